Context: an optimization exercise on an open-source flow, tuned for small area, a short achievable clock period and few clock cycles per item. The choices shown serve that exercise and are no tape-out recipe. Where RTL was checked, it was by simulation tests only, not by an equivalence proof against the original. Runs are listed by start time; runs that overlapped did not see each other's results, and the first one shown may already differ from the original design. Not every run is shown, and edits may drop behaviour that the tests do not exercise. No functional check of the RTL was part of runs 2 to 5, 8 and 9. No activity file was given, so power comes from the tool's default toggle rates.

==> flow/config.mk <==
export PLATFORM = sky130hd
export DESIGN_NAME = MCycle
export DESIGN_NICKNAME = MCycle
export VERILOG_FILES = /design/flow/design.v
export SDC_FILE = /design/flow/constraint.sdc
export NUM_CORES = 4
export LEC_CHECK = 0
export CAP_MARGIN = 20
export CORE_MARGIN = 2
export CORE_UTILIZATION = 40
export SLEW_MARGIN = 20
==> flow/design.v <==
module MCycle
#(
    parameter WIDTH = 32   
) 
(
    input CLK,    
    input RESET,  
    input Start,  
    input [1:0] MCycleOp,  
    input [WIDTH-1:0] Operand1,  
    input [WIDTH-1:0] Operand2,  
    output reg [WIDTH-1:0] Result,   
    output reg Busy  
);
    localparam IDLE = 1'b0;
    localparam COMPUTING = 1'b1;
    localparam ADD_LATENCY = 3;
    localparam MUL_LATENCY = 26;
    localparam EXP_WIDTH = 8;
    localparam FRAC_WIDTH = 24;
    localparam EXP_MAX = 2 ** EXP_WIDTH - 1;
    reg state, n_state;
    reg done;
    reg [1:0] reg_op;
    always @(posedge CLK or posedge RESET) begin
      if(RESET)
        state <= IDLE;
      else
        state <= n_state;
    end
    always @(*) begin
      case(state)
        IDLE: begin
          if(Start) begin
            n_state = COMPUTING;
            Busy = 1'b1;
          end
          else  begin
            n_state = IDLE;
            Busy = 1'b0;
          end
        end
        COMPUTING:  begin
          if(~done) begin
            n_state = COMPUTING;
            Busy = 1'b1;
          end
          else begin
            n_state = IDLE;
            Busy = 1'b0;
          end
        end
      endcase
    end
    reg [5:0] count;  
    reg [2*WIDTH-1:0] shifted_op1;
    reg [WIDTH-1:0] op2;
    wire DIVIDE_READY = (op2 <= shifted_op1[2*WIDTH-2:WIDTH-1]) ? 1: 0;
    wire [WIDTH-1:0] divide_temp_result = (DIVIDE_READY) ? shifted_op1[2*WIDTH-2:WIDTH-1] - op2 : shifted_op1[2*WIDTH-2:WIDTH-1];
    always@(posedge CLK or posedge RESET) begin: COMPUTING_PROCESS  
      if(RESET) begin
        count <= 0 ;
        shifted_op1 <= 0;
        op2 <= 0;
        done <= 0;
      end
      else if(state == IDLE) begin
        if(n_state == COMPUTING) begin
          count <= 0 ;
          shifted_op1 <= {{(WIDTH-1){1'b0}},Operand1};
          op2 <= Operand2;
          done <= 0;
          reg_op <= MCycleOp;
        end
      end
      else if(n_state == COMPUTING)
      begin
        case (reg_op)
          2'd0: begin
            if(count == WIDTH-1) begin  
                done <= 1'b1;
                count <= 0;
              end else begin 
                done <= 1'b0;
                count <= count + 1;
              end 
              if(shifted_op1[0])  begin
                shifted_op1 <= {op2, {(WIDTH-1){1'b0}}} + shifted_op1[2*WIDTH-1:1];
              end
              else  begin
                shifted_op1 <= {1'b0, shifted_op1[2*WIDTH-1:1]};
              end
              op2 <= op2;
          end
          2'd1: begin
            if(count == WIDTH-1) begin  
              done <= 1'b1;
              count <= 0;
            end else begin
              done <= 1'b0;
              count <= count + 1;
            end
            shifted_op1 <= {divide_temp_result, shifted_op1[WIDTH-2:0], DIVIDE_READY};
            op2 <= op2;
          end
          2'd2: begin
            if(count == ADD_LATENCY-2) begin  
              done <= 1'b1;
              count <= 0;
            end else begin
              done <= 1'b0;
              count <= count + 1;
            end
            shifted_op1 <= shifted_op1;
            op2 <= op2;
          end
          2'd3: begin
            if(count == MUL_LATENCY-2) begin  
              done <= 1'b1;
              count <= 0;
            end else begin
              done <= 1'b0;
              count <= count + 1;
            end
            shifted_op1 <= shifted_op1;
            op2 <= op2;
          end
        endcase
      end
    end
    wire [WIDTH-1:0] test = shifted_op1[2*WIDTH-2:WIDTH-1];
    wire zero_sig1,zero_sig2;  
    assign zero_sig1 = (Operand1[WIDTH-2-:EXP_WIDTH] == 0) ;
    assign zero_sig2 = (Operand2[WIDTH-2-:EXP_WIDTH] == 0) ;
    wire sign1,sign2;
    wire [EXP_WIDTH-1:0] exp1,exp2;
    wire [FRAC_WIDTH-2:0] frac1,frac2;
    wire inf_sig1,inf_sig2,nan_sig1,nan_sig2;
    assign {sign1,exp1,frac1} = Operand1;
    assign {sign2,exp2,frac2} = Operand2[EXP_WIDTH+FRAC_WIDTH-1:0];
    assign inf_sig1 = (exp1==EXP_MAX)&&(frac1=={(FRAC_WIDTH-1){1'b0}});
    assign nan_sig1 = (exp1==EXP_MAX)&&(frac1!={(FRAC_WIDTH-1){1'b0}});
    assign inf_sig2 = (exp2==EXP_MAX)&&(frac2=={(FRAC_WIDTH-1){1'b0}});
    assign nan_sig2 = (exp2==EXP_MAX)&&(frac2!={(FRAC_WIDTH-1){1'b0}});
    wire [EXP_WIDTH -1:0] exp_b = exp1> exp2 ? exp1 : exp2;
    wire [EXP_WIDTH - 1:0] shift_num1 = exp_b - exp1;  
    wire [EXP_WIDTH - 1:0] shift_num2 = exp_b - exp2;  
    wire [FRAC_WIDTH - 1 : 0] shift_data1= {1'b1,frac1} >>shift_num1;
    wire [FRAC_WIDTH - 1 : 0] shift_data2= {1'b1,frac2} >>shift_num2;
    reg signed [FRAC_WIDTH + 1 : 0] fix_num1 ;
    reg signed [FRAC_WIDTH + 1 : 0] fix_num2 ;
    wire [FRAC_WIDTH  : 0] shift_data1_comp = ~shift_data1 + 1;
    wire [FRAC_WIDTH  : 0] shift_data2_comp = ~shift_data2 + 1;
    always @(posedge CLK) begin
        if(zero_sig1)
            fix_num1 <= 0;
        else if(sign1)
            fix_num1 <= { sign1,shift_data1_comp};
        else
            fix_num1 <= { sign1,1'b0,shift_data1};  
    end
    always @(posedge CLK) begin
        if(zero_sig2)
            fix_num2 <= 0;
        else if(sign2)
            fix_num2 <= { sign2,shift_data2_comp};
        else
            fix_num2 <= { sign2,1'b0,shift_data2};  
    end
    reg signed [FRAC_WIDTH + 1 : 0] add_num_out_comp ; 
    wire [FRAC_WIDTH : 0] add_num_out_signed = ~add_num_out_comp[FRAC_WIDTH : 0] + 1;
    always @(posedge CLK) begin
        add_num_out_comp <= fix_num1 + fix_num2;; 
    end
    reg signed [FRAC_WIDTH + 1 : 0] add_num_out ; 
    always @(*) begin
        if(add_num_out_comp[FRAC_WIDTH + 1] )
          add_num_out = { add_num_out_comp[FRAC_WIDTH + 1],add_num_out_signed};
        else
          add_num_out = add_num_out_comp;
    end
    wire [31:0] a = add_num_out[FRAC_WIDTH : 0];  
    wire [4:0] one_location;
    wire [1:0] find_one1;
    wire [3:0] find_one2;
    wire [7:0] find_one3;
    wire [15:0] find_one4;
    assign one_location[4] = (|a[31:16]);
    assign find_one4 = one_location[4] ? a[31:16] : a[15:0];
    assign one_location[3] = (|find_one4[15:8]);
    assign find_one3 = one_location[3] ? find_one4[15:8] : find_one4[7:0];
    assign one_location[2] = (|find_one3[7:4]);
    assign find_one2 = one_location[2] ? find_one3[7:4] : find_one3[3:0];
    assign one_location[1] = (|find_one2[3:2]);
    assign find_one1 = one_location[1] ? find_one2[3:2] : find_one2[1:0];
    assign one_location[0] = find_one1[1];
    wire zero_judge_add = (one_location == 1'b0) && (find_one1[0] == 1'b0) ? 1'b1 : 1'b0; 
    wire [EXP_WIDTH -1:0] exp_b_delay;
    shiftregister #( 2, EXP_WIDTH)  u_reg_exp_b (
          .din(exp_b),
          .clk(CLK),
          .rst(RESET),
          .dout(exp_b_delay)
      );
    wire [EXP_WIDTH - 1:0] exp_o_add = exp_b_delay + one_location - 23;  
    wire [EXP_WIDTH - 1:0] shift_num = 25 - one_location;
    wire [FRAC_WIDTH : 0] shift_data = add_num_out << shift_num;  
    reg [WIDTH - 1:0] fl_out_add;
    wire inf_sig1_add,inf_sig2_add,nan_sig1_add,nan_sig2_add;
    wire sign1_add,sign2_add;
    shiftregister #( 2, 6)  u_reg_sig_add (
          .din({inf_sig1,inf_sig2,nan_sig1,nan_sig2,sign1,sign2}),
          .clk(CLK),
          .rst(RESET),
          .dout({inf_sig1_add,inf_sig2_add,nan_sig1_add,nan_sig2_add,sign1_add,sign2_add})
      );
    always @(posedge CLK) begin
        if(nan_sig1_add ||nan_sig2_add || ( inf_sig1_add && inf_sig2_add && sign1_add !=sign2_add )   ) 
            fl_out_add <= {1'b0, {EXP_WIDTH{1'b1}}, 1'b1, {(FRAC_WIDTH-2){1'b0}}};  
        else if(  (inf_sig1_add && !sign1_add ) || (inf_sig2_add && !sign2_add ) )
            fl_out_add <= {1'b0, {EXP_WIDTH{1'b1}}, {(FRAC_WIDTH-1){1'b0}}};  
        else if(  (inf_sig1_add && sign1_add ) || (inf_sig2_add && sign2_add ) )
            fl_out_add <= {1'b1, {EXP_WIDTH{1'b1}}, {(FRAC_WIDTH-1){1'b0}}};  
        else if(zero_judge_add)
            fl_out_add <= 32'b0;  
        else
            fl_out_add <= {add_num_out[FRAC_WIDTH + 1],exp_o_add,shift_data[FRAC_WIDTH  : 2]};
    end
    wire [FRAC_WIDTH - 1 : 0] mul_num1= zero_sig1 ? 0 : {1'b1,frac1};
    wire [FRAC_WIDTH - 1 : 0] mul_num2= zero_sig2 ? 0 : {1'b1,frac2};
    wire [FRAC_WIDTH * 2 -1 : 0] mul_num_out;
    wire  add_one_sig = mul_num_out[FRAC_WIDTH * 2 -1];
    wire sign_mul = sign1 + sign2;  
    mul u_mul(
      .clk(CLK),
      .RESET(RESET),
      .Start(Start&( &MCycleOp )),
      .a(mul_num1),
      .b(mul_num2),
      .c(mul_num_out)
    );
    wire [EXP_WIDTH-1:0] exp1_delay,exp2_delay;
    shiftregister #(25, EXP_WIDTH *2)  u_reg_exp_in (
        .din({exp1,exp2}),
        .clk(CLK),
        .rst(RESET),
        .dout({exp1_delay,exp2_delay})
    );
    wire inf_sig1_mul,inf_sig2_mul,nan_sig1_mul,nan_sig2_mul;
    wire sign_mul_delay;
    shiftregister #( 25, 5)  u_reg_sig_mul (
          .din({sign_mul,inf_sig1,inf_sig2,nan_sig1,nan_sig2}),
          .clk(CLK),
          .rst(RESET),
          .dout({sign_mul_delay,inf_sig1_mul,inf_sig2_mul,nan_sig1_mul,nan_sig2_mul})
      );
    wire [EXP_WIDTH : 0] exp_mul = exp1_delay + exp2_delay - 127;  
    wire [EXP_WIDTH : 0] exp_mul_p = exp_mul + 1;
    wire inf_judge = add_one_sig ? exp_mul_p[EXP_WIDTH] : exp_mul[EXP_WIDTH];
    wire [FRAC_WIDTH -2 :0] mantissa_mul = add_one_sig? mul_num_out[FRAC_WIDTH * 2 -2 -: (FRAC_WIDTH -1) ] : mul_num_out[FRAC_WIDTH * 2 -3 -: (FRAC_WIDTH -1)  ];
    wire [EXP_WIDTH -1 :0] exp_o_mul = add_one_sig? exp_mul_p[EXP_WIDTH -1 :0] : exp_mul[EXP_WIDTH -1 :0];
    reg [WIDTH - 1:0] fl_out_mul;
    always @(posedge CLK) begin
        if(nan_sig1_mul ||nan_sig2_mul   ) 
            fl_out_mul <= {1'b0, {EXP_WIDTH{1'b1}}, 1'b1, {(FRAC_WIDTH-2){1'b0}}};  
        else if(  inf_sig1_mul || inf_sig2_mul || inf_judge)
            fl_out_mul <= {sign_mul_delay, {EXP_WIDTH{1'b1}}, {(FRAC_WIDTH-1){1'b0}}};  
        else
            fl_out_mul <= {sign_mul_delay, exp_o_mul  , mantissa_mul };
    end
    reg Busy_reg;
    always @(*) begin
        case (reg_op)
          2'd0: Result = shifted_op1[WIDTH-1:0];
          2'd1: Result = shifted_op1[WIDTH-1:0];
          2'd2: Result = fl_out_add;
          2'd3: Result = fl_out_mul;
        endcase
    end
endmodule
module mul
#(
    parameter WIDTH = 24
) 
(
    input clk,   
    input RESET, 
    input Start, 
    input [WIDTH-1:0] a, 
    input [WIDTH-1:0] b, 
    output [WIDTH *2-1:0] c, 
    output reg Busy  
);
    reg [4:0] cnt;
    reg [WIDTH *2-1:0] Multiplicand;
    reg [WIDTH -1:0] Multiplier;
    reg [WIDTH *2-1:0] Product;
    assign c = Product;
    always @(posedge clk or posedge RESET) begin
      if(RESET) begin
        cnt <= 0 ;
        Multiplicand <=0;
        Multiplier <= 0;
        Product <=0;
        Busy <=0;
      end
      else if(Start) begin
        cnt <= 0;
        Multiplicand <=a;
        Multiplier <= b;
        Product <=0;
        Busy <= 1;
      end
      else if(Busy) begin
        if(cnt == WIDTH-1) begin
            cnt <= 0 ;
            Multiplicand <=0;
            Multiplier <= 0;
            Product <= Multiplier[0]? Product + Multiplicand : Product;
            Busy <=0;
        end
        else begin
            cnt <= cnt + 1;
            Multiplicand <= Multiplicand<<1;
            Multiplier <= Multiplier >>1;
            Busy <= Busy;
            Product <= Multiplier[0]? Product + Multiplicand : Product;
        end
      end
      else begin
        cnt <= 0 ;
        Multiplicand <=0;
        Multiplier <= 0;
        Product <=0;
        Busy <=0;
      end
    end
endmodule
module shiftregister #(parameter FIXED_DEPTH = 1, DATA_WIDTH = 1) (
    input clk,
    input rst,
    input [DATA_WIDTH-1:0] din,
    output [DATA_WIDTH-1:0] dout
);
generate
if(FIXED_DEPTH == 0) begin
    assign dout = din;
end
else if (FIXED_DEPTH == 1) begin
    regist #(DATA_WIDTH) u_reg (
        .i_clk(clk),  
        .i_rst_n(~rst),  
        .i_d(din),
        .o_q(dout)
    );
end else begin
    wire [FIXED_DEPTH*DATA_WIDTH-1:0] out_delay;
    regist #(FIXED_DEPTH*DATA_WIDTH) u_reg (
        .i_clk(clk),  
        .i_rst_n(~rst),  
        .i_d({out_delay[(FIXED_DEPTH-1)*DATA_WIDTH-1:0], din}),
        .o_q(out_delay)
    );
    assign dout = out_delay[FIXED_DEPTH*DATA_WIDTH-1-:DATA_WIDTH];
end
endgenerate
endmodule
module regist #(parameter N = 64) (
    input i_clk,
    input i_rst_n,
    input [N-1:0] i_d,
    output reg [N-1:0] o_q
);
always @(posedge i_clk or negedge i_rst_n) begin: blk_reg
    if (!i_rst_n)
        o_q <= {N{1'b0}};
    else
        o_q <= i_d;
end
endmodule
==> flow/run.sh <==
#!/bin/bash
# synth_recipe.tcl (not shown) runs the flow's synth.tcl, then flattens the netlist and writes it again
# the make line also repeats each setting of config.mk as NAME=value (left out here)
make -C /OpenROAD-flow-scripts/flow DESIGN_CONFIG=/design/flow/config.mk WORK_HOME=/design/flow/orfs CLKGATE_MAP_FILE= SYNTH_SCRIPT=/design/flow/synth_recipe.tcl finish
==> flow/constraint.sdc <==
create_clock -name core_clock -period 6.5 [get_ports {CLK}]
set_input_delay 1.3000 -clock core_clock [delete_from_list [all_inputs] [get_ports {CLK}]]
set_output_delay 1.3000 -clock core_clock [all_outputs]
set_load 0.01 [all_outputs]
==> impl_metrics.toml, run 1 <==
[die]
design.core.area_sq_mm = 0.1056
rows = 119
die_h_um = 330.6
dieArea_sq_mm = 0.1093
die_w_um = 330.6
initial_core_util = 0.4041
ioPinCount = 102

[pwr]
peakVddDrop_uv = 577.2
p_per_area_mw_per_mm2 = 539.2
p_leak_nw = 23.05

[critical_path]
r2r_setup_slack_ps = 580
startpoint_type = "primary input"
path_delay_family = "compound AO/OA/AOI/OAI gates"
critPathMaxFanout = 6
crit_path_top_delay_cell = "or4b_4"
path_class = "in2reg"
cp_common_cell = "mux2i_1"
end_kind = "register"
worstSetupStartpoint = "Operand2[26]"
cpPeakStageDelay_ps = 510
r2r_cells = 16
timing.rr.start = "add_num_out_comp[8]"
regToRegEndpoint = "fl_out_add[16]"
worst_ep_required_time_ps = 7080
arrival_ps = 6750
path_buf_inv = 5

[grt]
grt.total_usage = 0.2075
grt_pass1_vias = 30840
grt_pass1_wl_um = 177400
grt_max_degree = 174
antenna_found_initial = 10
overflow = 0

[sta]
worst_pin_slew_ps = 1129
setup_viol = 0
max_freq_ghz = 0.1620
slew_violations = 0
timing_hold_violations_final = 0
fin_skew_ps = 45.18
finalWorstSetupSlack_ps = 328.0
timing.hold.ws_ps = 320.9
fin_setup_tns_ps = 0
max-slew-margin-rel = 0.2450
post-route-period-util = 0.9495
fin_crit_ps = 6172

[clock_tree]
cts_made_buffers = 93
clock_sinks = 919
path_clk_slew_ps = 60
clk_latency_ps = 690
htree_levels = 3
clockBufferDepth = 3
cts_tree = "yes"
cts_root_buffer = "clkbuf_16"

[yosys]
synth_flop_cell = "dfrtp_1"
synth_edf_count = 2
avgSynthCellArea_sq_um = 10.52
synthesis.nets = 4327
ys_seq_area_frac = 0.5227
synth-seq-cells = 919
syn_inst = 4057
yosys_warnings = 6
synthArstFlopShare = 0.8433
syn_area_sq_mm = 0.04266
yosysUniqueCellTypes = 102

[outcome]
status = "finished clean"

[hold_path]
hold_end = "u_reg_exp_in.genblk1.genblk1.u_reg.o_q[24]"
min_from = "u_reg_exp_in.genblk1.genblk1.u_reg.o_q[8]"
hold_depth = 0
holdCritPathClass = "reg2reg"

[final_layout]
top_regs = "u_reg_exp_in.genblk1.genblk1.u_reg.o_q (400), u_reg_sig_mul.genblk1.genblk1.u_reg.o_q (125), shifted_op1 (64)"
largest_reg_flops = 400
fin_nets = 4647
area_growth_pct = 18.01
nFillCells = 9683
final_cell_area_sq_mm = 0.05034
drive_gt1_frac = 0.1290
largest-register = "u_reg_exp_in.genblk1.genblk1.u_reg.o_q"

[flow_run]
cap_violations = 0

[drt]
drtIter0Drc = 2330
wl_per_cell_um = 19.33
drc = 0
vias_per_cell = 5.365
dr.pass1.iters = 5
wl_um = 113000
vias = 31360
ant_nets = 0

[place]
gp_congestion = 0.9217
hpwl_um = 80800
post-place-ws_ps = -743.4
portBuffers = 101
placed_area_sq_mm = 0.04709
-- synthesized netlist by cell type (8+ instances only) --
cell | instances | share of area
inv_1 | 144 | 0.013
dfrtp_1 | 775 | 0.45
a21o_1 | 64 | 0.011
nor2b_1 | 31 | 0.0045
nand4_1 | 37 | 0.0054
nor4_1 | 30 | 0.0044
a211oi_1 | 46 | 0.0081
mux2_2 | 26 | 0.0069
or4_1 | 10 | 0.0018
or3_1 | 21 | 0.0031
buf_1 | 30 | 0.0026
o22ai_1 | 15 | 0.0022
o41ai_1 | 14 | 0.0029
a22o_1 | 54 | 0.011
xor2_1 | 70 | 0.014
o21a_1 | 23 | 0.0040
o31ai_1 | 27 | 0.0048
and4_1 | 10 | 0.0021
xnor2_1 | 147 | 0.030
o21ai_0 | 287 | 0.034
mux2i_1 | 212 | 0.050
ha_1 | 193 | 0.057
o31a_1 | 10 | 0.0021
fa_1 | 8 | 0.0038
nand2b_1 | 44 | 0.0065
o211ai_1 | 25 | 0.0044
mux4_2 | 18 | 0.0095
clkbuf_1 | 131 | 0.012
and2_1 | 49 | 0.0072
a21boi_0 | 12 | 0.0021
o21bai_1 | 23 | 0.0040
a2111oi_0 | 9 | 0.0018
or2_2 | 16 | 0.0023
dfxtp_1 | 142 | 0.067
a211o_1 | 13 | 0.0027
nand2_1 | 359 | 0.032
a21oi_1 | 235 | 0.028
nand3_1 | 117 | 0.014
and3_1 | 15 | 0.0022
nor3_1 | 51 | 0.0060
nor2_1 | 335 | 0.029
a31oi_1 | 20 | 0.0029
-- cells by family after synthesis --
family / after synthesis / share of synthesized area
buf+inv: 319 / 0.02918
mux: 257 / 0.06646
simple gates: 1173 / 0.1304
compound gates: 970 / 0.1460
flops: 919 / 0.5227
fa+ha+maj: 201 / 0.06036
xor+xnor: 218 / 0.04493
-- layout make-up --
type                       count  area (sq um)  area share
sequential                   919         22300      0.4430
timing repair buffer         396          3341     0.06636
clock inverter                40         439.2    0.008724
multi-input combinational   2819         19340      0.3841
antenna                        4         10.01   0.0001988
inverter                     148         564.3     0.01121
tap                         1391          1740     0.03457
clock buffer                 128          2610     0.05185
-- worst register-to-register path, cell delays in order (launching register included) --
cell	delay, ps
dfxtp_1	370
or3_1	550
or4_1	620
o21ai_2	250
xor2_2	450
and4b_1	530
inv_2	100
o2111ai_1	240
o31a_4	240
clkinv_4	260
ha_1	350
nand2b_1	440
nand2b_1	200
mux2i_1	110
mux2_2	300
a2111oi_0	660
nor4_1	120
-- worst max path at each step --
stage,to,cells after the start
finish,fix_num2[23],26
global placement,fix_num2[19],27
global route,fix_num2[11],29
detailed placement,fix_num2[17],25
floorplan,count[0],1
CTS,fix_num2[17],25
-- per-stage QoR --
step           cells  utilization  total power, W
2_1_floorplan   4057            -         0.01771
3_3_place_gp    5668       0.4461         0.02158
3_5_place_dp    5668       0.4461         0.02170
4_1_cts         5836       0.4750         0.02712
5_1_grt         5844       0.4768         0.02917
6_report        5845       0.4769         0.02714
-- placed cells by master, fill, tap and decap left out, drive strengths merged, types with 54 or more instances in the layout --
cell type,Yosys,layout
nand2,359,359
buf,40,295
a22o,54,54
ha,193,193
mux2i,212,212
a21oi,237,237
inv,146,149
dfrtp,775,775
o21ai,292,292
nand3,117,117
dfxtp,142,142
nor2,335,335
clkbuf,131,128
clkdlybuf4s50,0,100
a21o,64,64
xnor2,147,147
xor2,71,71
-- what timing repair did --
item	CTS	global route
setup endpoints to repair	4	38
resized for setup	1	44
buffers inserted	0	5
pin swaps	0	7
hold buffers	0	0
hold endpoints to repair	0	0
-- power breakdown --
part / leakage, nW / switching, W / internal, W
Clock: 1.47 / 0.00231 / 0.00296
Combinational: 10.8 / 0.00817 / 0.00601
Sequential: 10.7 / 0.000839 / 0.00684
Total: 23.0 / 0.0113 / 0.0158
-- metal layers --
layer | wire length [um] | GRT usage | up-vias | share of wire
met1 | 52370 | 0.2911 | 15340 | 0.46
met3 | 6074 | 0.03653 | 191 | 0.054
li1 | - | - | 15050 | -
met4 | 4332 | 0.08086 | 8 | 0.038
met5 | 50 | 0 | - | 0.00044
met2 | 50140 | 0.3203 | 763 | 0.44
Testbench counts, summed over its fixed seeds: cycles 48,074, items 1,920.
==> inputs of run 2 (changes only) <==
==> flow/design.v (replaced) <==
module MCycle
#(
    parameter WIDTH = 32
)
(
    input CLK,
    input RESET,
    input Start,
    input [1:0] MCycleOp,
    input [WIDTH-1:0] Operand1,
    input [WIDTH-1:0] Operand2,
    output [WIDTH-1:0] Result,
    output Busy
);
    reg        busy;
    reg [1:0]  op;
    reg [1:0]  stg;
    reg [4:0]  cnt;
    reg        one_q, two_q, neg_q, cin_q;    
    reg [31:0] R, X, Y;
    reg [8:0]  E;
    reg [4:0]  F;    
    reg [7:0]  E2;   
    assign Result = R;
    assign Busy = busy;
    function [32:0] padd;
        input [31:0] a, b;
        input cin;
        reg [32:0] g, p, G, P;
        integer l, i, j;
        begin
            g = {a & b, cin};
            p = {a ^ b, 1'b0};
            G = g; P = p;
            for (l = 0; l < 6; l = l + 1)
                for (i = 0; i < 33; i = i + 1)
                    if ((i >> l) & 1) begin
                        j = ((i >> l) << l) - 1;
                        G[i] = G[i] | (P[i] & G[j]);
                        P[i] = P[i] & P[j];
                    end
            padd = {G[32], p[32:1] ^ G[31:0]};
        end
    endfunction
    function [5:0] lzc32;
        input [31:0] v;
        reg [31:0] z1; reg [15:0] z2; reg [7:0] z3; reg [3:0] z4; reg [1:0] z5;
        reg [15:0] c2; reg [15:0] c3; reg [11:0] c4; reg [7:0] c5;
        integer k;
        begin
            z1 = ~v;
            for (k = 0; k < 16; k = k + 1) begin
                z2[k] = z1[2*k+1] & z1[2*k];
                c2[k] = z1[2*k+1];
            end
            for (k = 0; k < 8; k = k + 1) begin
                z3[k] = z2[2*k+1] & z2[2*k];
                c3[2*k+1 -: 2] = z2[2*k+1] ? {1'b1, c2[2*k]} : {1'b0, c2[2*k+1]};
            end
            for (k = 0; k < 4; k = k + 1) begin
                z4[k] = z3[2*k+1] & z3[2*k];
                c4[3*k+2 -: 3] = z3[2*k+1] ? {1'b1, c3[4*k+1 -: 2]} : {1'b0, c3[4*k+3 -: 2]};
            end
            for (k = 0; k < 2; k = k + 1) begin
                z5[k] = z4[2*k+1] & z4[2*k];
                c5[4*k+3 -: 4] = z4[2*k+1] ? {1'b1, c4[6*k+2 -: 3]} : {1'b0, c4[6*k+5 -: 3]};
            end
            lzc32 = (z5[1] & z5[0]) ? 6'd32 : z5[1] ? {2'b01, c5[3:0]} : {2'b00, c5[7:4]};
        end
    endfunction
    function [23:0] rev24;
        input [23:0] v;
        integer k;
        begin
            for (k = 0; k < 24; k = k + 1) rev24[k] = v[23-k];
        end
    endfunction
    wire        s1 = X[31], s2 = Y[31];
    wire [7:0]  e1 = X[30:23], e2 = Y[30:23];
    wire [22:0] f1 = X[22:0], f2 = Y[22:0];
    wire [7:0]  ie1 = Operand1[30:23], ie2 = Operand2[30:23];
    wire        iz1 = (ie1 == 8'd0), iz2 = (ie2 == 8'd0);
    wire        inan1 = (ie1 == 8'hff) && (Operand1[22:0] != 23'd0);
    wire        inan2 = (ie2 == 8'hff) && (Operand2[22:0] != 23'd0);
    wire        iinf1 = (ie1 == 8'hff) && (Operand1[22:0] == 23'd0);
    wire        iinf2 = (ie2 == 8'hff) && (Operand2[22:0] == 23'd0);
    wire [1:0]  im = (MCycleOp == 2'd3 && iz2) ? 2'b00 : Operand2[1:0];
    reg  st4;
    wire fa_align = (op == 2'd2) && (stg == 2'd1) && !st4;
    wire [32:0] agb_s = padd({1'b0, X[30:0]}, ~{1'b0, Y[30:0]}, 1'b1);
    wire [32:0] d12_s = padd({24'd0, e1}, ~{24'd0, e2}, 1'b1);
    wire [32:0] d21_s = padd({24'd0, e2}, ~{24'd0, e1}, 1'b1);
    wire [7:0]  dexp  = d12_s[8] ? d21_s[7:0] : d12_s[7:0];
    wire [32:0] esum_s = padd({23'd0, E}, {24'd0, E2}, 1'b0);
    wire [32:0] esum2_s = padd(esum_s[31:0], 32'd386, 1'b0);
    wire        agb = F[4];
    wire [23:0] mb  = agb ? {1'b1, f1} : {1'b1, f2};
    wire [23:0] ms  = agb ? {1'b1, f2} : {1'b1, f1};
    wire [7:0]  eb  = agb ? e1 : e2;
    wire [7:0]  es  = agb ? e2 : e1;
    wire        sb  = agb ? s1 : s2;
    wire        ss  = agb ? s2 : s1;
    wire        zb  = (eb == 8'd0);
    wire        zs  = (es == 8'd0);
    wire [32:0] ebp1 = padd({24'd0, eb}, 32'd1, 1'b0);
    wire        agb0 = agb_s[32];
    wire        zs0  = agb0 ? (e2 == 8'd0) : (e1 == 8'd0);
    wire        ss0  = agb0 ? s2 : s1;
    wire        kill0  = zs0 | (dexp[7:5] != 3'd0);
    wire        quirk0 = ~zs0 & ss0 & (dexp >= 8'd24);   
    wire        kill  = F[3];
    wire        quirk = F[2];
    wire        inf1 = (e1 == 8'hff) && (f1 == 23'd0);
    wire        inf2 = (e2 == 8'hff) && (f2 == 23'd0);
    wire        nan1 = (e1 == 8'hff) && (f1 != 23'd0);
    wire        nan2 = (e2 == 8'hff) && (f2 != 23'd0);
    wire        fa_nan  = nan1 | nan2 | (inf1 & inf2 & (s1 != s2));
    wire        fa_pinf = (inf1 & ~s1) | (inf2 & ~s2);
    wire        fa_ninf = (inf1 & s1) | (inf2 & s2);
    wire        fa_sub  = s1 ^ s2;
    wire        fa_sgn  = fa_pinf ? 1'b0 : fa_ninf ? 1'b1 : (quirk ? ~sb : sb);
    wire [31:0] shin = (op == 2'd1) ? Y :
                       fa_align ? {8'b0, rev24(ms)} :
                       {R[24:0] ^ {25{F[3]}}, 7'b0};
    wire [4:0]  shamt = fa_align ? (kill ? 5'd31 : E[4:0]) :
                        (op == 2'd3) ? {4'b0, ~R[24]} : cnt;
    wire [31:0] shout = shin << shamt;
    wire [5:0]  lz_in = lzc32(shin);
    wire [5:0]  lz_x  = lzc32(X);
    wire [32:0] i0_s  = padd({26'd0, F[0], cnt}, ~{26'd0, E[5:0]}, 1'b1);
    wire [5:0]  i0    = i0_s[5:0];           
    wire        div_b0 = F[0];               
    wire [31:0] bmag = ({32{one_q}} & X) | ({32{two_q}} & {X[30:0], 1'b0});
    wire [31:0] badd = bmag ^ {32{neg_q}};
    wire [32:0] S = padd(R, badd, cin_q);
    wire        cout = S[32];
    wire        nb2 = Y[3], nb1 = Y[2], nb0 = Y[1];
    wire [32:0] fexp_s = padd({23'd0, E}, ~{27'd0, cnt}, 1'b1);
    wire [8:0]  em1 = E - 9'd1;
    wire [8:0]  fexp = op[0] ? (R[24] ? E : em1) : fexp_s[8:0];
    wire        finf = F[1] | (op[0] & fexp[8]);
    wire [31:0] fres = F[2] ? 32'h7FC0_0000 :
                       finf ? {F[0], 8'hff, 23'd0} :
                       (F[4] & ~op[0]) ? 32'd0 : {F[0], fexp[7:0], shout[30:8]};
    reg done;
    always @(*) begin
        case (op)
            2'd0: done = (Y[31:1] == 31'd0);
            2'd1: done = (stg == 2'd1) ? (div_b0 | i0[5]) : (stg == 2'd3) && (cnt == 5'd0);
            2'd2: done = st4;
            default: done = (stg == 2'd1);
        endcase
    end
    always @(posedge CLK or posedge RESET) begin
        if (RESET)
            busy <= 1'b0;
        else if (!busy)
            busy <= Start;
        else if (done)
            busy <= 1'b0;
    end
    wire r_add   = busy && ((op == 2'd0) || (op == 2'd1 && stg == 2'd3 && cnt != 5'd0) ||
                            (op == 2'd2 && stg == 2'd2) || (op == 2'd3 && stg == 2'd0 && cnt == 5'd0));
    wire r_addsh = busy && (op == 2'd3) && (stg == 2'd0) && (cnt != 5'd0);
    reg [31:0] r_other;
    always @(*) begin
        r_other = fres;
        if (!busy)
            r_other = 32'd0;
        else if (op == 2'd1)
            r_other = (stg == 2'd0) ? R : (stg == 2'd1) ? {32{div_b0}} : (stg == 2'd2) ? X : {Y[30:0], cout};
        else if (fa_align)
            r_other = {6'd0, quirk, 1'b0, rev24(shout[23:0])};
        else if (op == 2'd2 && !st4)
            r_other = R;
    end
    always @(posedge CLK)
        R <= r_add ? S[31:0] : r_addsh ? {{2{S[31]}}, S[31:2]} : r_other;
    always @(posedge CLK) begin
        if (!busy) begin
            op   <= MCycleOp;
            stg  <= 2'd0;
            st4  <= 1'b0;
            cnt  <= 5'd12;
            one_q <= im[0];
            two_q <= im[1] & ~im[0];
            neg_q <= im[1];
            cin_q <= im[1];
            if (MCycleOp == 2'd3) begin
                X <= iz1 ? 32'd0 : {7'd0, 1'b1, Operand1[22:0], 1'b0};
                Y <= iz2 ? 32'd0 : {8'd0, 1'b1, Operand2[22:0]};
                E <= {1'b0, ie1};                  
            end else begin
                X <= Operand1;
                Y <= Operand2;
            end
            E2 <= ie2;
            F <= {1'b0, 1'b0, inan1 | inan2, iinf1 | iinf2, Operand1[31] ^ Operand2[31]};
        end else begin
            case (op)
                2'd0: begin
                    X     <= {X[29:0], 2'b0};
                    Y     <= {2'b0, Y[31:2]};
                    one_q <= nb1 ^ nb0;
                    two_q <= (nb2 & ~nb1 & ~nb0) | (~nb2 & nb1 & nb0);
                    neg_q <= nb2;
                    cin_q <= nb2;
                end
                2'd1: begin
                    if (stg == 2'd0) begin
                        E[5:0] <= lz_x;
                        cnt    <= lz_in[4:0];
                        F[0]   <= lz_in[5];
                        stg    <= 2'd1;
                    end else if (stg == 2'd1) begin
                        cnt <= i0[4:0];
                        stg <= 2'd2;
                    end else if (stg == 2'd2) begin
                        X     <= shout;
                        Y     <= 32'd0;
                        one_q <= 1'b1;
                        two_q <= 1'b0;
                        neg_q <= 1'b1;
                        cin_q <= 1'b1;
                        stg   <= 2'd3;
                    end else begin
                        X     <= {1'b0, X[31:1]};
                        Y     <= {Y[30:0], cout};
                        neg_q <= cout;
                        cin_q <= cout;
                        cnt   <= cnt - 5'd1;
                    end
                end
                2'd2: begin
                    stg <= stg + 2'd1;
                    if (stg == 2'd3) st4 <= 1'b1;
                    if (stg == 2'd0) begin
                        E    <= {1'b0, dexp};
                        F    <= {agb0, kill0, quirk0, 2'b00};
                    end else if (stg == 2'd1) begin
                        X     <= {8'd0, zb ? 24'd0 : mb};
                        one_q <= 1'b1;
                        two_q <= 1'b0;
                        neg_q <= fa_sub | quirk;
                        cin_q <= quirk;
                        E     <= ebp1[8:0];
                        F     <= {1'b0, fa_sub & ~quirk, fa_nan, fa_pinf | fa_ninf, fa_sgn};
                    end else if (stg == 2'd3) begin
                        cnt  <= lz_in[4:0];
                        F[4] <= lz_in[5];
                    end
                end
                default: begin
                    if (stg == 2'd0) begin
                        Y     <= {2'b0, Y[31:2]};
                        one_q <= nb1 ^ nb0;
                        two_q <= (nb2 & ~nb1 & ~nb0) | (~nb2 & nb1 & nb0);
                        neg_q <= nb2;
                        cin_q <= nb2;
                        cnt   <= cnt - 5'd1;
                        if (cnt == 5'd12) E <= esum2_s[8:0];
                        if (cnt == 5'd0) stg <= 2'd1;
                    end
                end
            endcase
        end
    end
endmodule
--- a/flow/config.mk
+++ b/flow/config.mk
@@ -6,6 +6,8 @@
 export NUM_CORES = 4
 export LEC_CHECK = 0
+export ABC_AREA = 1
 export CAP_MARGIN = 20
 export CORE_MARGIN = 2
-export CORE_UTILIZATION = 40
+export CORE_UTILIZATION = 50
+export SETUP_SLACK_MARGIN = 3.8
 export SLEW_MARGIN = 20
==> run 2 against run 1 <==
Net effect: the run now fails in global routing; area after synthesis shrank 58%; synthesized cell count shrank 31%.
==> impl_metrics.toml, run 2 <==
[outcome]
status = "aborted with a tool error"
stop_stage = "global routing"
stop_error = "[ERROR GRT-0232] Routing congestion too high. Check the congestion heatmap in the GUI."

[yosys]
synth_edf_count = 122
synth-seq-cells = 133
yosys.area.top_type = "edfxtp_1"
synthArstFlopShare = 0.007519
ys_seq_area_frac = 0.2195
yosysMostFrequentCell = "nand2_1"
avgSynthCellArea_sq_um = 6.300
synthesis.nets = 3005
yosys_warnings = 1
yosys.area.top_type_share = 0.2068
synth_flop_cell = "edfxtp_1"
syn_inst = 2812
synthTopCellsByArea = "edfxtp_1 (21%), nand2_1 (17%), nand3_1 (12%)"
synth_common_cells = "nand2_1 (787), nand3_1 (425), inv_1 (271)"
yosysUniqueCellTypes = 61
syn_area_sq_mm = 0.01772

[place]
placed_area_sq_mm = 0.01908
post-place-ws_ps = 1669
hpwl_um = 68950
portBuffers = 101
gp_congestion = 1.107

[clock_tree]
clock_sinks = 133
cts_made_buffers = 17
cts_root_buffer = "clkbuf_16"
htree_levels = 4
clockBufferDepth = 2

[grt]
grt_max_degree = 66
overflow = 171
grt.total_usage = 0.7812

[die]
ioPinCount = 102
initial_core_util = 0.5104
die_w_um = 192.2
rows = 68
die_h_um = 192.2

[sta]
worstEndpointType = "register input"
grt_worst_setup_endpoint = "R[0]$_DFFE_PP_/D"
[run 2: changes by cell type after synthesis, moves of 131 or more]
cell,previous run,this run
nor2_1,335,130
dfrtp_1,775,1
nand2_1,359,787
nand3_1,117,425
mux2i_1,212,0
dfxtp_1,142,10
xnor2_1,147,16
[run 2: timing repair]
action	CTS
pin swaps	231
endpoints found under the setup margin	259
hold buffers	0
setup buffers	275
gates resized for setup	868
gates cloned	35
endpoints found under the hold margin	0
[run 2: worst min-delay path by stage]
stage            from     end  depth (start not counted)
2_1_floorplan  cnt[1]  cnt[1]                          2
3_3_place_gp   cnt[1]  cnt[1]                          2
3_5_place_dp   cnt[1]  cnt[1]                          2
4_1_cts        cnt[1]  cnt[1]                          2
[run 2: kinds of logic after synthesis]
kind of cell             synth area share
AND/OR/NAND/NOR                    0.3562
AO/OA/AOI/OAI                      0.1939
buffers and inverters             0.09894
flip-flops                         0.2195
adder cells (fa/ha/maj)           0.09520
XOR/XNOR                          0.03559
multiplexers                    0.0006355
[run 2: through the flow]
| step | util | cells |
|---|---|---|
| after floorplan | - | 2812 |
| after global placement | 0.5496 | 3252 |
| after detailed placement | 0.5496 | 3252 |
| after CTS | 0.7510 | 3594 |
[run 2: metal layers]
layer	GRT overflow	global-route usage
met1	12	0.8034
met2	80	0.9263
met3	9	0.6393
met4	65	0.7108
met5	5	0.4698
==> inputs of run 3 (changes only) <==
--- a/flow/design.v
+++ b/flow/design.v
@@ -131,7 +131,6 @@
     wire [5:0]  i0    = i0_s[5:0];           
     wire        div_b0 = F[0];               
-    wire [31:0] bmag = ({32{one_q}} & X) | ({32{two_q}} & {X[30:0], 1'b0});
-    wire [31:0] badd = bmag ^ {32{neg_q}};
-    wire [32:0] S = padd(R, badd, cin_q);
+    wire [32:0] S;
+    mc_adder u_add (.a(R), .x(X), .one(one_q), .two(two_q), .neg(neg_q), .cin(cin_q), .s(S));
     wire        cout = S[32];
     wire        nb2 = Y[3], nb1 = Y[2], nb0 = Y[1];
@@ -160,7 +159,10 @@
             busy <= 1'b0;
     end
-    wire r_add   = busy && ((op == 2'd0) || (op == 2'd1 && stg == 2'd3 && cnt != 5'd0) ||
-                            (op == 2'd2 && stg == 2'd2) || (op == 2'd3 && stg == 2'd0 && cnt == 5'd0));
+    wire div_step = busy && (op == 2'd1) && (stg == 2'd3);
+    wire r_add   = busy && ((op == 2'd0) || (div_step && cnt != 5'd0) ||
+                            (op == 2'd2 && stg == 2'd2 && !st4) || (op == 2'd3 && stg == 2'd0 && cnt == 5'd0));
     wire r_addsh = busy && (op == 2'd3) && (stg == 2'd0) && (cnt != 5'd0);
+    wire r_quot  = div_step && (cnt == 5'd0);
+    wire r_oth   = ~(r_add | r_addsh | r_quot);
     reg [31:0] r_other;
     always @(*) begin
@@ -169,5 +171,5 @@
             r_other = 32'd0;
         else if (op == 2'd1)
-            r_other = (stg == 2'd0) ? R : (stg == 2'd1) ? {32{div_b0}} : (stg == 2'd2) ? X : {Y[30:0], cout};
+            r_other = (stg == 2'd1) ? {32{div_b0}} : (stg == 2'd2) ? X : 32'd0;
         else if (fa_align)
             r_other = {6'd0, quirk, 1'b0, rev24(shout[23:0])};
@@ -176,5 +178,46 @@
     end
     always @(posedge CLK)
-        R <= r_add ? S[31:0] : r_addsh ? {{2{S[31]}}, S[31:2]} : r_other;
+        R <= ({32{r_add}} & S[31:0]) | ({32{r_addsh}} & {{2{S[31]}}, S[31:2]}) |
+             ({32{r_quot}} & {Y[30:0], cout}) | ({32{r_oth}} & r_other);
+    reg [31:0] y_other;
+    reg        neg_other, cin_other;
+    always @(*) begin
+        y_other = Y;
+        neg_other = nb2;
+        cin_other = nb2;
+        if (!busy) begin
+            y_other = (MCycleOp == 2'd3) ? (iz2 ? 32'd0 : {8'd0, 1'b1, Operand2[22:0]}) : Operand2;
+            neg_other = im[1];
+            cin_other = im[1];
+        end else if (op == 2'd0 || (op == 2'd3 && stg == 2'd0)) begin
+            y_other = {2'b0, Y[31:2]};
+            neg_other = nb2;
+            cin_other = nb2;
+        end else if (op == 2'd1 && stg == 2'd2) begin
+            y_other = 32'd0;
+            neg_other = 1'b1;
+            cin_other = 1'b1;
+        end else if (fa_align) begin
+            neg_other = fa_sub | quirk;
+            cin_other = quirk;
+        end
+    end
+    always @(posedge CLK) begin
+        if (!busy) begin
+            one_q <= im[0];
+            two_q <= im[1] & ~im[0];
+        end else if ((op == 2'd1) || fa_align) begin
+            one_q <= 1'b1;
+            two_q <= 1'b0;
+        end else begin
+            one_q <= nb1 ^ nb0;
+            two_q <= (nb2 & ~nb1 & ~nb0) | (~nb2 & nb1 & nb0);
+        end
+    end
+    always @(posedge CLK) begin
+        Y     <= div_step ? {Y[30:0], cout} : y_other;
+        neg_q <= div_step ? cout : neg_other;
+        cin_q <= div_step ? cout : cin_other;
+    end
     always @(posedge CLK) begin
         if (!busy) begin
@@ -183,15 +226,9 @@
             st4  <= 1'b0;
             cnt  <= 5'd12;
-            one_q <= im[0];
-            two_q <= im[1] & ~im[0];
-            neg_q <= im[1];
-            cin_q <= im[1];
             if (MCycleOp == 2'd3) begin
                 X <= iz1 ? 32'd0 : {7'd0, 1'b1, Operand1[22:0], 1'b0};
-                Y <= iz2 ? 32'd0 : {8'd0, 1'b1, Operand2[22:0]};
                 E <= {1'b0, ie1};                  
             end else begin
                 X <= Operand1;
-                Y <= Operand2;
             end
             E2 <= ie2;
@@ -201,9 +238,4 @@
                 2'd0: begin
                     X     <= {X[29:0], 2'b0};
-                    Y     <= {2'b0, Y[31:2]};
-                    one_q <= nb1 ^ nb0;
-                    two_q <= (nb2 & ~nb1 & ~nb0) | (~nb2 & nb1 & nb0);
-                    neg_q <= nb2;
-                    cin_q <= nb2;
                 end
                 2'd1: begin
@@ -218,15 +250,7 @@
                     end else if (stg == 2'd2) begin
                         X     <= shout;
-                        Y     <= 32'd0;
-                        one_q <= 1'b1;
-                        two_q <= 1'b0;
-                        neg_q <= 1'b1;
-                        cin_q <= 1'b1;
                         stg   <= 2'd3;
                     end else begin
                         X     <= {1'b0, X[31:1]};
-                        Y     <= {Y[30:0], cout};
-                        neg_q <= cout;
-                        cin_q <= cout;
                         cnt   <= cnt - 5'd1;
                     end
@@ -240,8 +264,4 @@
                     end else if (stg == 2'd1) begin
                         X     <= {8'd0, zb ? 24'd0 : mb};
-                        one_q <= 1'b1;
-                        two_q <= 1'b0;
-                        neg_q <= fa_sub | quirk;
-                        cin_q <= quirk;
                         E     <= ebp1[8:0];
                         F     <= {1'b0, fa_sub & ~quirk, fa_nan, fa_pinf | fa_ninf, fa_sgn};
@@ -253,9 +273,4 @@
                 default: begin
                     if (stg == 2'd0) begin
-                        Y     <= {2'b0, Y[31:2]};
-                        one_q <= nb1 ^ nb0;
-                        two_q <= (nb2 & ~nb1 & ~nb0) | (~nb2 & nb1 & nb0);
-                        neg_q <= nb2;
-                        cin_q <= nb2;
                         cnt   <= cnt - 5'd1;
                         if (cnt == 5'd12) E <= esum2_s[8:0];
@@ -267,2 +282,30 @@
     end
 endmodule
+module mc_adder (
+    input  [31:0] a,
+    input  [31:0] x,
+    input         one, two, neg, cin,
+    output [32:0] s
+);
+    function [32:0] padd;
+        input [31:0] a, b;
+        input cin;
+        reg [32:0] g, p, G, P;
+        integer l, i, j;
+        begin
+            g = {a & b, cin};
+            p = {a ^ b, 1'b0};
+            G = g; P = p;
+            for (l = 0; l < 6; l = l + 1)
+                for (i = 0; i < 33; i = i + 1)
+                    if ((i >> l) & 1) begin
+                        j = ((i >> l) << l) - 1;
+                        G[i] = G[i] | (P[i] & G[j]);
+                        P[i] = P[i] & P[j];
+                    end
+            padd = {G[32], p[32:1] ^ G[31:0]};
+        end
+    endfunction
+    wire [31:0] bmag = ({32{one}} & x) | ({32{two}} & {x[30:0], 1'b0});
+    assign s = padd(a, bmag ^ {32{neg}}, cin);
+endmodule
--- a/flow/config.mk
+++ b/flow/config.mk
@@ -9,5 +9,6 @@
 export CAP_MARGIN = 20
 export CORE_MARGIN = 2
-export CORE_UTILIZATION = 50
-export SETUP_SLACK_MARGIN = 3.8
+export CORE_UTILIZATION = 40
+export SETUP_SLACK_MARGIN = 3.0
 export SLEW_MARGIN = 20
+export SYNTH_HIERARCHICAL = 1
==> run 3 against run 2 <==
Net effect: now clean on timing, DRC and antenna; synthesized cell count is 2.3% higher; area after synthesis is 0.49% lower.
==> impl_metrics.toml, run 3 <==
[outcome]
status = "finished clean"

[yosys]
synth_common_cells = "nand2_1 (838), nand3_1 (337), inv_1 (328)"
yosysUniqueCellTypes = 65
syn_area_sq_mm = 0.01763
synth_mux_area_frac = 0.001136
yosys.area.top_type_share = 0.1784
avgSynthCellArea_sq_um = 6.130
synthesis.nets = 3069
yosys_warnings = 8
synth_flop_cell = "edfxtp_1"
synthTopCellsByArea = "nand2_1 (18%), edfxtp_1 (15%), nand3_1 (9.6%)"
synthAdderAreaFrac = 0.09567
yosysMostFrequentCell = "nand2_1"
synth_compound_area_frac = 0.1921
synth_top_family_by_area = "simple AND/OR/NAND/NOR gates"
ys_seq_area_frac = 0.2001
synth_edf_count = 86
synth_xor_area_frac = 0.03676
synthSimpleGateAreaFrac = 0.3619
synthArstFlopShare = 0.007519
synth-seq-cells = 133
syn_inst = 2876
yosys.area.top_type = "nand2_1"

[place]
portBuffers = 101
hpwl_um = 72540
dp_cells = 3470
gp_congestion = 1.056

[sta]
timing.hold.ws_ps = 538.7
fin_crit_ps = 3443
rsz0062_at_grt = "yes"
fin_setup_tns_ps = 0
worst_pin_slew_ps = 988.2
post-route-period-util = 0.5297
slew_violations = 0
setup_viol = 0
timing_hold_violations_final = 0
fin_skew_ps = 15.27
max-slew-margin-rel = 0.3396
max_freq_ghz = 0.2905

[grt]
antenna_found_initial = 3
grt_pass1_wl_um = 135300
grt_max_degree = 63
grt_pass1_vias = 20240
overflow = 0
grt.total_usage = 0.3973

[drt]
wl_met2_um = 39630
vias_per_cell = 6.198
vias = 22050
ant_nets = 0
drc = 0
wl_um = 94280
dr.max_layer_used = "met5"
dr.pass1.iters = 6
wl_met1_um = 39290
routed-wl-met3_um = 11590
wl_per_cell_um = 26.51
drtIter0Drc = 3250

[flow_run]
cap_violations = 0

[die]
ioPinCount = 102
rows = 76
initial_core_util = 0.4075
dieArea_sq_mm = 0.04577
die_h_um = 213.9
design.core.area_sq_mm = 0.04327
die_w_um = 213.9

[critical_path]
cpPeakStageDelay_ps = 440
r2r_setup_slack_ps = 3060
r2r_cells = 17
timing.rr.start = "op[0]"
startpoint_type = "register"
path_class = "reg2reg"
cp-endpoint = "X[9]"
path_delay_family = "simple AND/OR/NAND/NOR gates"
cp.depth = 17
regToRegEndpoint = "X[9]"
end_kind = "register"
arrival_ps = 3790
critPathMaxFanout = 19
crit_chain = "clkinvlp_4 > ha_4 > nand2_4 > nor2_8 > buf_6 > nand2_1 > nand3_1 > nand2_1 > inv_1 > nand2_1 > nand3_1 > nand3_1 > nand3_1 > nand3_2 > nor2_1 > o221ai_1 > nand3_1"
path_buf_inv = 3
worst_ep_required_time_ps = 6850
worstSetupStartpoint = "op[0]"
crit_path_top_delay_cell = "edfxtp_1"
cp_common_cell = "nand3_1"

[clock_tree]
cts_root_buffer = "clkbuf_16"
clk_latency_ps = 480
path_clk_slew_ps = 80
clockBufferDepth = 2
clock_sinks = 133
cts_made_buffers = 17
cts_tree = "yes"
htree_levels = 4

[final_layout]
fin_nets = 3152
drive_gt1_frac = 0.08950
layout_commonest_cell = "nand2_1"
fin_cells = 3557
top_regs = "R (32), X (32), Y (32)"
final_cell_mix = "nand2_1 (829), nand3_1 (330), inv_1 (319)"
insertedDiodeCount = 0
area_growth_pct = 16.81

[hold_path]
holdCritPathClass = "reg2reg"
==> run 3: cell types whose count changed after synthesis, moves of 9 or more <==
cell,previous run,this run
edfxtp_1,122,86
dfxtp_1,10,46
inv_1,271,328
a31oi_1,9,27
nor2_1,130,157
nand2_2,4,13
nand2_1,787,838
nand3_1,425,337
a22oi_1,21,5
a21oi_1,194,174
o21ai_1,15,34
o2111ai_1,4,13
==> run 3: cell families after synthesis <==
logic type,Yosys count
and+or+nand+nor,1476
buffers and inverters,488
DFF,133
adders and majority gates,124
AOI/OAI and AO/OA,579
xor gates and xnor gates,74
muxes,2
==> run 3: per-module statistics from Yosys, one instance, submodules excluded <==
module | area [sq um] | flops+latches | cells inside | copies in the design
MCycle | 15240 | 133 | 2461 | 1
mc_adder | 2390 | 0 | 415 | 1
==> run 3: what timing repair did <==
| action | in CTS | in global routing |
|---|---|---|
| pin swaps | 2 | 7 |
| buffers inserted | 18 | 32 |
| hold buffers | 0 | 0 |
| resized for setup | 36 | 57 |
| gates cloned | 4 | 1 |
| endpoints found under the setup margin | 120 | 113 |
==> run 3: worst min-delay path by stage <==
| stage | slack, ps | start | cells after the start | endpoint |
|---|---|---|---|---|
| floorplan | 500 | cnt[1] | 2 | cnt[1] |
| global placement | 510 | cnt[1] | 2 | cnt[1] |
| detailed placement | 530 | cnt[1] | 2 | cnt[1] |
| CTS | 540 | cnt[1] | 2 | cnt[1] |
| global route | 590 | cnt[1] | 2 | cnt[1] |
| finish | 540 | cnt[1] | 2 | cnt[1] |
==> run 3: cell type report <==
class                           instances  area (sq um)
Clock inverter                         15         193.9
Tap cell                              585         732.0
Multi-Input combinational cell       2258         12430
Fill cell                            4581         22670
Timing Repair Buffer                  205          1929
Inverter                              342          1334
Sequential cell                       133          3536
Clock buffer                           17         425.4
Timing Repair inverter                  2         15.01
==> run 3: routing by layer <==
| metal | global-route usage | vias up |
|---|---|---|
| met4 | 0.1531 | 6 |
| li1 | - | 9879 |
| met5 | 0 | - |
| met3 | 0.1088 | 229 |
| met1 | 0.5472 | 10520 |
| met2 | 0.5876 | 1417 |
==> run 3: tightest hold or removal path, cell delays in order (launching register included) <==
cell and delay, ps:
dfxtp_1 360, nand2_1 80, a21oi_1 50
==> run 3: metrics by stage <==
stage / worst slack (ps) / cell area, sq um / util
final: 3057 / 20590 / 0.4760
after global routing: 2957 / 20590 / 0.4760
after floorplan: 3218 / 17640 / -
after CTS: 2976 / 20090 / 0.4642
after detailed placement: 1901 / 19120 / 0.4418
after global placement: 1957 / 19120 / 0.4418
Power of run 3 is not shown: the default activity estimate is doubtful for this run.
==> inputs of run 4 (changes only) <==
--- a/flow/design.v
+++ b/flow/design.v
@@ -20,6 +20,8 @@
     reg [31:0] R, X, Y;
     reg [8:0]  E;
-    reg [4:0]  F;    
-    reg [7:0]  E2;   
+    reg [7:0]  E2;    
+    reg [4:0]  F;     
+    reg        A3;    
+    reg        dz;    
     assign Result = R;
     assign Busy = busy;
@@ -76,7 +78,4 @@
         end
     endfunction
-    wire        s1 = X[31], s2 = Y[31];
-    wire [7:0]  e1 = X[30:23], e2 = Y[30:23];
-    wire [22:0] f1 = X[22:0], f2 = Y[22:0];
     wire [7:0]  ie1 = Operand1[30:23], ie2 = Operand2[30:23];
     wire        iz1 = (ie1 == 8'd0), iz2 = (ie2 == 8'd0);
@@ -85,30 +84,25 @@
     wire        iinf1 = (ie1 == 8'hff) && (Operand1[22:0] == 23'd0);
     wire        iinf2 = (ie2 == 8'hff) && (Operand2[22:0] == 23'd0);
+    wire [32:0] iagb_s = padd({1'b0, Operand1[30:0]}, ~{1'b0, Operand2[30:0]}, 1'b1);
+    wire        iagb  = iagb_s[32];
+    wire [32:0] id12_s = padd({24'd0, ie1}, ~{24'd0, ie2}, 1'b1);
+    wire [32:0] id21_s = padd({24'd0, ie2}, ~{24'd0, ie1}, 1'b1);
     wire [1:0]  im = (MCycleOp == 2'd3 && iz2) ? 2'b00 : Operand2[1:0];
-    reg  st4;
-    wire fa_align = (op == 2'd2) && (stg == 2'd1) && !st4;
-    wire [32:0] agb_s = padd({1'b0, X[30:0]}, ~{1'b0, Y[30:0]}, 1'b1);
-    wire [32:0] d12_s = padd({24'd0, e1}, ~{24'd0, e2}, 1'b1);
-    wire [32:0] d21_s = padd({24'd0, e2}, ~{24'd0, e1}, 1'b1);
-    wire [7:0]  dexp  = d12_s[8] ? d21_s[7:0] : d12_s[7:0];
-    wire [32:0] esum_s = padd({23'd0, E}, {24'd0, E2}, 1'b0);
-    wire [32:0] esum2_s = padd(esum_s[31:0], 32'd386, 1'b0);
-    wire        agb = F[4];
+    wire        s1 = X[31], s2 = Y[31];
+    wire [7:0]  e1 = X[30:23], e2 = Y[30:23];
+    wire [22:0] f1 = X[22:0], f2 = Y[22:0];
+    wire        fa_align = (op == 2'd2) && (stg == 2'd0);
+    wire        agb   = A3;
+    wire [7:0]  dexp  = E[8] ? E2 : E[7:0];              
+    wire        zs    = agb ? (e2 == 8'd0) : (e1 == 8'd0);
+    wire        ss    = agb ? s2 : s1;
+    wire        kill  = zs | (dexp[7:5] != 3'd0);
+    wire        quirk = ~zs & ss & (dexp >= 8'd24);     
     wire [23:0] mb  = agb ? {1'b1, f1} : {1'b1, f2};
     wire [23:0] ms  = agb ? {1'b1, f2} : {1'b1, f1};
     wire [7:0]  eb  = agb ? e1 : e2;
-    wire [7:0]  es  = agb ? e2 : e1;
     wire        sb  = agb ? s1 : s2;
-    wire        ss  = agb ? s2 : s1;
     wire        zb  = (eb == 8'd0);
-    wire        zs  = (es == 8'd0);
     wire [32:0] ebp1 = padd({24'd0, eb}, 32'd1, 1'b0);
-    wire        agb0 = agb_s[32];
-    wire        zs0  = agb0 ? (e2 == 8'd0) : (e1 == 8'd0);
-    wire        ss0  = agb0 ? s2 : s1;
-    wire        kill0  = zs0 | (dexp[7:5] != 3'd0);
-    wire        quirk0 = ~zs0 & ss0 & (dexp >= 8'd24);   
-    wire        kill  = F[3];
-    wire        quirk = F[2];
     wire        inf1 = (e1 == 8'hff) && (f1 == 23'd0);
     wire        inf2 = (e2 == 8'hff) && (f2 == 23'd0);
@@ -123,18 +117,19 @@
                        fa_align ? {8'b0, rev24(ms)} :
                        {R[24:0] ^ {25{F[3]}}, 7'b0};
-    wire [4:0]  shamt = fa_align ? (kill ? 5'd31 : E[4:0]) :
+    wire [4:0]  shamt = fa_align ? (kill ? 5'd31 : dexp[4:0]) :
                         (op == 2'd3) ? {4'b0, ~R[24]} : cnt;
     wire [31:0] shout = shin << shamt;
     wire [5:0]  lz_in = lzc32(shin);
     wire [5:0]  lz_x  = lzc32(X);
-    wire [32:0] i0_s  = padd({26'd0, F[0], cnt}, ~{26'd0, E[5:0]}, 1'b1);
+    wire [32:0] i0_s  = padd({26'd0, dz, cnt}, ~{26'd0, E[5:0]}, 1'b1);
     wire [5:0]  i0    = i0_s[5:0];           
-    wire        div_b0 = F[0];               
     wire [32:0] S;
     mc_adder u_add (.a(R), .x(X), .one(one_q), .two(two_q), .neg(neg_q), .cin(cin_q), .s(S));
     wire        cout = S[32];
     wire        nb2 = Y[3], nb1 = Y[2], nb0 = Y[1];
+    wire [32:0] esum_s  = padd({23'd0, E}, {24'd0, E2}, 1'b0);
+    wire [32:0] esum2_s = padd(esum_s[31:0], 32'd386, 1'b0);
     wire [32:0] fexp_s = padd({23'd0, E}, ~{27'd0, cnt}, 1'b1);
-    wire [8:0]  em1 = E - 9'd1;
+    wire [8:0]  em1  = E - 9'd1;
     wire [8:0]  fexp = op[0] ? (R[24] ? E : em1) : fexp_s[8:0];
     wire        finf = F[1] | (op[0] & fexp[8]);
@@ -142,10 +137,11 @@
                        finf ? {F[0], 8'hff, 23'd0} :
                        (F[4] & ~op[0]) ? 32'd0 : {F[0], fexp[7:0], shout[30:8]};
+    wire div_step = (op == 2'd1) && (stg == 2'd3);
     reg done;
     always @(*) begin
         case (op)
             2'd0: done = (Y[31:1] == 31'd0);
-            2'd1: done = (stg == 2'd1) ? (div_b0 | i0[5]) : (stg == 2'd3) && (cnt == 5'd0);
-            2'd2: done = st4;
+            2'd1: done = (stg == 2'd1) ? (dz | i0[5]) : div_step && (cnt == 5'd0);
+            2'd2: done = (stg == 2'd3);
             default: done = (stg == 2'd1);
         endcase
@@ -159,9 +155,8 @@
             busy <= 1'b0;
     end
-    wire div_step = busy && (op == 2'd1) && (stg == 2'd3);
     wire r_add   = busy && ((op == 2'd0) || (div_step && cnt != 5'd0) ||
-                            (op == 2'd2 && stg == 2'd2 && !st4) || (op == 2'd3 && stg == 2'd0 && cnt == 5'd0));
+                            (op == 2'd2 && stg == 2'd1) || (op == 2'd3 && stg == 2'd0 && cnt == 5'd0));
     wire r_addsh = busy && (op == 2'd3) && (stg == 2'd0) && (cnt != 5'd0);
-    wire r_quot  = div_step && (cnt == 5'd0);
+    wire r_quot  = busy && div_step && (cnt == 5'd0);
     wire r_oth   = ~(r_add | r_addsh | r_quot);
     reg [31:0] r_other;
@@ -171,8 +166,8 @@
             r_other = 32'd0;
         else if (op == 2'd1)
-            r_other = (stg == 2'd1) ? {32{div_b0}} : (stg == 2'd2) ? X : 32'd0;
+            r_other = (stg == 2'd1) ? {32{dz}} : (stg == 2'd2) ? X : 32'd0;
         else if (fa_align)
             r_other = {6'd0, quirk, 1'b0, rev24(shout[23:0])};
-        else if (op == 2'd2 && !st4)
+        else if (op == 2'd2 && stg == 2'd2)
             r_other = R;
     end
@@ -190,8 +185,6 @@
             neg_other = im[1];
             cin_other = im[1];
-        end else if (op == 2'd0 || (op == 2'd3 && stg == 2'd0)) begin
+        end else if (op == 2'd0 || op == 2'd3) begin
             y_other = {2'b0, Y[31:2]};
-            neg_other = nb2;
-            cin_other = nb2;
         end else if (op == 2'd1 && stg == 2'd2) begin
             y_other = 32'd0;
@@ -204,4 +197,9 @@
     end
     always @(posedge CLK) begin
+        Y     <= (busy && div_step) ? {Y[30:0], cout} : y_other;
+        neg_q <= (busy && div_step) ? cout : neg_other;
+        cin_q <= (busy && div_step) ? cout : cin_other;
+    end
+    always @(posedge CLK) begin
         if (!busy) begin
             one_q <= im[0];
@@ -216,7 +214,6 @@
     end
     always @(posedge CLK) begin
-        Y     <= div_step ? {Y[30:0], cout} : y_other;
-        neg_q <= div_step ? cout : neg_other;
-        cin_q <= div_step ? cout : cin_other;
+        A3 <= iagb;
+        E2 <= (MCycleOp == 2'd3) ? ie2 : id21_s[7:0];
     end
     always @(posedge CLK) begin
@@ -224,18 +221,17 @@
             op   <= MCycleOp;
             stg  <= 2'd0;
-            st4  <= 1'b0;
             cnt  <= 5'd12;
             if (MCycleOp == 2'd3) begin
                 X <= iz1 ? 32'd0 : {7'd0, 1'b1, Operand1[22:0], 1'b0};
-                E <= {1'b0, ie1};                  
+                E <= {1'b0, ie1};
             end else begin
                 X <= Operand1;
+                E <= id12_s[8:0];
             end
-            E2 <= ie2;
             F <= {1'b0, 1'b0, inan1 | inan2, iinf1 | iinf2, Operand1[31] ^ Operand2[31]};
         end else begin
             case (op)
                 2'd0: begin
-                    X     <= {X[29:0], 2'b0};
+                    X <= {X[29:0], 2'b0};
                 end
                 2'd1: begin
@@ -243,5 +239,5 @@
                         E[5:0] <= lz_x;
                         cnt    <= lz_in[4:0];
-                        F[0]   <= lz_in[5];
+                        dz     <= lz_in[5];
                         stg    <= 2'd1;
                     end else if (stg == 2'd1) begin
@@ -249,22 +245,18 @@
                         stg <= 2'd2;
                     end else if (stg == 2'd2) begin
-                        X     <= shout;
-                        stg   <= 2'd3;
+                        X   <= shout;
+                        stg <= 2'd3;
                     end else begin
-                        X     <= {1'b0, X[31:1]};
-                        cnt   <= cnt - 5'd1;
+                        X   <= {1'b0, X[31:1]};
+                        cnt <= cnt - 5'd1;
                     end
                 end
                 2'd2: begin
                     stg <= stg + 2'd1;
-                    if (stg == 2'd3) st4 <= 1'b1;
                     if (stg == 2'd0) begin
-                        E    <= {1'b0, dexp};
-                        F    <= {agb0, kill0, quirk0, 2'b00};
-                    end else if (stg == 2'd1) begin
-                        X     <= {8'd0, zb ? 24'd0 : mb};
-                        E     <= ebp1[8:0];
-                        F     <= {1'b0, fa_sub & ~quirk, fa_nan, fa_pinf | fa_ninf, fa_sgn};
-                    end else if (stg == 2'd3) begin
+                        X <= {8'd0, zb ? 24'd0 : mb};
+                        E <= ebp1[8:0];
+                        F <= {1'b0, fa_sub & ~quirk, fa_nan, fa_pinf | fa_ninf, fa_sgn};
+                    end else if (stg == 2'd2) begin
                         cnt  <= lz_in[4:0];
                         F[4] <= lz_in[5];
@@ -273,5 +265,5 @@
                 default: begin
                     if (stg == 2'd0) begin
-                        cnt   <= cnt - 5'd1;
+                        cnt <= cnt - 5'd1;
                         if (cnt == 5'd12) E <= esum2_s[8:0];
                         if (cnt == 5'd0) stg <= 2'd1;
--- a/flow/config.mk
+++ b/flow/config.mk
@@ -9,6 +9,7 @@
 export CAP_MARGIN = 20
 export CORE_MARGIN = 2
-export CORE_UTILIZATION = 40
-export SETUP_SLACK_MARGIN = 3.0
+export CORE_UTILIZATION = 30
+export GPL_ROUTABILITY_DRIVEN = 1
+export SETUP_SLACK_MARGIN = 3.2
 export SLEW_MARGIN = 20
 export SYNTH_HIERARCHICAL = 1
==> run 4 against run 3 <==
Net effect: still clean on timing, DRC and antenna; via count grew 0.11%; register-to-register slack gained 140 ps; synthesized cell count is the same; flip-flop and latch count grew 1; clock skew grew 1.7 ps; critical path type unchanged.
==> impl_metrics.toml, run 4 <==
[outcome]
status = "finished clean"

[yosys]
synthArstFlopShare = 0.007463
synth_flop_cell = "edfxtp_1"
synthTopCellsByArea = "nand2_1 (18%), edfxtp_1 (13%), inv_1 (7.6%)"
yosysUniqueCellTypes = 70
syn_area_sq_mm = 0.01777
yosys.area.top_type_share = 0.1827
avgSynthCellArea_sq_um = 6.179
synth_common_cells = "nand2_1 (865), inv_1 (359), nand3_1 (230)"
synth_edf_count = 79
yosys.area.top_type = "nand2_1"
yosysMostFrequentCell = "nand2_1"
synthesis.nets = 3068
yosys_warnings = 8
ys_seq_area_frac = 0.1957
syn_inst = 2876
synth-seq-cells = 134

[grt]
grt_max_degree = 53
grt_pass1_vias = 19900
grt.total_usage = 0.2856
grt_pass1_wl_um = 130300
overflow = 0
antenna_found_initial = 1

[critical_path]
end_kind = "register"
path_class = "reg2reg"
startpoint_type = "register"
critPathMaxFanout = 5
worst_ep_required_time_ps = 6920
arrival_ps = 3720

[sta]
worst_pin_slew_ps = 1235
fin_setup_tns_ps = 0
rsz0062_at_grt = "yes"
setup_viol = 0
max_freq_ghz = 0.3029
post-route-period-util = 0.5080
fin_crit_ps = 3302
max-slew-margin-rel = 0.1719
timing_hold_violations_final = 0
slew_violations = 0
fin_skew_ps = 17.02

[drt]
vias = 22070
wl_met1_um = 35760
drtIter0Drc = 3207
dr.max_layer_used = "met4"
drc = 0
dr.pass1.iters = 6
routed-wl-met3_um = 11150
wl_um = 91800
ant_nets = 0
vias_per_cell = 5.816
wl_met2_um = 39330
wl_per_cell_um = 24.19

[clock_tree]
cts_tree = "yes"
clock_sinks = 134
clockBufferDepth = 2
path_clk_slew_ps = 80
cts_root_buffer = "clkbuf_16"
htree_levels = 4
cts_hold_buf = 0
clk_latency_ps = 470
cts_made_buffers = 17

[die]
dieArea_sq_mm = 0.06119
ioPinCount = 102
initial_core_util = 0.3022
design.core.area_sq_mm = 0.05880
rows = 89
die_w_um = 247.4
die_h_um = 247.4

[final_layout]
layout_commonest_cell = "nand2_1"
drive_gt1_frac = 0.1410
fin_nets = 3201
regArea_sq_mm = 0.003495
multi_input_area_sq_mm = 0.01309
nFillCells = 6353
insertedDiodeCount = 0
top_regs = "R (32), X (32), Y (32)"
area_growth_pct = 24.31
final_cell_mix = "nand2_1 (846), inv_1 (348), nand3_1 (209)"

[flow_run]
cap_violations = 0

[hold_path]
holdCritPathClass = "reg2reg"

[place]
gp_congestion = 1.027
portBuffers = 101
hpwl_um = 65730
-- run 4: cell count changes in the layout (fill, tap and decap cells not counted), sizes merged, moves of 20 or more --
| cell | previous run | this run |
|---|---|---|
| nand2 | 855 | 898 |
| o21ai | 214 | 234 |
| o211ai | 23 | 56 |
| nand3 | 343 | 233 |
| buf | 104 | 141 |
| inv | 337 | 375 |
-- run 4: repair_timing --
action / in CTS / in global routing
cloned: 12 / 10
pin swaps: 32 / 63
gates resized for setup: 156 / 111
setup buffers: 43 / 63
hold endpoints to repair: 0 / 0
setup endpoints to repair: 170 / 115
-- run 4: stage by stage --
step,utilization,hold slack [ps],instances,area (sq um),setup WS (ps)
after global routing,0.3757,571.9,3795,22090,3099
after detailed placement,0.3279,519.8,3635,19280,1318
after CTS,0.3560,532.5,3722,20930,3172
after global placement,0.3279,515.9,3635,19280,1275
final,0.3757,534.8,3795,22090,3198
after floorplan,-,475.0,2876,17790,3254
-- run 4: worst paths after layout --
path / from / endpoint / slack, ps / cells after the start
setup / recovery: op[0] / R[13] / 3200 / 22
hold / removal: F[4] / F[4] / 530 / 2
setup reg to reg: op[0] / R[13] / 3200 / 22
hold reg to reg: F[4] / F[4] / 530 / 2
max in group asynchronous: RESET / busy / 5450 / 2
min in group asynchronous: RESET / busy / 960 / 2
-- run 4: routing by layer --
metal,up-vias,GRT usage
met1,10240,0.3780
met5,-,0
met3,351,0.06034
li1,9947,-
met4,0,0.1411
met2,1535,0.4393
-- run 4: layout make-up --
| type | instances | area share |
|---|---|---|
| multi-input combinational | 2226 | 0.5928 |
| sequential | 134 | 0.1582 |
| timing repair buffer | 249 | 0.1102 |
| inverter | 376 | 0.06746 |
| tap | 773 | 0.04379 |
| clock buffer | 17 | 0.01926 |
| clock inverter | 15 | 0.006401 |
| timing repair inverter | 5 | 0.001869 |
-- run 4: cell families (layout without fill, tap and decap cells) --
group,Yosys count,after routing,share of synthesized area
adders and majority gates,123,123,0.09421
xor gates and xnor gates,72,72,0.03549
buffers and inverters,525,662,0.1234
DFF,134,134,0.1957
AOI/OAI and AO/OA,660,661,0.2268
and+or+nand+nor,1361,1369,0.3238
muxes,1,1,0.0006337
-- run 4: worst max-delay path: stages (launching register included) --
cell and delay, ps:
edfxtp_1 460, inv_2 120, ha_4 270, buf_4 160
buf_12 90, nand2_4 80, nand3_1 200, nand2_1 150
o21ai_2 230, inv_1 150, nand2_1 90, o21ai_0 110
nand2_1 110, nand3_1 140, nand3_2 160, nand3_1 120
nand2_1 240, nand2_1 90, nand2_1 70, nand2_1 40
nand2_1 70, nand2_1 60, nand2_1 50
-- run 4: Yosys stat by module, one instance, submodules excluded --
module	copies in the design	cell area [sq um]
mc_adder	1	2384
MCycle	1	15390
Power of run 4 is not shown: the default activity estimate is doubtful for this run.
==> inputs of run 5 (changes only) <==
--- a/flow/design.v
+++ b/flow/design.v
@@ -18,4 +18,5 @@
     reg [4:0]  cnt;
     reg        one_q, two_q, neg_q, cin_q;    
+    reg        one1_q, two1_q, neg1_q;        
     reg [31:0] R, X, Y;
     reg [8:0]  E;
@@ -88,5 +89,5 @@
     wire [32:0] id12_s = padd({24'd0, ie1}, ~{24'd0, ie2}, 1'b1);
     wire [32:0] id21_s = padd({24'd0, ie2}, ~{24'd0, ie1}, 1'b1);
-    wire [1:0]  im = (MCycleOp == 2'd3 && iz2) ? 2'b00 : Operand2[1:0];
+    wire [3:0]  im = (MCycleOp == 2'd3 && iz2) ? 4'b0000 : Operand2[3:0];
     wire        s1 = X[31], s2 = Y[31];
     wire [7:0]  e1 = X[30:23], e2 = Y[30:23];
@@ -125,7 +126,15 @@
     wire [5:0]  i0    = i0_s[5:0];           
     wire [32:0] S;
-    mc_adder u_add (.a(R), .x(X), .one(one_q), .two(two_q), .neg(neg_q), .cin(cin_q), .s(S));
+    mc_adder u_add (.a(R), .x(X), .one(one_q), .two(two_q), .neg(neg_q), .cin(cin_q),
+                    .one1(one1_q), .two1(two1_q), .neg1(neg1_q), .s(S));
     wire        cout = S[32];
-    wire        nb2 = Y[3], nb1 = Y[2], nb0 = Y[1];
+    function [2:0] benc;    
+        input b2, b1, b0;
+        benc = {b1 ^ b0, (b2 & ~b1 & ~b0) | (~b2 & b1 & b0), b2};
+    endfunction
+    wire [2:0]  nd0 = benc(Y[5], Y[4], Y[3]);
+    wire [2:0]  nd1 = benc(Y[7], Y[6], Y[5]);
+    wire [2:0]  id0 = benc(im[1], im[0], 1'b0);
+    wire [2:0]  id1 = benc(im[3], im[2], im[1]);
     wire [32:0] esum_s  = padd({23'd0, E}, {24'd0, E2}, 1'b0);
     wire [32:0] esum2_s = padd(esum_s[31:0], 32'd386, 1'b0);
@@ -141,5 +150,5 @@
     always @(*) begin
         case (op)
-            2'd0: done = (Y[31:1] == 31'd0);
+            2'd0: done = (Y[31:3] == 29'd0);
             2'd1: done = (stg == 2'd1) ? (dz | i0[5]) : div_step && (cnt == 5'd0);
             2'd2: done = (stg == 2'd3);
@@ -173,5 +182,5 @@
     end
     always @(posedge CLK)
-        R <= ({32{r_add}} & S[31:0]) | ({32{r_addsh}} & {{2{S[31]}}, S[31:2]}) |
+        R <= ({32{r_add}} & S[31:0]) | ({32{r_addsh}} & {{4{S[31]}}, S[31:4]}) |
              ({32{r_quot}} & {Y[30:0], cout}) | ({32{r_oth}} & r_other);
     reg [31:0] y_other;
@@ -179,12 +188,12 @@
     always @(*) begin
         y_other = Y;
-        neg_other = nb2;
-        cin_other = nb2;
+        neg_other = nd0[0];
+        cin_other = nd0[0];
         if (!busy) begin
             y_other = (MCycleOp == 2'd3) ? (iz2 ? 32'd0 : {8'd0, 1'b1, Operand2[22:0]}) : Operand2;
-            neg_other = im[1];
-            cin_other = im[1];
+            neg_other = id0[0];
+            cin_other = id0[0];
         end else if (op == 2'd0 || op == 2'd3) begin
-            y_other = {2'b0, Y[31:2]};
+            y_other = {4'b0, Y[31:4]};
         end else if (op == 2'd1 && stg == 2'd2) begin
             y_other = 32'd0;
@@ -203,12 +212,13 @@
     always @(posedge CLK) begin
         if (!busy) begin
-            one_q <= im[0];
-            two_q <= im[1] & ~im[0];
+            {one_q, two_q} <= id0[2:1];
+            {one1_q, two1_q, neg1_q} <= id1;
         end else if ((op == 2'd1) || fa_align) begin
             one_q <= 1'b1;
             two_q <= 1'b0;
+            {one1_q, two1_q, neg1_q} <= 3'b000;
         end else begin
-            one_q <= nb1 ^ nb0;
-            two_q <= (nb2 & ~nb1 & ~nb0) | (~nb2 & nb1 & nb0);
+            {one_q, two_q} <= nd0[2:1];
+            {one1_q, two1_q, neg1_q} <= nd1;
         end
     end
@@ -221,5 +231,5 @@
             op   <= MCycleOp;
             stg  <= 2'd0;
-            cnt  <= 5'd12;
+            cnt  <= 5'd6;
             if (MCycleOp == 2'd3) begin
                 X <= iz1 ? 32'd0 : {7'd0, 1'b1, Operand1[22:0], 1'b0};
@@ -233,5 +243,5 @@
             case (op)
                 2'd0: begin
-                    X <= {X[29:0], 2'b0};
+                    X <= {X[27:0], 4'b0};
                 end
                 2'd1: begin
@@ -266,5 +276,5 @@
                     if (stg == 2'd0) begin
                         cnt <= cnt - 5'd1;
-                        if (cnt == 5'd12) E <= esum2_s[8:0];
+                        if (cnt == 5'd6) E <= esum2_s[8:0];
                         if (cnt == 5'd0) stg <= 2'd1;
                     end
@@ -278,4 +288,5 @@
     input  [31:0] x,
     input         one, two, neg, cin,
+    input         one1, two1, neg1,
     output [32:0] s
 );
@@ -299,5 +310,9 @@
         end
     endfunction
-    wire [31:0] bmag = ({32{one}} & x) | ({32{two}} & {x[30:0], 1'b0});
-    assign s = padd(a, bmag ^ {32{neg}}, cin);
+    wire [31:0] p0 = (({32{one}} & x) | ({32{two}} & {x[30:0], 1'b0})) ^ {32{neg}};
+    wire [31:0] p1 = (({32{one1}} & {x[29:0], 2'b0}) | ({32{two1}} & {x[28:0], 3'b0})) ^ {32{neg1}};
+    wire [31:0] cs = a ^ p0 ^ p1;
+    wire [31:0] cc = (a & p0) | (a & p1) | (p0 & p1);
+    wire [32:0] t  = padd(cs, {cc[30:0], neg1}, cin);
+    assign s = {t[32] ^ cc[31], t[31:0]};
 endmodule
--- a/flow/config.mk
+++ b/flow/config.mk
@@ -11,5 +11,5 @@
 export CORE_UTILIZATION = 30
 export GPL_ROUTABILITY_DRIVEN = 1
-export SETUP_SLACK_MARGIN = 3.2
+export SETUP_SLACK_MARGIN = 2.6
 export SLEW_MARGIN = 20
 export SYNTH_HIERARCHICAL = 1
==> run 5 against run 4 <==
Net effect: highest routed layer unchanged; still clean; register-to-register slack worse by 630 ps; worst hold slack better by 14 ps; via count up 8.4%; flip-flop and latch count up 3; synthesized cell count up 11%; sequential share of layout area down 0.31 points; wire length up 9.0%.
==> impl_metrics.toml, run 5 <==
[die]
initial_core_util = 0.3027
die_h_um = 261.6
design.core.area_sq_mm = 0.06575
dieArea_sq_mm = 0.06841
ioPinCount = 102
rows = 94
die_w_um = 261.6

[clock_tree]
clockBufferDepth = 2
htree_levels = 4
clk_latency_ps = 470
cts_hold_buf = 0
path_clk_slew_ps = 70
clock_sinks = 137
cts_root_buffer = "clkbuf_16"
cts_tree = "yes"
cts_made_buffers = 17

[critical_path]
worst_ep_required_time_ps = 6920
arrival_ps = 4340
startpoint_type = "register"
end_kind = "register"
timing.rr.start = "E[8]"
critPathMaxFanout = 18
worstSetupStartpoint = "E[8]"
path_class = "reg2reg"

[drt]
drc = 0
ant_nets = 0
wl_per_cell_um = 24.24
vias_per_cell = 5.795
drtIter0Drc = 3587
dr.pass1.iters = 7
vias = 23930
wl_um = 100100

[yosys]
yosysMostFrequentCell = "nand2_1"
synthTopCellsByArea = "nand2_1 (15%), edfxtp_1 (12%), nand3_1 (12%)"
synth-seq-cells = 137
synth_edf_count = 79
yosysUniqueCellTypes = 64
yosys.area.top_type = "nand2_1"
synth_common_cells = "nand2_1 (792), nand3_1 (473), inv_1 (442)"
syn_area_sq_mm = 0.01990
yosys_warnings = 8
avgSynthCellArea_sq_um = 6.207
yosys.area.top_type_share = 0.1494
synth_flop_cell = "edfxtp_1"
ys_seq_area_frac = 0.1778
syn_inst = 3206
synthesis.nets = 3431
synthArstFlopShare = 0.007299

[grt]
grt_pass1_vias = 21430
overflow = 0
grt_use_met2 = 0.4156
grt.total_usage = 0.2838
met3_usage = 0.05536
grtUsageMet1 = 0.3730
grt_max_degree = 55
antenna_found_initial = 1
grt_pass1_wl_um = 143200
top_usage_layer = "met2"

[sta]
finalWorstSetupSlack_ps = 2573
setup_viol = 0
slew_violations = 0
max-slew-margin-rel = 0.2950
timing_hold_violations_final = 0
post-route-period-util = 0.6041
max_freq_ghz = 0.2547
timing.hold.ws_ps = 549.1
worst_pin_slew_ps = 1048
fin_skew_ps = 13.72
rsz0062_at_grt = "yes"
fin_setup_tns_ps = 0
fin_crit_ps = 3927

[final_layout]
layout_commonest_cell = "nand2_1"
top_regs = "R (32), X (32), Y (32)"
final_cell_mix = "nand2_1 (781), nand3_1 (471), inv_1 (431)"
multi_input_area_sq_mm = 0.01418
drive_gt1_frac = 0.08425
area_growth_pct = 15.40
fin_nets = 3476
regArea_sq_mm = 0.003562
nFillCells = 7164

[hold_path]
min_from = "F[4]"
holdCritPathClass = "reg2reg"

[place]
hpwl_um = 76590
post-place-ws_ps = 1461
portBuffers = 101
gp_congestion = 1.057

[flow_run]
cap_violations = 0

[outcome]
status = "finished clean"
[run 5: changes by cell type in the layout (fill, tap and decap cells not counted), moves of 18 or more]
cell,previous run,this run
xor2_1,58,85
fa_1,17,48
nand2_2,34,13
buf_4,123,82
nand3_2,23,4
o221ai_1,27,45
o22ai_1,33,64
nand3_1,209,471
inv_1,348,431
nand2_1,846,781
[run 5: per-module statistics from Yosys, one instance, submodules excluded]
| module | flip-flops and latches | cells |
|---|---|---|
| MCycle | 137 | 2635 |
| mc_adder | 0 | 571 |
[run 5: critical path, cell delays in order (launching register included)]
cell	delay (ps)
edfxtp_1	570
inv_4	160
nand3_1	80
nand2_1	420
nand3_1	400
o21ai_4	730
buf_4	340
nand3_1	160
nand3_1	150
nand3_1	220
a21oi_1	200
nand2_1	160
nand2_1	120
nand2_1	50
nand2_1	70
[run 5: final timing paths]
| kind | endpoint | slack, ps | cells after the start |
|---|---|---|---|
| setup reg to reg | R[13] | 2570 | 14 |
| setup / recovery | R[13] | 2570 | 14 |
| hold / removal | F[4] | 550 | 2 |
| hold reg to reg | F[4] | 550 | 2 |
| min in group asynchronous | busy | 970 | 2 |
| max in group asynchronous | busy | 5440 | 2 |
[run 5: metal layers]
| layer | wire length [um] | part of all wire | vias to the layer above |
|---|---|---|---|
| met5 | 0 | 0 | - |
| met4 | 8027 | 0.080 | 0 |
| met3 | 10900 | 0.11 | 306 |
| met2 | 41730 | 0.42 | 1651 |
| met1 | 39420 | 0.39 | 11080 |
| li1 | - | - | 10890 |
[run 5: cells by family (layout without fill, tap and decap cells)]
logic type	after synthesis	in the layout	synth area share
flip-flops	137	137	0.1778
AND/OR/NAND/NOR	1525	1528	0.3332
AO/OA/AOI/OAI	638	639	0.1961
buffers and inverters	647	701	0.1310
XOR/XNOR	103	103	0.04533
other	0	1	0
adder cells (fa/ha/maj)	156	156	0.1166
[run 5: what timing repair did]
item / in CTS / in global routing
setup endpoints to repair: 128 / 69
gates resized for setup: 45 / 80
pin swaps: 3 / 10
cloned: 8 / 2
buffers inserted: 18 / 35
hold endpoints to repair: 0 / 0
[run 5: cell type report]
cell class	instances	share of cell area
flip-flops and latches	137	0.1551
repair buffers	187	0.07377
repair inverters	6	0.001852
multi-input cells	2426	0.6175
diodes	1	0.0001090
clock inverters	14	0.006429
clock buffers	18	0.01869
inverters	476	0.07943
well taps	864	0.04707
[run 5: metrics by stage]
stage / util / instances / area, sq um
after global placement: 0.3263 / 4033 / 21450
after detailed placement: 0.3263 / 4033 / 21450
after floorplan: - / 3206 / 19900
after global routing: 0.3493 / 4129 / 22970
after CTS: 0.3403 / 4091 / 22370
final: 0.3493 / 4129 / 22970
Power of run 5 is not shown: default switching activity piles up to over one toggle a cycle in this logic, so the estimate is an artifact.
==> inputs of run 6 (changes only) <==
--- a/flow/design.v
+++ b/flow/design.v
@@ -24,5 +24,4 @@
     reg [4:0]  F;     
     reg        A3;    
-    reg        dz;    
     assign Result = R;
     assign Busy = busy;
@@ -123,6 +122,7 @@
     wire [5:0]  lz_in = lzc32(shin);
     wire [5:0]  lz_x  = lzc32(X);
-    wire [32:0] i0_s  = padd({26'd0, dz, cnt}, ~{26'd0, E[5:0]}, 1'b1);
+    wire [32:0] i0_s  = padd({26'd0, lz_in}, ~{26'd0, lz_x}, 1'b1);
     wire [5:0]  i0    = i0_s[5:0];           
+    wire        dquit = lz_in[5] | i0[5];    
     wire [32:0] S;
     mc_adder u_add (.a(R), .x(X), .one(one_q), .two(two_q), .neg(neg_q), .cin(cin_q),
@@ -146,10 +146,10 @@
                        finf ? {F[0], 8'hff, 23'd0} :
                        (F[4] & ~op[0]) ? 32'd0 : {F[0], fexp[7:0], shout[30:8]};
-    wire div_step = (op == 2'd1) && (stg == 2'd3);
+    wire div_step = (op == 2'd1) && (stg == 2'd2);
     reg done;
     always @(*) begin
         case (op)
             2'd0: done = (Y[31:3] == 29'd0);
-            2'd1: done = (stg == 2'd1) ? (dz | i0[5]) : div_step && (cnt == 5'd0);
+            2'd1: done = (stg == 2'd0) ? dquit : div_step && (cnt == 5'd0);
             2'd2: done = (stg == 2'd3);
             default: done = (stg == 2'd1);
@@ -175,5 +175,5 @@
             r_other = 32'd0;
         else if (op == 2'd1)
-            r_other = (stg == 2'd1) ? {32{dz}} : (stg == 2'd2) ? X : 32'd0;
+            r_other = (stg == 2'd0) ? {32{lz_in[5]}} : X;
         else if (fa_align)
             r_other = {6'd0, quirk, 1'b0, rev24(shout[23:0])};
@@ -196,5 +196,5 @@
         end else if (op == 2'd0 || op == 2'd3) begin
             y_other = {4'b0, Y[31:4]};
-        end else if (op == 2'd1 && stg == 2'd2) begin
+        end else if (op == 2'd1 && stg == 2'd1) begin
             y_other = 32'd0;
             neg_other = 1'b1;
@@ -247,14 +247,9 @@
                 2'd1: begin
                     if (stg == 2'd0) begin
-                        E[5:0] <= lz_x;
-                        cnt    <= lz_in[4:0];
-                        dz     <= lz_in[5];
-                        stg    <= 2'd1;
-                    end else if (stg == 2'd1) begin
                         cnt <= i0[4:0];
-                        stg <= 2'd2;
-                    end else if (stg == 2'd2) begin
+                        stg <= 2'd1;
+                    end else if (stg == 2'd1) begin
                         X   <= shout;
-                        stg <= 2'd3;
+                        stg <= 2'd2;
                     end else begin
                         X   <= {1'b0, X[31:1]};
@@ -312,6 +307,7 @@
     wire [31:0] p0 = (({32{one}} & x) | ({32{two}} & {x[30:0], 1'b0})) ^ {32{neg}};
     wire [31:0] p1 = (({32{one1}} & {x[29:0], 2'b0}) | ({32{two1}} & {x[28:0], 3'b0})) ^ {32{neg1}};
-    wire [31:0] cs = a ^ p0 ^ p1;
-    wire [31:0] cc = (a & p0) | (a & p1) | (p0 & p1);
+    wire [31:0] t1 = a ^ p1;
+    wire [31:0] cs = t1 ^ p0;
+    wire [31:0] cc = (a & p1) | (t1 & p0);
     wire [32:0] t  = padd(cs, {cc[30:0], neg1}, cin);
     assign s = {t[32] ^ cc[31], t[31:0]};
==> run 6 against run 5 <==
Net effect: wire length fell by 1.2%; register-to-register slack got worse by 220 ps; cell count shrank 0.24%; critical endpoint is now cnt[3]; fmax shrank 5.2%; via count decreased by 1.7%; still clean; critical path depth increased by 3.
==> impl_metrics.toml, run 6 <==
[die]
dieArea_sq_mm = 0.06697
initial_core_util = 0.3027
design.core.area_sq_mm = 0.06435
rows = 93
die_w_um = 258.8
ioPinCount = 102
die_h_um = 258.8

[critical_path]
end_kind = "register"
arrival_ps = 4540
path_class = "reg2reg"
startpoint_type = "register"
crit_path_top_delay_cell = "edfxtp_1"
cp_common_cell = "nor2_1"
path_buf_inv = 2
critPathMaxFanout = 5
path_delay_family = "simple AND/OR/NAND/NOR gates"
timing.rr.start = "X[15]"
r2r_setup_slack_ps = 2360
cpPeakStageDelay_ps = 500
r2r_cells = 17
crit_chain = "nor2_1 > inv_1 > nor3_2 > nand2_1 > nor3_2 > inv_1 > o21ai_0 > ha_1 > nand2_2 > nor2_2 > a211oi_2 > fa_1 > nor2_1 > nor2_1 > nand3_1 > nand3_2 > a21oi_2"
worst_ep_required_time_ps = 6900
regToRegEndpoint = "cnt[3]"

[hold_path]
min_from = "cnt[4]"
hold_end = "cnt[4]"
hold_depth = 2
holdCritPathClass = "reg2reg"

[clock_tree]
cts_root_buffer = "clkbuf_16"
clk_latency_ps = 470
clockBufferDepth = 2
cts_tree = "yes"
path_clk_slew_ps = 70
clock_sinks = 136
htree_levels = 4
cts_made_buffers = 17

[yosys]
synth_edf_count = 78
avgSynthCellArea_sq_um = 6.200
synthesis.nets = 3366
synth_flop_cell = "edfxtp_1"
syn_inst = 3141
synthArstFlopShare = 0.007353
synth_common_cells = "nand2_1 (807), nand3_1 (431), inv_1 (407)"
synth-seq-cells = 136
syn_area_sq_mm = 0.01947
yosys.area.top_type_share = 0.1555
yosys_warnings = 8
yosysMostFrequentCell = "nand2_1"
synthTopCellsByArea = "nand2_1 (16%), edfxtp_1 (12%), nand3_1 (11%)"
yosys.area.top_type = "nand2_1"
ys_seq_area_frac = 0.1801
yosysUniqueCellTypes = 63

[final_layout]
fin_nets = 3476
area_growth_pct = 22.08
top_regs = "R (32), X (32), Y (32)"
drive_gt1_frac = 0.1253
insertedDiodeCount = 0
final_cell_mix = "nand2_1 (776), nand3_1 (424), inv_1 (391)"
layout_commonest_cell = "nand2_1"

[sta]
slew_violations = 0
fin_crit_ps = 4144
timing_hold_violations_final = 0
fin_skew_ps = 16.96
fin_setup_tns_ps = 0
max_freq_ghz = 0.2413
setup_viol = 0
max-slew-margin-rel = 0.3101
rsz0062_at_grt = "yes"
worst_pin_slew_ps = 1034
post-route-period-util = 0.6376

[grt]
grt_pass1_wl_um = 141900
grt_pass1_vias = 21220
grt.total_usage = 0.2845
met3_usage = 0.06142
overflow = 0
grtUsageMet1 = 0.3804
grt_max_degree = 76
antenna_found_initial = 1
top_usage_layer = "met2"
grt_use_met2 = 0.4196

[place]
portBuffers = 101
gp_congestion = 1.042
hpwl_um = 74950

[drt]
wl_per_cell_um = 24.01
dr.pass1.iters = 8
vias = 23520
drtIter0Drc = 3410
wl_um = 98890
vias_per_cell = 5.709
drc = 0
ant_nets = 0

[outcome]
status = "finished clean"

[flow_run]
cap_violations = 0
==> run 6: cells by family (layout without fill, tap and decap cells) <==
group	count (synthesis)	count (layout)	synth area share
adder cells (fa/ha/maj)	156	156	0.1195
flip-flops	136	136	0.1801
AO/OA/AOI/OAI	647	647	0.1966
XOR/XNOR	103	103	0.04632
buffers and inverters	604	726	0.1248
AND/OR/NAND/NOR	1495	1496	0.3327
==> run 6: Yosys stat by module, one instance, submodules excluded <==
module / cells inside / copies in the design / area [sq um]
MCycle: 2602 / 1 / 15900
mc_adder: 539 / 1 / 3578
==> run 6: layout make-up <==
class,count,area [sq um]
clock buffers,17,425.4
clock inverters,15,152.6
fillers,6916,40570
inverters,440,1724
multi-input cells,2402,14430
flip-flops and latches,136,3538
well taps,855,1070
repair buffers,247,2375
repair inverters,7,56.30
==> run 6: worst max path at each step <==
| stage | from | end | slack [ps] | cells after the start |
|---|---|---|---|---|
| detailed placement | op[0] | cnt[3] | 1520 | 26 |
| global route | op[1] | cnt[3] | 2230 | 25 |
| finish | X[15] | cnt[3] | 2360 | 17 |
| floorplan | op[0] | cnt[3] | 2750 | 27 |
| global placement | op[0] | cnt[3] | 1590 | 26 |
| CTS | op[0] | cnt[3] | 2460 | 24 |
==> run 6: through the flow <==
stage          hold WS, ps  std cells    util  cell area, sq um  setup slack (ps)
3_3_place_gp         499.6       3967  0.3272             21060              1591
3_5_place_dp         502.3       3967  0.3272             21060              1517
4_1_cts              511.8       4063  0.3540             22780              2461
6_report             508.7       4119  0.3695             23780              2356
2_1_floorplan        479.5       3141       -             19470              2746
5_1_grt              552.7       4119  0.3695             23780              2229
==> run 6: what timing repair did <==
item / 4_1_cts / 5_1_grt
resized for setup: 121 / 134
hold buffers: 0 / 0
pin swaps: 47 / 62
setup endpoints to repair: 73 / 68
cloned: 9 / 4
setup buffers: 55 / 52
==> run 6: tightest hold or removal path, cell delays in order (launching register included) <==
cell	delay [ps]
dfxtp_1	340
nand2_1	70
a21oi_1	50
==> run 6: metal layers <==
| metal | vias up | wire (um) |
|---|---|---|
| met5 | - | 17 |
| met4 | 2 | 7089 |
| met3 | 308 | 10620 |
| met2 | 1498 | 41350 |
| met1 | 10920 | 39810 |
| li1 | 10790 | - |
Testbench counts for the RTL of run 6, summed over its fixed seeds: cycles 16,284, items 1,920.
Power of run 6 is left out for the same reason.
==> inputs of run 7 (changes only) <==
--- a/flow/design.v
+++ b/flow/design.v
@@ -118,11 +118,17 @@
                        {R[24:0] ^ {25{F[3]}}, 7'b0};
     wire [4:0]  shamt = fa_align ? (kill ? 5'd31 : dexp[4:0]) :
-                        (op == 2'd3) ? {4'b0, ~R[24]} : cnt;
+                        (op == 2'd3) ? {4'b0, ~R[24]} : (op == 2'd1) ? i0[4:0] : cnt;
     wire [31:0] shout = shin << shamt;
     wire [5:0]  lz_in = lzc32(shin);
     wire [5:0]  lz_x  = lzc32(X);
-    wire [32:0] i0_s  = padd({26'd0, lz_in}, ~{26'd0, lz_x}, 1'b1);
-    wire [5:0]  i0    = i0_s[5:0];           
-    wire        dquit = lz_in[5] | i0[5];    
+    wire [32:0] i0_s  = padd({27'd0, cnt}, ~{26'd0, E[5:0]}, 1'b1);
+    wire [5:0]  i0    = i0_s[5:0];
+    wire [31:0] xs1   = X | {1'b0, X[31:1]};
+    wire [31:0] xs2   = xs1 | {2'b0, xs1[31:2]};
+    wire [31:0] xs4   = xs2 | {4'b0, xs2[31:4]};
+    wire [31:0] xs8   = xs4 | {8'b0, xs4[31:8]};
+    wire [31:0] xsm   = xs8 | {16'b0, xs8[31:16]};    
+    wire        div_b0 = (Y == 32'd0);
+    wire        dquit = div_b0 | ((Y & ~xsm) != 32'd0);    
     wire [32:0] S;
     mc_adder u_add (.a(R), .x(X), .one(one_q), .two(two_q), .neg(neg_q), .cin(cin_q),
@@ -175,5 +181,5 @@
             r_other = 32'd0;
         else if (op == 2'd1)
-            r_other = (stg == 2'd0) ? {32{lz_in[5]}} : X;
+            r_other = (stg == 2'd0) ? {32{div_b0}} : X;
         else if (fa_align)
             r_other = {6'd0, quirk, 1'b0, rev24(shout[23:0])};
@@ -247,8 +253,10 @@
                 2'd1: begin
                     if (stg == 2'd0) begin
-                        cnt <= i0[4:0];
-                        stg <= 2'd1;
+                        cnt    <= lz_in[4:0];
+                        E[5:0] <= lz_x;
+                        stg    <= 2'd1;
                     end else if (stg == 2'd1) begin
                         X   <= shout;
+                        cnt <= i0[4:0];
                         stg <= 2'd2;
                     end else begin
==> run 7 against run 6 <==
Net effect: via count increased by 3.7%; sequential share of layout area decreased by 0.12 points; first-iteration DRC count increased by 15%; fmax increased by 5.7%; clock skew decreased by 1.0 ps; flip-flop and latch count unchanged; cell count increased by 0.75%; still clean; wire length increased by 4.9%; count of clock-buffer cells in the layout unchanged.
==> impl_metrics.toml, run 7 <==
[outcome]
status = "finished clean"

[critical_path]
regToRegEndpoint = "X[5]"
path_class = "reg2reg"
path_buf_inv = 4
startpoint_type = "register"
r2r_cells = 10
cp_common_cell = "inv_1"
path_delay_family = "buffers and inverters"
worstSetupStartpoint = "Y[23]"
cp-endpoint = "X[5]"
end_kind = "register"
arrival_ps = 4020
timing.rr.start = "Y[23]"
worst_ep_required_time_ps = 6600
cpPeakStageDelay_ps = 580
cp.depth = 10
crit_path_top_delay_cell = "o31ai_2"
r2r_setup_slack_ps = 2580
crit_chain = "inv_1 > o21ai_0 > inv_1 > ha_1 > nand2_1 > nor4_1 > nor2_4 > inv_1 > o31ai_2 > clkinvlp_4"
critPathMaxFanout = 13

[die]
die_w_um = 260.7
ioPinCount = 102
die_h_um = 260.7
rows = 94
dieArea_sq_mm = 0.06797
initial_core_util = 0.3018
design.core.area_sq_mm = 0.06551

[final_layout]
fin_nets = 3497
fin_cells = 4150
drive_gt1_frac = 0.1129
nFillCells = 6971
area_growth_pct = 20.82
insertedDiodeCount = 0
final_cell_mix = "nand2_1 (760), nand3_1 (485), inv_1 (407)"
top_regs = "R (32), X (32), Y (32)"
final_cell_area_sq_mm = 0.02389
utilization = 0.3646
layout_commonest_cell = "nand2_1"

[sta]
rsz0062_at_grt = "yes"
max_freq_ghz = 0.2551
post-route-period-util = 0.6030
setup_viol = 0
worst_pin_slew_ps = 1141
fin_setup_tns_ps = 0
fin_crit_ps = 3919
slew_violations = 0
fin_skew_ps = 15.92
max-slew-margin-rel = 0.2297
timing_hold_violations_final = 0

[drt]
wl_per_cell_um = 25.01
ant_nets = 0
vias = 24390
drtIter0Drc = 3933
drc = 0
vias_per_cell = 5.877
dr.pass1.iters = 7
wl_um = 103800

[yosys]
yosysUniqueCellTypes = 68
yosys.area.top_type_share = 0.1470
ys_seq_area_frac = 0.1775
syn_area_sq_mm = 0.01977
synth_common_cells = "nand2_1 (774), nand3_1 (489), inv_1 (421)"
yosysMostFrequentCell = "nand2_1"
synthArstFlopShare = 0.007353
synth-seq-cells = 136
synth_edf_count = 78
syn_inst = 3181
synthesis.nets = 3405
yosys_warnings = 8
synth_flop_cell = "edfxtp_1"
avgSynthCellArea_sq_um = 6.215
yosys.area.top_type = "nand2_1"
synthTopCellsByArea = "nand2_1 (15%), nand3_1 (12%), edfxtp_1 (12%)"

[clock_tree]
htree_levels = 4
clk_latency_ps = 470
cts_made_buffers = 17
path_clk_slew_ps = 70
cts_root_buffer = "clkbuf_16"
clockBufferDepth = 2
clock_sinks = 136
cts_tree = "yes"
cts_hold_buf = 0

[grt]
grt_max_degree = 52
overflow = 0
antenna_found_initial = 1
grt_pass1_vias = 21760
grt_pass1_wl_um = 146400
grt.total_usage = 0.2898

[hold_path]
holdCritPathClass = "reg2reg"

[flow_run]
cap_violations = 0

[place]
gp_congestion = 1.037
placed_area_sq_mm = 0.02141
hpwl_um = 77740
portBuffers = 101
dp_cells = 4015
## run 7: layout make-up
class | count | area (sq um) | share of cell area
clock buffer | 17 | 425.4 | 0.01781
timing repair inverter | 5 | 37.54 | 0.001572
timing repair buffer | 236 | 2242 | 0.09387
multi-input combinational | 2437 | 14750 | 0.6175
inverter | 440 | 1684 | 0.07051
sequential | 136 | 3527 | 0.1477
tap | 864 | 1081 | 0.04526
clock inverter | 15 | 138.9 | 0.005815
## run 7: tightest hold or removal path, cell delays in order, from the launching register on
cell and delay, ps:
dfxtp_1 340, nand2_1 70, a21oi_1 60
## run 7: timing repair
action,4_1_cts,5_1_grt
gates resized for setup,60,140
cloned,5,6
setup buffers,36,56
setup endpoints to repair,96,93
pin swaps,7,52
## run 7: kinds of logic after synthesis
| family | synth area share |
|---|---|
| simple gates | 0.3404 |
| compound gates | 0.1959 |
| buf+inv | 0.1227 |
| fa+ha+maj | 0.1171 |
| xor+xnor | 0.04652 |
| flops | 0.1775 |
## run 7: worst min path at each step
stage / startpoint / to / slack [ps] / depth (start not counted)
6_report: cnt[4] / cnt[4] / 520 / 2
5_1_grt: cnt[0] / cnt[0] / 560 / 2
4_1_cts: cnt[4] / cnt[4] / 520 / 2
3_5_place_dp: cnt[4] / cnt[4] / 490 / 2
3_3_place_gp: cnt[4] / cnt[4] / 480 / 2
2_1_floorplan: cnt[4] / cnt[4] / 470 / 2
## run 7: metal layers
layer,GRT usage,wire (um)
met4,0.1698,7588
met3,0.05177,11780
met2,0.4401,44280
met5,0,8
met1,0.3838,40120
## run 7: metrics by stage
| stage | hold slack (ps) | setup slack, ps |
|---|---|---|
| floorplan | 471.9 | 2809 |
| global placement | 484.8 | 1881 |
| detailed placement | 488.3 | 1895 |
| CTS | 519.0 | 2550 |
| global route | 557.4 | 2506 |
| finish | 517.2 | 2581 |
## run 7: Yosys stat by module, one instance, submodules excluded
| module | copies in the design | flops+latches | cells inside |
|---|---|---|---|
| mc_adder | 1 | 0 | 538 |
| MCycle | 1 | 136 | 2643 |
Testbench counts for the RTL of run 7, summed over its fixed seeds: cycles 16,284, items 1,920.
Power of run 7 is left out for the same reason.
==> inputs of run 8 (changes only) <==
--- a/flow/design.v
+++ b/flow/design.v
@@ -88,5 +88,6 @@
     wire [32:0] id12_s = padd({24'd0, ie1}, ~{24'd0, ie2}, 1'b1);
     wire [32:0] id21_s = padd({24'd0, ie2}, ~{24'd0, ie1}, 1'b1);
-    wire [3:0]  im = (MCycleOp == 2'd3 && iz2) ? 4'b0000 : Operand2[3:0];
+    wire [3:0]  im = (MCycleOp != 2'd3) ? Operand2[3:0] : iz2 ? 4'b0000 : Operand2[4:1];
+    wire        ifm0 = (MCycleOp == 2'd3) && !iz1 && !iz2 && Operand2[0];
     wire        s1 = X[31], s2 = Y[31];
     wire [7:0]  e1 = X[30:23], e2 = Y[30:23];
@@ -171,6 +172,6 @@
     end
     wire r_add   = busy && ((op == 2'd0) || (div_step && cnt != 5'd0) ||
-                            (op == 2'd2 && stg == 2'd1) || (op == 2'd3 && stg == 2'd0 && cnt == 5'd0));
-    wire r_addsh = busy && (op == 2'd3) && (stg == 2'd0) && (cnt != 5'd0);
+                            (op == 2'd2 && stg == 2'd1) || 1'b0);
+    wire r_addsh = busy && (op == 2'd3) && (stg == 2'd0);
     wire r_quot  = busy && div_step && (cnt == 5'd0);
     wire r_oth   = ~(r_add | r_addsh | r_quot);
@@ -179,5 +180,5 @@
         r_other = fres;
         if (!busy)
-            r_other = 32'd0;
+            r_other = {7'd0, ifm0, Operand1[22:0] & {23{ifm0}}, 1'b0};    
         else if (op == 2'd1)
             r_other = (stg == 2'd0) ? {32{div_b0}} : X;
@@ -197,5 +198,5 @@
         cin_other = nd0[0];
         if (!busy) begin
-            y_other = (MCycleOp == 2'd3) ? (iz2 ? 32'd0 : {8'd0, 1'b1, Operand2[22:0]}) : Operand2;
+            y_other = (MCycleOp == 2'd3) ? (iz2 ? 32'd0 : {9'd0, 1'b1, Operand2[22:1]}) : Operand2;
             neg_other = id0[0];
             cin_other = id0[0];
@@ -237,7 +238,7 @@
             op   <= MCycleOp;
             stg  <= 2'd0;
-            cnt  <= 5'd6;
+            cnt  <= 5'd5;
             if (MCycleOp == 2'd3) begin
-                X <= iz1 ? 32'd0 : {7'd0, 1'b1, Operand1[22:0], 1'b0};
+                X <= iz1 ? 32'd0 : {6'd0, 1'b1, Operand1[22:0], 2'b0};
                 E <= {1'b0, ie1};
             end else begin
@@ -279,5 +280,5 @@
                     if (stg == 2'd0) begin
                         cnt <= cnt - 5'd1;
-                        if (cnt == 5'd6) E <= esum2_s[8:0];
+                        if (cnt == 5'd5) E <= esum2_s[8:0];
                         if (cnt == 5'd0) stg <= 2'd1;
                     end
--- a/flow/config.mk
+++ b/flow/config.mk
@@ -14,2 +14,3 @@
 export SLEW_MARGIN = 20
 export SYNTH_HIERARCHICAL = 1
+export TNS_END_PERCENT = 10
==> run 8 against run 7 <==
Net effect: fmax down 1.4%; first-iteration DRC count is 6.7% lower; sequential share of layout area is 0.58 points higher; global-route usage is 1.7 points higher; design area decreased by 3.7%; via count fell by 1.4%; count of clock-buffer cells in the layout is 2 higher; worst setup slack got worse by 57 ps; die area shrank 1.8%; wire length increased by 2.8%; non-clock buffer count decreased by 13.
==> impl_metrics.toml, run 8 <==
[outcome]
status = "finished clean"

[drt]
dr.pass1.iters = 7
ant_nets = 0
wl_um = 106700
wl_per_cell_um = 26.60
drtIter0Drc = 3671
vias_per_cell = 5.993
vias = 24040
drc = 0

[sta]
post-route-period-util = 0.6118
slew_violations = 0
max_freq_ghz = 0.2515
fin_skew_ps = 28.74
setup_viol = 0
worst_pin_slew_ps = 1076
timing_hold_violations_final = 0
max-slew-margin-rel = 0.2818
fin_crit_ps = 3977
finalWorstSetupSlack_ps = 2523
fin_setup_tns_ps = 0
rsz0062_at_grt = "yes"

[critical_path]
timing.rr.start = "op[1]"
end_kind = "register"
startpoint_type = "primary input"
worst_ep_required_time_ps = 6790
worstSetupStartpoint = "MCycleOp[0]"
crit_path_top_delay_cell = "o21ai_0"
r2r_cells = 18
cpPeakStageDelay_ps = 690
arrival_ps = 4270
path_class = "in2reg"
r2r_setup_slack_ps = 2560
regToRegEndpoint = "R[16]"
critPathMaxFanout = 47
crit_chain = "clkdlybuf4s50_1 > nand2_1 > buf_4 > nor2_1 > clkinv_1 > o22ai_1 > xnor2_1 > o21ai_0"

[yosys]
ys_seq_area_frac = 0.1807
yosys_warnings = 8
yosysMostFrequentCell = "nand2_1"
synth_top_family_by_area = "simple AND/OR/NAND/NOR gates"
avgSynthCellArea_sq_um = 6.372
synth_compound_area_frac = 0.2380
synthAdderAreaFrac = 0.1192
syn_inst = 3047
synth_common_cells = "nand2_1 (736), inv_1 (369), nand3_1 (284)"
synthesis.nets = 3271
synth_edf_count = 78
synth_xor_area_frac = 0.05007
syn_area_sq_mm = 0.01942
yosys.area.top_type_share = 0.1423
synthArstFlopShare = 0.007353
synthTopCellsByArea = "nand2_1 (14%), edfxtp_1 (12%), nand3_1 (7.3%)"
synth_mux_area_frac = 0
yosys.area.top_type = "nand2_1"
yosysUniqueCellTypes = 72
synthSimpleGateAreaFrac = 0.2958
synth-seq-cells = 136
synth_flop_cell = "edfxtp_1"

[grt]
grt_pass1_wl_um = 150700
antenna_found_initial = 9
overflow = 0
grt.total_usage = 0.3072
grt_max_degree = 63
grt_pass1_vias = 21760

[place]
hpwl_um = 79960
post-place-ws_ps = 1501
portBuffers = 101
gp_congestion = 1.030

[clock_tree]
clock_sinks = 136
path_clk_slew_ps = 80
cts_made_buffers = 17
htree_levels = 4
cts_root_buffer = "clkbuf_16"
clk_latency_ps = 490
cts_hold_buf = 0
cts_tree = "yes"
clockBufferDepth = 2

[final_layout]
top_regs = "R (32), X (32), Y (32)"
nFillCells = 7077
drive_gt1_frac = 0.1044
fin_nets = 3362
utilization = 0.3581
area_growth_pct = 18.48
layout_commonest_cell = "nand2_1"
final_cell_mix = "nand2_1 (727), inv_1 (343), nand3_1 (280)"

[die]
dieArea_sq_mm = 0.06677
initial_core_util = 0.3023
die_h_um = 258.4
ioPinCount = 102
design.core.area_sq_mm = 0.06423
die_w_um = 258.4
rows = 93

[hold_path]
hold_end = "cnt[4]"
hold_depth = 2
holdCritPathClass = "reg2reg"
min_from = "cnt[4]"

[flow_run]
cap_violations = 0
==> run 8: cell types whose count changed in the layout (fill, tap and decap cells not counted), sizes merged, moves of 24 or more <==
cell   delta
a21oi    +37
o21ai    +52
nand2    -40
inv      -50
nand3   -204
a32oi    +24
nor2     +30
==> run 8: logic make-up (layout without fill, tap and decap cells) <==
| kind of cell | Yosys count | in the layout |
|---|---|---|
| AO/OA/AOI/OAI | 761 | 762 |
| buffers and inverters | 551 | 653 |
| XOR/XNOR | 111 | 111 |
| adder cells (fa/ha/maj) | 155 | 155 |
| flip-flops | 136 | 136 |
| other | 0 | 5 |
| AND/OR/NAND/NOR | 1333 | 1334 |
==> run 8: layout make-up <==
cell class              count  area, sq um  area share
clock buffers              19        442.9     0.01925
diodes                      5        12.51   0.0005439
flip-flops and latches    136         3530      0.1534
well taps                 855         1070     0.04651
multi-input cells        2362        14150      0.6152
inverters                 390         1506     0.06549
clock inverters            13        133.9    0.005820
repair buffers            223         2096     0.09111
repair inverters            8        60.06    0.002611
==> run 8: critical path, delay by kind of cell <==
| kind | cells | cell delay, ps |
|---|---|---|
| buf+inv | 3 | 1160 |
| xor+xnor | 1 | 170 |
| compound gates | 2 | 1170 |
| simple gates | 2 | 430 |
==> run 8: worst max-delay path by stage <==
stage	slack, ps	to
floorplan	2820	neg_q
global route	2550	R[16]
global placement	1430	X[16]
detailed placement	1500	X[16]
finish	2520	one1_q
CTS	2550	neg_q
==> run 8: timing repair <==
action,in CTS,in global routing
pin swaps,4,31
gates resized for setup,52,103
endpoints found under the setup margin,96,92
setup buffers,36,41
gates cloned,8,2
==> run 8: stage by stage <==
stage | area [sq um] | hold WS (ps) | instances
2_1_floorplan | 19420 | 482.9 | 3047
3_3_place_gp | 21060 | 506.6 | 3887
3_5_place_dp | 21060 | 517.6 | 3887
4_1_cts | 22150 | 528.6 | 3963
5_1_grt | 22990 | 578.3 | 4006
6_report | 23000 | 525.0 | 4011
==> run 8: metal layers <==
| metal | GRT usage | up-vias | wire [um] |
|---|---|---|---|
| li1 | - | 10600 | - |
| met1 | 0.4118 | 11340 | 43170 |
| met2 | 0.4405 | 1764 | 43210 |
| met3 | 0.1101 | 323 | 15080 |
| met4 | 0.1346 | 12 | 5184 |
| met5 | 0 | - | 77 |
==> run 8: modules after synthesis, one instance, submodules excluded <==
module    flops+latches  times used  cells  area (sq um)
MCycle              136           1   2509         15800
mc_adder              0           1    538          3616
Power of run 8 is left out for the same reason.
==> inputs of run 9 (changes only) <==
--- a/flow/config.mk
+++ b/flow/config.mk
@@ -11,5 +11,5 @@
 export CORE_UTILIZATION = 30
 export GPL_ROUTABILITY_DRIVEN = 1
-export SETUP_SLACK_MARGIN = 2.6
+export SETUP_SLACK_MARGIN = 2.9
 export SLEW_MARGIN = 20
 export SYNTH_HIERARCHICAL = 1
==> run 9 against run 8 <==
Net effect: still clean; sequential share of layout area is 0.30 points lower; area after synthesis stayed put; register-to-register slack better by 80 ps; global-route usage is 0.28 points lower; critical endpoint is now R[24]; largest cell class unchanged.
==> impl_metrics.toml, run 9 <==
[critical_path]
startpoint_type = "register"
end_kind = "register"
worstSetupStartpoint = "Y[7]"
arrival_ps = 4240
path_class = "reg2reg"
critPathMaxFanout = 27
worst_ep_required_time_ps = 6880
timing.rr.start = "Y[7]"

[place]
post-place-ws_ps = 1756
placed_area_sq_mm = 0.02106
gp_congestion = 1.099
portBuffers = 101
hpwl_um = 76900

[yosys]
yosys.area.top_type = "nand2_1"
syn_area_sq_mm = 0.01942
synthSimpleGateAreaFrac = 0.2958
yosys_warnings = 8
synth-seq-cells = 136
synth_flop_cell = "edfxtp_1"
synthArstFlopShare = 0.007353
syn_inst = 3047
synth_compound_area_frac = 0.2380
avgSynthCellArea_sq_um = 6.372
synthTopCellsByArea = "nand2_1 (14%), edfxtp_1 (12%), nand3_1 (7.3%)"
ys_seq_area_frac = 0.1807
synth_common_cells = "nand2_1 (736), inv_1 (369), nand3_1 (284)"
yosys.area.top_type_share = 0.1423
synth_top_family_by_area = "simple AND/OR/NAND/NOR gates"
synth_xor_area_frac = 0.05007
synth_edf_count = 78
synth_mux_area_frac = 0
yosysUniqueCellTypes = 72
yosysMostFrequentCell = "nand2_1"
synthAdderAreaFrac = 0.1192
synthesis.nets = 3271

[sta]
post-route-period-util = 0.5933
setup_viol = 0
slew_violations = 0
fin_crit_ps = 3856
max_freq_ghz = 0.2593
timing.hold.ws_ps = 527.9
max-slew-margin-rel = 0.2809
timing_hold_violations_final = 0
fin_setup_tns_ps = 0
finalWorstSetupSlack_ps = 2644
rsz0062_at_grt = "yes"
worst_pin_slew_ps = 1077
fin_skew_ps = 13.24

[drt]
dr.pass1.iters = 8
wl_per_cell_um = 26.24
drc = 0
vias = 23990
drtIter0Drc = 3718
ant_nets = 0
vias_per_cell = 6.003
wl_um = 104900

[grt]
overflow = 0
grt_pass1_wl_um = 151000
grt.total_usage = 0.3045
grt_pass1_vias = 22020
antenna_found_initial = 4
grt_max_degree = 64

[final_layout]
final_cell_area_sq_mm = 0.02346
layout_commonest_cell = "nand2_1"
fin_nets = 3350
top_regs = "R (32), X (32), Y (32)"
final_cell_mix = "nand2_1 (711), inv_1 (352), nand3_1 (277)"
area_growth_pct = 20.85
nFillCells = 6957
drive_gt1_frac = 0.1220

[die]
die_w_um = 258.4
die_h_um = 258.4
initial_core_util = 0.3023
rows = 93
design.core.area_sq_mm = 0.06423
dieArea_sq_mm = 0.06677
ioPinCount = 102

[clock_tree]
htree_levels = 4
cts_tree = "yes"
path_clk_slew_ps = 80
clock_sinks = 136
cts_hold_buf = 0
clockBufferDepth = 2
cts_root_buffer = "clkbuf_16"
cts_made_buffers = 17
clk_latency_ps = 470

[hold_path]
holdCritPathClass = "reg2reg"
min_from = "cnt[4]"

[outcome]
status = "finished clean"

[flow_run]
cap_violations = 0
==> run 9: stage by stage <==
| step | std cells | utilization |
|---|---|---|
| finish | 3996 | 0.3653 |
| global route | 3994 | 0.3652 |
| CTS | 3983 | 0.3559 |
| detailed placement | 3884 | 0.3279 |
| global placement | 3884 | 0.3278 |
| floorplan | 3047 | - |
==> run 9: logic make-up (layout without fill, tap and decap cells) <==
logic type / count (synthesis) / in the layout
other cells: 0 / 2
simple gates: 1333 / 1335
compound gates: 761 / 761
buf+inv: 551 / 641
flops: 136 / 136
xor+xnor: 111 / 111
fa+ha+maj: 155 / 155
==> run 9: cell type report <==
type,instances,area (sq um),share of cell area
Multi-Input combinational cell,2362,14710,0.6271
Sequential cell,136,3531,0.1505
Timing Repair Buffer,214,2019,0.08607
Inverter,390,1506,0.06420
Tap cell,855,1070,0.04559
Clock buffer,17,425.4,0.01813
Clock inverter,15,156.4,0.006666
Timing Repair inverter,5,36.28,0.001546
Antenna cell,2,5.005,0.0002133
==> run 9: routing by layer <==
metal  GRT usage  vias up  part of all wire
met5           0        -           0.00012
met4      0.1911        2             0.076
met3     0.09233      414              0.13
met2      0.4449     1822              0.41
met1      0.3901    11170              0.38
li1            -    10580                 -
==> run 9: Yosys stat by module (local to each module, per instance) <==
module,area (sq um),flip-flops and latches,times used
MCycle,15800,136,1
mc_adder,3616,0,1
==> run 9: what timing repair did <==
action / in CTS / in global routing
setup buffers: 59 / 10
resized for setup: 140 / 106
endpoints found under the setup margin: 99 / 75
cloned: 8 / 1
pin swaps: 40 / 55
==> run 9: worst max-delay path, cell delays in order, from the launching register on <==
cell and delay, ps:
edfxtp_1 610, inv_1 390, nand2_1 130, nor3_1 430, nand4_1 210, nor3_2 330, nand3_1 190, nand2_4 330
nand2_1 280, o221ai_1 530, nand2_1 190, o2111ai_1 110
==> run 9: path summary, 6_finish.rpt <==
path                          end  slack (ps)  depth (start not counted)
setup / recovery            R[24]        2640                         11
hold / removal             cnt[4]         530                          2
setup reg to reg            R[24]        2640                         11
hold reg to reg            cnt[4]         530                          2
max in group asynchronous    busy        5440                          2
min in group asynchronous    busy         970                          2
Power of run 9 is left out for the same reason.
==> inputs of run 10 (changes only) <==
--- a/flow/design.v
+++ b/flow/design.v
@@ -115,5 +115,5 @@
     wire        fa_sub  = s1 ^ s2;
     wire        fa_sgn  = fa_pinf ? 1'b0 : fa_ninf ? 1'b1 : (quirk ? ~sb : sb);
-    wire [31:0] shin = (op == 2'd1) ? Y :
+    wire [31:0] shin = !busy ? Operand2 : (op == 2'd1) ? Y :
                        fa_align ? {8'b0, rev24(ms)} :
                        {R[24:0] ^ {25{F[3]}}, 7'b0};
@@ -122,14 +122,14 @@
     wire [31:0] shout = shin << shamt;
     wire [5:0]  lz_in = lzc32(shin);
-    wire [5:0]  lz_x  = lzc32(X);
+    wire [5:0]  ilz1  = lzc32(Operand1);
     wire [32:0] i0_s  = padd({27'd0, cnt}, ~{26'd0, E[5:0]}, 1'b1);
     wire [5:0]  i0    = i0_s[5:0];
-    wire [31:0] xs1   = X | {1'b0, X[31:1]};
+    wire [31:0] xs1   = Operand1 | {1'b0, Operand1[31:1]};
     wire [31:0] xs2   = xs1 | {2'b0, xs1[31:2]};
     wire [31:0] xs4   = xs2 | {4'b0, xs2[31:4]};
     wire [31:0] xs8   = xs4 | {8'b0, xs4[31:8]};
     wire [31:0] xsm   = xs8 | {16'b0, xs8[31:16]};    
-    wire        div_b0 = (Y == 32'd0);
-    wire        dquit = div_b0 | ((Y & ~xsm) != 32'd0);    
+    wire        div_b0 = (Operand2 == 32'd0);
+    wire        dquit = (MCycleOp == 2'd1) && (div_b0 || ((Operand2 & ~xsm) != 32'd0));
     wire [32:0] S;
     mc_adder u_add (.a(R), .x(X), .one(one_q), .two(two_q), .neg(neg_q), .cin(cin_q),
@@ -153,10 +153,10 @@
                        finf ? {F[0], 8'hff, 23'd0} :
                        (F[4] & ~op[0]) ? 32'd0 : {F[0], fexp[7:0], shout[30:8]};
-    wire div_step = (op == 2'd1) && (stg == 2'd2);
+    wire div_step = (op == 2'd1) && (stg == 2'd1);
     reg done;
     always @(*) begin
         case (op)
-            2'd0: done = (Y[31:3] == 29'd0);
-            2'd1: done = (stg == 2'd0) ? dquit : div_step && (cnt == 5'd0);
+            2'd0: done = (Y[31:3] == 29'd0) || (X[27:0] == 28'd0);    
+            2'd1: done = div_step && (cnt == 5'd0);
             2'd2: done = (stg == 2'd3);
             default: done = (stg == 2'd1);
@@ -167,5 +167,5 @@
             busy <= 1'b0;
         else if (!busy)
-            busy <= Start;
+            busy <= Start && !dquit;
         else if (done)
             busy <= 1'b0;
@@ -180,7 +180,8 @@
         r_other = fres;
         if (!busy)
-            r_other = {7'd0, ifm0, Operand1[22:0] & {23{ifm0}}, 1'b0};    
+            r_other = dquit ? {32{div_b0}} :
+                      {7'd0, ifm0, Operand1[22:0] & {23{ifm0}}, 1'b0};    
         else if (op == 2'd1)
-            r_other = (stg == 2'd0) ? {32{div_b0}} : X;
+            r_other = X;
         else if (fa_align)
             r_other = {6'd0, quirk, 1'b0, rev24(shout[23:0])};
@@ -203,5 +204,5 @@
         end else if (op == 2'd0 || op == 2'd3) begin
             y_other = {4'b0, Y[31:4]};
-        end else if (op == 2'd1 && stg == 2'd1) begin
+        end else if (op == 2'd1 && stg == 2'd0) begin
             y_other = 32'd0;
             neg_other = 1'b1;
@@ -238,5 +239,5 @@
             op   <= MCycleOp;
             stg  <= 2'd0;
-            cnt  <= 5'd5;
+            cnt  <= (MCycleOp == 2'd1) ? lz_in[4:0] : 5'd5;
             if (MCycleOp == 2'd3) begin
                 X <= iz1 ? 32'd0 : {6'd0, 1'b1, Operand1[22:0], 2'b0};
@@ -244,5 +245,5 @@
             end else begin
                 X <= Operand1;
-                E <= id12_s[8:0];
+                E <= (MCycleOp == 2'd1) ? {3'd0, ilz1} : id12_s[8:0];
             end
             F <= {1'b0, 1'b0, inan1 | inan2, iinf1 | iinf2, Operand1[31] ^ Operand2[31]};
@@ -254,11 +255,7 @@
                 2'd1: begin
                     if (stg == 2'd0) begin
-                        cnt    <= lz_in[4:0];
-                        E[5:0] <= lz_x;
-                        stg    <= 2'd1;
-                    end else if (stg == 2'd1) begin
                         X   <= shout;
                         cnt <= i0[4:0];
-                        stg <= 2'd2;
+                        stg <= 2'd1;
                     end else begin
                         X   <= {1'b0, X[31:1]};
==> run 10 against run 9 <==
Net effect: worst hold slack better by 2.0 ps; sequential share of layout area is 0.064 points lower; first-iteration DRC count is 5.9% lower; area after synthesis is 0.67% higher; still clean; clock skew is 4.2 ps higher; count of clock-buffer cells in the layout is 3 higher; critical endpoint is now R[0]; register-to-register slack worse by 90 ps; die area is 0.66% higher.
==> impl_metrics.toml, run 10 <==
[drt]
vias = 23990
drtIter0Drc = 3497
wl_um = 107000
vias_per_cell = 5.918
ant_nets = 0
dr.pass1.iters = 7
wl_per_cell_um = 26.39
drc = 0

[yosys]
ys_seq_area_frac = 0.1821
synth_compound_area_frac = 0.2084
synth_xor_area_frac = 0.04481
synthesis.nets = 3311
synthAdderAreaFrac = 0.1191
yosys_warnings = 8
synth-seq-cells = 136
synthSimpleGateAreaFrac = 0.3267
yosysUniqueCellTypes = 65
syn_inst = 3086
yosys.area.top_type_share = 0.1483
yosys.area.top_type = "nand2_1"
synthArstFlopShare = 0.007353
synth_common_cells = "nand2_1 (772), inv_1 (387), nand3_1 (363)"
synth_mux_area_frac = 0
synth_flop_cell = "edfxtp_1"
synthTopCellsByArea = "nand2_1 (15%), edfxtp_1 (13%), nand3_1 (9.3%)"
synth_top_family_by_area = "simple AND/OR/NAND/NOR gates"
avgSynthCellArea_sq_um = 6.334
synth_edf_count = 83
yosysMostFrequentCell = "nand2_1"
syn_area_sq_mm = 0.01955

[final_layout]
layout_commonest_cell = "nand2_1"
area_growth_pct = 22.01
drive_gt1_frac = 0.1357
top_regs = "R (32), X (32), Y (32)"
fin_nets = 3411
insertedDiodeCount = 0
final_cell_mix = "nand2_1 (745), nand3_1 (359), inv_1 (354)"
nFillCells = 6992
final_cell_area_sq_mm = 0.02385

[place]
placed_area_sq_mm = 0.02133
portBuffers = 101
hpwl_um = 81250
gp_congestion = 1.020

[die]
design.core.area_sq_mm = 0.06446
dieArea_sq_mm = 0.06721
rows = 93
ioPinCount = 102
initial_core_util = 0.3032
die_w_um = 259.3
die_h_um = 259.3

[grt]
overflow = 0
grt.total_usage = 0.3076
grt_pass1_wl_um = 152100
grt_pass1_vias = 22010
antenna_found_initial = 3
grt_max_degree = 62

[clock_tree]
clockBufferDepth = 2
cts_tree = "yes"
clk_latency_ps = 490
path_clk_slew_ps = 70
cts_root_buffer = "clkbuf_16"
htree_levels = 4
cts_hold_buf = 0
clock_sinks = 136
cts_made_buffers = 17

[critical_path]
path_buf_inv = 5
end_kind = "register"
crit_path_top_delay_cell = "fa_1"
critPathMaxFanout = 7
worst_ep_required_time_ps = 6920
cpPeakStageDelay_ps = 510
path_class = "reg2reg"
path_delay_family = "adder cells"
arrival_ps = 4360
crit_chain = "clkinvlp_4 > buf_4 > buf_12 > o22ai_1 > xor2_1 > fa_1 > ha_4 > a21oi_2 > nand2_4 > a21oi_4 > nand2_8 > nand3_4 > nand3_4 > fa_2 > xor2_1 > inv_1 > nor2_4 > clkinv_4 > nor2_4 > a221oi_2 > nand2_1"
startpoint_type = "register"

[sta]
fin_crit_ps = 3943
fin_setup_tns_ps = 0
slew_violations = 0
rsz0062_at_grt = "yes"
post-route-period-util = 0.6066
max_freq_ghz = 0.2536
fin_skew_ps = 17.41
timing_hold_violations_final = 0
setup_viol = 0
worst_pin_slew_ps = 1151
max-slew-margin-rel = 0.2125

[hold_path]
holdCritPathClass = "reg2reg"

[flow_run]
cap_violations = 0

[outcome]
status = "finished clean"
-- run 10: cell families after synthesis --
kind of cell    after synthesis
flops                       136
buf+inv                     567
compound gates              661
xor+xnor                    100
simple gates               1466
fa+ha+maj                   156
-- run 10: final timing paths --
check | slack (ps) | endpoint | depth (start not counted) | from
worst min register to register | 530 | stg[0] | 1 | stg[0]
min in group asynchronous | 940 | busy | 2 | RESET
worst max register to register | 2560 | R[0] | 21 | two1_q
worst max-delay path | 2560 | R[0] | 21 | two1_q
worst min-delay path | 530 | stg[0] | 1 | stg[0]
max in group asynchronous | 5460 | busy | 2 | RESET
-- run 10: per-layer routing --
metal	global-route usage	part of all wire	up-vias
li1	-	-	10680
met2	0.4454	0.41	1717
met5	0	0.00042	-
met4	0.1188	0.047	6
met1	0.4209	0.41	11310
met3	0.1002	0.14	281
-- run 10: timing repair --
action,CTS,global route
pin swaps,47,56
gates resized for setup,136,150
buffers inserted,49,31
cloned,7,0
setup endpoints to repair,107,87
-- run 10: worst register-to-register path, stage by stage (launching register included) --
cell and delay, ps:
dfxtp_2 340, clkinvlp_4 90, buf_4 140, buf_12 140, o22ai_1 190, xor2_1 290, fa_1 510, ha_4 250
a21oi_2 180, nand2_4 100, a21oi_4 210, nand2_8 90, nand3_4 70, nand3_4 70, fa_2 340, xor2_1 130
inv_1 90, nor2_4 210, clkinv_4 150, nor2_4 150, a221oi_2 50, nand2_1 90
-- run 10: modules after synthesis, one instance, submodules excluded --
module / flops+latches / cells inside
MCycle: 136 / 2548
mc_adder: 0 / 538
-- run 10: per-stage QoR --
step	hold WS, ps	std cells	worst slack [ps]	utilization
floorplan	468.4	3086	2901	-
global placement	496.8	3935	1426	0.3308
detailed placement	506.1	3935	1475	0.3308
CTS	524.9	4023	2683	0.3559
global route	550.3	4054	2403	0.3699
finish	529.8	4054	2557	0.3699
-- run 10: cell type report --
cell class              count  area [sq um]  share of cell area
clock buffers              20         489.2             0.02051
clock inverters            12         98.84            0.004145
inverters                 417          1627             0.06821
multi-input cells        2386         14790              0.6200
flip-flops and latches    136          3573              0.1498
well taps                 855          1070             0.04486
repair buffers            226          2188             0.09176
repair inverters            2         15.01           0.0006296
Testbench counts for the RTL of run 10, summed over its fixed seeds: cycles 15,195, items 1,920.
Power of run 10 is left out for the same reason.
==> inputs of run 11 (changes only) <==
--- a/flow/design.v
+++ b/flow/design.v
@@ -118,6 +118,12 @@
                        fa_align ? {8'b0, rev24(ms)} :
                        {R[24:0] ^ {25{F[3]}}, 7'b0};
+    wire [24:0] fmag  = R[24:0] ^ {25{F[3]}};
+    wire        fzero = (fmag == 25'd0);
+    wire        fast2 = F[2] | F[1] | fzero | (fmag[24:22] != 3'd0);
+    wire [1:0]  fsm   = fmag[24] ? 2'd0 : fmag[23] ? 2'd1 : 2'd2;
+    wire        fa_st2 = (op == 2'd2) && (stg == 2'd2);
     wire [4:0]  shamt = fa_align ? (kill ? 5'd31 : dexp[4:0]) :
-                        (op == 2'd3) ? {4'b0, ~R[24]} : (op == 2'd1) ? i0[4:0] : cnt;
+                        (op == 2'd3) ? {4'b0, ~R[24]} : (op == 2'd1) ? i0[4:0] :
+                        fa_st2 ? {3'b0, fsm} : cnt;
     wire [31:0] shout = shin << shamt;
     wire [5:0]  lz_in = lzc32(shin);
@@ -146,5 +152,5 @@
     wire [32:0] esum_s  = padd({23'd0, E}, {24'd0, E2}, 1'b0);
     wire [32:0] esum2_s = padd(esum_s[31:0], 32'd386, 1'b0);
-    wire [32:0] fexp_s = padd({23'd0, E}, ~{27'd0, cnt}, 1'b1);
+    wire [32:0] fexp_s = padd({23'd0, E}, ~{27'd0, shamt}, 1'b1);
     wire [8:0]  em1  = E - 9'd1;
     wire [8:0]  fexp = op[0] ? (R[24] ? E : em1) : fexp_s[8:0];
@@ -152,5 +158,5 @@
     wire [31:0] fres = F[2] ? 32'h7FC0_0000 :
                        finf ? {F[0], 8'hff, 23'd0} :
-                       (F[4] & ~op[0]) ? 32'd0 : {F[0], fexp[7:0], shout[30:8]};
+                       (fzero & ~op[0]) ? 32'd0 : {F[0], fexp[7:0], shout[30:8]};
     wire div_step = (op == 2'd1) && (stg == 2'd1);
     reg done;
@@ -159,5 +165,5 @@
             2'd0: done = (Y[31:3] == 29'd0) || (X[27:0] == 28'd0);    
             2'd1: done = div_step && (cnt == 5'd0);
-            2'd2: done = (stg == 2'd3);
+            2'd2: done = (stg == 2'd3) || (fa_st2 && fast2);
             default: done = (stg == 2'd1);
         endcase
@@ -186,5 +192,5 @@
         else if (fa_align)
             r_other = {6'd0, quirk, 1'b0, rev24(shout[23:0])};
-        else if (op == 2'd2 && stg == 2'd2)
+        else if (fa_st2 && !fast2)
             r_other = R;
     end
@@ -271,5 +277,4 @@
                     end else if (stg == 2'd2) begin
                         cnt  <= lz_in[4:0];
-                        F[4] <= lz_in[5];
                     end
                 end
==> run 11 against run 10 <==
Net effect: still clean on timing, DRC and antenna; worst hold slack got worse by 19 ps; cell count fell by 0.96%; synthesized cell count fell by 1.4%; die area fell by 0.80%; clock skew barely moved; wire length rose by 0.39%; count of clock-buffer cells in the layout fell by 2; non-clock buffer count fell by 1; sequential share of layout area rose by 0.11 points; global-route usage rose by 0.19 points; largest cell class unchanged.
==> impl_metrics.toml, run 11 <==
[grt]
overflow = 0
grt_pass1_wl_um = 151900
grt_pass1_vias = 21980
grt_max_degree = 49
grt.total_usage = 0.3095
antenna_found_initial = 2

[die]
ioPinCount = 102
initial_core_util = 0.3019
die_w_um = 258.2
rows = 93
dieArea_sq_mm = 0.06668
die_h_um = 258.2
design.core.area_sq_mm = 0.06423

[critical_path]
cp-endpoint = "R[8]"
arrival_ps = 4310
critPathMaxFanout = 12
worst_ep_required_time_ps = 6870
worstSetupStartpoint = "F[3]"
r2r_cells = 14
timing.rr.start = "F[3]"
end_kind = "register"
path_class = "reg2reg"
startpoint_type = "register"
r2r_setup_slack_ps = 2560
regToRegEndpoint = "R[8]"

[sta]
post-route-period-util = 0.6065
timing.hold.ws_ps = 510.5
fin_skew_ps = 17.71
setup_viol = 0
rsz0062_at_grt = "yes"
slew_violations = 0
fin_setup_tns_ps = 0
worst_pin_slew_ps = 1027
fin_crit_ps = 3942
max_freq_ghz = 0.2537
max-slew-margin-rel = 0.3143
timing_hold_violations_final = 0

[final_layout]
drive_gt1_frac = 0.1259
utilization = 0.3666
top_regs = "R (32), X (32), Y (32)"
fin_nets = 3370
final_cell_area_sq_mm = 0.02355
insertedDiodeCount = 0
final_cell_mix = "nand2_1 (736), inv_1 (351), nor2_1 (218)"
layout_commonest_cell = "nand2_1"
area_growth_pct = 21.46

[yosys]
synth_flop_cell = "edfxtp_1"
yosys.area.top_type = "nand2_1"
yosys_warnings = 8
syn_area_sq_mm = 0.01939
synthesis.nets = 3265
yosysUniqueCellTypes = 72
syn_inst = 3042
synthArstFlopShare = 0.007407
yosysMostFrequentCell = "nand2_1"
ys_seq_area_frac = 0.1825
synth_edf_count = 83
yosys.area.top_type_share = 0.1466
avgSynthCellArea_sq_um = 6.374
synth-seq-cells = 135
synthTopCellsByArea = "nand2_1 (15%), edfxtp_1 (13%), inv_1 (7.4%)"
synth_common_cells = "nand2_1 (757), inv_1 (382), nor2_1 (231)"

[place]
placed_area_sq_mm = 0.02104
portBuffers = 101
hpwl_um = 82910
gp_congestion = 1.021

[drt]
vias = 23980
drtIter0Drc = 2990
vias_per_cell = 5.971
drc = 0
ant_nets = 0
dr.pass1.iters = 8
wl_um = 107400
wl_per_cell_um = 26.75
dr.max_layer_used = "met5"
routed-wl-met3_um = 12790
wl_met2_um = 45450
wl_met1_um = 43480

[clock_tree]
clock_sinks = 135
cts_hold_buf = 0
cts_made_buffers = 17
clockBufferDepth = 2
cts_tree = "yes"
cts_root_buffer = "clkbuf_16"
clk_latency_ps = 480
htree_levels = 4
path_clk_slew_ps = 70

[hold_path]
min_from = "stg[0]"
holdCritPathClass = "reg2reg"

[flow_run]
cap_violations = 0

[outcome]
status = "finished clean"
==> run 11: cell type report <==
cell class	count	area, sq um
repair inverters	1	7.507
fillers	7021	40680
repair buffers	225	2203
well taps	855	1070
clock inverters	14	197.7
inverters	412	1658
flip-flops and latches	135	3553
multi-input cells	2355	14430
clock buffers	18	429.2
==> run 11: timing repair <==
item,4_1_cts,5_1_grt
cloned,3,3
setup endpoints to repair,97,82
resized for setup,180,78
pin swaps,32,26
buffers inserted,59,23
==> run 11: cells by family after synthesis <==
family          Yosys count  synth area share
xor+xnor                111           0.05053
simple gates           1328            0.2918
flops                   135            0.1825
compound gates          758            0.2371
mux                       1         0.0005163
buf+inv                 555            0.1188
fa+ha+maj               154            0.1187
==> run 11: Yosys stat by module (local to each module, per instance) <==
module / cells inside / copies in the design / flops+latches
mc_adder: 538 / 1 / 0
MCycle: 2504 / 1 / 135
==> run 11: worst min path at each step <==
stage,to,slack [ps],cells past startpoint
after floorplan,stg[0],470,1
after global placement,stg[0],490,1
after detailed placement,stg[0],500,1
after CTS,stg[0],510,1
after global routing,stg[0],550,1
final,stg[0],510,1
==> run 11: through the flow <==
step | setup WS [ps] | cells
3_3_place_gp | 1199 | 3895
3_5_place_dp | 1258 | 3895
4_1_cts | 2727 | 3989
5_1_grt | 2572 | 4015
2_1_floorplan | 2852 | 3042
6_report | 2558 | 4015
==> run 11: layer usage <==
layer | global-route usage | vias to the layer above
met5 | 0 | -
met4 | 0.1389 | 4
met3 | 0.07326 | 318
met2 | 0.4644 | 1711
met1 | 0.4204 | 11410
li1 | - | 10530
==> run 11: critical path, stage by stage (launching register included) <==
cell        delay [ps]
dfxtp_1            430
inv_4              200
nand2_1             90
nand2_1            140
nand3_1            360
nor4_1             570
nand3_2            350
nor2_1             380
nor2_1             110
nand2_2            310
clkinvlp_4         380
nand3_1            230
nand2_1             70
nand3_1            110
nand2_1             50
Testbench counts for the RTL of run 11, summed over its fixed seeds: cycles 14,740, items 1,920.
Power of run 11 is left out for the same reason.
==> inputs of run 12 (changes only) <==
--- a/flow/config.mk
+++ b/flow/config.mk
@@ -11,5 +11,5 @@
 export CORE_UTILIZATION = 30
 export GPL_ROUTABILITY_DRIVEN = 1
-export SETUP_SLACK_MARGIN = 2.9
+export SETUP_SLACK_MARGIN = 3.2
 export SLEW_MARGIN = 20
 export SYNTH_HIERARCHICAL = 1
==> run 12 against run 11 <==
Net effect: wire length shrank 2.9%; critical path type unchanged; clock skew shrank 3.8 ps; non-clock buffer count grew 54; first-iteration DRC count increased by 28%; cell count is 1.5% higher.
==> impl_metrics.toml, run 12 <==
[critical_path]
cp-endpoint = "R[12]"
timing.rr.start = "two1_q"
crit_path_top_delay_cell = "fa_1"
path_delay_family = "adder cells"
r2r_cells = 16
regToRegEndpoint = "R[12]"
critPathMaxFanout = 7
worst_ep_required_time_ps = 6860
cp_common_cell = "fa_1"
worstSetupStartpoint = "two1_q"
crit_chain = "clkinvlp_4 > buf_12 > o22ai_2 > xor2_2 > fa_1 > inv_2 > ha_4 > a21oi_1 > nand2_2 > a21oi_4 > nand2_8 > buf_4 > fa_1 > xor2_1 > a221oi_1 > nand2_1"
r2r_setup_slack_ps = 2680
path_class = "reg2reg"
arrival_ps = 4180
startpoint_type = "register"
cpPeakStageDelay_ps = 500
end_kind = "register"
cp.depth = 16
path_buf_inv = 4

[grt]
grt_pass1_vias = 22400
antenna_found_initial = 4
grt.total_usage = 0.2979
grt_max_degree = 65
overflow = 0
grt_pass1_wl_um = 147800

[sta]
worst_pin_slew_ps = 943.7
post-route-period-util = 0.5879
slew_violations = 0
rsz0062_at_grt = "yes"
max_freq_ghz = 0.2617
fin_setup_tns_ps = 0
finalWorstSetupSlack_ps = 2678
setup_viol = 0
max-slew-margin-rel = 0.3709
timing.hold.ws_ps = 523.8
fin_crit_ps = 3822
timing_hold_violations_final = 0
fin_skew_ps = 13.94

[yosys]
synth_common_cells = "nand2_1 (757), inv_1 (382), nor2_1 (231)"
yosys.area.top_type = "nand2_1"
syn_area_sq_mm = 0.01939
yosysMostFrequentCell = "nand2_1"
synthTopCellsByArea = "nand2_1 (15%), edfxtp_1 (13%), inv_1 (7.4%)"
yosys_warnings = 8
synth-seq-cells = 135
synth_flop_cell = "edfxtp_1"
avgSynthCellArea_sq_um = 6.374
yosys.area.top_type_share = 0.1466
yosysUniqueCellTypes = 72
synth_edf_count = 83
synthesis.nets = 3265
syn_inst = 3042
ys_seq_area_frac = 0.1825
synthArstFlopShare = 0.007407

[place]
post-place-ws_ps = 1700
gp_congestion = 1.100
portBuffers = 101
hpwl_um = 77900

[drt]
vias = 24310
wl_um = 104300
drc = 0
ant_nets = 0
wl_per_cell_um = 25.60
vias_per_cell = 5.966
dr.pass1.iters = 7
drtIter0Drc = 3826

[clock_tree]
cts_made_buffers = 17
cts_root_buffer = "clkbuf_16"
cts_tree = "yes"
clk_latency_ps = 480
path_clk_slew_ps = 60
clock_sinks = 135
htree_levels = 4
clockBufferDepth = 2

[hold_path]
holdCritPathClass = "reg2reg"

[final_layout]
area_growth_pct = 26.26
fin_nets = 3427
drive_gt1_frac = 0.1735
utilization = 0.3811
layout_commonest_cell = "nand2_1"
final_cell_mix = "nand2_1 (719), inv_1 (328), nor2_1 (208)"
top_regs = "R (32), X (32), Y (32)"

[die]
ioPinCount = 102
rows = 93
die_w_um = 258.2
die_h_um = 258.2
initial_core_util = 0.3019
dieArea_sq_mm = 0.06668
design.core.area_sq_mm = 0.06423

[flow_run]
cap_violations = 0

[outcome]
status = "finished clean"
run 12: layer usage:
layer | vias up | global-route usage | part of all wire | wire length (um)
li1 | 10660 | - | - | -
met1 | 11370 | 0.3769 | 0.38 | 39580
met2 | 1846 | 0.4331 | 0.41 | 42870
met3 | 440 | 0.1212 | 0.15 | 15180
met4 | 2 | 0.1543 | 0.064 | 6682
met5 | - | 0 | 0.00014 | 15
run 12: per-stage QoR:
stage | instances | instance area (sq um)
finish | 4075 | 24480
global route | 4072 | 24470
CTS | 4016 | 23370
detailed placement | 3891 | 21330
global placement | 3891 | 21330
floorplan | 3042 | 19780
run 12: how the worst min path moves through the flow:
stage,from,slack (ps),to,depth (start not counted)
finish,stg[0],520,stg[0],1
global route,stg[1],560,stg[1],2
CTS,stg[0],520,stg[0],1
detailed placement,stg[0],500,stg[0],1
global placement,stg[0],500,stg[0],1
floorplan,stg[0],470,stg[0],1
run 12: repair_timing:
item	in CTS	in global routing
endpoints found under the setup margin	135	92
gates cloned	10	2
setup buffers	83	54
hold buffers	0	0
gates resized for setup	179	205
pin swaps	35	75
run 12: worst register-to-register path, cell delays in order, from the launching register on:
cell and delay (ps):
dfxtp_4 360, clkinvlp_4 160, buf_12 190, o22ai_2 150
xor2_2 230, fa_1 500, inv_2 90, ha_4 210
a21oi_1 170, nand2_2 90, a21oi_4 180, nand2_8 90
buf_4 140, fa_1 360, xor2_1 220, a221oi_1 440
nand2_1 90
run 12: logic make-up after synthesis:
logic type / Yosys count / synth area share
compound gates: 758 / 0.2371
xor+xnor: 111 / 0.05053
fa+ha+maj: 154 / 0.1187
buf+inv: 555 / 0.1188
flops: 135 / 0.1825
mux: 1 / 0.0005163
simple gates: 1328 / 0.2918
run 12: area by class of cell:
class,instances,area (sq um)
fillers,6946,39750
multi-input cells,2356,14910
flip-flops and latches,135,3562
repair buffers,279,2673
inverters,412,1683
well taps,855,1070
clock buffers,21,450.4
clock inverters,11,98.84
repair inverters,3,22.52
diodes,3,7.507
run 12: modules after synthesis, one instance, submodules excluded:
module / area [sq um] / copies in the design / flip-flops and latches / cells inside
MCycle: 15770 / 1 / 135 / 2504
mc_adder: 3616 / 1 / 0 / 538
Power of run 12 is left out for the same reason.
==> inputs of run 13 (changes only) <==
--- a/flow/config.mk
+++ b/flow/config.mk
@@ -9,7 +9,7 @@
 export CAP_MARGIN = 20
 export CORE_MARGIN = 2
-export CORE_UTILIZATION = 30
+export CORE_UTILIZATION = 40
 export GPL_ROUTABILITY_DRIVEN = 1
-export SETUP_SLACK_MARGIN = 3.2
+export SETUP_SLACK_MARGIN = 2.9
 export SLEW_MARGIN = 20
 export SYNTH_HIERARCHICAL = 1
==> run 13 against run 12 <==
Net effect: die area fell by 25%; area after synthesis is the same; count of clock-buffer cells in the layout down 2; register-to-register slack got worse by 40 ps; largest cell class unchanged; first-iteration DRC count decreased by 5.3%.
==> impl_metrics.toml, run 13 <==
[grt]
grt_use_met2 = 0.6574
antenna_found_initial = 11
overflow = 0
met3_usage = 0.1448
grtUsageMet1 = 0.5724
grt_max_degree = 65
top_usage_layer = "met2"
grt.total_usage = 0.4398
grt_pass1_vias = 22810
grt_pass1_wl_um = 159700

[yosys]
yosysMostFrequentCell = "nand2_1"
synthTopCellsByArea = "nand2_1 (15%), edfxtp_1 (13%), inv_1 (7.4%)"
yosys_warnings = 8
synth_common_cells = "nand2_1 (757), inv_1 (382), nor2_1 (231)"
synth-seq-cells = 135
syn_inst = 3042
yosys.area.top_type_share = 0.1466
ys_seq_area_frac = 0.1825
syn_area_sq_mm = 0.01939
synth_flop_cell = "edfxtp_1"
avgSynthCellArea_sq_um = 6.374
yosys.area.top_type = "nand2_1"
synth_edf_count = 83
synthArstFlopShare = 0.007407
yosysUniqueCellTypes = 72
synthesis.nets = 3265

[critical_path]
end_kind = "register"
startpoint_type = "register"
path_class = "reg2reg"
r2r_cells = 19
critPathMaxFanout = 5
worst_ep_required_time_ps = 6860
arrival_ps = 4220

[drt]
ant_nets = 0
wl_um = 116100
vias_per_cell = 6.472
drc = 0
wl_per_cell_um = 29.96
dr.pass1.iters = 7
drtIter0Drc = 3625
vias = 25090

[sta]
slew_violations = 0
fin_skew_ps = 15.93
setup_viol = 0
post-route-period-util = 0.5939
worst_pin_slew_ps = 1115
timing_hold_violations_final = 0
fin_crit_ps = 3860
timing.hold.ws_ps = 511.2
max-slew-margin-rel = 0.2558
rsz0062_at_grt = "yes"
finalWorstSetupSlack_ps = 2640
fin_setup_tns_ps = 0
max_freq_ghz = 0.2591

[place]
hpwl_um = 86020
gp_congestion = 1.072
portBuffers = 101
post-place-ws_ps = 1243
dp_cells = 3655

[final_layout]
layout_commonest_cell = "nand2_1"
fin_cells = 3876
drive_gt1_frac = 0.1958
top_regs = "R (32), X (32), Y (32)"
area_growth_pct = 29.28
nFillCells = 4783
fin_nets = 3469
final_cell_mix = "nand2_1 (714), inv_1 (331), nor2_1 (211)"

[clock_tree]
clockBufferDepth = 2
htree_levels = 4
cts_made_buffers = 17
cts_tree = "yes"
cts_root_buffer = "clkbuf_16"
clk_latency_ps = 480
clock_sinks = 135
path_clk_slew_ps = 70

[die]
initial_core_util = 0.4061
rows = 80
dieArea_sq_mm = 0.05025
ioPinCount = 102
die_h_um = 224.2
die_w_um = 224.2
design.core.area_sq_mm = 0.04775

[hold_path]
holdCritPathClass = "reg2reg"
hold_depth = 1

[flow_run]
cap_violations = 0

[outcome]
status = "finished clean"
==> run 13: Yosys stat by module (local to each module, per instance) <==
module	flops+latches	area [sq um]	copies in the design
mc_adder	0	3616	1
MCycle	135	15770	1
==> run 13: cells by family after synthesis <==
| group | count (synthesis) | share of synthesized area |
|---|---|---|
| xor gates and xnor gates | 111 | 0.05053 |
| DFF | 135 | 0.1825 |
| muxes | 1 | 0.0005163 |
| buffers and inverters | 555 | 0.1188 |
| adders and majority gates | 154 | 0.1187 |
| AOI/OAI and AO/OA | 758 | 0.2371 |
| and+or+nand+nor | 1328 | 0.2918 |
==> run 13: final timing paths <==
kind	from	end	slack, ps
setup reg to reg	one_q	neg_q	2640
setup / recovery	one_q	neg_q	2640
hold / removal	stg[0]	stg[0]	510
hold reg to reg	stg[0]	stg[0]	510
max in group asynchronous	RESET	busy	5430
min in group asynchronous	RESET	busy	970
==> run 13: cell type report <==
cell class / count / area (sq um) / share of cell area
multi-input cells: 2355 / 15350 / 0.6124
flip-flops and latches: 135 / 3566 / 0.1423
repair buffers: 320 / 3019 / 0.1205
inverters: 412 / 1694 / 0.06759
well taps: 615 / 769.5 / 0.03070
clock buffers: 19 / 452.9 / 0.01807
clock inverters: 13 / 166.4 / 0.006639
repair inverters: 5 / 41.29 / 0.001647
diodes: 2 / 5.005 / 0.0001997
==> run 13: metrics by stage <==
| stage | util | instance area (sq um) |
|---|---|---|
| 2_1_floorplan | - | 19410 |
| 3_3_place_gp | 0.4346 | 20750 |
| 3_5_place_dp | 0.4348 | 20760 |
| 4_1_cts | 0.4851 | 23160 |
| 5_1_grt | 0.5249 | 25060 |
| 6_report | 0.5250 | 25070 |
==> run 13: repair_timing <==
action	4_1_cts	5_1_grt
gates resized for setup	242	236
setup endpoints to repair	89	81
pin swaps	59	118
setup buffers	88	87
cloned	7	5
hold buffers	0	0
==> run 13: per-layer routing <==
| metal | part of all wire | vias to the layer above |
|---|---|---|
| met2 | 0.42 | 1991 |
| met5 | 0.0012 | - |
| li1 | - | 10730 |
| met3 | 0.14 | 396 |
| met4 | 0.061 | 14 |
| met1 | 0.38 | 11950 |
==> run 13: critical path, stage by stage (launching register included) <==
cell	delay, ps
dfxtp_4	380
clkinvlp_4	170
buf_12	200
o22ai_4	150
xor2_1	280
fa_1	520
ha_4	290
nand2_2	70
nand2_2	80
nand2_2	80
nand2_2	60
a21oi_4	180
nand2_8	100
nand3_2	70
nand3_2	70
fa_2	390
xor2_4	200
nand2_4	150
o21ai_1	120
a21o_1	180
Power of run 13 is left out for the same reason.
==> inputs of run 14 (changes only) <==
--- a/flow/config.mk
+++ b/flow/config.mk
@@ -9,8 +9,8 @@
 export CAP_MARGIN = 20
 export CORE_MARGIN = 2
-export CORE_UTILIZATION = 40
+export CORE_UTILIZATION = 30
 export GPL_ROUTABILITY_DRIVEN = 1
 export SETUP_SLACK_MARGIN = 2.9
 export SLEW_MARGIN = 20
 export SYNTH_HIERARCHICAL = 1
-export TNS_END_PERCENT = 10
+export TNS_END_PERCENT = 3
==> run 14 against run 13 <==
Net effect: worst setup slack worse by 67 ps; register-to-register slack worse by 70 ps; sequential share of layout area up 0.78 points; area after synthesis unchanged; non-clock buffer count down 87; die area up 33%; still clean on timing, DRC and antenna; flip-flop and latch count unchanged; global-route usage down 13 points; count of clock-buffer cells in the layout down 1; design area down 5.5%; clock skew up 3.0 ps; cell count up 3.8%; critical endpoint is now R[12].
==> impl_metrics.toml, run 14 <==
[critical_path]
path_class = "reg2reg"
timing.rr.start = "busy"
regToRegEndpoint = "R[12]"
r2r_setup_slack_ps = 2570
arrival_ps = 4340
critPathMaxFanout = 48
startpoint_type = "register"
r2r_cells = 14
cpPeakStageDelay_ps = 690
end_kind = "register"
crit_path_top_delay_cell = "dfrtp_4"
worst_ep_required_time_ps = 6920
crit_chain = "inv_6 > buf_8 > nand2_1 > nand2_1 > nand2_1 > o21ai_1 > nand2_1 > o21ai_1 > o21ai_1 > nand2_1 > nand3_1 > a211oi_1 > nand2_1 > nand2_1"
cp_common_cell = "nand2_1"

[drt]
drc = 0
ant_nets = 0
wl_per_cell_um = 26.77
dr.pass1.iters = 6
wl_um = 107800
vias = 23850
vias_per_cell = 5.926
drtIter0Drc = 2936

[clock_tree]
clockBufferDepth = 2
clock_sinks = 135
cts_tree = "yes"
path_clk_slew_ps = 70
cts_hold_buf = 0
clk_latency_ps = 490
cts_root_buffer = "clkbuf_16"
cts_made_buffers = 17
htree_levels = 4

[sta]
timing_hold_violations_final = 0
worst_pin_slew_ps = 1059
max-slew-margin-rel = 0.2932
max_freq_ghz = 0.2546
setup_viol = 0
fin_crit_ps = 3927
slew_violations = 0
fin_setup_tns_ps = 0
rsz0062_at_grt = "yes"
fin_skew_ps = 18.94
post-route-period-util = 0.6042

[outcome]
status = "finished clean"

[place]
portBuffers = 101
placed_area_sq_mm = 0.02104
hpwl_um = 82910
gp_congestion = 1.021

[final_layout]
regArea_sq_mm = 0.003555
area_growth_pct = 22.18
nFillCells = 7001
fin_nets = 3378
multi_input_area_sq_mm = 0.01450
drive_gt1_frac = 0.1310
final_cell_mix = "nand2_1 (739), inv_1 (349), nor2_1 (218)"
final_cell_area_sq_mm = 0.02369
layout_commonest_cell = "nand2_1"
top_regs = "R (32), X (32), Y (32)"

[yosys]
ys_seq_area_frac = 0.1825
avgSynthCellArea_sq_um = 6.374
synth_common_cells = "nand2_1 (757), inv_1 (382), nor2_1 (231)"
syn_inst = 3042
synth_flop_cell = "edfxtp_1"
yosys.area.top_type_share = 0.1466
yosysUniqueCellTypes = 72
synth_edf_count = 83
synthesis.nets = 3265
yosysMostFrequentCell = "nand2_1"
synthArstFlopShare = 0.007407
yosys_warnings = 8
syn_area_sq_mm = 0.01939
synthTopCellsByArea = "nand2_1 (15%), edfxtp_1 (13%), inv_1 (7.4%)"
yosys.area.top_type = "nand2_1"
synth-seq-cells = 135

[hold_path]
holdCritPathClass = "reg2reg"
hold_depth = 1
hold_end = "stg[0]"
min_from = "stg[0]"

[die]
initial_core_util = 0.3019
dieArea_sq_mm = 0.06668
die_h_um = 258.2
ioPinCount = 102
design.core.area_sq_mm = 0.06423
die_w_um = 258.2
rows = 93

[grt]
grt_pass1_wl_um = 151300
overflow = 0
grt.total_usage = 0.3090
grt_max_degree = 49
antenna_found_initial = 3
grt_pass1_vias = 21900

[flow_run]
cap_violations = 0
==> run 14: cell count changes in the layout (fill, tap and decap cells not counted), sizes merged <==
cell	previous run	this run
dlymetal6s2s	2	3
bufbuf	1	0
dlygate4sd2	14	5
bufinv	3	4
clkdlybuf4s15	2	0
clkdlybuf4s50	83	92
clkinvlp	15	11
buf	215	129
==> run 14: area by class of cell <==
type	count	share of cell area
inverters	412	0.07009
multi-input cells	2355	0.6119
repair inverters	1	0.0003169
clock inverters	14	0.008345
repair buffers	233	0.09576
diodes	2	0.0002113
clock buffers	18	0.01812
flip-flops and latches	135	0.1501
well taps	855	0.04516
==> run 14: stage by stage <==
step | worst slack, ps | hold WS, ps | util | cells
after floorplan | 2852 | 468.4 | - | 3042
after global placement | 1199 | 488.3 | 0.3275 | 3895
after detailed placement | 1258 | 496.1 | 0.3275 | 3895
after CTS | 2727 | 510.7 | 0.3561 | 3984
after global routing | 2590 | 548.0 | 0.3687 | 4023
final | 2573 | 517.5 | 0.3688 | 4025
==> run 14: timing repair <==
action | 4_1_cts | 5_1_grt
resized for setup | 169 | 98
setup buffers | 54 | 35
pin swaps | 29 | 32
hold endpoints to repair | 0 | 0
gates cloned | 3 | 4
setup endpoints to repair | 97 | 82
==> run 14: logic make-up after synthesis <==
family / Yosys count / share of synthesized area
muxes: 1 / 0.0005163
DFF: 135 / 0.1825
xor gates and xnor gates: 111 / 0.05053
buffers and inverters: 555 / 0.1188
and+or+nand+nor: 1328 / 0.2918
AOI/OAI and AO/OA: 758 / 0.2371
adders and majority gates: 154 / 0.1187
==> run 14: worst max-delay path by stage <==
stage                      start  endpoint  depth (start not counted)
after floorplan           one1_q      R[0]                         22
after global placement     op[0]     R[30]                         23
after detailed placement   op[0]     R[30]                         23
after CTS                  one_q      R[0]                         20
after global routing      one1_q     R[29]                         18
final                       busy     R[12]                         14
==> run 14: worst max-delay path: cells and delay by family (launching register included) <==
kind	cells	cell delay, ps
buffers and inverters	2	700
and+or+nand+nor	8	1380
DFF	1	690
AOI/OAI and AO/OA	4	1030
==> run 14: layer usage <==
metal  track usage  share of wire  up-vias
li1              -              -    10570
met1        0.4165           0.40    11320
met2        0.4644           0.42     1682
met3       0.08001           0.12      283
met4        0.1341          0.053        4
met5             0        0.00025        -
==> run 14: per-module statistics from Yosys, one instance, submodules excluded <==
module | copies in the design | cells inside
mc_adder | 1 | 538
MCycle | 1 | 2504
Power of run 14 is left out for the same reason.
==> inputs of run 15 (changes only) <==
--- a/flow/config.mk
+++ b/flow/config.mk
@@ -9,8 +9,8 @@
 export CAP_MARGIN = 20
 export CORE_MARGIN = 2
-export CORE_UTILIZATION = 30
+export CORE_UTILIZATION = 22
 export GPL_ROUTABILITY_DRIVEN = 1
 export SETUP_SLACK_MARGIN = 2.9
 export SLEW_MARGIN = 20
 export SYNTH_HIERARCHICAL = 1
-export TNS_END_PERCENT = 3
+export TNS_END_PERCENT = 10
==> run 15 against run 14 <==
Net effect: sequential share of layout area is 0.74 points lower; area after synthesis is the same; global-route usage shrank 8.2 points; worst setup slack improved by 91 ps; clock skew decreased by 1.2 ps; synthesized cell count unchanged; critical path type unchanged; critical endpoint is now R[23]; largest cell class unchanged.
==> impl_metrics.toml, run 15 <==
[outcome]
status = "finished clean"

[grt]
grt_max_degree = 62
overflow = 0
grt_pass1_wl_um = 151300
grt.total_usage = 0.2271
grt_pass1_vias = 21860
antenna_found_initial = 2

[drt]
drc = 0
vias_per_cell = 5.477
wl_per_cell_um = 24.75
dr.pass1.iters = 6
ant_nets = 0
vias = 24040
drtIter0Drc = 3496
wl_um = 108700

[yosys]
yosys.area.top_type = "nand2_1"
synth_compound_area_frac = 0.2371
synthTopCellsByArea = "nand2_1 (15%), edfxtp_1 (13%), inv_1 (7.4%)"
ys_seq_area_frac = 0.1825
synthSimpleGateAreaFrac = 0.2918
synth_edf_count = 83
synth_top_family_by_area = "simple AND/OR/NAND/NOR gates"
synthAdderAreaFrac = 0.1187
yosysUniqueCellTypes = 72
syn_area_sq_mm = 0.01939
synth-seq-cells = 135
synth_mux_area_frac = 0.0005163
synth_flop_cell = "edfxtp_1"
synth_common_cells = "nand2_1 (757), inv_1 (382), nor2_1 (231)"
synth_xor_area_frac = 0.05053
synthArstFlopShare = 0.007407
yosysMostFrequentCell = "nand2_1"
avgSynthCellArea_sq_um = 6.374
synthesis.nets = 3265
yosys_warnings = 8
syn_inst = 3042
yosys.area.top_type_share = 0.1466

[sta]
fin_setup_tns_ps = 0
post-route-period-util = 0.5903
slew_violations = 0
rsz0062_at_grt = "yes"
fin_crit_ps = 3837
max-slew-margin-rel = 0.3883
setup_viol = 0
fin_skew_ps = 17.76
worst_pin_slew_ps = 917.6
max_freq_ghz = 0.2606
timing_hold_violations_final = 0

[final_layout]
multi_input_area_sq_mm = 0.01494
layout_commonest_cell = "nand2_1"
fin_nets = 3443
nFillCells = 9761
top_regs = "R (32), X (32), Y (32)"
area_growth_pct = 28.60
drive_gt1_frac = 0.1717
regArea_sq_mm = 0.003556
final_cell_mix = "nand2_1 (726), inv_1 (338), nor2_1 (214)"

[clock_tree]
cts_tree = "yes"
clockBufferDepth = 2
htree_levels = 4
path_clk_slew_ps = 80
clock_sinks = 135
cts_made_buffers = 17
cts_hold_buf = 0
clk_latency_ps = 480
cts_root_buffer = "clkbuf_16"

[hold_path]
holdCritPathClass = "reg2reg"

[critical_path]
crit_path_top_delay_cell = "nor4_2"
end_kind = "register"
r2r_setup_slack_ps = 2660
crit_chain = "inv_4 > nand2_1 > nand2_1 > nand3_1 > nor4_2 > nand3_2 > nand3_2 > inv_1 > buf_4 > nand2_1 > nand3_1 > o211ai_1 > nand2_1 > o21ai_1"
arrival_ps = 4230
path_class = "reg2reg"
cpPeakStageDelay_ps = 520
startpoint_type = "register"
worst_ep_required_time_ps = 6890
critPathMaxFanout = 16
cp_common_cell = "nand2_1"

[place]
hpwl_um = 83060
portBuffers = 101
gp_congestion = 1.042

[die]
dieArea_sq_mm = 0.09052
ioPinCount = 102
die_h_um = 300.9
rows = 108
initial_core_util = 0.2228
die_w_um = 300.9
design.core.area_sq_mm = 0.08702

[flow_run]
cap_violations = 0
-- run 15: cell types whose count changed in the layout (fill, tap and decap cells not counted), sizes merged, moves of 2 or more --
cell and change:
clkinv +3, dlygate4sd2 +5, buf +61, bufinv -3, clkdlybuf4s50 -9, inv +4, clkdlybuf4s15 +2, dlymetal6s2s +3
-- run 15: cell families (layout without fill, tap and decap cells) --
group                    after synthesis  count (layout)
AO/OA/AOI/OAI                        758             758
AND/OR/NAND/NOR                     1328            1332
XOR/XNOR                             111             111
buffers and inverters                555             742
other                                  0               2
flip-flops                           135             135
multiplexers                           1               1
adder cells (fa/ha/maj)              154             154
-- run 15: cell type report --
| class | count | share of cell area |
|---|---|---|
| Clock buffer | 17 | 0.01706 |
| Timing Repair inverter | 3 | 0.0009033 |
| Sequential cell | 135 | 0.1426 |
| Antenna cell | 2 | 0.0002007 |
| Tap cell | 1155 | 0.05796 |
| Multi-Input combinational cell | 2356 | 0.5991 |
| Inverter | 412 | 0.06714 |
| Timing Repair Buffer | 295 | 0.1103 |
| Clock inverter | 15 | 0.004767 |
-- run 15: layer usage --
| metal | share of wire | wire length (um) | vias up | track usage |
|---|---|---|---|---|
| met5 | 0.00012 | 13 | - | 0 |
| met4 | 0.047 | 5160 | 2 | 0.09003 |
| met3 | 0.13 | 14070 | 289 | 0.06544 |
| met2 | 0.42 | 45270 | 1662 | 0.3344 |
| met1 | 0.41 | 44140 | 11400 | 0.3099 |
| li1 | - | - | 10700 | - |
-- run 15: worst max-delay path, delay by kind of cell (launching register included) --
| family | cells | cell delay [ps] |
|---|---|---|
| simple gates | 9 | 2300 |
| compound gates | 2 | 320 |
| buf+inv | 3 | 680 |
| flops | 1 | 410 |
-- run 15: repair_timing --
item                                    CTS  global route
endpoints found under the setup margin   90            83
buffers inserted                         56            92
gates resized for setup                 193           198
pin swaps                                53            80
gates cloned                              5             6
-- run 15: worst paths after layout --
path | from | end | cells after the start
hold / removal | stg[0] | stg[0] | 1
max in group asynchronous | RESET | busy | 2
min in group asynchronous | RESET | busy | 2
hold reg to reg | stg[0] | stg[0] | 1
setup / recovery | F[3] | R[23] | 14
setup reg to reg | F[3] | R[23] | 14
-- run 15: Yosys stat by module (local to each module, per instance) --
module / cells inside / cell area, sq um / flops+latches / times used
MCycle: 2504 / 15770 / 135 / 1
mc_adder: 538 / 3616 / 0 / 1
-- run 15: metrics by stage --
step / hold WS (ps) / util / area [sq um] / setup WS (ps) / instances
global placement: 491.4 / 0.2463 / 21430 / 1345 / 4197
floorplan: 468.4 / - / 19410 / 2852 / 3042
finish: 515.5 / 0.2865 / 24930 / 2663 / 4390
CTS: 517.3 / 0.2673 / 23260 / 2722 / 4290
detailed placement: 497.2 / 0.2463 / 21430 / 1311 / 4197
global route: 532.3 / 0.2865 / 24930 / 2662 / 4388
Power of run 15 is left out for the same reason.
==> inputs of run 16 (changes only) <==
--- a/flow/config.mk
+++ b/flow/config.mk
@@ -7,10 +7,10 @@
 export LEC_CHECK = 0
 export ABC_AREA = 1
-export CAP_MARGIN = 20
+export CAP_MARGIN = 10
 export CORE_MARGIN = 2
-export CORE_UTILIZATION = 22
+export CORE_UTILIZATION = 30
 export GPL_ROUTABILITY_DRIVEN = 1
 export SETUP_SLACK_MARGIN = 2.9
-export SLEW_MARGIN = 20
+export SLEW_MARGIN = 10
 export SYNTH_HIERARCHICAL = 1
 export TNS_END_PERCENT = 10
==> run 16 against run 15 <==
Net effect: register-to-register slack worse by 120 ps; critical path depth unchanged; fmax shrank 3.0%; core utilization up 8.0 points; design area shrank 5.6%; non-clock buffer count shrank 70; area after synthesis unchanged; worst setup slack worse by 120 ps; cell count shrank 8.5%; sequential share of layout area increased by 0.83 points; clock skew about the same; first-iteration DRC count shrank 13%; critical path type unchanged; critical endpoint is now R[8].
==> impl_metrics.toml, run 16 <==
[die]
die_w_um = 258.2
ioPinCount = 102
rows = 93
initial_core_util = 0.3019
design.core.area_sq_mm = 0.06423
dieArea_sq_mm = 0.06668
die_h_um = 258.2

[grt]
grt_pass1_vias = 21980
grt_pass1_wl_um = 151900
antenna_found_initial = 2
grt.total_usage = 0.3095
overflow = 0
grt_max_degree = 49

[yosys]
avgSynthCellArea_sq_um = 6.374
syn_inst = 3042
yosys_warnings = 8
synth_flop_cell = "edfxtp_1"
syn_area_sq_mm = 0.01939
synthTopCellsByArea = "nand2_1 (15%), edfxtp_1 (13%), inv_1 (7.4%)"
synth-seq-cells = 135
yosysUniqueCellTypes = 72
yosys.area.top_type_share = 0.1466
synth_edf_count = 83
synth_common_cells = "nand2_1 (757), inv_1 (382), nor2_1 (231)"
synthArstFlopShare = 0.007407
synthesis.nets = 3265
ys_seq_area_frac = 0.1825
yosysMostFrequentCell = "nand2_1"
yosys.area.top_type = "nand2_1"

[critical_path]
cp.depth = 14
crit_chain = "inv_4 > nand2_1 > nand2_1 > nand3_1 > nor4_1 > nand3_2 > nor2_1 > nor2_1 > nand2_2 > clkinvlp_4 > nand3_1 > nand2_1 > nand3_1 > nand2_1"
crit_path_top_delay_cell = "nor4_1"
r2r_cells = 14
end_kind = "register"
cpPeakStageDelay_ps = 580
worstSetupStartpoint = "F[3]"
timing.rr.start = "F[3]"
regToRegEndpoint = "R[8]"
startpoint_type = "register"
r2r_setup_slack_ps = 2540
arrival_ps = 4320
critPathMaxFanout = 12
cp-endpoint = "R[8]"
path_buf_inv = 2
cp_common_cell = "nand2_1"
path_delay_family = "simple AND/OR/NAND/NOR gates"
worst_ep_required_time_ps = 6870
path_class = "reg2reg"

[final_layout]
drive_gt1_frac = 0.1256
layout_commonest_cell = "nand2_1"
final_cell_mix = "nand2_1 (736), inv_1 (351), nor2_1 (219)"
top_regs = "R (32), X (32), Y (32)"
fin_cells = 4015
insertedDiodeCount = 0
fin_nets = 3370
area_growth_pct = 21.44

[clock_tree]
cts_made_buffers = 17
cts_tree = "yes"
clockBufferDepth = 2
clock_sinks = 135
htree_levels = 4
clk_latency_ps = 480
cts_root_buffer = "clkbuf_16"
path_clk_slew_ps = 70

[sta]
fin_setup_tns_ps = 0
worst_pin_slew_ps = 1174
fin_skew_ps = 17.75
slew_violations = 0
setup_viol = 0
fin_crit_ps = 3955
rsz0062_at_grt = "yes"
max-slew-margin-rel = 0.2144
max_freq_ghz = 0.2528
timing_hold_violations_final = 0
post-route-period-util = 0.6085
timing.hold.ws_ps = 511.0

[drt]
vias_per_cell = 5.971
dr.pass1.iters = 6
wl_um = 107400
drtIter0Drc = 3027
ant_nets = 0
wl_per_cell_um = 26.75
drc = 0
vias = 23970

[place]
dp_cells = 3895
hpwl_um = 82910
gp_congestion = 1.021
portBuffers = 101

[hold_path]
holdCritPathClass = "reg2reg"

[flow_run]
cap_violations = 0

[outcome]
status = "finished clean"
[run 16: cell count changes in the layout (fill, tap and decap cells not counted), sizes merged, moves of 3 or more]
cell | before | now
inv | 405 | 402
clkinv | 14 | 10
buf | 190 | 122
dlygate4sd2 | 10 | 4
clkdlybuf4s50 | 83 | 94
dlymetal6s2s | 6 | 1
bufinv | 1 | 4
[run 16: what timing repair did]
item,4_1_cts,5_1_grt
gates resized for setup,180,78
hold endpoints to repair,0,0
pin swaps,32,26
buffers inserted,59,23
setup endpoints to repair,97,85
gates cloned,3,3
hold buffers,0,0
[run 16: logic make-up after synthesis]
family                     after synthesis  share of synthesized area
muxes                                    1                  0.0005163
adders and majority gates              154                     0.1187
DFF                                    135                     0.1825
AOI/OAI and AO/OA                      758                     0.2371
buffers and inverters                  555                     0.1188
xor gates and xnor gates               111                    0.05053
and+or+nand+nor                       1328                     0.2918
[run 16: modules after synthesis (local to each module, per instance)]
| module | cells | cell area (sq um) | copies in the design | flops+latches |
|---|---|---|---|---|
| MCycle | 2504 | 15770 | 1 | 135 |
| mc_adder | 538 | 3616 | 1 | 0 |
[run 16: stage by stage]
step           setup WS, ps  instance area, sq um    util
6_report               2545                 23550  0.3666
5_1_grt                2572                 23550  0.3666
4_1_cts                2727                 22940  0.3572
3_5_place_dp           1258                 21040  0.3275
3_3_place_gp           1199                 21040  0.3275
2_1_floorplan          2852                 19410       -
[run 16: worst min path at each step]
stage / start / to / slack (ps) / cells past startpoint
final: stg[0] / stg[0] / 510 / 1
after global routing: stg[0] / stg[0] / 550 / 1
after CTS: stg[0] / stg[0] / 510 / 1
after detailed placement: stg[0] / stg[0] / 500 / 1
after global placement: stg[0] / stg[0] / 490 / 1
after floorplan: stg[0] / stg[0] / 470 / 1
[run 16: routing by layer]
| layer | routed length (um) | up-vias | global-route usage |
|---|---|---|---|
| li1 | - | 10530 | - |
| met1 | 43670 | 11460 | 0.4204 |
| met2 | 45510 | 1669 | 0.4644 |
| met3 | 12620 | 314 | 0.07326 |
| met4 | 5553 | 4 | 0.1389 |
| met5 | 28 | - | 0 |
[run 16: area by class of cell]
type	instances	area, sq um
Timing Repair Buffer	225	2203
Timing Repair inverter	1	7.507
Multi-Input combinational cell	2355	14430
Clock inverter	14	197.7
Sequential cell	135	3553
Fill cell	7021	40690
Clock buffer	18	429.2
Tap cell	855	1070
Inverter	412	1658
Power of run 16 is left out for the same reason.
==> inputs of run 17 (changes only) <==
--- a/flow/config.mk
+++ b/flow/config.mk
@@ -9,5 +9,5 @@
 export CAP_MARGIN = 10
 export CORE_MARGIN = 2
-export CORE_UTILIZATION = 30
+export CORE_UTILIZATION = 22
 export GPL_ROUTABILITY_DRIVEN = 1
 export SETUP_SLACK_MARGIN = 2.9
==> run 17 against run 16 <==
Net effect: non-clock buffer count rose by 70; area after synthesis did not move; synthesized cell count did not move; largest cell class unchanged; worst hold slack improved by 4.5 ps; global-route usage fell by 8.2 points; core utilization fell by 8.0 points; first-iteration DRC count rose by 15%; cell count rose by 9.3%; sequential share of layout area fell by 0.83 points; count of clock-buffer cells in the layout fell by 1; critical path depth did not move; worst setup slack improved by 120 ps.
==> impl_metrics.toml, run 17 <==
[critical_path]
cpPeakStageDelay_ps = 520
path_delay_family = "simple AND/OR/NAND/NOR gates"
worstSetupStartpoint = "F[3]"
timing.rr.start = "F[3]"
critPathMaxFanout = 16
worst_ep_required_time_ps = 6890
startpoint_type = "register"
end_kind = "register"
crit_chain = "inv_4 > nand2_1 > nand2_1 > nand3_1 > nor4_2 > nand3_2 > nand3_2 > inv_1 > buf_4 > nand2_1 > nand3_1 > o211ai_1 > nand2_1 > o21ai_1"
cp_common_cell = "nand2_1"
crit_path_top_delay_cell = "nor4_2"
path_buf_inv = 3
arrival_ps = 4230
path_class = "reg2reg"

[clock_tree]
path_clk_slew_ps = 80
cts_tree = "yes"
cts_hold_buf = 0
clockBufferDepth = 2
htree_levels = 4
clk_latency_ps = 480
clock_sinks = 135
cts_root_buffer = "clkbuf_16"
cts_made_buffers = 17

[die]
rows = 108
design.core.area_sq_mm = 0.08702
dieArea_sq_mm = 0.09052
initial_core_util = 0.2228
ioPinCount = 102
die_h_um = 300.9
die_w_um = 300.9

[yosys]
synth_flop_cell = "edfxtp_1"
yosysMostFrequentCell = "nand2_1"
yosysUniqueCellTypes = 72
avgSynthCellArea_sq_um = 6.374
yosys.area.top_type = "nand2_1"
syn_area_sq_mm = 0.01939
syn_inst = 3042
synth_edf_count = 83
synth_common_cells = "nand2_1 (757), inv_1 (382), nor2_1 (231)"
synthArstFlopShare = 0.007407
yosys_warnings = 8
synth-seq-cells = 135
ys_seq_area_frac = 0.1825
synthesis.nets = 3265
synthTopCellsByArea = "nand2_1 (15%), edfxtp_1 (13%), inv_1 (7.4%)"
yosys.area.top_type_share = 0.1466

[drt]
dr.pass1.iters = 6
drc = 0
ant_nets = 0
wl_met1_um = 44140
drtIter0Drc = 3496
wl_um = 108700
wl_per_cell_um = 24.75
routed-wl-met3_um = 14070
vias_per_cell = 5.477
wl_met2_um = 45270
dr.max_layer_used = "met5"
vias = 24040

[final_layout]
fin_nets = 3443
top_regs = "R (32), X (32), Y (32)"
area_growth_pct = 28.60
nFillCells = 9761
final_cell_mix = "nand2_1 (726), inv_1 (338), nor2_1 (214)"
drive_gt1_frac = 0.1717
layout_commonest_cell = "nand2_1"

[hold_path]
holdCritPathClass = "reg2reg"
min_from = "stg[0]"

[sta]
max-slew-margin-rel = 0.3883
rsz0062_at_grt = "yes"
fin_skew_ps = 17.76
slew_violations = 0
setup_viol = 0
fin_crit_ps = 3837
post-route-period-util = 0.5903
max_freq_ghz = 0.2606
timing_hold_violations_final = 0
fin_setup_tns_ps = 0
worst_pin_slew_ps = 917.6

[place]
hpwl_um = 83060
gp_congestion = 1.042
portBuffers = 101

[grt]
antenna_found_initial = 2
grt_pass1_vias = 21860
overflow = 0
grt.total_usage = 0.2271
grt_pass1_wl_um = 151300
grt_max_degree = 62

[flow_run]
cap_violations = 0

[outcome]
status = "finished clean"
## run 17: cell counts after synthesis
Identical to the previous run, type by type.
## run 17: layer usage
| metal | vias up | global-route usage |
|---|---|---|
| li1 | 10700 | - |
| met4 | 2 | 0.09003 |
| met3 | 289 | 0.06544 |
| met2 | 1662 | 0.3344 |
| met1 | 11400 | 0.3099 |
| met5 | - | 0 |
## run 17: kinds of logic (layout without fill, tap and decap cells)
logic type / Yosys count / in the layout / share of synthesized area
compound gates: 758 / 758 / 0.2371
fa+ha+maj: 154 / 154 / 0.1187
xor+xnor: 111 / 111 / 0.05053
simple gates: 1328 / 1332 / 0.2918
other cells: 0 / 2 / 0
buf+inv: 555 / 742 / 0.1188
flops: 135 / 135 / 0.1825
mux: 1 / 1 / 0.0005163
## run 17: cell type report
cell class | count | area (sq um) | share of cell area
Antenna cell | 2 | 5.005 | 0.0002007
Timing Repair Buffer | 295 | 2750 | 0.1103
Clock buffer | 17 | 425.4 | 0.01706
Sequential cell | 135 | 3556 | 0.1426
Clock inverter | 15 | 118.9 | 0.004767
Tap cell | 1155 | 1445 | 0.05796
Multi-Input combinational cell | 2356 | 14940 | 0.5991
Timing Repair inverter | 3 | 22.52 | 0.0009033
Inverter | 412 | 1674 | 0.06714
## run 17: repair_timing
| item | in CTS | in global routing |
|---|---|---|
| gates cloned | 5 | 6 |
| gates resized for setup | 193 | 198 |
| setup endpoints to repair | 90 | 83 |
| pin swaps | 53 | 80 |
| setup buffers | 56 | 92 |
## run 17: worst paths after layout
check                               to  slack (ps)  depth (start not counted)
min in group asynchronous         busy         950                          2
worst max register to register   R[23]        2660                         14
worst min-delay path            stg[0]         520                          1
max in group asynchronous         busy        5450                          2
worst max-delay path             R[23]        2660                         14
worst min register to register  stg[0]         520                          1
## run 17: per-stage QoR
stage	util	cells	instance area (sq um)	setup slack (ps)	hold slack [ps]
final	0.2865	4390	24930	2663	515.5
after global routing	0.2865	4388	24930	2662	532.3
after CTS	0.2673	4290	23260	2722	517.3
after detailed placement	0.2463	4197	21430	1311	497.2
after global placement	0.2463	4197	21430	1345	491.4
after floorplan	-	3042	19410	2852	468.4
## run 17: Yosys stat by module (local to each module, per instance)
module / times used / cell area [sq um] / flops+latches / cells
mc_adder: 1 / 3616 / 0 / 538
MCycle: 1 / 15770 / 135 / 2504
Power of run 17 is left out for the same reason.
==> inputs of run 18 (changes only) <==
--- a/flow/config.mk
+++ b/flow/config.mk
@@ -7,10 +7,10 @@
 export LEC_CHECK = 0
 export ABC_AREA = 1
-export CAP_MARGIN = 10
+export CAP_MARGIN = 20
 export CORE_MARGIN = 2
-export CORE_UTILIZATION = 22
+export CORE_UTILIZATION = 18
 export GPL_ROUTABILITY_DRIVEN = 1
 export SETUP_SLACK_MARGIN = 2.9
-export SLEW_MARGIN = 10
+export SLEW_MARGIN = 20
 export SYNTH_HIERARCHICAL = 1
 export TNS_END_PERCENT = 10
==> run 18 against run 17 <==
Net effect: clock skew grew 1.4 ps; critical path depth rose by 6; design area fell by 1.5%; worst hold slack improved by 22 ps; flip-flop and latch count is the same; wire length grew 5.5%; global-route usage shrank 2.9 points; via count rose by 0.51%; die area is 22% higher; area after synthesis did not move; critical path type unchanged; critical endpoint is now Y[0].
==> impl_metrics.toml, run 18 <==
[outcome]
status = "finished clean"

[yosys]
yosysUniqueCellTypes = 72
syn_inst = 3042
synth_edf_count = 83
synthArstFlopShare = 0.007407
synthesis.nets = 3265
ys_seq_area_frac = 0.1825
synthTopCellsByArea = "nand2_1 (15%), edfxtp_1 (13%), inv_1 (7.4%)"
yosysMostFrequentCell = "nand2_1"
syn_area_sq_mm = 0.01939
yosys.area.top_type = "nand2_1"
synth_common_cells = "nand2_1 (757), inv_1 (382), nor2_1 (231)"
synth-seq-cells = 135
avgSynthCellArea_sq_um = 6.374
yosys_warnings = 8
synth_flop_cell = "edfxtp_1"
yosys.area.top_type_share = 0.1466

[flow_run]
cap_violations = 0

[die]
die_h_um = 332.2
ioPinCount = 102
design.core.area_sq_mm = 0.1069
die_w_um = 332.2
initial_core_util = 0.1814
rows = 120
dieArea_sq_mm = 0.1104

[hold_path]
hold_depth = 1
holdCritPathClass = "reg2reg"
hold_end = "stg[0]"
min_from = "stg[0]"

[sta]
fin_crit_ps = 3955
rsz0062_at_grt = "yes"
slew_violations = 0
fin_setup_tns_ps = 0
timing_hold_violations_final = 0
max-slew-margin-rel = 0.2683
max_freq_ghz = 0.2529
fin_skew_ps = 19.17
post-route-period-util = 0.6084
timing.hold.ws_ps = 537.6
worst_pin_slew_ps = 1095
setup_viol = 0

[clock_tree]
cts_tree = "yes"
cts_root_buffer = "clkbuf_16"
cts_hold_buf = 0
clk_latency_ps = 480
htree_levels = 4
cts_made_buffers = 17
path_clk_slew_ps = 70
clockBufferDepth = 2
clock_sinks = 135

[grt]
grt_pass1_vias = 22610
grt_pass1_wl_um = 161200
grt_max_degree = 65
grt.total_usage = 0.1983
antenna_found_initial = 2
overflow = 0

[final_layout]
nFillCells = 12110
regArea_sq_mm = 0.003558
final_cell_mix = "nand2_1 (736), inv_1 (342), nor2_1 (219)"
area_growth_pct = 26.71
multi_input_area_sq_mm = 0.01450
drive_gt1_frac = 0.1421
top_regs = "R (32), X (32), Y (32)"
final_cell_area_sq_mm = 0.02457
layout_commonest_cell = "nand2_1"
fin_nets = 3407

[place]
placed_area_sq_mm = 0.02174
gp_congestion = 1.041
hpwl_um = 87300
portBuffers = 101

[critical_path]
arrival_ps = 4150
regToRegEndpoint = "Y[0]"
worstSetupStartpoint = "two1_q"
end_kind = "register"
startpoint_type = "register"
r2r_cells = 20
worst_ep_required_time_ps = 6690
r2r_setup_slack_ps = 2550
timing.rr.start = "two1_q"
critPathMaxFanout = 12
path_class = "reg2reg"

[drt]
wl_um = 114600
vias_per_cell = 5.253
wl_per_cell_um = 24.91
drtIter0Drc = 3527
dr.pass1.iters = 8
ant_nets = 0
vias = 24170
drc = 0
==> run 18: cell counts after synthesis <==
No cell type changed its count.
==> run 18: routing by layer <==
layer	global-route usage	share of wire
met1	0.2650	0.40
met2	0.2884	0.41
met3	0.06130	0.13
met4	0.09323	0.054
met5	0	0
==> run 18: per-stage QoR <==
step	utilization	setup slack (ps)	cells
floorplan	-	2852	3042
global placement	0.2033	1418	4444
detailed placement	0.2033	1454	4444
CTS	0.2257	2742	4573
global route	0.2298	2484	4599
finish	0.2298	2545	4601
==> run 18: kinds of logic after synthesis <==
group	synth area share
buf+inv	0.1188
simple gates	0.2918
xor+xnor	0.05053
compound gates	0.2371
flops	0.1825
fa+ha+maj	0.1187
mux	0.0005163
==> run 18: how the worst max path moves through the flow <==
stage	end	slack [ps]
finish	Y[0]	2550
global route	R[0]	2480
CTS	R[0]	2740
detailed placement	R[3]	1450
global placement	R[3]	1420
floorplan	R[0]	2850
==> run 18: critical path: stages (launching register included) <==
cell	delay [ps]
dfxtp_2	370
clkinvlp_4	190
buf_12	210
buf_4	140
o22ai_2	120
xor2_1	180
fa_1	480
ha_4	260
nand2_1	70
nand2_1	80
nand2_1	70
nand2_1	80
a21oi_4	180
nand2_8	90
nand3_2	80
nand3_2	90
fa_2	370
xor2_1	160
nand2_2	190
buf_4	160
o221ai_1	90
==> run 18: area by class of cell <==
class	count	area share
diodes	2	0.0002037
clock buffers	17	0.01732
clock inverters	14	0.007130
inverters	412	0.06707
multi-input cells	2355	0.5903
flip-flops and latches	135	0.1448
well taps	1403	0.07145
repair buffers	257	0.09977
repair inverters	6	0.001884
==> run 18: repair_timing <==
action,in CTS,in global routing
buffers inserted,87,22
endpoints found under the setup margin,89,80
gates resized for setup,226,69
pin swaps,63,11
cloned,11,3
hold endpoints to repair,0,0
==> run 18: Yosys stat by module, one instance, submodules excluded <==
module,cells inside,flops+latches,area [sq um]
MCycle,2504,135,15770
mc_adder,538,0,3616
Power of run 18 is left out for the same reason.
==> inputs of run 19 (changes only) <==
--- a/flow/config.mk
+++ b/flow/config.mk
@@ -9,7 +9,7 @@
 export CAP_MARGIN = 20
 export CORE_MARGIN = 2
-export CORE_UTILIZATION = 18
+export CORE_UTILIZATION = 22
 export GPL_ROUTABILITY_DRIVEN = 1
-export SETUP_SLACK_MARGIN = 2.9
+export SETUP_SLACK_MARGIN = 3.1
 export SLEW_MARGIN = 20
 export SYNTH_HIERARCHICAL = 1
==> run 19 against run 18 <==
Net effect: area after synthesis unchanged; first-iteration DRC count up 6.7%; count of clock-buffer cells in the layout up 5; worst hold slack about the same; non-clock buffer count up 1; still clean; global-route usage up 3.7 points; design area down 0.10%.
==> impl_metrics.toml, run 19 <==
[flow_run]
cap_violations = 0

[die]
ioPinCount = 102
die_h_um = 300.9
die_w_um = 300.9
dieArea_sq_mm = 0.09052
design.core.area_sq_mm = 0.08702
initial_core_util = 0.2228
rows = 108

[critical_path]
arrival_ps = 4180
startpoint_type = "register"
worst_ep_required_time_ps = 6860
critPathMaxFanout = 11
path_class = "reg2reg"
end_kind = "register"
timing.rr.start = "F[3]"
worstSetupStartpoint = "F[3]"

[yosys]
yosys.area.top_type = "nand2_1"
synth_common_cells = "nand2_1 (757), inv_1 (382), nor2_1 (231)"
synth-seq-cells = 135
yosys_warnings = 8
avgSynthCellArea_sq_um = 6.374
ys_seq_area_frac = 0.1825
syn_inst = 3042
yosys.area.top_type_share = 0.1466
synthesis.nets = 3265
synthArstFlopShare = 0.007407
yosysMostFrequentCell = "nand2_1"
yosysUniqueCellTypes = 72
synthTopCellsByArea = "nand2_1 (15%), edfxtp_1 (13%), inv_1 (7.4%)"
synth_edf_count = 83
synth_flop_cell = "edfxtp_1"
syn_area_sq_mm = 0.01939

[clock_tree]
cts_root_buffer = "clkbuf_16"
clk_latency_ps = 480
cts_tree = "yes"
htree_levels = 4
cts_hold_buf = 0
clockBufferDepth = 2
cts_made_buffers = 17
clock_sinks = 135
path_clk_slew_ps = 70

[hold_path]
min_from = "stg[0]"
holdCritPathClass = "reg2reg"

[drt]
wl_um = 110400
drc = 0
vias_per_cell = 5.561
dr.pass1.iters = 9
vias = 24210
drtIter0Drc = 3764
wl_per_cell_um = 25.36
ant_nets = 0

[sta]
fin_crit_ps = 3815
timing_hold_violations_final = 0
max-slew-margin-rel = 0.2986
fin_skew_ps = 16.24
slew_violations = 0
timing.hold.ws_ps = 537.9
fin_setup_tns_ps = 0
setup_viol = 0
rsz0062_at_grt = "yes"
worst_pin_slew_ps = 1052
post-route-period-util = 0.5869
max_freq_ghz = 0.2621

[final_layout]
final_cell_mix = "nand2_1 (725), inv_1 (327), nor2_1 (216)"
fin_nets = 3405
drive_gt1_frac = 0.1587
nFillCells = 9623
layout_commonest_cell = "nand2_1"
area_growth_pct = 26.58
multi_input_area_sq_mm = 0.01479
top_regs = "R (32), X (32), Y (32)"
regArea_sq_mm = 0.003556

[grt]
antenna_found_initial = 5
overflow = 0
grt_pass1_wl_um = 156100
grt_pass1_vias = 22290
grt.total_usage = 0.2349
grt_max_degree = 47

[place]
gp_congestion = 1.069
portBuffers = 101
hpwl_um = 83620

[outcome]
status = "finished clean"
[run 19: area by class of cell]
cell class,instances,share of cell area
Sequential cell,135,0.1449
Inverter,412,0.06862
Antenna cell,3,0.0003059
Clock inverter,10,0.004028
Tap cell,1155,0.05888
Multi-Input combinational cell,2356,0.6028
Clock buffer,22,0.01851
Timing Repair Buffer,258,0.1012
Timing Repair inverter,2,0.0007137
[run 19: cells by family (layout without fill, tap and decap cells)]
logic type                 Yosys count  in the layout  synth area share
muxes                                1              1         0.0005163
buffers and inverters              555            704            0.1188
AOI/OAI and AO/OA                  758            758            0.2371
and+or+nand+nor                   1328           1332            0.2918
xor gates and xnor gates           111            111           0.05053
other                                0              3                 0
DFF                                135            135            0.1825
adders and majority gates          154            154            0.1187
[run 19: final timing paths]
path / end / depth (start not counted) / slack (ps)
worst max-delay path: R[17] / 15 / 2690
worst max register to register: R[17] / 15 / 2690
worst min-delay path: stg[0] / 1 / 540
min in group asynchronous: busy / 2 / 950
worst min register to register: stg[0] / 1 / 540
max in group asynchronous: busy / 2 / 5440
[run 19: critical path: stages, from the launching register on]
cell and delay, ps:
dfxtp_2 450, inv_4 190, nand2_1 90, nand2_1 150, nand3_1 320, nor4_1 470
nand3_2 330, nor2_1 390, nor2_1 130, nand2_2 380, clkinvlp_4 230, buf_4 210
nand3_1 120, nand3_1 80, nand2_1 80, nand2_1 40
[run 19: Yosys stat by module, one instance, submodules excluded]
| module | flip-flops and latches | cell area, sq um | copies in the design |
|---|---|---|---|
| MCycle | 135 | 15770 | 1 |
| mc_adder | 0 | 3616 | 1 |
[run 19: stage by stage]
stage          setup slack [ps]  area [sq um]    util  instances
2_1_floorplan              3040         19680       -       3042
3_3_place_gp               1618         21650  0.2488       4198
3_5_place_dp               1561         21660  0.2489       4199
4_1_cts                    2818         23760  0.2730       4312
5_1_grt                    2659         24540  0.2820       4352
6_report                   2685         24540  0.2820       4353
[run 19: metal layers]
metal,track usage,up-vias,wire length [um],share of wire
met2,0.3411,1762,45230,0.41
li1,-,10620,-,-
met4,0.1033,8,5605,0.051
met3,0.06854,330,15110,0.14
met5,0,-,156,0.0014
met1,0.3201,11490,44310,0.40
[run 19: timing repair]
action                     4_1_cts  5_1_grt
buffers inserted                72       36
gates resized for setup        224      108
pin swaps                       55       47
setup endpoints to repair      109       89
cloned                           9        2
Power of run 19 is left out for the same reason.
==> inputs of run 20 (changes only) <==
--- a/flow/config.mk
+++ b/flow/config.mk
@@ -9,7 +9,7 @@
 export CAP_MARGIN = 20
 export CORE_MARGIN = 2
-export CORE_UTILIZATION = 22
+export CORE_UTILIZATION = 25
 export GPL_ROUTABILITY_DRIVEN = 1
-export SETUP_SLACK_MARGIN = 3.1
+export SETUP_SLACK_MARGIN = 2.9
 export SLEW_MARGIN = 20
 export SYNTH_HIERARCHICAL = 1
==> run 20 against run 19 <==
Net effect: worst setup slack got worse by 54 ps; largest cell class unchanged; core utilization rose by 2.5 points; still clean; first-iteration DRC count fell by 2.9%; cell count fell by 3.5%; highest routed layer unchanged; synthesized cell count did not move.
==> impl_metrics.toml, run 20 <==
[critical_path]
startpoint_type = "primary input"
path_class = "in2reg"
end_kind = "register"
r2r_setup_slack_ps = 2670
timing.rr.start = "F[3]"
critPathMaxFanout = 7
cp-endpoint = "E[0]"
r2r_cells = 15
worst_ep_required_time_ps = 6790
worstSetupStartpoint = "Operand1[22]"
arrival_ps = 4160
regToRegEndpoint = "R[8]"

[grt]
grt_pass1_vias = 21690
antenna_found_initial = 2
overflow = 0
grt.total_usage = 0.2525
grt_pass1_wl_um = 147900
grt_max_degree = 61

[final_layout]
utilization = 0.3069
drive_gt1_frac = 0.1275
final_cell_mix = "nand2_1 (739), inv_1 (342), nor2_1 (217)"
area_growth_pct = 22.02
nFillCells = 8611
final_cell_area_sq_mm = 0.02366
fin_nets = 3371
layout_commonest_cell = "nand2_1"
top_regs = "R (32), X (32), Y (32)"

[yosys]
syn_area_sq_mm = 0.01939
synth_xor_area_frac = 0.05053
ys_seq_area_frac = 0.1825
yosysMostFrequentCell = "nand2_1"
synthAdderAreaFrac = 0.1187
synth-seq-cells = 135
synthSimpleGateAreaFrac = 0.2918
synth_top_family_by_area = "simple AND/OR/NAND/NOR gates"
synth_mux_area_frac = 0.0005163
yosys_warnings = 8
synth_compound_area_frac = 0.2371
yosysUniqueCellTypes = 72
synth_flop_cell = "edfxtp_1"
avgSynthCellArea_sq_um = 6.374
syn_inst = 3042
yosys.area.top_type = "nand2_1"
synth_common_cells = "nand2_1 (757), inv_1 (382), nor2_1 (231)"
synthArstFlopShare = 0.007407
synthTopCellsByArea = "nand2_1 (15%), edfxtp_1 (13%), inv_1 (7.4%)"
synthesis.nets = 3265
synth_edf_count = 83
yosys.area.top_type_share = 0.1466

[drt]
wl_per_cell_um = 24.70
drtIter0Drc = 3655
vias_per_cell = 5.647
dr.pass1.iters = 6
ant_nets = 0
wl_um = 103800
drc = 0
wl_met1_um = 42180
vias = 23730
routed-wl-met3_um = 13150
wl_met2_um = 43170
dr.max_layer_used = "met5"

[clock_tree]
clock_sinks = 135
clk_latency_ps = 470
path_clk_slew_ps = 70
htree_levels = 4
clockBufferDepth = 2
cts_made_buffers = 17
cts_hold_buf = 0
cts_tree = "yes"
cts_root_buffer = "clkbuf_16"

[sta]
max_freq_ghz = 0.2585
rsz0062_at_grt = "yes"
setup_viol = 0
timing_hold_violations_final = 0
post-route-period-util = 0.5951
fin_skew_ps = 14.06
fin_setup_tns_ps = 0
worst_pin_slew_ps = 959.7
slew_violations = 0
finalWorstSetupSlack_ps = 2632
fin_crit_ps = 3868
max-slew-margin-rel = 0.3602

[outcome]
status = "finished clean"

[place]
gp_congestion = 1.064
hpwl_um = 80870
placed_area_sq_mm = 0.02127
portBuffers = 101
post-place-ws_ps = 1394

[die]
die_h_um = 282.5
die_w_um = 282.5
dieArea_sq_mm = 0.07980
ioPinCount = 102
rows = 102
initial_core_util = 0.2515
design.core.area_sq_mm = 0.07708

[flow_run]
cap_violations = 0

[hold_path]
hold_depth = 2
holdCritPathClass = "reg2reg"
min_from = "stg[1]"
-- run 20: cell families (layout without fill, tap and decap cells) --
logic type | Yosys count | count (layout)
simple gates | 1328 | 1331
compound gates | 758 | 758
buf+inv | 555 | 671
fa+ha+maj | 154 | 154
flops | 135 | 135
xor+xnor | 111 | 111
mux | 1 | 1
other cells | 0 | 1
-- run 20: critical path: stages --
cell and delay [ps]:
clkdlybuf4s50_1 690, nor2_1 340, nand2_1 130, nor2_1 220, nand2_1 140, nor2_4 210, inv_1 80, nor2_1 280
o2111ai_1 270, a21oi_1 180, o21ai_0 150, o211ai_1 160
-- run 20: per-layer routing --
layer / track usage / up-vias
li1: - / 10530
met1: 0.3417 / 11190
met2: 0.3719 / 1728
met3: 0.06533 / 272
met4: 0.1190 / 4
met5: 0 / -
-- run 20: through the flow --
stage,instances,hold WS [ps]
finish,4202,537.8
global placement,4080,491.8
global route,4201,570.2
detailed placement,4080,527.1
floorplan,3042,468.4
CTS,4174,534.0
-- run 20: how the worst min path moves through the flow --
stage	to	slack, ps
6_report	stg[1]	540
5_1_grt	stg[1]	570
4_1_cts	stg[1]	530
3_5_place_dp	stg[1]	530
3_3_place_gp	stg[0]	490
2_1_floorplan	stg[0]	470
-- run 20: final cells by class --
| class | count | area, sq um | share of cell area |
|---|---|---|---|
| antenna | 1 | 2.502 | 0.0001058 |
| clock buffer | 17 | 425.4 | 0.01798 |
| clock inverter | 15 | 177.7 | 0.007510 |
| inverter | 412 | 1644 | 0.06949 |
| multi-input combinational | 2355 | 14430 | 0.6100 |
| sequential | 135 | 3551 | 0.1501 |
| tap | 1040 | 1301 | 0.05500 |
| timing repair buffer | 226 | 2118 | 0.08953 |
| timing repair inverter | 1 | 7.507 | 0.0003173 |
-- run 20: modules after synthesis, one instance, submodules excluded --
module | cells inside | flip-flops and latches | cell area (sq um)
MCycle | 2504 | 135 | 15770
mc_adder | 538 | 0 | 3616
-- run 20: timing repair --
item	in CTS	in global routing
endpoints found under the setup margin	89	84
pin swaps	39	24
resized for setup	174	75
gates cloned	5	0
endpoints found under the hold margin	0	0
buffers inserted	57	27
Power of run 20 is left out for the same reason.
==> inputs of run 21 (changes only) <==
--- a/flow/config.mk
+++ b/flow/config.mk
@@ -11,5 +11,5 @@
 export CORE_UTILIZATION = 25
 export GPL_ROUTABILITY_DRIVEN = 1
-export SETUP_SLACK_MARGIN = 2.9
+export SETUP_SLACK_MARGIN = 2.8
 export SLEW_MARGIN = 20
 export SYNTH_HIERARCHICAL = 1
==> run 21 against run 20 <==
Net effect: fmax rose by 0.52%; clock skew grew 1.5 ps; register-to-register slack got worse by 20 ps.
==> impl_metrics.toml, run 21 <==
[outcome]
status = "finished clean"

[yosys]
synth_edf_count = 83
yosysMostFrequentCell = "nand2_1"
syn_area_sq_mm = 0.01939
synthesis.nets = 3265
syn_inst = 3042
synthArstFlopShare = 0.007407
yosys.area.top_type_share = 0.1466
synth-seq-cells = 135
synth_common_cells = "nand2_1 (757), inv_1 (382), nor2_1 (231)"
avgSynthCellArea_sq_um = 6.374
yosys_warnings = 8
synthTopCellsByArea = "nand2_1 (15%), edfxtp_1 (13%), inv_1 (7.4%)"
yosys.area.top_type = "nand2_1"
synth_flop_cell = "edfxtp_1"
ys_seq_area_frac = 0.1825
yosysUniqueCellTypes = 72

[critical_path]
arrival_ps = 4220
worst_ep_required_time_ps = 6870
path_class = "reg2reg"
critPathMaxFanout = 14
startpoint_type = "register"
end_kind = "register"

[grt]
grt.total_usage = 0.2529
overflow = 0
grt_pass1_wl_um = 148100
grt_pass1_vias = 21840
antenna_found_initial = 2
grt_max_degree = 50

[final_layout]
area_growth_pct = 25.80
layout_commonest_cell = "nand2_1"
regArea_sq_mm = 0.003567
fin_nets = 3413
final_cell_mix = "nand2_1 (729), inv_1 (345), nor2_1 (220)"
utilization = 0.3164
multi_input_area_sq_mm = 0.01479
top_regs = "R (32), X (32), Y (32)"
nFillCells = 8487
drive_gt1_frac = 0.1545

[drt]
drtIter0Drc = 3625
vias_per_cell = 5.639
dr.pass1.iters = 9
ant_nets = 0
wl_um = 105700
drc = 0
wl_per_cell_um = 24.89
vias = 23950

[clock_tree]
cts_made_buffers = 17
cts_root_buffer = "clkbuf_16"
htree_levels = 4
path_clk_slew_ps = 70
cts_hold_buf = 0
clockBufferDepth = 2
clk_latency_ps = 490
clock_sinks = 135
cts_tree = "yes"

[sta]
fin_skew_ps = 15.58
max_freq_ghz = 0.2599
post-route-period-util = 0.5920
max-slew-margin-rel = 0.2896
setup_viol = 0
worst_pin_slew_ps = 1062
fin_crit_ps = 3848
timing_hold_violations_final = 0
slew_violations = 0
rsz0062_at_grt = "yes"
fin_setup_tns_ps = 0

[die]
ioPinCount = 102
rows = 102
initial_core_util = 0.2515
die_w_um = 282.5
design.core.area_sq_mm = 0.07708
dieArea_sq_mm = 0.07980
die_h_um = 282.5

[place]
portBuffers = 101
hpwl_um = 80040
gp_congestion = 1.055

[flow_run]
cap_violations = 0

[hold_path]
holdCritPathClass = "reg2reg"
run 21: cell counts after synthesis:
No cell type changed its count.
run 21: per-module statistics from Yosys, one instance, submodules excluded:
| module | flip-flops and latches | cell area [sq um] | copies in the design |
|---|---|---|---|
| MCycle | 135 | 15770 | 1 |
| mc_adder | 0 | 3616 | 1 |
run 21: path summary, 6_finish.rpt:
kind,end,startpoint,cells after the start,slack (ps)
worst max register to register,R[21],F[3],14,2650
worst min register to register,stg[0],stg[0],1,510
min in group asynchronous,busy,RESET,2,940
worst max-delay path,R[21],F[3],14,2650
worst min-delay path,stg[0],stg[0],1,510
max in group asynchronous,busy,RESET,2,5450
run 21: kinds of logic (layout without fill, tap and decap cells):
family,after synthesis,count (layout),synth area share
xor+xnor,111,111,0.05053
fa+ha+maj,154,154,0.1187
compound gates,758,758,0.2371
other cells,0,4,0
simple gates,1328,1333,0.2918
buf+inv,555,711,0.1188
mux,1,1,0.0005163
flops,135,135,0.1825
run 21: critical path: stages, from the launching register on:
cell        delay (ps)
dfxtp_4            450
inv_4              200
nand2_1            100
nand2_1            110
nand3_1            310
nor4_1             350
nand3_1            430
nor2_1             410
nor2_1             120
nand2_2            350
clkinvlp_2         440
nand3_1            240
nand2_1             80
nand2_1             70
nand2_1             50
run 21: area by class of cell:
cell class,count,area share
well taps,1040,0.05335
inverters,412,0.06787
diodes,4,0.0004104
repair inverters,8,0.002360
repair buffers,259,0.1000
flip-flops and latches,135,0.1463
clock buffers,21,0.01980
multi-input cells,2357,0.6064
clock inverters,11,0.003540
run 21: what timing repair did:
item	in CTS	in global routing
endpoints found under the setup margin	84	78
buffers inserted	50	72
pin swaps	44	86
resized for setup	157	168
gates cloned	10	6
run 21: routing by layer:
| metal | share of wire | routed length [um] | track usage |
|---|---|---|---|
| met5 | 0 | 0 | 0 |
| met4 | 0.060 | 6376 | 0.1304 |
| met3 | 0.14 | 14990 | 0.08458 |
| met2 | 0.41 | 43480 | 0.3703 |
| met1 | 0.39 | 40850 | 0.3281 |
run 21: per-stage QoR:
step	hold slack [ps]	cells	setup WS (ps)	instance area, sq um
after floorplan	468.4	3042	2785	19390
after global placement	492.5	4073	1359	21210
after detailed placement	493.5	4073	1415	21210
after CTS	511.8	4165	2732	22920
after global routing	536.1	4243	2568	24380
final	514.6	4247	2652	24390
Power of run 21 is left out for the same reason.

==> static timing again, ports no longer ideal <==
The flow's constraints put no driver on any port. The routed layouts listed below were extracted and timed again, unchanged, in two steps. Step 1: set_driving_cell puts a clkbuf_16 on CLK and a buf_2 on each other input, an assumption about the parent block. Step 2 adds t to the input delays and takes it off the output delays; t is the mean of the earliest and latest rising clock arrival at the registers after step 1. Input paths then give back, and output paths get back, about the clock's delay inside the block. Three values: ideal ports, drivers, drivers and shift; two values: the first two.
run | shift t [ns] | setup WS [ns] | worst setup path after step 2 | worst data-port slew with drivers (ns) | pins driven straight from the clock port
run 1 | 0.731 | 0.328 / 0.376 / -0.355 | input to register | 0.16 | 1
run 3 | 0.530 | 3.057 / 3.057 / 2.568 | input to register | 0.04 | 1
run 4 | 0.520 | 3.198 / 3.198 / 2.805 | input to register | 0.04 | 1
run 5 | 0.515 | 2.573 / 2.573 / 2.222 | input to register | 0.05 | 1
run 6 | 0.516 | 2.356 / 2.356 / 2.257 | input to register | 0.04 | 1
run 7 | 0.527 | 2.581 / 2.581 / 2.376 | input to register | 0.05 | 1
run 8 | 0.533 | 2.523 / 2.558 / 2.025 | input to register | 0.04 | 1
run 9 | 0.524 | 2.644 / 2.644 / 2.390 | input to register | 0.04 | 1
run 10 | 0.534 | 2.557 / 2.557 / 2.121 | input to register | 0.04 | 1
run 11 | 0.528 | 2.558 / 2.558 / 2.176 | input to register | 0.06 | 1
run 12 | 0.535 | 2.678 / 2.678 / 2.216 | input to register | 0.05 | 1
run 13 | 0.523 | 2.640 / 2.640 / 2.203 | input to register | 0.06 | 1
run 14 | 0.534 | 2.573 / 2.573 / 2.131 | input to register | 0.06 | 1
run 15 | 0.534 | 2.663 / 2.663 / 2.287 | input to register | 0.07 | 1
run 16 | 0.529 | 2.545 / 2.545 / 2.163 | input to register | 0.06 | 1
run 17 | 0.534 | 2.663 / 2.663 / 2.287 | input to register | 0.07 | 1
run 18 | 0.537 | 2.545 / 2.545 / 2.125 | input to register | 0.10 | 1
run 19 | 0.539 | 2.685 / 2.685 / 2.225 | input to register | 0.07 | 1
run 20 | 0.525 | 2.632 / 2.665 / 2.140 | input to register | 0.05 | 1
run 21 | 0.539 | 2.652 / 2.652 / 2.200 | input to register | 0.06 | 1
Met with ideal ports but missed after step 2: setup timing in run 1. The setup slack of run 1, which loses most, moves by +0.048 ns with the drivers and by -0.683 ns with both steps.
